What follows belongs to an exercise in optimizing a design on an open flow for small area and few clock cycles per item; a production flow would make more cautious choices. RTL that was checked went through simulation tests only; none was proved equivalent to the original. Runs are listed by start time; runs that overlapped did not see each other's results, and the first one shown may already differ from the original design. Some runs may be left out. An edit can pass the tests and still lose a function that they never use. The RTL of runs 2 to 4 was laid out without a check of its function. No activity file was given, so power comes from the tool's default toggle rates.

### design/flow/config.mk
export PLATFORM = sky130hd
export DESIGN_NAME = sorting_network
export DESIGN_NICKNAME = sorting_network
export VERILOG_FILES = /design/flow/design.v
export SDC_FILE = /design/flow/constraint.sdc
export NUM_CORES = 4
export LEC_CHECK = 0
export CAP_MARGIN = 20
export CORE_MARGIN = 2
export CORE_UTILIZATION = 35
export PLACE_DENSITY = 0.5
export SLEW_MARGIN = 20
### design/flow/constraint.sdc
create_clock -name core_clock -period 5.0 [get_ports {clk_i}]
set_input_delay 1.0000 -clock core_clock [delete_from_list [all_inputs] [get_ports {clk_i}]]
set_output_delay 1.0000 -clock core_clock [all_outputs]
set_load 0.01 [all_outputs]
### design/flow/design.v
module sorting_network #(
  parameter int NUMBER_WIDTH   = 16,
  parameter int NUMBERS_AMOUNT = 16
)(
  input                                                 clk_i,
  input                                                 rst_i,
  input  [NUMBERS_AMOUNT * NUMBER_WIDTH - 1 : 0]       data_i,
  input                                                 data_valid_i,
  output                                                ready_o,
  output [NUMBERS_AMOUNT * NUMBER_WIDTH - 1 : 0]       data_o,
  output                                                data_valid_o,
  input                                                 ready_i
);
localparam int LAYERS_AMOUNT = NUMBERS_AMOUNT + 1;
function logic [2 * NUMBER_WIDTH - 1 : 0] comp_and_swap
(
  input logic [2 * NUMBER_WIDTH - 1 : 0] unsorted_data
);
  if( unsorted_data[NUMBER_WIDTH - 1 : 0] > unsorted_data[2 * NUMBER_WIDTH - 1 : NUMBER_WIDTH] )
    comp_and_swap = { unsorted_data[NUMBER_WIDTH - 1 : 0],
                      unsorted_data[2 * NUMBER_WIDTH - 1 : NUMBER_WIDTH] };
  else
    comp_and_swap = unsorted_data;
endfunction
logic [LAYERS_AMOUNT - 1 : 0][NUMBERS_AMOUNT - 1 : 0][NUMBER_WIDTH - 1 : 0] network;
logic [LAYERS_AMOUNT - 1 : 0][NUMBERS_AMOUNT - 1 : 0][NUMBER_WIDTH - 1 : 0] network_comb;
logic [LAYERS_AMOUNT - 1 : 0]                                               data_valid_d;
always_comb
  begin
    network_comb[0] = data_i;
    network_comb[LAYERS_AMOUNT - 1 : 1] = network[LAYERS_AMOUNT - 1 : 1];
    for( int layer = 1; layer < LAYERS_AMOUNT; layer++ )
      if( layer % 2 )
        if( NUMBERS_AMOUNT % 2 )
          begin
            for( int pair = 0; pair < NUMBERS_AMOUNT - 1; pair += 2 )
              network_comb[layer][pair + 1 -: 2] = comp_and_swap( network[layer - 1][pair + 1 -: 2] );
            network_comb[layer][NUMBERS_AMOUNT - 1] = network[layer - 1][NUMBERS_AMOUNT - 1];
          end
        else
          for( int pair = 0; pair < NUMBERS_AMOUNT; pair += 2 )
            network_comb[layer][pair + 1 -: 2] = comp_and_swap( network[layer - 1][pair + 1 -: 2] );
      else
        if( NUMBERS_AMOUNT % 2 )
          begin
            network_comb[layer][0] = network[layer - 1][0];
            for( int pair = 1; pair < NUMBERS_AMOUNT; pair += 2 ) 
              network_comb[layer][pair + 1 -: 2] = comp_and_swap( network[layer - 1][pair + 1 -: 2] );
          end
        else
          begin
            network_comb[layer][0]                  = network[layer - 1][0];
            for( int pair = 1; pair < NUMBERS_AMOUNT - 1; pair += 2 ) 
              network_comb[layer][pair + 1 -: 2] = comp_and_swap( network[layer - 1][pair + 1 -: 2] );
            network_comb[layer][NUMBERS_AMOUNT - 1] = network[layer - 1][NUMBERS_AMOUNT - 1];
          end
  end
always_ff @( posedge clk_i, posedge rst_i )
  if( rst_i )
    network <= '0;
  else
    if( ready_o )
      network <= network_comb;
always_ff @( posedge clk_i, posedge rst_i )
  if( rst_i )
    data_valid_d <= '0;
  else
    if( ready_o )
      begin
        data_valid_d[0] <= data_valid_i;
        for( int i = 1; i < LAYERS_AMOUNT; i++ )
          data_valid_d[i] <= data_valid_d[i - 1];
      end
assign data_o       = network[LAYERS_AMOUNT - 1];
assign data_valid_o = data_valid_d[LAYERS_AMOUNT - 1];
assign ready_o      = ready_i || !data_valid_o;
endmodule
### design/flow/run.sh
#!/bin/bash
# synth_recipe.tcl (not shown) runs the flow's synth.tcl, then flattens the netlist and writes it again
# the make line also repeats each setting of config.mk as NAME=value (left out here)
make -C /OpenROAD-flow-scripts/flow DESIGN_CONFIG=/design/flow/config.mk WORK_HOME=/design/flow/orfs CLKGATE_MAP_FILE= SYNTH_SCRIPT=/design/flow/synth_recipe.tcl finish
==> flow_summary.ini, run 1 <==
[synth]
async_flop_share_pct = 100.0
synth_xor_area_share_pct = 0
yosysTopAreaCell = dfrtp_1
synth_simple_gate_area_share_pct = 24.61
ys_ff_latch = 4369
synth_adder_area_share_pct = 8.571
synth-compound-area-share_pct = 19.77
synth_area_um2 = 280300
synth_cell_types = 44
synth-seq-area-share_pct = 39.01
synth_common_cells = 4369 x dfrtp_1, 3619 x nand2_1, 3424 x a21oi_1
synth_edf_count = 0
yosys-top-cells-area = dfrtp_1 39%, ha_1 8.6%, nand4_1 7.2%
ys.flop_type = dfrtp_1
yosysWarnings = 1
yosysMostFrequentCell = dfrtp_1
avgSynthCellArea_um2 = 8.235
synth_top_family_by_area = simple AND/OR/NAND/NOR gates
synth_top_area_share_pct = 39.01
synth_cells = 34040
muxShareOfSynthArea_pct = 0
synth_fp_nets = 36220

[detailed_routing]
vias_per_cell = 5.965
drt-total-wl_um = 1009000
drt_iter0_drc = 23570
ant_nets = 0
via_count = 257800
drc = 0
wl_per_cell_um = 23.35
firstDrtPassIters = 6

[power_and_ir_drop]
ir_drop_mv = 0.6131
p_total_uw = 208900
power_density_nw_per_um2 = 679.3
p_leak_uw = 0.1284

[worst_setup_path]
startpoint = data_valid_d[16]$_DFFE_PP0P_
worst_ep_required_time_ns = 4.00
crit_path_start_kind = flop
cp_max_fo = 69
regToRegStartpoint = network[4030]$_DFFE_PP0P_
path_class = reg -> out
cp.arrival_ns = 2.96
endpoint_kind = output port

[grt]
gr-total-overflow = 0
grt.total_usage_pct = 23.84
grt_pass1_wl_um = 1533000
grt_pass1_vias = 237400
grt_max_degree = 247
antenna_found_initial = 2

[timing]
maxSlewHeadroom_pct = 17.40
rsz0062_at_grt = no
min_period_over_period_pct = 79.11
finalSetupViolations = 0
clock_skew_ns = 0.05232
hold_viol = 0
slew_violations = 0
setup_tns_ns = 0
period_needed_ns = 3.956
layout_setup_ws_ns = 1.044
fmax_mhz = 252.8
tightest_slew_ns = 1.239

[cells_and_area]
areaGrowthSynthToFinish_pct = 9.728
final_cell_area_um2 = 307600
fin_util_pct = 38.55
drive_gt1_share_pct = 5.161
nNetsFinal = 34430
num-fill-cells = 81050
regArea_um2 = 109300
multi_input_area_um2 = 149600

[flow_run]
maxCapViolations = 0

[die]
start_util_pct = 35.13
dieWidth_um = 898.9
core_area_um2 = 797800
ios = 518
placementRows = 328
dieHeight_um = 898.9
die_area_um2 = 808000

[place]
io_buffers = 517
placed_area_um2 = 288800
place_ws_ns = 0.8714
gp_congestion = 0.8609
hpwl_um = 718500

[clocking]
cts.sinks = 4369
cts_tree = yes
cts_max_level = 6
post_cts_buffers = 0
clk_latency_ns = 1.12
numCtsBuffers = 554
post_cts_resized = 0
cts_root_buffer = clkbuf_16
hold_buffers = 0
cts_buffer_depth = 4
clkSlewWorstSetupHoldPaths_ns = 0.06

[run_status]
status = timing/DRC/antenna clean

[worst_hold_path]
hold_path.class = in -> async
[stage by stage]
stage	hold WS, ns	instances
floorplan	0.4300	34040
global placement	0.4495	42250
detailed placement	0.4552	42250
CTS	0.1698	43200
global route	0.2158	43220
finish	0.2535	43220
[registers in the layout, summed over array words and instances (netlist names)]
signal        count
network        4352
data_valid_d     17
[cell usage in the layout, fill, tap and decap left out, types with 74 or more instances in the layout]
master / count
dfrtp_1: 4369
nand2_1: 3554
a21oi_1: 3424
nand4_1: 3211
nor2_1: 3006
nand3_1: 2904
o211ai_1: 2029
inv_1: 1929
ha_1: 1920
a22oi_1: 992
o311ai_1: 852
and3_1: 848
clkbuf_16: 576
clkdlybuf4s50_1: 517
o21ai_0: 340
buf_4: 323
o311ai_0: 140
clkbuf_1: 129
a21o_1: 120
o22a_1: 120
buf_12: 117
clkbuf_8: 114
nor2b_1: 111
clkinv_2: 74
[layout make-up]
type	instances	area share [%]
flip-flops and latches	4369	35.55
clock buffers	818	5.350
well taps	10560	4.296
diodes	5	0.004068
repair buffers	964	3.272
multi-input cells	24430	48.63
inverters	1931	2.363
clock inverters	137	0.5415
[final timing paths]
check                      cells after the start                         to  slack, ns
max                                            3                    ready_o       1.04
min                                            2  network[4345]$_DFFE_PP0P_       0.25
max reg2reg                                    7  network[4277]$_DFFE_PP0P_       1.22
min reg2reg                                    2  network[3083]$_DFFE_PP0P_       0.46
max in group asynchronous                      5  network[1873]$_DFFE_PP0P_       2.93
min in group core_clock                        3   network[170]$_DFFE_PP0P_       0.43
[cells by family (layout without fill, tap and decap cells)]
| group | after synthesis | count (layout) |
|---|---|---|
| other cells | 0 | 5 |
| simple gates | 14120 | 14120 |
| fa+ha+maj | 1920 | 1920 |
| flops | 4369 | 4369 |
| buf+inv | 5238 | 3850 |
| compound gates | 8392 | 8392 |
[routing by layer]
| metal | vias up | track usage [%] | share of wire [%] |
|---|---|---|---|
| met3 | 1570 | 2.085 | 4.0 |
| li1 | 122200 | - | - |
| met5 | - | 0 | 0 |
| met4 | 0 | 9.867 | 4.9 |
| met1 | 127600 | 31.90 | 44 |
| met2 | 6467 | 39.72 | 48 |
[where the power goes]
part	internal (uW)	total, uW	switching [uW]
Sequential	48400	68800	20400
Clock	24100	41000	16900
Combinational	33800	99000	65300
[worst max-delay path, stage by stage, from the launching register on]
cell,delay [ns]
dfrtp_1,0.38
nor2b_4,0.18
inv_16,0.39
clkdlybuf4s50_1,0.69
Testbench counts, summed over its fixed seeds: cycles 4,068, items 4,000.
==> inputs of run 2 (changes only) <==
==> design/flow/design.v (replaced) <==
module sorting_network #(
  parameter int NUMBER_WIDTH   = 16,
  parameter int NUMBERS_AMOUNT = 16
)(
  input                                                 clk_i,
  input                                                 rst_i,
  input  [NUMBERS_AMOUNT * NUMBER_WIDTH - 1 : 0]       data_i,
  input                                                 data_valid_i,
  output                                                ready_o,
  output [NUMBERS_AMOUNT * NUMBER_WIDTH - 1 : 0]       data_o,
  output                                                data_valid_o,
  input                                                 ready_i
);
logic [1:0] valid_d;
logic       adv;
assign adv     = ready_i | ~valid_d[1];
assign ready_o = adv;
assign data_valid_o = valid_d[1];
always_ff @( posedge clk_i, posedge rst_i )
  if( rst_i )
    valid_d <= '0;
  else if( adv )
    valid_d <= { valid_d[0:0], data_valid_i };
wire [15:0] l1_0, l1_13;
sn_cas c1_0_13 ( .a( data_i[0 +: 16] ), .b( data_i[208 +: 16] ), .lo( l1_0 ), .hi( l1_13 ) );
wire [15:0] l1_1, l1_12;
sn_cas c1_1_12 ( .a( data_i[16 +: 16] ), .b( data_i[192 +: 16] ), .lo( l1_1 ), .hi( l1_12 ) );
wire [15:0] l1_2, l1_15;
sn_cas c1_2_15 ( .a( data_i[32 +: 16] ), .b( data_i[240 +: 16] ), .lo( l1_2 ), .hi( l1_15 ) );
wire [15:0] l1_3, l1_14;
sn_cas c1_3_14 ( .a( data_i[48 +: 16] ), .b( data_i[224 +: 16] ), .lo( l1_3 ), .hi( l1_14 ) );
wire [15:0] l1_4, l1_8;
sn_cas c1_4_8 ( .a( data_i[64 +: 16] ), .b( data_i[128 +: 16] ), .lo( l1_4 ), .hi( l1_8 ) );
wire [15:0] l1_5, l1_6;
sn_cas c1_5_6 ( .a( data_i[80 +: 16] ), .b( data_i[96 +: 16] ), .lo( l1_5 ), .hi( l1_6 ) );
wire [15:0] l1_7, l1_11;
sn_cas c1_7_11 ( .a( data_i[112 +: 16] ), .b( data_i[176 +: 16] ), .lo( l1_7 ), .hi( l1_11 ) );
wire [15:0] l1_9, l1_10;
sn_cas c1_9_10 ( .a( data_i[144 +: 16] ), .b( data_i[160 +: 16] ), .lo( l1_9 ), .hi( l1_10 ) );
wire [15:0] l2_0, l2_5;
sn_cas c2_0_5 ( .a( l1_0 ), .b( l1_5 ), .lo( l2_0 ), .hi( l2_5 ) );
wire [15:0] l2_1, l2_7;
sn_cas c2_1_7 ( .a( l1_1 ), .b( l1_7 ), .lo( l2_1 ), .hi( l2_7 ) );
wire [15:0] l2_2, l2_9;
sn_cas c2_2_9 ( .a( l1_2 ), .b( l1_9 ), .lo( l2_2 ), .hi( l2_9 ) );
wire [15:0] l2_3, l2_4;
sn_cas c2_3_4 ( .a( l1_3 ), .b( l1_4 ), .lo( l2_3 ), .hi( l2_4 ) );
wire [15:0] l2_6, l2_13;
sn_cas c2_6_13 ( .a( l1_6 ), .b( l1_13 ), .lo( l2_6 ), .hi( l2_13 ) );
wire [15:0] l2_8, l2_14;
sn_cas c2_8_14 ( .a( l1_8 ), .b( l1_14 ), .lo( l2_8 ), .hi( l2_14 ) );
wire [15:0] l2_10, l2_15;
sn_cas c2_10_15 ( .a( l1_10 ), .b( l1_15 ), .lo( l2_10 ), .hi( l2_15 ) );
wire [15:0] l2_11, l2_12;
sn_cas c2_11_12 ( .a( l1_11 ), .b( l1_12 ), .lo( l2_11 ), .hi( l2_12 ) );
wire [15:0] l3_0, l3_1;
sn_cas c3_0_1 ( .a( l2_0 ), .b( l2_1 ), .lo( l3_0 ), .hi( l3_1 ) );
wire [15:0] l3_2, l3_3;
sn_cas c3_2_3 ( .a( l2_2 ), .b( l2_3 ), .lo( l3_2 ), .hi( l3_3 ) );
wire [15:0] l3_4, l3_5;
sn_cas c3_4_5 ( .a( l2_4 ), .b( l2_5 ), .lo( l3_4 ), .hi( l3_5 ) );
wire [15:0] l3_6, l3_8;
sn_cas c3_6_8 ( .a( l2_6 ), .b( l2_8 ), .lo( l3_6 ), .hi( l3_8 ) );
wire [15:0] l3_7, l3_9;
sn_cas c3_7_9 ( .a( l2_7 ), .b( l2_9 ), .lo( l3_7 ), .hi( l3_9 ) );
wire [15:0] l3_10, l3_11;
sn_cas c3_10_11 ( .a( l2_10 ), .b( l2_11 ), .lo( l3_10 ), .hi( l3_11 ) );
wire [15:0] l3_12, l3_13;
sn_cas c3_12_13 ( .a( l2_12 ), .b( l2_13 ), .lo( l3_12 ), .hi( l3_13 ) );
wire [15:0] l3_14, l3_15;
sn_cas c3_14_15 ( .a( l2_14 ), .b( l2_15 ), .lo( l3_14 ), .hi( l3_15 ) );
logic [15:0][15:0] r0_d, r0_q;
assign r0_d[0] = l3_0;
assign r0_d[1] = l3_1;
assign r0_d[2] = l3_2;
assign r0_d[3] = l3_3;
assign r0_d[4] = l3_4;
assign r0_d[5] = l3_5;
assign r0_d[6] = l3_6;
assign r0_d[7] = l3_7;
assign r0_d[8] = l3_8;
assign r0_d[9] = l3_9;
assign r0_d[10] = l3_10;
assign r0_d[11] = l3_11;
assign r0_d[12] = l3_12;
assign r0_d[13] = l3_13;
assign r0_d[14] = l3_14;
assign r0_d[15] = l3_15;
always_ff @( posedge clk_i )
  if( adv )
    r0_q <= r0_d;
wire [15:0] l4_0, l4_2;
sn_cas c4_0_2 ( .a( r0_q[0] ), .b( r0_q[2] ), .lo( l4_0 ), .hi( l4_2 ) );
wire [15:0] l4_1, l4_3;
sn_cas c4_1_3 ( .a( r0_q[1] ), .b( r0_q[3] ), .lo( l4_1 ), .hi( l4_3 ) );
wire [15:0] l4_4, l4_10;
sn_cas c4_4_10 ( .a( r0_q[4] ), .b( r0_q[10] ), .lo( l4_4 ), .hi( l4_10 ) );
wire [15:0] l4_5, l4_11;
sn_cas c4_5_11 ( .a( r0_q[5] ), .b( r0_q[11] ), .lo( l4_5 ), .hi( l4_11 ) );
wire [15:0] l4_6, l4_7;
sn_cas c4_6_7 ( .a( r0_q[6] ), .b( r0_q[7] ), .lo( l4_6 ), .hi( l4_7 ) );
wire [15:0] l4_8, l4_9;
sn_cas c4_8_9 ( .a( r0_q[8] ), .b( r0_q[9] ), .lo( l4_8 ), .hi( l4_9 ) );
wire [15:0] l4_12, l4_14;
sn_cas c4_12_14 ( .a( r0_q[12] ), .b( r0_q[14] ), .lo( l4_12 ), .hi( l4_14 ) );
wire [15:0] l4_13, l4_15;
sn_cas c4_13_15 ( .a( r0_q[13] ), .b( r0_q[15] ), .lo( l4_13 ), .hi( l4_15 ) );
wire [15:0] l5_1, l5_2;
sn_cas c5_1_2 ( .a( l4_1 ), .b( l4_2 ), .lo( l5_1 ), .hi( l5_2 ) );
wire [15:0] l5_3, l5_12;
sn_cas c5_3_12 ( .a( l4_3 ), .b( l4_12 ), .lo( l5_3 ), .hi( l5_12 ) );
wire [15:0] l5_4, l5_6;
sn_cas c5_4_6 ( .a( l4_4 ), .b( l4_6 ), .lo( l5_4 ), .hi( l5_6 ) );
wire [15:0] l5_5, l5_7;
sn_cas c5_5_7 ( .a( l4_5 ), .b( l4_7 ), .lo( l5_5 ), .hi( l5_7 ) );
wire [15:0] l5_8, l5_10;
sn_cas c5_8_10 ( .a( l4_8 ), .b( l4_10 ), .lo( l5_8 ), .hi( l5_10 ) );
wire [15:0] l5_9, l5_11;
sn_cas c5_9_11 ( .a( l4_9 ), .b( l4_11 ), .lo( l5_9 ), .hi( l5_11 ) );
wire [15:0] l5_13, l5_14;
sn_cas c5_13_14 ( .a( l4_13 ), .b( l4_14 ), .lo( l5_13 ), .hi( l5_14 ) );
wire [15:0] l6_1, l6_4;
sn_cas c6_1_4 ( .a( l5_1 ), .b( l5_4 ), .lo( l6_1 ), .hi( l6_4 ) );
wire [15:0] l6_2, l6_6;
sn_cas c6_2_6 ( .a( l5_2 ), .b( l5_6 ), .lo( l6_2 ), .hi( l6_6 ) );
wire [15:0] l6_5, l6_8;
sn_cas c6_5_8 ( .a( l5_5 ), .b( l5_8 ), .lo( l6_5 ), .hi( l6_8 ) );
wire [15:0] l6_7, l6_10;
sn_cas c6_7_10 ( .a( l5_7 ), .b( l5_10 ), .lo( l6_7 ), .hi( l6_10 ) );
wire [15:0] l6_9, l6_13;
sn_cas c6_9_13 ( .a( l5_9 ), .b( l5_13 ), .lo( l6_9 ), .hi( l6_13 ) );
wire [15:0] l6_11, l6_14;
sn_cas c6_11_14 ( .a( l5_11 ), .b( l5_14 ), .lo( l6_11 ), .hi( l6_14 ) );
wire [15:0] l7_2, l7_4;
sn_cas c7_2_4 ( .a( l6_2 ), .b( l6_4 ), .lo( l7_2 ), .hi( l7_4 ) );
wire [15:0] l7_3, l7_6;
sn_cas c7_3_6 ( .a( l5_3 ), .b( l6_6 ), .lo( l7_3 ), .hi( l7_6 ) );
wire [15:0] l7_9, l7_12;
sn_cas c7_9_12 ( .a( l6_9 ), .b( l5_12 ), .lo( l7_9 ), .hi( l7_12 ) );
wire [15:0] l7_11, l7_13;
sn_cas c7_11_13 ( .a( l6_11 ), .b( l6_13 ), .lo( l7_11 ), .hi( l7_13 ) );
logic [15:0][15:0] r1_d, r1_q;
assign r1_d[0] = l4_0;
assign r1_d[1] = l6_1;
assign r1_d[2] = l7_2;
assign r1_d[3] = l7_3;
assign r1_d[4] = l7_4;
assign r1_d[5] = l6_5;
assign r1_d[6] = l7_6;
assign r1_d[7] = l6_7;
assign r1_d[8] = l6_8;
assign r1_d[9] = l7_9;
assign r1_d[10] = l6_10;
assign r1_d[11] = l7_11;
assign r1_d[12] = l7_12;
assign r1_d[13] = l7_13;
assign r1_d[14] = l6_14;
assign r1_d[15] = l4_15;
always_ff @( posedge clk_i )
  if( adv )
    r1_q <= r1_d;
wire [15:0] l8_3, l8_5;
sn_cas c8_3_5 ( .a( r1_q[3] ), .b( r1_q[5] ), .lo( l8_3 ), .hi( l8_5 ) );
wire [15:0] l8_6, l8_8;
sn_cas c8_6_8 ( .a( r1_q[6] ), .b( r1_q[8] ), .lo( l8_6 ), .hi( l8_8 ) );
wire [15:0] l8_7, l8_9;
sn_cas c8_7_9 ( .a( r1_q[7] ), .b( r1_q[9] ), .lo( l8_7 ), .hi( l8_9 ) );
wire [15:0] l8_10, l8_12;
sn_cas c8_10_12 ( .a( r1_q[10] ), .b( r1_q[12] ), .lo( l8_10 ), .hi( l8_12 ) );
wire [15:0] l9_3, l9_4;
sn_cas c9_3_4 ( .a( l8_3 ), .b( r1_q[4] ), .lo( l9_3 ), .hi( l9_4 ) );
wire [15:0] l9_5, l9_6;
sn_cas c9_5_6 ( .a( l8_5 ), .b( l8_6 ), .lo( l9_5 ), .hi( l9_6 ) );
wire [15:0] l9_7, l9_8;
sn_cas c9_7_8 ( .a( l8_7 ), .b( l8_8 ), .lo( l9_7 ), .hi( l9_8 ) );
wire [15:0] l9_9, l9_10;
sn_cas c9_9_10 ( .a( l8_9 ), .b( l8_10 ), .lo( l9_9 ), .hi( l9_10 ) );
wire [15:0] l9_11, l9_12;
sn_cas c9_11_12 ( .a( r1_q[11] ), .b( l8_12 ), .lo( l9_11 ), .hi( l9_12 ) );
wire [15:0] l10_6, l10_7;
sn_cas c10_6_7 ( .a( l9_6 ), .b( l9_7 ), .lo( l10_6 ), .hi( l10_7 ) );
wire [15:0] l10_8, l10_9;
sn_cas c10_8_9 ( .a( l9_8 ), .b( l9_9 ), .lo( l10_8 ), .hi( l10_9 ) );
assign data_o = { r1_q[15], r1_q[14], r1_q[13], l9_12, l9_11, l9_10, l10_9, l10_8, l10_7, l10_6, l9_5, l9_4, l9_3, r1_q[2], r1_q[1], r1_q[0] };
endmodule
module sn_cas (
  input  [15:0] a,
  input  [15:0] b,
  output [15:0] lo,
  output [15:0] hi
);
  wire [15:0] g0 = a & ~b;
  wire [15:0] l0 = ~a & b;
  wire [7:0]  g1, l1;
  wire [3:0]  g2, l2;
  wire [1:0]  g3, l3;
  genvar i;
  generate
    for( i = 0; i < 8; i++ ) begin : t1
      assign g1[i] = g0[2*i+1] | ( ~l0[2*i+1] & g0[2*i] );
      assign l1[i] = l0[2*i+1] | ( ~g0[2*i+1] & l0[2*i] );
    end
    for( i = 0; i < 4; i++ ) begin : t2
      assign g2[i] = g1[2*i+1] | ( ~l1[2*i+1] & g1[2*i] );
      assign l2[i] = l1[2*i+1] | ( ~g1[2*i+1] & l1[2*i] );
    end
    for( i = 0; i < 2; i++ ) begin : t3
      assign g3[i] = g2[2*i+1] | ( ~l2[2*i+1] & g2[2*i] );
      assign l3[i] = l2[2*i+1] | ( ~g2[2*i+1] & l2[2*i] );
    end
  endgenerate
  wire swap = g3[1] | ( ~l3[1] & g3[0] );
  assign lo = swap ? b : a;
  assign hi = swap ? a : b;
endmodule
--- a/design/flow/config.mk
+++ b/design/flow/config.mk
@@ -6,7 +6,8 @@
 export NUM_CORES = 4
 export LEC_CHECK = 0
+export ABC_AREA = 1
 export CAP_MARGIN = 20
 export CORE_MARGIN = 2
-export CORE_UTILIZATION = 35
-export PLACE_DENSITY = 0.5
+export CORE_UTILIZATION = 55
+export PLACE_DENSITY = 0.65
 export SLEW_MARGIN = 20
==> flow_summary.ini, run 2 <==
[die]
dieWidth_um = 335.3
ios = 518
placementRows = 121
dieHeight_um = 335.3
start_util_pct = 55.47

[synth]
synth_edf_count = 512
yosysWarnings = 1
ys_ff_latch = 514
yosys-top-cells-area = nand2_1 28%, edfxtp_1 25%, o21ai_0 9.9%
yosysMostFrequentCell = nand2_1
avgSynthCellArea_um2 = 5.494
async_flop_share_pct = 0.3891
synth_cell_types = 56
synth-seq-area-share_pct = 25.55
synth_cells = 10990
synth_area_um2 = 60380
synth_common_cells = 4494 x nand2_1, 1564 x inv_1, 1189 x o21ai_0
synth_fp_nets = 11250
ys.flop_type = edfxtp_1
yosysTopAreaCell = nand2_1
synth_top_area_share_pct = 27.94

[place]
placed_area_um2 = 86900
place_ws_ns = -1.597
io_buffers = 517
gp_congestion = 1.193
hpwl_um = 213900

[grt]
gr-total-overflow = 499
grt_max_degree = 169
grt.total_usage_pct = 80.22

[run_status]
haltStage = 5_1_grt
status = stopped before the end
tool.error = [ERROR GRT-0232] Routing congestion too high. Check the congestion heatmap in the GUI.

[clocking]
cts.sinks = 514
cts_root_buffer = clkbuf_16
cts_max_level = 2
numCtsBuffers = 53
cts_buffer_depth = 3

[timing]
crit_endpoint = data_o[122]
worst-ep-kind = primary output
run 2: cell types whose count changed after synthesis, moves of 1912 or more:
cell      change
nor2_1     -2259
o211ai_1   -1985
a21oi_1    -3125
nand4_1    -3181
ha_1       -1920
dfrtp_1    -4367
nand3_1    -1912
run 2: how the worst max path moves through the flow:
stage,endpoint,slack (ns)
2_1_floorplan,data_o[133],-0.09
3_3_place_gp,r0_q[58]$_DFFE_PP_,-1.43
3_5_place_dp,r0_q[47]$_DFFE_PP_,-1.60
4_1_cts,data_o[153],-1.12
run 2: cells by family after synthesis:
kind of cell             count (synthesis)  synth area share [%]
AND/OR/NAND/NOR                       6443                 42.92
adder cells (fa/ha/maj)                  2               0.03316
buffers and inverters                 2052                 13.48
AO/OA/AOI/OAI                         1979                 18.02
flip-flops                             514                 25.55
run 2: per-layer routing:
layer | global-route usage, % | overflow
met1 | 80.03 | 55
met2 | 92.90 | 214
met3 | 69.42 | 64
met4 | 75.76 | 160
met5 | 58.97 | 6
run 2: timing repair:
action / 4_1_cts
endpoints found under the setup margin: 608
buffers inserted: 107
hold buffers: 0
gates cloned: 25
pin swaps: 100
gates resized for setup: 701
run 2: stage by stage:
step,TNS (ns),cells
after CTS,-336.32,15470
after global placement,-385.62,15240
after floorplan,-1.772,10990
after detailed placement,-498.66,15240
==> inputs of run 3 (changes only) <==
==> design/flow/design.v (replaced) <==
module sorting_network #(
  parameter int NUMBER_WIDTH   = 16,
  parameter int NUMBERS_AMOUNT = 16
)(
  input                                                 clk_i,
  input                                                 rst_i,
  input  [NUMBERS_AMOUNT * NUMBER_WIDTH - 1 : 0]       data_i,
  input                                                 data_valid_i,
  output                                                ready_o,
  output [NUMBERS_AMOUNT * NUMBER_WIDTH - 1 : 0]       data_o,
  output                                                data_valid_o,
  input                                                 ready_i
);
logic [2:0] valid_d;
logic       adv;
assign adv          = ready_i | ~valid_d[2];
assign ready_o      = adv;
assign data_valid_o = valid_d[2];
always_ff @( posedge clk_i, posedge rst_i )
  if( rst_i )
    valid_d <= '0;
  else if( adv )
    valid_d <= { valid_d[1:0], data_valid_i };
wire s1_0_13, s1_0_13n;
sn_gt u_gt1_0_13 ( .x( data_i[0 +: 16] ), .y( data_i[208 +: 16] ), .gt( s1_0_13 ), .gtn( s1_0_13n ) );
wire [15:0] l1_0;
sn_seli u_sel1_0 ( .s( s1_0_13 ), .sn( s1_0_13n ), .a( data_i[0 +: 16] ), .b( data_i[208 +: 16] ), .y( l1_0 ) );
wire [15:0] l1_13;
sn_seli u_sel1_13 ( .s( s1_0_13 ), .sn( s1_0_13n ), .a( data_i[208 +: 16] ), .b( data_i[0 +: 16] ), .y( l1_13 ) );
wire s1_1_12, s1_1_12n;
sn_gt u_gt1_1_12 ( .x( data_i[16 +: 16] ), .y( data_i[192 +: 16] ), .gt( s1_1_12 ), .gtn( s1_1_12n ) );
wire [15:0] l1_1;
sn_seli u_sel1_1 ( .s( s1_1_12 ), .sn( s1_1_12n ), .a( data_i[16 +: 16] ), .b( data_i[192 +: 16] ), .y( l1_1 ) );
wire [15:0] l1_12;
sn_seli u_sel1_12 ( .s( s1_1_12 ), .sn( s1_1_12n ), .a( data_i[192 +: 16] ), .b( data_i[16 +: 16] ), .y( l1_12 ) );
wire s1_2_15, s1_2_15n;
sn_gt u_gt1_2_15 ( .x( data_i[32 +: 16] ), .y( data_i[240 +: 16] ), .gt( s1_2_15 ), .gtn( s1_2_15n ) );
wire [15:0] l1_2;
sn_seli u_sel1_2 ( .s( s1_2_15 ), .sn( s1_2_15n ), .a( data_i[32 +: 16] ), .b( data_i[240 +: 16] ), .y( l1_2 ) );
wire [15:0] l1_15;
sn_seli u_sel1_15 ( .s( s1_2_15 ), .sn( s1_2_15n ), .a( data_i[240 +: 16] ), .b( data_i[32 +: 16] ), .y( l1_15 ) );
wire s1_3_14, s1_3_14n;
sn_gt u_gt1_3_14 ( .x( data_i[48 +: 16] ), .y( data_i[224 +: 16] ), .gt( s1_3_14 ), .gtn( s1_3_14n ) );
wire [15:0] l1_3;
sn_seli u_sel1_3 ( .s( s1_3_14 ), .sn( s1_3_14n ), .a( data_i[48 +: 16] ), .b( data_i[224 +: 16] ), .y( l1_3 ) );
wire [15:0] l1_14;
sn_seli u_sel1_14 ( .s( s1_3_14 ), .sn( s1_3_14n ), .a( data_i[224 +: 16] ), .b( data_i[48 +: 16] ), .y( l1_14 ) );
wire s1_4_8, s1_4_8n;
sn_gt u_gt1_4_8 ( .x( data_i[64 +: 16] ), .y( data_i[128 +: 16] ), .gt( s1_4_8 ), .gtn( s1_4_8n ) );
wire [15:0] l1_4;
sn_seli u_sel1_4 ( .s( s1_4_8 ), .sn( s1_4_8n ), .a( data_i[64 +: 16] ), .b( data_i[128 +: 16] ), .y( l1_4 ) );
wire [15:0] l1_8;
sn_seli u_sel1_8 ( .s( s1_4_8 ), .sn( s1_4_8n ), .a( data_i[128 +: 16] ), .b( data_i[64 +: 16] ), .y( l1_8 ) );
wire s1_5_6, s1_5_6n;
sn_gt u_gt1_5_6 ( .x( data_i[80 +: 16] ), .y( data_i[96 +: 16] ), .gt( s1_5_6 ), .gtn( s1_5_6n ) );
wire [15:0] l1_5;
sn_seli u_sel1_5 ( .s( s1_5_6 ), .sn( s1_5_6n ), .a( data_i[80 +: 16] ), .b( data_i[96 +: 16] ), .y( l1_5 ) );
wire [15:0] l1_6;
sn_seli u_sel1_6 ( .s( s1_5_6 ), .sn( s1_5_6n ), .a( data_i[96 +: 16] ), .b( data_i[80 +: 16] ), .y( l1_6 ) );
wire s1_7_11, s1_7_11n;
sn_gt u_gt1_7_11 ( .x( data_i[112 +: 16] ), .y( data_i[176 +: 16] ), .gt( s1_7_11 ), .gtn( s1_7_11n ) );
wire [15:0] l1_7;
sn_seli u_sel1_7 ( .s( s1_7_11 ), .sn( s1_7_11n ), .a( data_i[112 +: 16] ), .b( data_i[176 +: 16] ), .y( l1_7 ) );
wire [15:0] l1_11;
sn_seli u_sel1_11 ( .s( s1_7_11 ), .sn( s1_7_11n ), .a( data_i[176 +: 16] ), .b( data_i[112 +: 16] ), .y( l1_11 ) );
wire s1_9_10, s1_9_10n;
sn_gt u_gt1_9_10 ( .x( data_i[144 +: 16] ), .y( data_i[160 +: 16] ), .gt( s1_9_10 ), .gtn( s1_9_10n ) );
wire [15:0] l1_9;
sn_seli u_sel1_9 ( .s( s1_9_10 ), .sn( s1_9_10n ), .a( data_i[144 +: 16] ), .b( data_i[160 +: 16] ), .y( l1_9 ) );
wire [15:0] l1_10;
sn_seli u_sel1_10 ( .s( s1_9_10 ), .sn( s1_9_10n ), .a( data_i[160 +: 16] ), .b( data_i[144 +: 16] ), .y( l1_10 ) );
wire s2_0_5, s2_0_5n;
sn_gt u_gt2_0_5 ( .x( l1_5 ), .y( l1_0 ), .gt( s2_0_5 ), .gtn( s2_0_5n ) );
wire [15:0] l2_0;
sn_seli u_sel2_0 ( .s( s2_0_5 ), .sn( s2_0_5n ), .a( l1_0 ), .b( l1_5 ), .y( l2_0 ) );
wire [15:0] l2_5;
sn_seli u_sel2_5 ( .s( s2_0_5 ), .sn( s2_0_5n ), .a( l1_5 ), .b( l1_0 ), .y( l2_5 ) );
wire s2_1_7, s2_1_7n;
sn_gt u_gt2_1_7 ( .x( l1_7 ), .y( l1_1 ), .gt( s2_1_7 ), .gtn( s2_1_7n ) );
wire [15:0] l2_1;
sn_seli u_sel2_1 ( .s( s2_1_7 ), .sn( s2_1_7n ), .a( l1_1 ), .b( l1_7 ), .y( l2_1 ) );
wire [15:0] l2_7;
sn_seli u_sel2_7 ( .s( s2_1_7 ), .sn( s2_1_7n ), .a( l1_7 ), .b( l1_1 ), .y( l2_7 ) );
wire s2_2_9, s2_2_9n;
sn_gt u_gt2_2_9 ( .x( l1_9 ), .y( l1_2 ), .gt( s2_2_9 ), .gtn( s2_2_9n ) );
wire [15:0] l2_2;
sn_seli u_sel2_2 ( .s( s2_2_9 ), .sn( s2_2_9n ), .a( l1_2 ), .b( l1_9 ), .y( l2_2 ) );
wire [15:0] l2_9;
sn_seli u_sel2_9 ( .s( s2_2_9 ), .sn( s2_2_9n ), .a( l1_9 ), .b( l1_2 ), .y( l2_9 ) );
wire s2_3_4, s2_3_4n;
sn_gt u_gt2_3_4 ( .x( l1_4 ), .y( l1_3 ), .gt( s2_3_4 ), .gtn( s2_3_4n ) );
wire [15:0] l2_3;
sn_seli u_sel2_3 ( .s( s2_3_4 ), .sn( s2_3_4n ), .a( l1_3 ), .b( l1_4 ), .y( l2_3 ) );
wire [15:0] l2_4;
sn_seli u_sel2_4 ( .s( s2_3_4 ), .sn( s2_3_4n ), .a( l1_4 ), .b( l1_3 ), .y( l2_4 ) );
wire s2_6_13, s2_6_13n;
sn_gt u_gt2_6_13 ( .x( l1_13 ), .y( l1_6 ), .gt( s2_6_13 ), .gtn( s2_6_13n ) );
wire [15:0] l2_6;
sn_seli u_sel2_6 ( .s( s2_6_13 ), .sn( s2_6_13n ), .a( l1_6 ), .b( l1_13 ), .y( l2_6 ) );
wire [15:0] l2_13;
sn_seli u_sel2_13 ( .s( s2_6_13 ), .sn( s2_6_13n ), .a( l1_13 ), .b( l1_6 ), .y( l2_13 ) );
wire s2_8_14, s2_8_14n;
sn_gt u_gt2_8_14 ( .x( l1_14 ), .y( l1_8 ), .gt( s2_8_14 ), .gtn( s2_8_14n ) );
wire [15:0] l2_8;
sn_seli u_sel2_8 ( .s( s2_8_14 ), .sn( s2_8_14n ), .a( l1_8 ), .b( l1_14 ), .y( l2_8 ) );
wire [15:0] l2_14;
sn_seli u_sel2_14 ( .s( s2_8_14 ), .sn( s2_8_14n ), .a( l1_14 ), .b( l1_8 ), .y( l2_14 ) );
wire s2_10_15, s2_10_15n;
sn_gt u_gt2_10_15 ( .x( l1_15 ), .y( l1_10 ), .gt( s2_10_15 ), .gtn( s2_10_15n ) );
wire [15:0] l2_10;
sn_seli u_sel2_10 ( .s( s2_10_15 ), .sn( s2_10_15n ), .a( l1_10 ), .b( l1_15 ), .y( l2_10 ) );
wire [15:0] l2_15;
sn_seli u_sel2_15 ( .s( s2_10_15 ), .sn( s2_10_15n ), .a( l1_15 ), .b( l1_10 ), .y( l2_15 ) );
wire s2_11_12, s2_11_12n;
sn_gt u_gt2_11_12 ( .x( l1_12 ), .y( l1_11 ), .gt( s2_11_12 ), .gtn( s2_11_12n ) );
wire [15:0] l2_11;
sn_seli u_sel2_11 ( .s( s2_11_12 ), .sn( s2_11_12n ), .a( l1_11 ), .b( l1_12 ), .y( l2_11 ) );
wire [15:0] l2_12;
sn_seli u_sel2_12 ( .s( s2_11_12 ), .sn( s2_11_12n ), .a( l1_12 ), .b( l1_11 ), .y( l2_12 ) );
logic [15:0][15:0] r0_q;
always_ff @( posedge clk_i )
  if( adv )
    r0_q <= { l2_15, l2_14, l2_13, l2_12, l2_11, l2_10, l2_9, l2_8, l2_7, l2_6, l2_5, l2_4, l2_3, l2_2, l2_1, l2_0 };
wire s3_0_1, s3_0_1n;
sn_gt u_gt3_0_1 ( .x( r0_q[0] ), .y( r0_q[1] ), .gt( s3_0_1 ), .gtn( s3_0_1n ) );
wire [15:0] l3_0;
sn_seli u_sel3_0 ( .s( s3_0_1 ), .sn( s3_0_1n ), .a( r0_q[0] ), .b( r0_q[1] ), .y( l3_0 ) );
wire [15:0] l3_1;
sn_seli u_sel3_1 ( .s( s3_0_1 ), .sn( s3_0_1n ), .a( r0_q[1] ), .b( r0_q[0] ), .y( l3_1 ) );
wire s3_2_3, s3_2_3n;
sn_gt u_gt3_2_3 ( .x( r0_q[2] ), .y( r0_q[3] ), .gt( s3_2_3 ), .gtn( s3_2_3n ) );
wire [15:0] l3_2;
sn_seli u_sel3_2 ( .s( s3_2_3 ), .sn( s3_2_3n ), .a( r0_q[2] ), .b( r0_q[3] ), .y( l3_2 ) );
wire [15:0] l3_3;
sn_seli u_sel3_3 ( .s( s3_2_3 ), .sn( s3_2_3n ), .a( r0_q[3] ), .b( r0_q[2] ), .y( l3_3 ) );
wire s3_4_5, s3_4_5n;
sn_gt u_gt3_4_5 ( .x( r0_q[4] ), .y( r0_q[5] ), .gt( s3_4_5 ), .gtn( s3_4_5n ) );
wire [15:0] l3_4;
sn_seli u_sel3_4 ( .s( s3_4_5 ), .sn( s3_4_5n ), .a( r0_q[4] ), .b( r0_q[5] ), .y( l3_4 ) );
wire [15:0] l3_5;
sn_seli u_sel3_5 ( .s( s3_4_5 ), .sn( s3_4_5n ), .a( r0_q[5] ), .b( r0_q[4] ), .y( l3_5 ) );
wire s3_6_8, s3_6_8n;
sn_gt u_gt3_6_8 ( .x( r0_q[6] ), .y( r0_q[8] ), .gt( s3_6_8 ), .gtn( s3_6_8n ) );
wire [15:0] l3_6;
sn_seli u_sel3_6 ( .s( s3_6_8 ), .sn( s3_6_8n ), .a( r0_q[6] ), .b( r0_q[8] ), .y( l3_6 ) );
wire [15:0] l3_8;
sn_seli u_sel3_8 ( .s( s3_6_8 ), .sn( s3_6_8n ), .a( r0_q[8] ), .b( r0_q[6] ), .y( l3_8 ) );
wire s3_7_9, s3_7_9n;
sn_gt u_gt3_7_9 ( .x( r0_q[7] ), .y( r0_q[9] ), .gt( s3_7_9 ), .gtn( s3_7_9n ) );
wire [15:0] l3_7;
sn_seli u_sel3_7 ( .s( s3_7_9 ), .sn( s3_7_9n ), .a( r0_q[7] ), .b( r0_q[9] ), .y( l3_7 ) );
wire [15:0] l3_9;
sn_seli u_sel3_9 ( .s( s3_7_9 ), .sn( s3_7_9n ), .a( r0_q[9] ), .b( r0_q[7] ), .y( l3_9 ) );
wire s3_10_11, s3_10_11n;
sn_gt u_gt3_10_11 ( .x( r0_q[10] ), .y( r0_q[11] ), .gt( s3_10_11 ), .gtn( s3_10_11n ) );
wire [15:0] l3_10;
sn_seli u_sel3_10 ( .s( s3_10_11 ), .sn( s3_10_11n ), .a( r0_q[10] ), .b( r0_q[11] ), .y( l3_10 ) );
wire [15:0] l3_11;
sn_seli u_sel3_11 ( .s( s3_10_11 ), .sn( s3_10_11n ), .a( r0_q[11] ), .b( r0_q[10] ), .y( l3_11 ) );
wire s3_12_13, s3_12_13n;
sn_gt u_gt3_12_13 ( .x( r0_q[12] ), .y( r0_q[13] ), .gt( s3_12_13 ), .gtn( s3_12_13n ) );
wire [15:0] l3_12;
sn_seli u_sel3_12 ( .s( s3_12_13 ), .sn( s3_12_13n ), .a( r0_q[12] ), .b( r0_q[13] ), .y( l3_12 ) );
wire [15:0] l3_13;
sn_seli u_sel3_13 ( .s( s3_12_13 ), .sn( s3_12_13n ), .a( r0_q[13] ), .b( r0_q[12] ), .y( l3_13 ) );
wire s3_14_15, s3_14_15n;
sn_gt u_gt3_14_15 ( .x( r0_q[14] ), .y( r0_q[15] ), .gt( s3_14_15 ), .gtn( s3_14_15n ) );
wire [15:0] l3_14;
sn_seli u_sel3_14 ( .s( s3_14_15 ), .sn( s3_14_15n ), .a( r0_q[14] ), .b( r0_q[15] ), .y( l3_14 ) );
wire [15:0] l3_15;
sn_seli u_sel3_15 ( .s( s3_14_15 ), .sn( s3_14_15n ), .a( r0_q[15] ), .b( r0_q[14] ), .y( l3_15 ) );
wire s4_0_2, s4_0_2n;
sn_gt u_gt4_0_2 ( .x( l3_2 ), .y( l3_0 ), .gt( s4_0_2 ), .gtn( s4_0_2n ) );
wire [15:0] l4_0;
sn_seli u_sel4_0 ( .s( s4_0_2 ), .sn( s4_0_2n ), .a( l3_0 ), .b( l3_2 ), .y( l4_0 ) );
wire [15:0] l4_2;
sn_seli u_sel4_2 ( .s( s4_0_2 ), .sn( s4_0_2n ), .a( l3_2 ), .b( l3_0 ), .y( l4_2 ) );
wire s4_1_3, s4_1_3n;
sn_gt u_gt4_1_3 ( .x( l3_3 ), .y( l3_1 ), .gt( s4_1_3 ), .gtn( s4_1_3n ) );
wire [15:0] l4_1;
sn_seli u_sel4_1 ( .s( s4_1_3 ), .sn( s4_1_3n ), .a( l3_1 ), .b( l3_3 ), .y( l4_1 ) );
wire [15:0] l4_3;
sn_seli u_sel4_3 ( .s( s4_1_3 ), .sn( s4_1_3n ), .a( l3_3 ), .b( l3_1 ), .y( l4_3 ) );
wire s4_4_10, s4_4_10n;
sn_gt u_gt4_4_10 ( .x( l3_10 ), .y( l3_4 ), .gt( s4_4_10 ), .gtn( s4_4_10n ) );
wire [15:0] l4_4;
sn_seli u_sel4_4 ( .s( s4_4_10 ), .sn( s4_4_10n ), .a( l3_4 ), .b( l3_10 ), .y( l4_4 ) );
wire [15:0] l4_10;
sn_seli u_sel4_10 ( .s( s4_4_10 ), .sn( s4_4_10n ), .a( l3_10 ), .b( l3_4 ), .y( l4_10 ) );
wire s4_5_11, s4_5_11n;
sn_gt u_gt4_5_11 ( .x( l3_11 ), .y( l3_5 ), .gt( s4_5_11 ), .gtn( s4_5_11n ) );
wire [15:0] l4_5;
sn_seli u_sel4_5 ( .s( s4_5_11 ), .sn( s4_5_11n ), .a( l3_5 ), .b( l3_11 ), .y( l4_5 ) );
wire [15:0] l4_11;
sn_seli u_sel4_11 ( .s( s4_5_11 ), .sn( s4_5_11n ), .a( l3_11 ), .b( l3_5 ), .y( l4_11 ) );
wire s4_6_7, s4_6_7n;
sn_gt u_gt4_6_7 ( .x( l3_7 ), .y( l3_6 ), .gt( s4_6_7 ), .gtn( s4_6_7n ) );
wire [15:0] l4_6;
sn_seli u_sel4_6 ( .s( s4_6_7 ), .sn( s4_6_7n ), .a( l3_6 ), .b( l3_7 ), .y( l4_6 ) );
wire [15:0] l4_7;
sn_seli u_sel4_7 ( .s( s4_6_7 ), .sn( s4_6_7n ), .a( l3_7 ), .b( l3_6 ), .y( l4_7 ) );
wire s4_8_9, s4_8_9n;
sn_gt u_gt4_8_9 ( .x( l3_9 ), .y( l3_8 ), .gt( s4_8_9 ), .gtn( s4_8_9n ) );
wire [15:0] l4_8;
sn_seli u_sel4_8 ( .s( s4_8_9 ), .sn( s4_8_9n ), .a( l3_8 ), .b( l3_9 ), .y( l4_8 ) );
wire [15:0] l4_9;
sn_seli u_sel4_9 ( .s( s4_8_9 ), .sn( s4_8_9n ), .a( l3_9 ), .b( l3_8 ), .y( l4_9 ) );
wire s4_12_14, s4_12_14n;
sn_gt u_gt4_12_14 ( .x( l3_14 ), .y( l3_12 ), .gt( s4_12_14 ), .gtn( s4_12_14n ) );
wire [15:0] l4_12;
sn_seli u_sel4_12 ( .s( s4_12_14 ), .sn( s4_12_14n ), .a( l3_12 ), .b( l3_14 ), .y( l4_12 ) );
wire [15:0] l4_14;
sn_seli u_sel4_14 ( .s( s4_12_14 ), .sn( s4_12_14n ), .a( l3_14 ), .b( l3_12 ), .y( l4_14 ) );
wire s4_13_15, s4_13_15n;
sn_gt u_gt4_13_15 ( .x( l3_15 ), .y( l3_13 ), .gt( s4_13_15 ), .gtn( s4_13_15n ) );
wire [15:0] l4_13;
sn_seli u_sel4_13 ( .s( s4_13_15 ), .sn( s4_13_15n ), .a( l3_13 ), .b( l3_15 ), .y( l4_13 ) );
wire [15:0] l4_15;
sn_seli u_sel4_15 ( .s( s4_13_15 ), .sn( s4_13_15n ), .a( l3_15 ), .b( l3_13 ), .y( l4_15 ) );
wire s5_1_2, s5_1_2n;
sn_gt u_gt5_1_2 ( .x( l4_1 ), .y( l4_2 ), .gt( s5_1_2 ), .gtn( s5_1_2n ) );
wire [15:0] l5_1;
sn_seli u_sel5_1 ( .s( s5_1_2 ), .sn( s5_1_2n ), .a( l4_1 ), .b( l4_2 ), .y( l5_1 ) );
wire [15:0] l5_2;
sn_seli u_sel5_2 ( .s( s5_1_2 ), .sn( s5_1_2n ), .a( l4_2 ), .b( l4_1 ), .y( l5_2 ) );
wire s5_3_12, s5_3_12n;
sn_gt u_gt5_3_12 ( .x( l4_3 ), .y( l4_12 ), .gt( s5_3_12 ), .gtn( s5_3_12n ) );
wire [15:0] l5_3;
sn_seli u_sel5_3 ( .s( s5_3_12 ), .sn( s5_3_12n ), .a( l4_3 ), .b( l4_12 ), .y( l5_3 ) );
wire [15:0] l5_12;
sn_seli u_sel5_12 ( .s( s5_3_12 ), .sn( s5_3_12n ), .a( l4_12 ), .b( l4_3 ), .y( l5_12 ) );
wire s5_4_6, s5_4_6n;
sn_gt u_gt5_4_6 ( .x( l4_4 ), .y( l4_6 ), .gt( s5_4_6 ), .gtn( s5_4_6n ) );
wire [15:0] l5_4;
sn_seli u_sel5_4 ( .s( s5_4_6 ), .sn( s5_4_6n ), .a( l4_4 ), .b( l4_6 ), .y( l5_4 ) );
wire [15:0] l5_6;
sn_seli u_sel5_6 ( .s( s5_4_6 ), .sn( s5_4_6n ), .a( l4_6 ), .b( l4_4 ), .y( l5_6 ) );
wire s5_5_7, s5_5_7n;
sn_gt u_gt5_5_7 ( .x( l4_5 ), .y( l4_7 ), .gt( s5_5_7 ), .gtn( s5_5_7n ) );
wire [15:0] l5_5;
sn_seli u_sel5_5 ( .s( s5_5_7 ), .sn( s5_5_7n ), .a( l4_5 ), .b( l4_7 ), .y( l5_5 ) );
wire [15:0] l5_7;
sn_seli u_sel5_7 ( .s( s5_5_7 ), .sn( s5_5_7n ), .a( l4_7 ), .b( l4_5 ), .y( l5_7 ) );
wire s5_8_10, s5_8_10n;
sn_gt u_gt5_8_10 ( .x( l4_8 ), .y( l4_10 ), .gt( s5_8_10 ), .gtn( s5_8_10n ) );
wire [15:0] l5_8;
sn_seli u_sel5_8 ( .s( s5_8_10 ), .sn( s5_8_10n ), .a( l4_8 ), .b( l4_10 ), .y( l5_8 ) );
wire [15:0] l5_10;
sn_seli u_sel5_10 ( .s( s5_8_10 ), .sn( s5_8_10n ), .a( l4_10 ), .b( l4_8 ), .y( l5_10 ) );
wire s5_9_11, s5_9_11n;
sn_gt u_gt5_9_11 ( .x( l4_9 ), .y( l4_11 ), .gt( s5_9_11 ), .gtn( s5_9_11n ) );
wire [15:0] l5_9;
sn_seli u_sel5_9 ( .s( s5_9_11 ), .sn( s5_9_11n ), .a( l4_9 ), .b( l4_11 ), .y( l5_9 ) );
wire [15:0] l5_11;
sn_seli u_sel5_11 ( .s( s5_9_11 ), .sn( s5_9_11n ), .a( l4_11 ), .b( l4_9 ), .y( l5_11 ) );
wire s5_13_14, s5_13_14n;
sn_gt u_gt5_13_14 ( .x( l4_13 ), .y( l4_14 ), .gt( s5_13_14 ), .gtn( s5_13_14n ) );
wire [15:0] l5_13;
sn_seli u_sel5_13 ( .s( s5_13_14 ), .sn( s5_13_14n ), .a( l4_13 ), .b( l4_14 ), .y( l5_13 ) );
wire [15:0] l5_14;
sn_seli u_sel5_14 ( .s( s5_13_14 ), .sn( s5_13_14n ), .a( l4_14 ), .b( l4_13 ), .y( l5_14 ) );
logic [15:0][15:0] r1_q;
always_ff @( posedge clk_i )
  if( adv )
    r1_q <= { l4_15, l5_14, l5_13, l5_12, l5_11, l5_10, l5_9, l5_8, l5_7, l5_6, l5_5, l5_4, l5_3, l5_2, l5_1, l4_0 };
wire s6_1_4, s6_1_4n;
sn_gt u_gt6_1_4 ( .x( r1_q[4] ), .y( r1_q[1] ), .gt( s6_1_4 ), .gtn( s6_1_4n ) );
wire [15:0] l6_1;
sn_seli u_sel6_1 ( .s( s6_1_4 ), .sn( s6_1_4n ), .a( r1_q[1] ), .b( r1_q[4] ), .y( l6_1 ) );
wire [15:0] l6_4;
sn_seli u_sel6_4 ( .s( s6_1_4 ), .sn( s6_1_4n ), .a( r1_q[4] ), .b( r1_q[1] ), .y( l6_4 ) );
wire s6_2_6, s6_2_6n;
sn_gt u_gt6_2_6 ( .x( r1_q[6] ), .y( r1_q[2] ), .gt( s6_2_6 ), .gtn( s6_2_6n ) );
wire [15:0] l6_2;
sn_seli u_sel6_2 ( .s( s6_2_6 ), .sn( s6_2_6n ), .a( r1_q[2] ), .b( r1_q[6] ), .y( l6_2 ) );
wire [15:0] l6_6;
sn_sel u_sel6_6 ( .s( s6_2_6 ), .sn( s6_2_6n ), .a( r1_q[6] ), .b( r1_q[2] ), .y( l6_6 ) );
wire s6_5_8, s6_5_8n;
sn_gt u_gt6_5_8 ( .x( r1_q[8] ), .y( r1_q[5] ), .gt( s6_5_8 ), .gtn( s6_5_8n ) );
wire [15:0] l6_5;
sn_seli u_sel6_5 ( .s( s6_5_8 ), .sn( s6_5_8n ), .a( r1_q[5] ), .b( r1_q[8] ), .y( l6_5 ) );
wire [15:0] l6_8;
sn_seli u_sel6_8 ( .s( s6_5_8 ), .sn( s6_5_8n ), .a( r1_q[8] ), .b( r1_q[5] ), .y( l6_8 ) );
wire s6_7_10, s6_7_10n;
sn_gt u_gt6_7_10 ( .x( r1_q[10] ), .y( r1_q[7] ), .gt( s6_7_10 ), .gtn( s6_7_10n ) );
wire [15:0] l6_7;
sn_seli u_sel6_7 ( .s( s6_7_10 ), .sn( s6_7_10n ), .a( r1_q[7] ), .b( r1_q[10] ), .y( l6_7 ) );
wire [15:0] l6_10;
sn_seli u_sel6_10 ( .s( s6_7_10 ), .sn( s6_7_10n ), .a( r1_q[10] ), .b( r1_q[7] ), .y( l6_10 ) );
wire s6_9_13, s6_9_13n;
sn_gt u_gt6_9_13 ( .x( r1_q[13] ), .y( r1_q[9] ), .gt( s6_9_13 ), .gtn( s6_9_13n ) );
wire [15:0] l6_9;
sn_sel u_sel6_9 ( .s( s6_9_13 ), .sn( s6_9_13n ), .a( r1_q[9] ), .b( r1_q[13] ), .y( l6_9 ) );
wire [15:0] l6_13;
sn_seli u_sel6_13 ( .s( s6_9_13 ), .sn( s6_9_13n ), .a( r1_q[13] ), .b( r1_q[9] ), .y( l6_13 ) );
wire s6_11_14, s6_11_14n;
sn_gt u_gt6_11_14 ( .x( r1_q[14] ), .y( r1_q[11] ), .gt( s6_11_14 ), .gtn( s6_11_14n ) );
wire [15:0] l6_11;
sn_seli u_sel6_11 ( .s( s6_11_14 ), .sn( s6_11_14n ), .a( r1_q[11] ), .b( r1_q[14] ), .y( l6_11 ) );
wire [15:0] l6_14;
sn_seli u_sel6_14 ( .s( s6_11_14 ), .sn( s6_11_14n ), .a( r1_q[14] ), .b( r1_q[11] ), .y( l6_14 ) );
wire s7_2_4, s7_2_4n;
sn_gt u_gt7_2_4 ( .x( l6_2 ), .y( l6_4 ), .gt( s7_2_4 ), .gtn( s7_2_4n ) );
wire [15:0] l7_2;
sn_sel u_sel7_2 ( .s( s7_2_4 ), .sn( s7_2_4n ), .a( l6_2 ), .b( l6_4 ), .y( l7_2 ) );
wire [15:0] l7_4;
sn_seli u_sel7_4 ( .s( s7_2_4 ), .sn( s7_2_4n ), .a( l6_4 ), .b( l6_2 ), .y( l7_4 ) );
wire s7_3_6, s7_3_6n;
sn_gt u_gt7_3_6 ( .x( l6_6 ), .y( r1_q[3] ), .gt( s7_3_6 ), .gtn( s7_3_6n ) );
wire [15:0] l7_3;
sn_seli u_sel7_3 ( .s( s7_3_6 ), .sn( s7_3_6n ), .a( r1_q[3] ), .b( l6_6 ), .y( l7_3 ) );
wire [15:0] l7_6;
sn_seli u_sel7_6 ( .s( s7_3_6 ), .sn( s7_3_6n ), .a( l6_6 ), .b( r1_q[3] ), .y( l7_6 ) );
wire s7_9_12, s7_9_12n;
sn_gt u_gt7_9_12 ( .x( r1_q[12] ), .y( l6_9 ), .gt( s7_9_12 ), .gtn( s7_9_12n ) );
wire [15:0] l7_9;
sn_seli u_sel7_9 ( .s( s7_9_12 ), .sn( s7_9_12n ), .a( l6_9 ), .b( r1_q[12] ), .y( l7_9 ) );
wire [15:0] l7_12;
sn_seli u_sel7_12 ( .s( s7_9_12 ), .sn( s7_9_12n ), .a( r1_q[12] ), .b( l6_9 ), .y( l7_12 ) );
wire s7_11_13, s7_11_13n;
sn_gt u_gt7_11_13 ( .x( l6_11 ), .y( l6_13 ), .gt( s7_11_13 ), .gtn( s7_11_13n ) );
wire [15:0] l7_11;
sn_seli u_sel7_11 ( .s( s7_11_13 ), .sn( s7_11_13n ), .a( l6_11 ), .b( l6_13 ), .y( l7_11 ) );
wire [15:0] l7_13;
sn_sel u_sel7_13 ( .s( s7_11_13 ), .sn( s7_11_13n ), .a( l6_13 ), .b( l6_11 ), .y( l7_13 ) );
wire s8_3_5, s8_3_5n;
sn_gt u_gt8_3_5 ( .x( l7_3 ), .y( l6_5 ), .gt( s8_3_5 ), .gtn( s8_3_5n ) );
wire [15:0] l8_3;
sn_seli u_sel8_3 ( .s( s8_3_5 ), .sn( s8_3_5n ), .a( l7_3 ), .b( l6_5 ), .y( l8_3 ) );
wire [15:0] l8_5;
sn_seli u_sel8_5 ( .s( s8_3_5 ), .sn( s8_3_5n ), .a( l6_5 ), .b( l7_3 ), .y( l8_5 ) );
wire s8_6_8, s8_6_8n;
sn_gt u_gt8_6_8 ( .x( l7_6 ), .y( l6_8 ), .gt( s8_6_8 ), .gtn( s8_6_8n ) );
wire [15:0] l8_6;
sn_seli u_sel8_6 ( .s( s8_6_8 ), .sn( s8_6_8n ), .a( l7_6 ), .b( l6_8 ), .y( l8_6 ) );
wire [15:0] l8_8;
sn_seli u_sel8_8 ( .s( s8_6_8 ), .sn( s8_6_8n ), .a( l6_8 ), .b( l7_6 ), .y( l8_8 ) );
wire s8_7_9, s8_7_9n;
sn_gt u_gt8_7_9 ( .x( l6_7 ), .y( l7_9 ), .gt( s8_7_9 ), .gtn( s8_7_9n ) );
wire [15:0] l8_7;
sn_seli u_sel8_7 ( .s( s8_7_9 ), .sn( s8_7_9n ), .a( l6_7 ), .b( l7_9 ), .y( l8_7 ) );
wire [15:0] l8_9;
sn_seli u_sel8_9 ( .s( s8_7_9 ), .sn( s8_7_9n ), .a( l7_9 ), .b( l6_7 ), .y( l8_9 ) );
wire s8_10_12, s8_10_12n;
sn_gt u_gt8_10_12 ( .x( l6_10 ), .y( l7_12 ), .gt( s8_10_12 ), .gtn( s8_10_12n ) );
wire [15:0] l8_10;
sn_seli u_sel8_10 ( .s( s8_10_12 ), .sn( s8_10_12n ), .a( l6_10 ), .b( l7_12 ), .y( l8_10 ) );
wire [15:0] l8_12;
sn_seli u_sel8_12 ( .s( s8_10_12 ), .sn( s8_10_12n ), .a( l7_12 ), .b( l6_10 ), .y( l8_12 ) );
logic [15:0][15:0] r2_q;
always_ff @( posedge clk_i )
  if( adv )
    r2_q <= { r1_q[15], l6_14, l7_13, l8_12, l7_11, l8_10, l8_9, l8_8, l8_7, l8_6, l8_5, l7_4, l8_3, l7_2, l6_1, r1_q[0] };
wire s9_3_4, s9_3_4n;
sn_gt u_gt9_3_4 ( .x( r2_q[4] ), .y( r2_q[3] ), .gt( s9_3_4 ), .gtn( s9_3_4n ) );
wire [15:0] l9_3;
sn_seli u_sel9_3 ( .s( s9_3_4 ), .sn( s9_3_4n ), .a( r2_q[3] ), .b( r2_q[4] ), .y( l9_3 ) );
wire [15:0] l9_4;
sn_seli u_sel9_4 ( .s( s9_3_4 ), .sn( s9_3_4n ), .a( r2_q[4] ), .b( r2_q[3] ), .y( l9_4 ) );
wire s9_5_6, s9_5_6n;
sn_gt u_gt9_5_6 ( .x( r2_q[6] ), .y( r2_q[5] ), .gt( s9_5_6 ), .gtn( s9_5_6n ) );
wire [15:0] l9_5;
sn_seli u_sel9_5 ( .s( s9_5_6 ), .sn( s9_5_6n ), .a( r2_q[5] ), .b( r2_q[6] ), .y( l9_5 ) );
wire [15:0] l9_6;
sn_seli u_sel9_6 ( .s( s9_5_6 ), .sn( s9_5_6n ), .a( r2_q[6] ), .b( r2_q[5] ), .y( l9_6 ) );
wire s9_7_8, s9_7_8n;
sn_gt u_gt9_7_8 ( .x( r2_q[8] ), .y( r2_q[7] ), .gt( s9_7_8 ), .gtn( s9_7_8n ) );
wire [15:0] l9_7;
sn_seli u_sel9_7 ( .s( s9_7_8 ), .sn( s9_7_8n ), .a( r2_q[7] ), .b( r2_q[8] ), .y( l9_7 ) );
wire [15:0] l9_8;
sn_seli u_sel9_8 ( .s( s9_7_8 ), .sn( s9_7_8n ), .a( r2_q[8] ), .b( r2_q[7] ), .y( l9_8 ) );
wire s9_9_10, s9_9_10n;
sn_gt u_gt9_9_10 ( .x( r2_q[10] ), .y( r2_q[9] ), .gt( s9_9_10 ), .gtn( s9_9_10n ) );
wire [15:0] l9_9;
sn_seli u_sel9_9 ( .s( s9_9_10 ), .sn( s9_9_10n ), .a( r2_q[9] ), .b( r2_q[10] ), .y( l9_9 ) );
wire [15:0] l9_10;
sn_seli u_sel9_10 ( .s( s9_9_10 ), .sn( s9_9_10n ), .a( r2_q[10] ), .b( r2_q[9] ), .y( l9_10 ) );
wire s9_11_12, s9_11_12n;
sn_gt u_gt9_11_12 ( .x( r2_q[12] ), .y( r2_q[11] ), .gt( s9_11_12 ), .gtn( s9_11_12n ) );
wire [15:0] l9_11;
sn_seli u_sel9_11 ( .s( s9_11_12 ), .sn( s9_11_12n ), .a( r2_q[11] ), .b( r2_q[12] ), .y( l9_11 ) );
wire [15:0] l9_12;
sn_seli u_sel9_12 ( .s( s9_11_12 ), .sn( s9_11_12n ), .a( r2_q[12] ), .b( r2_q[11] ), .y( l9_12 ) );
wire s10_6_7, s10_6_7n;
sn_gt u_gt10_6_7 ( .x( l9_6 ), .y( l9_7 ), .gt( s10_6_7 ), .gtn( s10_6_7n ) );
wire [15:0] l10_6;
sn_sel u_sel10_6 ( .s( s10_6_7 ), .sn( s10_6_7n ), .a( l9_6 ), .b( l9_7 ), .y( l10_6 ) );
wire [15:0] l10_7;
sn_sel u_sel10_7 ( .s( s10_6_7 ), .sn( s10_6_7n ), .a( l9_7 ), .b( l9_6 ), .y( l10_7 ) );
wire s10_8_9, s10_8_9n;
sn_gt u_gt10_8_9 ( .x( l9_8 ), .y( l9_9 ), .gt( s10_8_9 ), .gtn( s10_8_9n ) );
wire [15:0] l10_8;
sn_sel u_sel10_8 ( .s( s10_8_9 ), .sn( s10_8_9n ), .a( l9_8 ), .b( l9_9 ), .y( l10_8 ) );
wire [15:0] l10_9;
sn_sel u_sel10_9 ( .s( s10_8_9 ), .sn( s10_8_9n ), .a( l9_9 ), .b( l9_8 ), .y( l10_9 ) );
assign data_o = { r2_q[15], r2_q[14], r2_q[13], l9_12, l9_11, l9_10, l10_9, l10_8, l10_7, l10_6, l9_5, l9_4, l9_3, r2_q[2], r2_q[1], r2_q[0] };
endmodule
module sn_gt (
  input  [15:0] x,
  input  [15:0] y,
  output        gt,
  output        gtn
);
  wire [7:0] gn1, gen1;    
  wire [3:0] g2, ge2;      
  wire [1:0] gn3, gen3;    
  genvar i;
  generate
    for( i = 0; i < 8; i++ ) begin : t1
      sn_cmp2 u ( .x1( x[2*i+1] ), .x0( x[2*i] ), .y1( y[2*i+1] ), .y0( y[2*i] ), .gn( gn1[i] ), .gen( gen1[i] ) );
    end
    for( i = 0; i < 4; i++ ) begin : t2
      sn_mrgn u ( .gnh( gn1[2*i+1] ), .genh( gen1[2*i+1] ), .gnl( gn1[2*i] ), .genl( gen1[2*i] ),
                  .g( g2[i] ), .ge( ge2[i] ) );
    end
    for( i = 0; i < 2; i++ ) begin : t3
      sn_mrgp u ( .gh( g2[2*i+1] ), .geh( ge2[2*i+1] ), .gl( g2[2*i] ), .gel( ge2[2*i] ),
                  .gn( gn3[i] ), .gen( gen3[i] ) );
    end
  endgenerate
  sn_rootn u_root ( .gnh( gn3[1] ), .genh( gen3[1] ), .gnl( gn3[0] ), .g( gt ) );
  sn_inv   u_inv  ( .a( gt ), .y( gtn ) );
endmodule
module sn_cmp2 ( input x1, input x0, input y1, input y0, output gn, output gen );
  wire g1  = x1 & ~y1;
  wire ge1 = x1 | ~y1;
  wire g0  = x0 & ~y0;
  wire ge0 = x0 | ~y0;
  assign gn  = ~( g1 | ( ge1 & g0 ) );
  assign gen = ~( g1 | ( ge1 & ge0 ) );
endmodule
module sn_mrgn ( input gnh, input genh, input gnl, input genl, output g, output ge );
  assign g  = ~( gnh & ( genh | gnl ) );
  assign ge = ~( gnh & ( genh | genl ) );
endmodule
module sn_mrgp ( input gh, input geh, input gl, input gel, output gn, output gen );
  assign gn  = ~( gh | ( geh & gl ) );
  assign gen = ~( gh | ( geh & gel ) );
endmodule
module sn_rootn ( input gnh, input genh, input gnl, output g );
  assign g = ~( gnh & ( genh | gnl ) );
endmodule
module sn_inv ( input a, output y );
  assign y = ~a;
endmodule
module sn_seli (
  input         s,
  input         sn,
  input  [15:0] a,
  input  [15:0] b,
  output [15:0] y
);
  genvar i;
  generate
    for( i = 0; i < 16; i++ ) begin : m
      sn_o22ai u ( .a1( s ), .a2( a[i] ), .b1( sn ), .b2( b[i] ), .y( y[i] ) );
    end
  endgenerate
endmodule
module sn_sel (
  input         s,
  input         sn,
  input  [15:0] a,
  input  [15:0] b,
  output [15:0] y
);
  genvar i;
  generate
    for( i = 0; i < 16; i++ ) begin : m
      sn_o22a u ( .a1( s ), .a2( a[i] ), .b1( sn ), .b2( b[i] ), .y( y[i] ) );
    end
  endgenerate
endmodule
module sn_o22ai ( input a1, input a2, input b1, input b2, output y );
  assign y = ~( ( a1 | a2 ) & ( b1 | b2 ) );
endmodule
module sn_o22a ( input a1, input a2, input b1, input b2, output y );
  assign y = ( a1 | a2 ) & ( b1 | b2 );
endmodule
--- a/design/flow/config.mk
+++ b/design/flow/config.mk
@@ -6,8 +6,8 @@
 export NUM_CORES = 4
 export LEC_CHECK = 0
-export ABC_AREA = 1
 export CAP_MARGIN = 20
 export CORE_MARGIN = 2
-export CORE_UTILIZATION = 55
-export PLACE_DENSITY = 0.65
+export CORE_UTILIZATION = 40
+export PLACE_DENSITY = 0.55
 export SLEW_MARGIN = 20
+export SYNTH_HIERARCHICAL = 1
==> flow_summary.ini, run 3 <==
[run_status]
status = finished with violations
violations = setup timing

[cells_and_area]
nNetsFinal = 7883
areaGrowthSynthToFinish_pct = 52.94
final_common_cell = o22ai_1
final_cell_mix = 1100 x o22ai_1, 1040 x buf_4, 900 x maj3_2
drive_gt1_share_pct = 46.53
final_cell_area_um2 = 88040
largest_registers = r0_q: 256 flops, r1_q: 256 flops, r2_q: 256 flops

[worst_setup_path]
cp_slowest_stage_delay_ns = 0.46
worst-r2r-cell-count = 27
cp_max_fo = 8
worst_ep_required_time_ns = 4.00
path_class = reg -> out
critical_path.slowest_cell = edfxtp_1
crit_path_start_kind = flop
cp.arrival_ns = 4.22
path_buf_inv = 7
endpoint_kind = output port
crit_family = compound AO/OA/AOI/OAI gates
cp.depth = 18
crit_path_cell_trace = nor2b_4 -> maj3_2 -> o21ai_2 -> a21oi_2 -> o21ai_4 -> clkinvlp_4 -> buf_4 -> o22ai_2 -> inv_1 -> maj3_2 -> o21ai_2 -> a21oi_2 -> o21ai_2 -> buf_6 -> buf_6 -> buf_16 -> o22a_1 -> buf_2
cp_common_cell = o21ai_2

[grt]
grt_pass1_vias = 51970
grt_pass1_wl_um = 334600
grt_max_degree = 183
antenna_found_initial = 16
gr-total-overflow = 0
grt.total_usage_pct = 30.41

[place]
io_buffers = 517
placed_area_um2 = 72680
gp_congestion = 0.9622
place_ws_ns = -0.4547
hpwl_um = 190500

[clocking]
numCtsBuffers = 86
cts_max_level = 3
cts.sinks = 771
cts_buffer_depth = 3
cts_tree = yes
hold_buffers = 0
clkSlewWorstSetupHoldPaths_ns = 0.06
cts_root_buffer = clkbuf_16
clk_latency_ns = 0.71

[timing]
fmax_mhz = 191.7
maxSlewHeadroom_pct = 18.69
hold_viol = 0
period_needed_ns = 5.217
tightest_slew_ns = 1.220
layout_setup_ws_ns = -0.2172
min_period_over_period_pct = 104.3
setup_tns_ns = -26.15
finalSetupViolations = 237
rsz0062_at_grt = yes
clock_skew_ns = 0.03258
slew_violations = 0

[synth]
synth_cells = 5792
avgSynthCellArea_um2 = 9.939
yosysWarnings = 7
synth_fp_nets = 6052
synth_area_um2 = 57570

[detailed_routing]
drc = 0
ant_nets = 0
wl_per_cell_um = 25.92
firstDrtPassIters = 6
vias_per_cell = 6.056
drt-total-wl_um = 248900
drt_iter0_drc = 5047
via_count = 58150

[die]
dieHeight_um = 383.4
core_area_um2 = 143300
start_util_pct = 40.17
placementRows = 139
dieWidth_um = 383.4
ios = 518
die_area_um2 = 147000

[flow_run]
maxCapViolations = 0

[worst_hold_path]
holdPathStages = 0
hold_path.class = reg -> reg
## run 3: path summary, 6_finish.rpt
kind / start / endpoint / slack (ns)
worst max-delay path: r2_q[84]$_DFFE_PP_ / data_o[120] / -0.22
worst min-delay path: r1_q[240]$_DFFE_PP_ / r2_q[240]$_DFFE_PP_ / 0.42
worst max register to register: r0_q[158]$_DFFE_PP_ / r1_q[97]$_DFFE_PP_ / -0.20
worst min register to register: r1_q[240]$_DFFE_PP_ / r2_q[240]$_DFFE_PP_ / 0.42
max in group asynchronous: rst_i / valid_d[2]$_DFFE_PP0P_ / 4.41
min in group asynchronous: rst_i / valid_d[0]$_DFFE_PP0P_ / 0.46
## run 3: metrics by stage
stage / hold WS, ns / cells / util (%)
CTS: 0.4190 / 9317 / 53.89
global route: 0.4248 / 9597 / 61.43
finish: 0.4171 / 9601 / 61.43
global placement: 0.4031 / 9086 / 50.71
detailed placement: 0.4045 / 9086 / 50.71
floorplan: 0.4003 / 5792 / -
## run 3: repair_timing
| action | CTS | global route |
|---|---|---|
| pin swaps | 30 | 193 |
| gates resized for setup | 504 | 1437 |
| cloned | 8 | 78 |
| setup endpoints to repair | 276 | 419 |
| buffers inserted | 66 | 237 |
## run 3: cell type report
| cell class | count | area (um2) |
|---|---|---|
| Clock inverter | 57 | 579.3 |
| Multi-Input combinational cell | 4384 | 39930 |
| Inverter | 541 | 2088 |
| Sequential cell | 771 | 23140 |
| Antenna cell | 6 | 15.01 |
| Timing Repair Buffer | 1837 | 17580 |
| Fill cell | 11640 | 55270 |
| Timing Repair inverter | 2 | 15.01 |
| Clock buffer | 100 | 2311 |
| Tap cell | 1903 | 2381 |
## run 3: routing by layer
layer	vias up	track usage [%]	wire length, um
li1	26940	-	-
met1	28720	38.05	99530
met2	1964	52.28	122000
met3	507	3.968	13660
met4	20	13.64	13570
met5	-	0	137
Power of run 3 is left out: the tool's default activity adds up to more than one toggle a clock period on the data nets, which glitch-free logic cannot reach.
==> inputs of run 4 (changes only) <==
--- a/design/flow/design.v
+++ b/design/flow/design.v
@@ -402,42 +402,49 @@
   output        gtn
 );
-  wire [7:0] gn1, gen1;    
-  wire [3:0] g2, ge2;      
-  wire [1:0] gn3, gen3;    
+  wire [15:0] gn0, gen0;    
+  wire [7:0]  g1, ge1;      
+  wire [3:0]  gn2, gen2;    
+  wire [1:0]  g3, ge3;      
   genvar i;
   generate
+    for( i = 0; i < 16; i++ ) begin : t0
+      sn_nand2b u_g  ( .a( x[i] ), .b( y[i] ), .y( gn0[i] ) );
+      if( i > 0 ) begin : ge
+        sn_nor2b u_ge ( .a( x[i] ), .b( y[i] ), .y( gen0[i] ) );
+      end
+    end
     for( i = 0; i < 8; i++ ) begin : t1
-      sn_cmp2 u ( .x1( x[2*i+1] ), .x0( x[2*i] ), .y1( y[2*i+1] ), .y0( y[2*i] ), .gn( gn1[i] ), .gen( gen1[i] ) );
+      sn_o21ai u_g ( .a1( gen0[2*i+1] ), .a2( gn0[2*i] ), .b1( gn0[2*i+1] ), .y( g1[i] ) );
+      if( i > 0 ) begin : ge
+        sn_o21ai u_ge ( .a1( gen0[2*i+1] ), .a2( gen0[2*i] ), .b1( gn0[2*i+1] ), .y( ge1[i] ) );
+      end
     end
     for( i = 0; i < 4; i++ ) begin : t2
-      sn_mrgn u ( .gnh( gn1[2*i+1] ), .genh( gen1[2*i+1] ), .gnl( gn1[2*i] ), .genl( gen1[2*i] ),
-                  .g( g2[i] ), .ge( ge2[i] ) );
+      sn_a21oi u_g ( .a1( ge1[2*i+1] ), .a2( g1[2*i] ), .b1( g1[2*i+1] ), .y( gn2[i] ) );
+      if( i > 0 ) begin : ge
+        sn_a21oi u_ge ( .a1( ge1[2*i+1] ), .a2( ge1[2*i] ), .b1( g1[2*i+1] ), .y( gen2[i] ) );
+      end
     end
     for( i = 0; i < 2; i++ ) begin : t3
-      sn_mrgp u ( .gh( g2[2*i+1] ), .geh( ge2[2*i+1] ), .gl( g2[2*i] ), .gel( ge2[2*i] ),
-                  .gn( gn3[i] ), .gen( gen3[i] ) );
+      sn_o21ai u_g ( .a1( gen2[2*i+1] ), .a2( gn2[2*i] ), .b1( gn2[2*i+1] ), .y( g3[i] ) );
+      if( i > 0 ) begin : ge
+        sn_o21ai u_ge ( .a1( gen2[2*i+1] ), .a2( gen2[2*i] ), .b1( gn2[2*i+1] ), .y( ge3[i] ) );
+      end
     end
   endgenerate
-  sn_rootn u_root ( .gnh( gn3[1] ), .genh( gen3[1] ), .gnl( gn3[0] ), .g( gt ) );
-  sn_inv   u_inv  ( .a( gt ), .y( gtn ) );
+  sn_a21oi u_root ( .a1( ge3[1] ), .a2( g3[0] ), .b1( g3[1] ), .y( gtn ) );
+  sn_inv   u_inv  ( .a( gtn ), .y( gt ) );
 endmodule
-module sn_cmp2 ( input x1, input x0, input y1, input y0, output gn, output gen );
-  wire g1  = x1 & ~y1;
-  wire ge1 = x1 | ~y1;
-  wire g0  = x0 & ~y0;
-  wire ge0 = x0 | ~y0;
-  assign gn  = ~( g1 | ( ge1 & g0 ) );
-  assign gen = ~( g1 | ( ge1 & ge0 ) );
+module sn_nand2b ( input a, input b, output y );
+  assign y = ~( a & ~b );
 endmodule
-module sn_mrgn ( input gnh, input genh, input gnl, input genl, output g, output ge );
-  assign g  = ~( gnh & ( genh | gnl ) );
-  assign ge = ~( gnh & ( genh | genl ) );
+module sn_nor2b ( input a, input b, output y );
+  assign y = ~( a | ~b );
 endmodule
-module sn_mrgp ( input gh, input geh, input gl, input gel, output gn, output gen );
-  assign gn  = ~( gh | ( geh & gl ) );
-  assign gen = ~( gh | ( geh & gel ) );
+module sn_o21ai ( input a1, input a2, input b1, output y );
+  assign y = ~( ( a1 | a2 ) & b1 );
 endmodule
-module sn_rootn ( input gnh, input genh, input gnl, output g );
-  assign g = ~( gnh & ( genh | gnl ) );
+module sn_a21oi ( input a1, input a2, input b1, output y );
+  assign y = ~( ( a1 & a2 ) | b1 );
 endmodule
 module sn_inv ( input a, output y );
==> design/flow/flow/run.sh (new file) <==
#!/bin/bash
set -euo pipefail
R=orfs/results/$FLOW_PLATFORM/sorting_network/base
bash standard.sh synth > flow_synth.log 2>&1
cp $R/1_2_yosys.v $R/1_2_yosys.orig.v
python3 flow/downsize.py $FLOW_HOME/platforms/$FLOW_PLATFORM/lib/sky130_fd_sc_hd__tt_025C_1v80.lib $R/1_2_yosys.v > flow_downsize.log 2>&1
bash standard.sh "BUFFER_PORTS_ARGS=-buffer_cell sky130_fd_sc_hd__buf_1" finish > flow_finish.log 2>&1
==> design/flow/flow/downsize.py (new file) <==
#!/usr/bin/env python3
# Rewrite a gate-level netlist so that every combinational sky130hd cell uses
# its _1 drive strength (when the library has one); flip-flops keep their cell.
# usage: downsize.py LIB NETLIST
import re, sys
lib, net = sys.argv[1], sys.argv[2]
cells = set(re.findall(r'cell\s*\(\s*"?(sky130_fd_sc_hd__\w+?)"?\s*\)', open(lib).read()))
keep = re.compile(r'sky130_fd_sc_hd__(s?e?df|dl|conb|tap|fill|decap|clk|lpflow|probe|dly)')
txt = open(net).read()
count = {}
def sub(m):
    name, base, drive = m.group(0), m.group(1), m.group(2)
    if keep.match(name) or drive == '1':
        return name
    new = base + '_1'
    if new not in cells:
        return name
    count[name] = count.get(name, 0) + 1
    return new
txt = re.sub(r'\b(sky130_fd_sc_hd__[a-z0-9]+(?:_[a-z0-9]+)*?)_(\d+)\b(?=\s+\S+\s*\()', sub, txt)
open(net, 'w').write(txt)
for k, v in sorted(count.items()):
    print('downsized %5d %s' % (v, k))
==> design/flow/standard.sh (new file) <==
#!/bin/bash
# synth_recipe.tcl (not shown) runs the flow's synth.tcl, then flattens the netlist and writes it again
# the make line also repeats each setting of config.mk as NAME=value (left out here)
make -C /OpenROAD-flow-scripts/flow DESIGN_CONFIG=/design/flow/config.mk WORK_HOME=/design/flow/orfs CLKGATE_MAP_FILE= SYNTH_SCRIPT=/design/flow/synth_recipe.tcl "${@:-finish}"
removed: design/flow/run.sh
==> flow_summary.ini, run 4 <==
[run_status]
status = finished with violations
violations = setup timing

[die]
die_area_um2 = 141800
core_area_um2 = 137700
dieHeight_um = 376.6
placementRows = 136
start_util_pct = 40.34
ios = 518
dieWidth_um = 376.6

[worst_setup_path]
path_class = reg -> out
crit_path_start_kind = flop
endpoint_kind = output port
cp_max_fo = 32
cp.arrival_ns = 4.08
worst_ep_required_time_ns = 4.00

[synth]
synth_area_um2 = 55540
synth_fp_nets = 6532
yosysWarnings = 7
synth_cells = 6272
avgSynthCellArea_um2 = 8.855

[grt]
antenna_found_initial = 9
grt_max_degree = 138
grt_pass1_wl_um = 328200
grt_pass1_vias = 50110
gr-total-overflow = 0
grt.total_usage_pct = 30.87

[cells_and_area]
nNetsFinal = 7668
fin_util_pct = 51.97
drive_gt1_share_pct = 17.99
final_cell_mix = 1388 x o22ai_1, 1055 x o21ai_1, 959 x nand2b_1
largest_registers = r0_q: 256 flops, r1_q: 256 flops, r2_q: 256 flops
stdcell_count = 9276
areaGrowthSynthToFinish_pct = 28.82
final_common_cell = o22ai_1

[clocking]
clk_latency_ns = 0.74
cts_max_level = 3
clkSlewWorstSetupHoldPaths_ns = 0.06
cts_buffer_depth = 3
numCtsBuffers = 87
cts_tree = yes
cts_root_buffer = clkbuf_16
cts.sinks = 771

[detailed_routing]
ant_nets = 0
via_count = 58260
vias_per_cell = 6.281
firstDrtPassIters = 7
drc = 0
drt-total-wl_um = 234100
drt_iter0_drc = 6292
wl_per_cell_um = 25.24

[place]
post-place-cells = 8957
io_buffers = 517
place_ws_ns = -0.08023
hpwl_um = 185600
gp_congestion = 1.032

[timing]
clock_skew_ns = 0.03386
setup_tns_ns = -0.4833
slew_violations = 0
finalSetupViolations = 15
period_needed_ns = 5.083
layout_setup_ws_ns = -0.08316
tightest_slew_ns = 0.9648
hold_viol = 0
fmax_mhz = 196.7
min_period_over_period_pct = 101.7
maxSlewHeadroom_pct = 35.61
rsz0062_at_grt = yes

[flow_run]
maxCapViolations = 0

[worst_hold_path]
hold_path.class = in -> async
## run 4: changes by cell type in the layout (fill, tap and decap cells not counted), moves of 288 or more
cell             before   now
buf_1                 0   483
buf_4              1040   547
nor2b_1             357   864
maj3_2              900     0
clkdlybuf4s50_1     453     0
nand2b_1            470   959
a21oi_1              63   406
inv_1               499    49
o21ai_1             267  1055
o22ai_1            1100  1388
## run 4: layout make-up
type | instances | area, um2
Clock inverter | 56 | 679.4
Antenna cell | 5 | 12.51
Timing Repair Buffer | 1140 | 7397
Clock buffer | 102 | 2233
Multi-Input combinational cell | 5344 | 35570
Timing Repair inverter | 3 | 22.52
Inverter | 61 | 242.7
Tap cell | 1794 | 2245
Sequential cell | 771 | 23140
Fill cell | 12760 | 66120
## run 4: worst paths after layout
| check | from | endpoint | slack [ns] | cells after the start |
|---|---|---|---|---|
| max in group asynchronous | rst_i | valid_d[0]$_DFFE_PP0P_ | 4.78 | 2 |
| worst min-delay path | rst_i | valid_d[2]$_DFFE_PP0P_ | 0.1 | 2 |
| worst max-delay path | r2_q[135]$_DFFE_PP_ | data_o[102] | -0.08 | 17 |
| min in group core_clock | r1_q[11]$_DFFE_PP_ | r2_q[11]$_DFFE_PP_ | 0.39 | 0 |
| worst min register to register | r1_q[11]$_DFFE_PP_ | r2_q[11]$_DFFE_PP_ | 0.39 | 0 |
| worst max register to register | r0_q[133]$_DFFE_PP_ | r1_q[136]$_DFFE_PP_ | 0.06 | 25 |
## run 4: timing repair
action,in CTS,in global routing
setup buffers,9,140
gates resized for setup,58,631
pin swaps,1,24
gates cloned,1,6
endpoints found under the setup margin,75,416
hold endpoints to repair,0,0
hold buffers,0,0
## run 4: worst max-delay path, cell delays in order, from the launching register on
cell and delay [ns]:
edfxtp_1 0.48, nor2b_2 0.18, o21ai_1 0.10, a21oi_1 0.19, o21ai_1 0.15, a21oi_2 0.18, buf_6 0.15, clkinvlp_4 0.11
buf_12 0.16, o22ai_4 0.18, nor2b_4 0.19, o21ai_1 0.08, a21oi_1 0.20, o21ai_1 0.12, a21oi_2 0.22, buf_8 0.23
o22a_1 0.25, clkbuf_2 0.17
## run 4: layer usage
layer | track usage [%] | part of all wire [%] | up-vias
li1 | - | - | 27460
met1 | 41.30 | 42 | 27950
met2 | 50.02 | 46 | 2406
met3 | 3.505 | 6.7 | 440
met4 | 14.29 | 5.1 | 2
met5 | 0 | 0.0056 | -
## run 4: through the flow
stage	area [um2]	hold slack [ns]
after floorplan	55830	0.4003
after global placement	63650	0.4022
after detailed placement	63650	0.4052
after CTS	66960	0.04609
after global routing	71540	0.09224
final	71540	0.09665
Power of run 4 is left out for the same reason.
==> inputs of run 5 (changes only) <==
--- a/design/flow/design.v
+++ b/design/flow/design.v
@@ -433,6 +433,9 @@
     end
   endgenerate
-  sn_a21oi u_root ( .a1( ge3[1] ), .a2( g3[0] ), .b1( g3[1] ), .y( gtn ) );
-  sn_inv   u_inv  ( .a( gtn ), .y( gt ) );
+  wire r, t;
+  sn_a21oi u_root ( .a1( ge3[1] ), .a2( g3[0] ), .b1( g3[1] ), .y( r ) );
+  sn_inv   u_sdrv  ( .a( r ), .y( gt ) );
+  sn_inv_b u_ndrv1 ( .a( r ), .y( t ) );
+  sn_inv_c u_ndrv2 ( .a( t ), .y( gtn ) );
 endmodule
 module sn_nand2b ( input a, input b, output y );
@@ -451,4 +454,10 @@
   assign y = ~a;
 endmodule
+module sn_inv_b ( input a, output y );
+  assign y = ~a;
+endmodule
+module sn_inv_c ( input a, output y );
+  assign y = ~a;
+endmodule
 module sn_seli (
   input         s,
==> design/flow/flow/downsize.py (replaced) <==
#!/usr/bin/env python3
# Rewrite a gate-level netlist so that every combinational sky130hd cell uses
# its _1 drive strength (when the library has one), except cells whose output
# net matches a rule in UP (those get the given drive strength).  Flip-flops
# keep their cell.
# usage: downsize.py LIB NETLIST
import re, sys
lib, net = sys.argv[1], sys.argv[2]
cells = set(re.findall(r'cell\s*\(\s*"?(sky130_fd_sc_hd__\w+?)"?\s*\)', open(lib).read()))
keep = re.compile(r'sky130_fd_sc_hd__(s?e?df|dl|conb|tap|fill|decap|clk|lpflow|probe|dly)')
# compare-and-swap select nets: s<layer>_<a>_<b> and s<layer>_<a>_<b>n
UP = [(re.compile(r'^s\d+_\d+_\d+n?$'), '4')]
txt = open(net).read()
count = {}
inst = re.compile(r'(sky130_fd_sc_hd__[a-z0-9]+(?:_[a-z0-9]+)*?)_(\d+)(\s+\S+\s*\()(.*?\)\s*;)', re.S)
def sub(m):
    base, drive, mid, body = m.group(1), m.group(2), m.group(3), m.group(4)
    name = base + '_' + drive
    if keep.match(name):
        return m.group(0)
    want = '1'
    out = re.search(r'\.(?:X|Y)\(\s*\\?([^\s)]+)\s*\)', body)
    if out:
        for rx, d in UP:
            if rx.match(out.group(1)):
                want = d
    new = base + '_' + want
    if new == name or new not in cells:
        return m.group(0)
    count[(name, new)] = count.get((name, new), 0) + 1
    return new + mid + body
txt = inst.sub(sub, txt)
open(net, 'w').write(txt)
for (a, b), v in sorted(count.items()):
    print('%5d %s -> %s' % (v, a, b))
--- a/design/flow/config.mk
+++ b/design/flow/config.mk
@@ -8,6 +8,6 @@
 export CAP_MARGIN = 20
 export CORE_MARGIN = 2
-export CORE_UTILIZATION = 40
-export PLACE_DENSITY = 0.55
+export CORE_UTILIZATION = 45
+export PLACE_DENSITY = 0.6
 export SLEW_MARGIN = 20
 export SYNTH_HIERARCHICAL = 1
==> flow_summary.ini, run 5 <==
[run_status]
status = finished with violations
violations = setup timing

[cells_and_area]
drive_gt1_share_pct = 17.64
largest_registers = r0_q: 256 flops, r1_q: 256 flops, r2_q: 256 flops
num-fill-cells = 11080
final_common_cell = o22ai_1
areaGrowthSynthToFinish_pct = 25.98
final_cell_mix = 1422 x o22ai_1, 1060 x o21ai_1, 960 x nand2b_1
nNetsFinal = 7716

[die]
core_area_um2 = 124000
dieWidth_um = 357.7
die_area_um2 = 127900
start_util_pct = 45.41
ios = 518
dieHeight_um = 357.7
placementRows = 129

[synth]
avgSynthCellArea_um2 = 8.806
synth_fp_nets = 6652
synth_area_um2 = 56290
synth_cells = 6392
yosysWarnings = 7

[worst_setup_path]
worst_ep_required_time_ns = 4.00
crit_path_start_kind = flop
r2r_setup_slack_ns = 0.07
path_class = reg -> out
cp.arrival_ns = 4.10
endpoint_kind = output port
cp_max_fo = 16

[grt]
grtUsageMet3_pct = 3.827
use_met1_pct = 44.26
antenna_found_initial = 9
grt_pass1_wl_um = 317400
grt_max_degree = 156
busiest_layer = met2
gr-total-overflow = 0
grt_pass1_vias = 49730
grt.total_usage_pct = 33.09
grt_util_met2_pct = 53.11

[timing]
tightest_slew_ns = 0.9740
clock_skew_ns = 0.04366
layout_setup_ws_ns = -0.09603
finalSetupViolations = 42
min_period_over_period_pct = 101.9
slew_violations = 0
hold_ws_ns = 0.1614
fmax_mhz = 196.2
setup_tns_ns = -1.961
rsz0062_at_grt = yes
period_needed_ns = 5.096
maxSlewHeadroom_pct = 35.07
hold_viol = 0

[place]
gp_congestion = 1.010
hpwl_um = 178700
io_buffers = 517

[detailed_routing]
firstDrtPassIters = 8
wl_per_cell_um = 25.01
drt-total-wl_um = 229200
ant_nets = 0
vias_per_cell = 6.476
drt_iter0_drc = 7703
via_count = 59370
drc = 0

[clocking]
cts_root_buffer = clkbuf_16
cts.sinks = 771
clk_latency_ns = 0.71
cts_max_level = 3
clkSlewWorstSetupHoldPaths_ns = 0.06
cts_tree = yes
numCtsBuffers = 85
cts_buffer_depth = 3

[worst_hold_path]
hold_path.class = in -> async

[flow_run]
maxCapViolations = 0
## run 5: area by class of cell
| class | instances | area [um2] | share of cell area, % |
|---|---|---|---|
| multi-input combinational | 5344 | 35250 | 49.72 |
| sequential | 771 | 23140 | 32.63 |
| timing repair buffer | 1045 | 6230 | 8.785 |
| clock buffer | 101 | 2251 | 3.174 |
| tap | 1637 | 2048 | 2.888 |
| inverter | 181 | 1284 | 1.810 |
| clock inverter | 54 | 471.7 | 0.6652 |
| timing repair inverter | 28 | 220.2 | 0.3105 |
| antenna | 6 | 15.01 | 0.02117 |
## run 5: through the flow
| stage | utilization (%) | setup WS (ns) | cell area [um2] | cells |
|---|---|---|---|---|
| global route | 57.20 | -0.2398 | 70910 | 9166 |
| floorplan | - | -2.245 | 56300 | 6392 |
| detailed placement | 51.12 | -0.1218 | 63370 | 8872 |
| CTS | 53.60 | -0.009660 | 66440 | 9032 |
| finish | 57.20 | -0.09603 | 70910 | 9167 |
| global placement | 51.12 | -0.003948 | 63370 | 8872 |
## run 5: critical path, cell delays in order (launching register included)
cell and delay, ns:
edfxtp_1 0.49, nor2b_2 0.21, o21ai_1 0.16, a21oi_2 0.18, o21ai_2 0.09, a21oi_4 0.37
inv_8 0.17, o22ai_2 0.30, nor2b_1 0.08, o21ai_1 0.21, a21oi_2 0.10, o21ai_1 0.16
a21oi_2 0.08, buf_4 0.16, buf_4 0.14, inv_4 0.15, o22a_1 0.17, buf_1 0.16
## run 5: final timing paths
check / end / cells past startpoint / startpoint
worst max-delay path: data_o[139] / 17 / r2_q[135]$_DFFE_PP_
worst min-delay path: valid_d[2]$_DFFE_PP0P_ / 2 / rst_i
worst max register to register: r1_q[207]$_DFFE_PP_ / 28 / r0_q[203]$_DFFE_PP_
worst min register to register: r2_q[246]$_DFFE_PP_ / 0 / r1_q[246]$_DFFE_PP_
max in group asynchronous: valid_d[0]$_DFFE_PP0P_ / 2 / rst_i
min in group core_clock: r2_q[246]$_DFFE_PP_ / 0 / r1_q[246]$_DFFE_PP_
## run 5: layer usage
layer  wire length [um]  up-vias
met2             104700     3138
met3              18600      488
met1              92920    28130
li1                   -    27620
met4              13060        0
met5                  0        -
## run 5: what timing repair did
| item | in CTS | in global routing |
|---|---|---|
| pin swaps | 0 | 37 |
| cloned | 3 | 25 |
| setup buffers | 2 | 104 |
| endpoints found under the setup margin | 199 | 416 |
| hold buffers | 0 | 0 |
| resized for setup | 59 | 697 |
Power of run 5 is left out for the same reason.
==> inputs of run 6 (changes only) <==
--- a/design/flow/config.mk
+++ b/design/flow/config.mk
@@ -8,6 +8,7 @@
 export CAP_MARGIN = 20
 export CORE_MARGIN = 2
-export CORE_UTILIZATION = 45
-export PLACE_DENSITY = 0.6
+export CORE_UTILIZATION = 55
+export GPL_TIMING_DRIVEN = 0
+export PLACE_DENSITY = 0.65
 export SLEW_MARGIN = 20
 export SYNTH_HIERARCHICAL = 1
==> flow_summary.ini, run 6 <==
[clocking]
cts_max_level = 3
cts.sinks = 771
cts_buffer_depth = 3
hold_buffers = 0
numCtsBuffers = 82
clk_latency_ns = 0.68
clkSlewWorstSetupHoldPaths_ns = 0.06
cts_root_buffer = clkbuf_16
cts_tree = yes

[worst_hold_path]
hold_path.class = in -> async

[die]
start_util_pct = 55.41
ios = 518
placementRows = 117
die_area_um2 = 104900
dieWidth_um = 323.9
dieHeight_um = 323.9
core_area_um2 = 101600

[worst_setup_path]
critical_path.slowest_cell = edfxtp_1
crit_family = compound AO/OA/AOI/OAI gates
crit_path_start_kind = flop
path_buf_inv = 4
cp_max_fo = 32
endpoint_kind = flop
path_class = reg -> reg
crit_path_cell_trace = nor2b_2 -> o21ai_2 -> a21oi_2 -> o21ai_4 -> a21oi_4 -> inv_8 -> o22ai_2 -> nand2b_1 -> o21ai_1 -> a21oi_1 -> o21ai_2 -> a21oi_4 -> inv_2 -> bufinv_16 -> o22ai_4 -> nor2b_1 -> o21ai_1 -> a21oi_1 -> o21ai_1 -> a21oi_4 -> bufinv_16 -> o22ai_2
cp.arrival_ns = 5.74
cp_slowest_stage_delay_ns = 0.53
worst_ep_required_time_ns = 5.48

[run_status]
violations = setup timing
status = finished with violations

[detailed_routing]
drt-total-wl_um = 221000
wl_per_cell_um = 25.54
vias_per_cell = 6.866
top_layer = met5
via_count = 59410
firstDrtPassIters = 14
ant_nets = 0
drc = 0
wl_met1_um = 83310
drt_iter0_drc = 8246
wl_met2_um = 100400
met3_wirelength_um = 21680

[grt]
grt_max_degree = 62
gr-total-overflow = 0
antenna_found_initial = 20
grt.total_usage_pct = 37.72
grt_pass1_vias = 48120
grt_pass1_wl_um = 295900

[synth]
synth_area_um2 = 56290
yosysWarnings = 7
synth_fp_nets = 6652
synth_cells = 6392
avgSynthCellArea_um2 = 8.806

[timing]
hold_ws_ns = 0.1578
finalSetupViolations = 95
fmax_mhz = 190.2
period_needed_ns = 5.257
layout_setup_ws_ns = -0.2575
hold_viol = 0
slew_violations = 0
maxSlewHeadroom_pct = 40.91
min_period_over_period_pct = 105.1
rsz0062_at_grt = yes
clock_skew_ns = 0.02633
tightest_slew_ns = 0.8863

[cells_and_area]
areaGrowthSynthToFinish_pct = 26.54
final_cell_area_um2 = 71230
final_cell_mix = 1191 x o22ai_1, 1052 x o21ai_1, 959 x nand2b_1
final_common_cell = o22ai_1
nNetsFinal = 7460
drive_gt1_share_pct = 16.71
largest_registers = r0_q: 256 flops, r1_q: 256 flops, r2_q: 256 flops
num-fill-cells = 7782

[place]
gp_congestion = 1.039
io_buffers = 517
hpwl_um = 164100
placed_area_um2 = 60320

[flow_run]
maxCapViolations = 0
run 6: stage by stage:
step	std cells	util (%)	setup TNS (ns)	worst slack (ns)
2_1_floorplan	6392	-	-1439.60	-2.245
3_3_place_gp	8277	59.01	-2885.34	-4.534
3_5_place_dp	8291	59.37	-48.84	-0.5698
4_1_cts	8450	63.79	-2.290	-0.1214
5_1_grt	8648	70.10	-45.81	-0.2821
6_report	8653	70.11	-11.97	-0.2575
run 6: worst paths after layout:
path | start | cells after the start | slack (ns) | to
min in group core_clock | r1_q[15]$_DFFE_PP_ | 0 | 0.40 | r2_q[15]$_DFFE_PP_
min reg2reg | r1_q[15]$_DFFE_PP_ | 0 | 0.40 | r2_q[15]$_DFFE_PP_
min | rst_i | 2 | 0.16 | valid_d[0]$_DFFE_PP0P_
max in group asynchronous | rst_i | 2 | 4.71 | valid_d[2]$_DFFE_PP0P_
max reg2reg | r0_q[231]$_DFFE_PP_ | 22 | -0.26 | r1_q[53]$_DFFE_PP_
max | r0_q[231]$_DFFE_PP_ | 22 | -0.26 | r1_q[53]$_DFFE_PP_
run 6: routing by layer:
layer  track usage, %  up-vias
met2            59.60     3651
met4            22.64        6
met5                0        -
met3            5.600      738
met1            49.19    27910
li1                 -    27100
run 6: final cells by class:
class | count | area, um2 | share of cell area (%)
repair buffers | 692 | 3523 | 4.946
clock buffers | 98 | 2133 | 2.995
flip-flops and latches | 771 | 23140 | 32.48
multi-input cells | 5344 | 37620 | 52.81
plain buffers | 96 | 360.3 | 0.5059
inverters | 181 | 1608 | 2.257
diodes | 18 | 45.04 | 0.06324
repair inverters | 32 | 257.7 | 0.3618
well taps | 1368 | 1712 | 2.403
clock inverters | 53 | 838.3 | 1.177
run 6: timing repair:
action,CTS,global route
pin swaps,2,54
endpoints found under the hold margin,0,0
endpoints found under the setup margin,368,416
gates cloned,0,32
buffers inserted,8,153
gates resized for setup,252,921
Power of run 6 is left out for the same reason.
==> inputs of run 7 (changes only) <==
--- a/design/flow/design.v
+++ b/design/flow/design.v
@@ -402,21 +402,22 @@
   output        gtn
 );
-  wire [15:0] gn0, gen0;    
-  wire [7:0]  g1, ge1;      
-  wire [3:0]  gn2, gen2;    
-  wire [1:0]  g3, ge3;      
+  wire r, t;
+  sn_gtree u_t     ( .x( x ), .y( y ), .r( r ) );
+  sn_inv   u_sdrv  ( .a( r ), .y( gt ) );
+  sn_inv_b u_ndrv1 ( .a( r ), .y( t ) );
+  sn_inv_c u_ndrv2 ( .a( t ), .y( gtn ) );
+endmodule
+module sn_gtree (
+  input  [15:0] x,
+  input  [15:0] y,
+  output        r
+);
+  wire [7:0] g1, ge1;      
+  wire [3:0] gn2, gen2;    
+  wire [1:0] g3, ge3;      
   genvar i;
   generate
-    for( i = 0; i < 16; i++ ) begin : t0
-      sn_nand2b u_g  ( .a( x[i] ), .b( y[i] ), .y( gn0[i] ) );
-      if( i > 0 ) begin : ge
-        sn_nor2b u_ge ( .a( x[i] ), .b( y[i] ), .y( gen0[i] ) );
-      end
-    end
     for( i = 0; i < 8; i++ ) begin : t1
-      sn_o21ai u_g ( .a1( gen0[2*i+1] ), .a2( gn0[2*i] ), .b1( gn0[2*i+1] ), .y( g1[i] ) );
-      if( i > 0 ) begin : ge
-        sn_o21ai u_ge ( .a1( gen0[2*i+1] ), .a2( gen0[2*i] ), .b1( gn0[2*i+1] ), .y( ge1[i] ) );
-      end
+      sn_cmp2 u ( .x1( x[2*i+1] ), .x0( x[2*i] ), .y1( y[2*i+1] ), .y0( y[2*i] ), .g( g1[i] ), .ge( ge1[i] ) );
     end
     for( i = 0; i < 4; i++ ) begin : t2
@@ -433,15 +434,25 @@
     end
   endgenerate
-  wire r, t;
   sn_a21oi u_root ( .a1( ge3[1] ), .a2( g3[0] ), .b1( g3[1] ), .y( r ) );
-  sn_inv   u_sdrv  ( .a( r ), .y( gt ) );
-  sn_inv_b u_ndrv1 ( .a( r ), .y( t ) );
-  sn_inv_c u_ndrv2 ( .a( t ), .y( gtn ) );
 endmodule
-module sn_nand2b ( input a, input b, output y );
-  assign y = ~( a & ~b );
+module sn_cmp2 ( input x1, input x0, input y1, input y0, output g, output ge );
+  wire xn0, lt1, le1;
+  sn_inv    u_i  ( .a( x0 ), .y( xn0 ) );
+  sn_lt     u_lt ( .a( x1 ), .b( y1 ), .y( lt1 ) );
+  sn_le     u_le ( .a( x1 ), .b( y1 ), .y( le1 ) );
+  sn_o31ai  u_g  ( .a1( xn0 ), .a2( y0 ), .a3( lt1 ), .b1( le1 ), .y( g ) );
+  sn_a31oi  u_ge ( .a1( xn0 ), .a2( y0 ), .a3( le1 ), .b1( lt1 ), .y( ge ) );
+endmodule
+module sn_lt ( input a, input b, output y );
+  assign y = ~a & b;
+endmodule
+module sn_le ( input a, input b, output y );
+  assign y = ~a | b;
+endmodule
+module sn_o31ai ( input a1, input a2, input a3, input b1, output y );
+  assign y = ~( ( a1 | a2 | a3 ) & b1 );
 endmodule
-module sn_nor2b ( input a, input b, output y );
-  assign y = ~( a | ~b );
+module sn_a31oi ( input a1, input a2, input a3, input b1, output y );
+  assign y = ~( ( a1 & a2 & a3 ) | b1 );
 endmodule
 module sn_o21ai ( input a1, input a2, input b1, output y );
--- a/design/flow/flow/downsize.py
+++ b/design/flow/flow/downsize.py
@@ -1,5 +1,5 @@
 #!/usr/bin/env python3
 # Rewrite a gate-level netlist so that every combinational sky130hd cell uses
-# its _1 drive strength (when the library has one), except cells whose output
+# its smallest drive strength (the strongest of those of least area), except cells whose output
 # net matches a rule in UP (those get the given drive strength).  Flip-flops
 # keep their cell.
@@ -7,8 +7,21 @@
 import re, sys
 lib, net = sys.argv[1], sys.argv[2]
-cells = set(re.findall(r'cell\s*\(\s*"?(sky130_fd_sc_hd__\w+?)"?\s*\)', open(lib).read()))
+libtxt = open(lib).read()
+area = {}
+for m in re.finditer(r'cell\s*\(\s*"?(sky130_fd_sc_hd__\w+?)"?\s*\)\s*\{', libtxt):
+    a = re.search(r'area\s*:\s*([\d.]+)', libtxt[m.end():m.end() + 20000])
+    area[m.group(1)] = float(a.group(1)) if a else 0.0
+cells = set(area)
+def smallest(base):
+    # strongest drive among the sizes of least area (inv_2 has inv_1's area)
+    sizes = [(area[c], -int(c.rsplit('_', 1)[1]), c) for c in cells
+             if c.rsplit('_', 1)[0] == base and c.rsplit('_', 1)[1].isdigit()]
+    return min(sizes)[2].rsplit('_', 1)[1] if sizes else None
 keep = re.compile(r'sky130_fd_sc_hd__(s?e?df|dl|conb|tap|fill|decap|clk|lpflow|probe|dly)')
 # compare-and-swap select nets: s<layer>_<a>_<b> and s<layer>_<a>_<b>n
-UP = [(re.compile(r'^s\d+_\d+_\d+n?$'), '4')]
+UP = [(re.compile(r'^s\d+_\d+_\d+n?$'), '8'),          # select drivers, 32 loads
+      (re.compile(r'^u_gt\d+_\d+_\d+\.r$'), '2'),       # comparator root feeding them
+      (re.compile(r'^c\d+_\d+_\d+n$'), '2'),              # root of a comparator at a register
+      (re.compile(r'^e[01]_\d+_\d+_\d+$'), '8')]          # select+hold enables, 32 loads
 txt = open(net).read()
 count = {}
@@ -19,5 +32,5 @@
     if keep.match(name):
         return m.group(0)
-    want = '1'
+    want = smallest(base) or drive
     out = re.search(r'\.(?:X|Y)\(\s*\\?([^\s)]+)\s*\)', body)
     if out:
--- a/design/flow/config.mk
+++ b/design/flow/config.mk
@@ -8,7 +8,7 @@
 export CAP_MARGIN = 20
 export CORE_MARGIN = 2
-export CORE_UTILIZATION = 55
-export GPL_TIMING_DRIVEN = 0
-export PLACE_DENSITY = 0.65
+export CORE_UTILIZATION = 40
+export PLACE_DENSITY = 0.55
+export SETUP_SLACK_MARGIN = 0.1
 export SLEW_MARGIN = 20
 export SYNTH_HIERARCHICAL = 1
==> flow_summary.ini, run 7 <==
[run_status]
status = finished with violations
violations = setup timing

[detailed_routing]
ant_nets = 0
drt_iter0_drc = 6963
drt-total-wl_um = 243300
via_count = 59760
wl_per_cell_um = 26.81
met3_wirelength_um = 18310
drc = 0
wl_met2_um = 111800
wl_met1_um = 98030
vias_per_cell = 6.585
top_layer = met5
firstDrtPassIters = 6

[cells_and_area]
final_cell_area_um2 = 76580
final_common_cell = o22ai_1
areaGrowthSynthToFinish_pct = 39.20
largest_registers = r0_q: 256 flops, r1_q: 256 flops, r2_q: 256 flops
final_cell_mix = 1207 x o22ai_1, 768 x edfxtp_1, 619 x buf_4
nNetsFinal = 7466
fin_util_pct = 55.91
num-fill-cells = 11880
regArea_um2 = 23140
drive_gt1_share_pct = 37.04
multi_input_area_um2 = 36400

[die]
start_util_pct = 40.16
dieHeight_um = 374.9
core_area_um2 = 137000
placementRows = 136
die_area_um2 = 140500
ios = 518
dieWidth_um = 374.9

[timing]
tightest_slew_ns = 1.043
slew_violations = 0
finalSetupViolations = 89
fmax_mhz = 192.6
hold_ws_ns = 0.1286
hold_viol = 0
min_period_over_period_pct = 103.9
layout_setup_ws_ns = -0.1931
clock_skew_ns = 0.03255
rsz0062_at_grt = yes
period_needed_ns = 5.193
maxSlewHeadroom_pct = 30.47

[grt]
grt.total_usage_pct = 30.61
grt_pass1_wl_um = 322700
grt_pass1_vias = 49340
gr-total-overflow = 0
grt_max_degree = 156
antenna_found_initial = 10

[clocking]
clk_latency_ns = 0.70
cts_tree = yes
hold_buffers = 0
cts.sinks = 771
numCtsBuffers = 85
clkSlewWorstSetupHoldPaths_ns = 0.06
cts_buffer_depth = 3
cts_max_level = 3
cts_root_buffer = clkbuf_16

[worst_setup_path]
cp.arrival_ns = 4.19
path_class = reg -> out
cp_max_fo = 16
worst_ep_required_time_ns = 4.00
endpoint_kind = output port
crit_path_start_kind = flop

[synth]
avgSynthCellArea_um2 = 9.212
yosysWarnings = 7
synth_cells = 5972
synth_area_um2 = 55010
synth_fp_nets = 6232

[flow_run]
maxCapViolations = 0

[place]
hpwl_um = 181700
gp_congestion = 0.9960
io_buffers = 517
placed_area_um2 = 61470

[worst_hold_path]
hold_path.class = in -> async
## run 7: cell count changes in the layout (fill, tap and decap cells not counted), moves of 59 or more
cell | before | now
inv_4 | 73 | 14
inv_2 | 12 | 520
o21ai_1 | 1052 | 148
buf_4 | 161 | 619
buf_1 | 610 | 483
nand2b_1 | 959 | 430
a21oi_1 | 424 | 348
a31oi_1 | 0 | 354
nor2b_1 | 861 | 346
o31ai_1 | 0 | 367
a21oi_2 | 51 | 122
inv_8 | 10 | 86
o31ai_2 | 0 | 95
## run 7: metrics by stage
step | setup WS (ns) | setup TNS (ns) | instances
floorplan | -2.245 | -1439.58 | 5972
global placement | -0.2652 | -12.28 | 8525
detailed placement | -0.1971 | -8.065 | 8525
CTS | 0.07892 | 0 | 8731
global route | -0.3170 | -28.62 | 9071
finish | -0.1931 | -6.461 | 9076
## run 7: worst paths after layout
path                                          start                     end  slack [ns]  depth (start not counted)
worst min-delay path                          rst_i  valid_d[2]$_DFFE_PP0P_        0.13                          2
worst min register to register  r1_q[251]$_DFFE_PP_     r2_q[251]$_DFFE_PP_        0.40                          0
max in group asynchronous                     rst_i  valid_d[0]$_DFFE_PP0P_        4.77                          2
min in group core_clock         r1_q[251]$_DFFE_PP_     r2_q[251]$_DFFE_PP_        0.40                          0
worst max register to register  r0_q[111]$_DFFE_PP_     r1_q[179]$_DFFE_PP_       -0.08                         26
worst max-delay path            r2_q[117]$_DFFE_PP_             data_o[122]       -0.19                         20
## run 7: layout make-up
class	instances	share of cell area, %
antenna	6	0.01961
clock buffer	97	2.947
clock inverter	60	0.8218
inverter	661	5.120
multi-input combinational	4444	47.54
sequential	771	30.21
tap	1794	2.931
timing repair buffer	1182	9.569
timing repair inverter	61	0.8398
## run 7: timing repair
item	in CTS	in global routing
pin swaps	25	185
endpoints found under the setup margin	268	416
gates cloned	10	53
gates resized for setup	151	1485
setup buffers	39	286
## run 7: critical path: stages, from the launching register on
cell	delay [ns]
edfxtp_1	0.45
nand2b_1	0.22
a31oi_2	0.27
a21oi_2	0.11
o21ai_2	0.21
a21oi_2	0.09
buf_6	0.15
buf_12	0.14
clkinv_16	0.10
o22ai_2	0.09
buf_4	0.14
nand2b_1	0.16
a31oi_1	0.24
a21oi_1	0.10
o21ai_1	0.23
a21oi_2	0.11
buf_4	0.16
inv_8	0.10
inv_8	0.05
o22a_1	0.21
clkbuf_2	0.15
## run 7: routing by layer
layer / track usage, % / vias to the layer above
met5: 0 / -
li1: - / 27240
met2: 49.19 / 2995
met3: 4.045 / 561
met4: 15.57 / 10
met1: 40.42 / 28960
Testbench counts for the RTL of run 7, summed over its fixed seeds: cycles 4,012, items 4,000.
Power of run 7 is left out for the same reason.
==> inputs of run 8 (changes only) <==
--- a/design/flow/design.v
+++ b/design/flow/design.v
@@ -12,14 +12,14 @@
   input                                                 ready_i
 );
-logic [2:0] valid_d;
+logic [3:0] valid_d;
 logic       adv;
-assign adv          = ready_i | ~valid_d[2];
+assign adv          = ready_i | ~valid_d[3];
 assign ready_o      = adv;
-assign data_valid_o = valid_d[2];
+assign data_valid_o = valid_d[3];
 always_ff @( posedge clk_i, posedge rst_i )
   if( rst_i )
     valid_d <= '0;
   else if( adv )
-    valid_d <= { valid_d[1:0], data_valid_i };
+    valid_d <= { valid_d[2:0], data_valid_i };
 wire s1_0_13, s1_0_13n;
 sn_gt u_gt1_0_13 ( .x( data_i[0 +: 16] ), .y( data_i[208 +: 16] ), .gt( s1_0_13 ), .gtn( s1_0_13n ) );
@@ -218,86 +218,86 @@
 wire [15:0] l4_15;
 sn_seli u_sel4_15 ( .s( s4_13_15 ), .sn( s4_13_15n ), .a( l3_15 ), .b( l3_13 ), .y( l4_15 ) );
+logic [15:0][15:0] r1_q;
+always_ff @( posedge clk_i )
+  if( adv )
+    r1_q <= { l4_15, l4_14, l4_13, l4_12, l4_11, l4_10, l4_9, l4_8, l4_7, l4_6, l4_5, l4_4, l4_3, l4_2, l4_1, l4_0 };
 wire s5_1_2, s5_1_2n;
-sn_gt u_gt5_1_2 ( .x( l4_1 ), .y( l4_2 ), .gt( s5_1_2 ), .gtn( s5_1_2n ) );
+sn_gt u_gt5_1_2 ( .x( r1_q[1] ), .y( r1_q[2] ), .gt( s5_1_2 ), .gtn( s5_1_2n ) );
 wire [15:0] l5_1;
-sn_seli u_sel5_1 ( .s( s5_1_2 ), .sn( s5_1_2n ), .a( l4_1 ), .b( l4_2 ), .y( l5_1 ) );
+sn_seli u_sel5_1 ( .s( s5_1_2 ), .sn( s5_1_2n ), .a( r1_q[1] ), .b( r1_q[2] ), .y( l5_1 ) );
 wire [15:0] l5_2;
-sn_seli u_sel5_2 ( .s( s5_1_2 ), .sn( s5_1_2n ), .a( l4_2 ), .b( l4_1 ), .y( l5_2 ) );
+sn_seli u_sel5_2 ( .s( s5_1_2 ), .sn( s5_1_2n ), .a( r1_q[2] ), .b( r1_q[1] ), .y( l5_2 ) );
 wire s5_3_12, s5_3_12n;
-sn_gt u_gt5_3_12 ( .x( l4_3 ), .y( l4_12 ), .gt( s5_3_12 ), .gtn( s5_3_12n ) );
+sn_gt u_gt5_3_12 ( .x( r1_q[3] ), .y( r1_q[12] ), .gt( s5_3_12 ), .gtn( s5_3_12n ) );
 wire [15:0] l5_3;
-sn_seli u_sel5_3 ( .s( s5_3_12 ), .sn( s5_3_12n ), .a( l4_3 ), .b( l4_12 ), .y( l5_3 ) );
+sn_seli u_sel5_3 ( .s( s5_3_12 ), .sn( s5_3_12n ), .a( r1_q[3] ), .b( r1_q[12] ), .y( l5_3 ) );
 wire [15:0] l5_12;
-sn_seli u_sel5_12 ( .s( s5_3_12 ), .sn( s5_3_12n ), .a( l4_12 ), .b( l4_3 ), .y( l5_12 ) );
+sn_seli u_sel5_12 ( .s( s5_3_12 ), .sn( s5_3_12n ), .a( r1_q[12] ), .b( r1_q[3] ), .y( l5_12 ) );
 wire s5_4_6, s5_4_6n;
-sn_gt u_gt5_4_6 ( .x( l4_4 ), .y( l4_6 ), .gt( s5_4_6 ), .gtn( s5_4_6n ) );
+sn_gt u_gt5_4_6 ( .x( r1_q[4] ), .y( r1_q[6] ), .gt( s5_4_6 ), .gtn( s5_4_6n ) );
 wire [15:0] l5_4;
-sn_seli u_sel5_4 ( .s( s5_4_6 ), .sn( s5_4_6n ), .a( l4_4 ), .b( l4_6 ), .y( l5_4 ) );
+sn_seli u_sel5_4 ( .s( s5_4_6 ), .sn( s5_4_6n ), .a( r1_q[4] ), .b( r1_q[6] ), .y( l5_4 ) );
 wire [15:0] l5_6;
-sn_seli u_sel5_6 ( .s( s5_4_6 ), .sn( s5_4_6n ), .a( l4_6 ), .b( l4_4 ), .y( l5_6 ) );
+sn_seli u_sel5_6 ( .s( s5_4_6 ), .sn( s5_4_6n ), .a( r1_q[6] ), .b( r1_q[4] ), .y( l5_6 ) );
 wire s5_5_7, s5_5_7n;
-sn_gt u_gt5_5_7 ( .x( l4_5 ), .y( l4_7 ), .gt( s5_5_7 ), .gtn( s5_5_7n ) );
+sn_gt u_gt5_5_7 ( .x( r1_q[5] ), .y( r1_q[7] ), .gt( s5_5_7 ), .gtn( s5_5_7n ) );
 wire [15:0] l5_5;
-sn_seli u_sel5_5 ( .s( s5_5_7 ), .sn( s5_5_7n ), .a( l4_5 ), .b( l4_7 ), .y( l5_5 ) );
+sn_seli u_sel5_5 ( .s( s5_5_7 ), .sn( s5_5_7n ), .a( r1_q[5] ), .b( r1_q[7] ), .y( l5_5 ) );
 wire [15:0] l5_7;
-sn_seli u_sel5_7 ( .s( s5_5_7 ), .sn( s5_5_7n ), .a( l4_7 ), .b( l4_5 ), .y( l5_7 ) );
+sn_seli u_sel5_7 ( .s( s5_5_7 ), .sn( s5_5_7n ), .a( r1_q[7] ), .b( r1_q[5] ), .y( l5_7 ) );
 wire s5_8_10, s5_8_10n;
-sn_gt u_gt5_8_10 ( .x( l4_8 ), .y( l4_10 ), .gt( s5_8_10 ), .gtn( s5_8_10n ) );
+sn_gt u_gt5_8_10 ( .x( r1_q[8] ), .y( r1_q[10] ), .gt( s5_8_10 ), .gtn( s5_8_10n ) );
 wire [15:0] l5_8;
-sn_seli u_sel5_8 ( .s( s5_8_10 ), .sn( s5_8_10n ), .a( l4_8 ), .b( l4_10 ), .y( l5_8 ) );
+sn_seli u_sel5_8 ( .s( s5_8_10 ), .sn( s5_8_10n ), .a( r1_q[8] ), .b( r1_q[10] ), .y( l5_8 ) );
 wire [15:0] l5_10;
-sn_seli u_sel5_10 ( .s( s5_8_10 ), .sn( s5_8_10n ), .a( l4_10 ), .b( l4_8 ), .y( l5_10 ) );
+sn_seli u_sel5_10 ( .s( s5_8_10 ), .sn( s5_8_10n ), .a( r1_q[10] ), .b( r1_q[8] ), .y( l5_10 ) );
 wire s5_9_11, s5_9_11n;
-sn_gt u_gt5_9_11 ( .x( l4_9 ), .y( l4_11 ), .gt( s5_9_11 ), .gtn( s5_9_11n ) );
+sn_gt u_gt5_9_11 ( .x( r1_q[9] ), .y( r1_q[11] ), .gt( s5_9_11 ), .gtn( s5_9_11n ) );
 wire [15:0] l5_9;
-sn_seli u_sel5_9 ( .s( s5_9_11 ), .sn( s5_9_11n ), .a( l4_9 ), .b( l4_11 ), .y( l5_9 ) );
+sn_seli u_sel5_9 ( .s( s5_9_11 ), .sn( s5_9_11n ), .a( r1_q[9] ), .b( r1_q[11] ), .y( l5_9 ) );
 wire [15:0] l5_11;
-sn_seli u_sel5_11 ( .s( s5_9_11 ), .sn( s5_9_11n ), .a( l4_11 ), .b( l4_9 ), .y( l5_11 ) );
+sn_seli u_sel5_11 ( .s( s5_9_11 ), .sn( s5_9_11n ), .a( r1_q[11] ), .b( r1_q[9] ), .y( l5_11 ) );
 wire s5_13_14, s5_13_14n;
-sn_gt u_gt5_13_14 ( .x( l4_13 ), .y( l4_14 ), .gt( s5_13_14 ), .gtn( s5_13_14n ) );
+sn_gt u_gt5_13_14 ( .x( r1_q[13] ), .y( r1_q[14] ), .gt( s5_13_14 ), .gtn( s5_13_14n ) );
 wire [15:0] l5_13;
-sn_seli u_sel5_13 ( .s( s5_13_14 ), .sn( s5_13_14n ), .a( l4_13 ), .b( l4_14 ), .y( l5_13 ) );
+sn_seli u_sel5_13 ( .s( s5_13_14 ), .sn( s5_13_14n ), .a( r1_q[13] ), .b( r1_q[14] ), .y( l5_13 ) );
 wire [15:0] l5_14;
-sn_seli u_sel5_14 ( .s( s5_13_14 ), .sn( s5_13_14n ), .a( l4_14 ), .b( l4_13 ), .y( l5_14 ) );
-logic [15:0][15:0] r1_q;
-always_ff @( posedge clk_i )
-  if( adv )
-    r1_q <= { l4_15, l5_14, l5_13, l5_12, l5_11, l5_10, l5_9, l5_8, l5_7, l5_6, l5_5, l5_4, l5_3, l5_2, l5_1, l4_0 };
+sn_seli u_sel5_14 ( .s( s5_13_14 ), .sn( s5_13_14n ), .a( r1_q[14] ), .b( r1_q[13] ), .y( l5_14 ) );
 wire s6_1_4, s6_1_4n;
-sn_gt u_gt6_1_4 ( .x( r1_q[4] ), .y( r1_q[1] ), .gt( s6_1_4 ), .gtn( s6_1_4n ) );
+sn_gt u_gt6_1_4 ( .x( l5_4 ), .y( l5_1 ), .gt( s6_1_4 ), .gtn( s6_1_4n ) );
 wire [15:0] l6_1;
-sn_seli u_sel6_1 ( .s( s6_1_4 ), .sn( s6_1_4n ), .a( r1_q[1] ), .b( r1_q[4] ), .y( l6_1 ) );
+sn_seli u_sel6_1 ( .s( s6_1_4 ), .sn( s6_1_4n ), .a( l5_1 ), .b( l5_4 ), .y( l6_1 ) );
 wire [15:0] l6_4;
-sn_seli u_sel6_4 ( .s( s6_1_4 ), .sn( s6_1_4n ), .a( r1_q[4] ), .b( r1_q[1] ), .y( l6_4 ) );
+sn_seli u_sel6_4 ( .s( s6_1_4 ), .sn( s6_1_4n ), .a( l5_4 ), .b( l5_1 ), .y( l6_4 ) );
 wire s6_2_6, s6_2_6n;
-sn_gt u_gt6_2_6 ( .x( r1_q[6] ), .y( r1_q[2] ), .gt( s6_2_6 ), .gtn( s6_2_6n ) );
+sn_gt u_gt6_2_6 ( .x( l5_6 ), .y( l5_2 ), .gt( s6_2_6 ), .gtn( s6_2_6n ) );
 wire [15:0] l6_2;
-sn_seli u_sel6_2 ( .s( s6_2_6 ), .sn( s6_2_6n ), .a( r1_q[2] ), .b( r1_q[6] ), .y( l6_2 ) );
+sn_seli u_sel6_2 ( .s( s6_2_6 ), .sn( s6_2_6n ), .a( l5_2 ), .b( l5_6 ), .y( l6_2 ) );
 wire [15:0] l6_6;
-sn_sel u_sel6_6 ( .s( s6_2_6 ), .sn( s6_2_6n ), .a( r1_q[6] ), .b( r1_q[2] ), .y( l6_6 ) );
+sn_sel u_sel6_6 ( .s( s6_2_6 ), .sn( s6_2_6n ), .a( l5_6 ), .b( l5_2 ), .y( l6_6 ) );
 wire s6_5_8, s6_5_8n;
-sn_gt u_gt6_5_8 ( .x( r1_q[8] ), .y( r1_q[5] ), .gt( s6_5_8 ), .gtn( s6_5_8n ) );
+sn_gt u_gt6_5_8 ( .x( l5_8 ), .y( l5_5 ), .gt( s6_5_8 ), .gtn( s6_5_8n ) );
 wire [15:0] l6_5;
-sn_seli u_sel6_5 ( .s( s6_5_8 ), .sn( s6_5_8n ), .a( r1_q[5] ), .b( r1_q[8] ), .y( l6_5 ) );
+sn_seli u_sel6_5 ( .s( s6_5_8 ), .sn( s6_5_8n ), .a( l5_5 ), .b( l5_8 ), .y( l6_5 ) );
 wire [15:0] l6_8;
-sn_seli u_sel6_8 ( .s( s6_5_8 ), .sn( s6_5_8n ), .a( r1_q[8] ), .b( r1_q[5] ), .y( l6_8 ) );
+sn_seli u_sel6_8 ( .s( s6_5_8 ), .sn( s6_5_8n ), .a( l5_8 ), .b( l5_5 ), .y( l6_8 ) );
 wire s6_7_10, s6_7_10n;
-sn_gt u_gt6_7_10 ( .x( r1_q[10] ), .y( r1_q[7] ), .gt( s6_7_10 ), .gtn( s6_7_10n ) );
+sn_gt u_gt6_7_10 ( .x( l5_10 ), .y( l5_7 ), .gt( s6_7_10 ), .gtn( s6_7_10n ) );
 wire [15:0] l6_7;
-sn_seli u_sel6_7 ( .s( s6_7_10 ), .sn( s6_7_10n ), .a( r1_q[7] ), .b( r1_q[10] ), .y( l6_7 ) );
+sn_seli u_sel6_7 ( .s( s6_7_10 ), .sn( s6_7_10n ), .a( l5_7 ), .b( l5_10 ), .y( l6_7 ) );
 wire [15:0] l6_10;
-sn_seli u_sel6_10 ( .s( s6_7_10 ), .sn( s6_7_10n ), .a( r1_q[10] ), .b( r1_q[7] ), .y( l6_10 ) );
+sn_seli u_sel6_10 ( .s( s6_7_10 ), .sn( s6_7_10n ), .a( l5_10 ), .b( l5_7 ), .y( l6_10 ) );
 wire s6_9_13, s6_9_13n;
-sn_gt u_gt6_9_13 ( .x( r1_q[13] ), .y( r1_q[9] ), .gt( s6_9_13 ), .gtn( s6_9_13n ) );
+sn_gt u_gt6_9_13 ( .x( l5_13 ), .y( l5_9 ), .gt( s6_9_13 ), .gtn( s6_9_13n ) );
 wire [15:0] l6_9;
-sn_sel u_sel6_9 ( .s( s6_9_13 ), .sn( s6_9_13n ), .a( r1_q[9] ), .b( r1_q[13] ), .y( l6_9 ) );
+sn_sel u_sel6_9 ( .s( s6_9_13 ), .sn( s6_9_13n ), .a( l5_9 ), .b( l5_13 ), .y( l6_9 ) );
 wire [15:0] l6_13;
-sn_seli u_sel6_13 ( .s( s6_9_13 ), .sn( s6_9_13n ), .a( r1_q[13] ), .b( r1_q[9] ), .y( l6_13 ) );
+sn_seli u_sel6_13 ( .s( s6_9_13 ), .sn( s6_9_13n ), .a( l5_13 ), .b( l5_9 ), .y( l6_13 ) );
 wire s6_11_14, s6_11_14n;
-sn_gt u_gt6_11_14 ( .x( r1_q[14] ), .y( r1_q[11] ), .gt( s6_11_14 ), .gtn( s6_11_14n ) );
+sn_gt u_gt6_11_14 ( .x( l5_14 ), .y( l5_11 ), .gt( s6_11_14 ), .gtn( s6_11_14n ) );
 wire [15:0] l6_11;
-sn_seli u_sel6_11 ( .s( s6_11_14 ), .sn( s6_11_14n ), .a( r1_q[11] ), .b( r1_q[14] ), .y( l6_11 ) );
+sn_seli u_sel6_11 ( .s( s6_11_14 ), .sn( s6_11_14n ), .a( l5_11 ), .b( l5_14 ), .y( l6_11 ) );
 wire [15:0] l6_14;
-sn_seli u_sel6_14 ( .s( s6_11_14 ), .sn( s6_11_14n ), .a( r1_q[14] ), .b( r1_q[11] ), .y( l6_14 ) );
+sn_seli u_sel6_14 ( .s( s6_11_14 ), .sn( s6_11_14n ), .a( l5_14 ), .b( l5_11 ), .y( l6_14 ) );
 wire s7_2_4, s7_2_4n;
 sn_gt u_gt7_2_4 ( .x( l6_2 ), .y( l6_4 ), .gt( s7_2_4 ), .gtn( s7_2_4n ) );
@@ -307,15 +307,15 @@
 sn_seli u_sel7_4 ( .s( s7_2_4 ), .sn( s7_2_4n ), .a( l6_4 ), .b( l6_2 ), .y( l7_4 ) );
 wire s7_3_6, s7_3_6n;
-sn_gt u_gt7_3_6 ( .x( l6_6 ), .y( r1_q[3] ), .gt( s7_3_6 ), .gtn( s7_3_6n ) );
+sn_gt u_gt7_3_6 ( .x( l6_6 ), .y( l5_3 ), .gt( s7_3_6 ), .gtn( s7_3_6n ) );
 wire [15:0] l7_3;
-sn_seli u_sel7_3 ( .s( s7_3_6 ), .sn( s7_3_6n ), .a( r1_q[3] ), .b( l6_6 ), .y( l7_3 ) );
+sn_seli u_sel7_3 ( .s( s7_3_6 ), .sn( s7_3_6n ), .a( l5_3 ), .b( l6_6 ), .y( l7_3 ) );
 wire [15:0] l7_6;
-sn_seli u_sel7_6 ( .s( s7_3_6 ), .sn( s7_3_6n ), .a( l6_6 ), .b( r1_q[3] ), .y( l7_6 ) );
+sn_seli u_sel7_6 ( .s( s7_3_6 ), .sn( s7_3_6n ), .a( l6_6 ), .b( l5_3 ), .y( l7_6 ) );
 wire s7_9_12, s7_9_12n;
-sn_gt u_gt7_9_12 ( .x( r1_q[12] ), .y( l6_9 ), .gt( s7_9_12 ), .gtn( s7_9_12n ) );
+sn_gt u_gt7_9_12 ( .x( l5_12 ), .y( l6_9 ), .gt( s7_9_12 ), .gtn( s7_9_12n ) );
 wire [15:0] l7_9;
-sn_seli u_sel7_9 ( .s( s7_9_12 ), .sn( s7_9_12n ), .a( l6_9 ), .b( r1_q[12] ), .y( l7_9 ) );
+sn_seli u_sel7_9 ( .s( s7_9_12 ), .sn( s7_9_12n ), .a( l6_9 ), .b( l5_12 ), .y( l7_9 ) );
 wire [15:0] l7_12;
-sn_seli u_sel7_12 ( .s( s7_9_12 ), .sn( s7_9_12n ), .a( r1_q[12] ), .b( l6_9 ), .y( l7_12 ) );
+sn_seli u_sel7_12 ( .s( s7_9_12 ), .sn( s7_9_12n ), .a( l5_12 ), .b( l6_9 ), .y( l7_12 ) );
 wire s7_11_13, s7_11_13n;
 sn_gt u_gt7_11_13 ( .x( l6_11 ), .y( l6_13 ), .gt( s7_11_13 ), .gtn( s7_11_13n ) );
@@ -324,75 +324,79 @@
 wire [15:0] l7_13;
 sn_sel u_sel7_13 ( .s( s7_11_13 ), .sn( s7_11_13n ), .a( l6_13 ), .b( l6_11 ), .y( l7_13 ) );
+logic [15:0][15:0] r2_q;
+always_ff @( posedge clk_i )
+  if( adv )
+    r2_q <= { r1_q[15], l6_14, l7_13, l7_12, l7_11, l6_10, l7_9, l6_8, l6_7, l7_6, l6_5, l7_4, l7_3, l7_2, l6_1, r1_q[0] };
 wire s8_3_5, s8_3_5n;
-sn_gt u_gt8_3_5 ( .x( l7_3 ), .y( l6_5 ), .gt( s8_3_5 ), .gtn( s8_3_5n ) );
+sn_gt u_gt8_3_5 ( .x( r2_q[3] ), .y( r2_q[5] ), .gt( s8_3_5 ), .gtn( s8_3_5n ) );
 wire [15:0] l8_3;
-sn_seli u_sel8_3 ( .s( s8_3_5 ), .sn( s8_3_5n ), .a( l7_3 ), .b( l6_5 ), .y( l8_3 ) );
+sn_seli u_sel8_3 ( .s( s8_3_5 ), .sn( s8_3_5n ), .a( r2_q[3] ), .b( r2_q[5] ), .y( l8_3 ) );
 wire [15:0] l8_5;
-sn_seli u_sel8_5 ( .s( s8_3_5 ), .sn( s8_3_5n ), .a( l6_5 ), .b( l7_3 ), .y( l8_5 ) );
+sn_seli u_sel8_5 ( .s( s8_3_5 ), .sn( s8_3_5n ), .a( r2_q[5] ), .b( r2_q[3] ), .y( l8_5 ) );
 wire s8_6_8, s8_6_8n;
-sn_gt u_gt8_6_8 ( .x( l7_6 ), .y( l6_8 ), .gt( s8_6_8 ), .gtn( s8_6_8n ) );
+sn_gt u_gt8_6_8 ( .x( r2_q[6] ), .y( r2_q[8] ), .gt( s8_6_8 ), .gtn( s8_6_8n ) );
 wire [15:0] l8_6;
-sn_seli u_sel8_6 ( .s( s8_6_8 ), .sn( s8_6_8n ), .a( l7_6 ), .b( l6_8 ), .y( l8_6 ) );
+sn_seli u_sel8_6 ( .s( s8_6_8 ), .sn( s8_6_8n ), .a( r2_q[6] ), .b( r2_q[8] ), .y( l8_6 ) );
 wire [15:0] l8_8;
-sn_seli u_sel8_8 ( .s( s8_6_8 ), .sn( s8_6_8n ), .a( l6_8 ), .b( l7_6 ), .y( l8_8 ) );
+sn_seli u_sel8_8 ( .s( s8_6_8 ), .sn( s8_6_8n ), .a( r2_q[8] ), .b( r2_q[6] ), .y( l8_8 ) );
 wire s8_7_9, s8_7_9n;
-sn_gt u_gt8_7_9 ( .x( l6_7 ), .y( l7_9 ), .gt( s8_7_9 ), .gtn( s8_7_9n ) );
+sn_gt u_gt8_7_9 ( .x( r2_q[7] ), .y( r2_q[9] ), .gt( s8_7_9 ), .gtn( s8_7_9n ) );
 wire [15:0] l8_7;
-sn_seli u_sel8_7 ( .s( s8_7_9 ), .sn( s8_7_9n ), .a( l6_7 ), .b( l7_9 ), .y( l8_7 ) );
+sn_seli u_sel8_7 ( .s( s8_7_9 ), .sn( s8_7_9n ), .a( r2_q[7] ), .b( r2_q[9] ), .y( l8_7 ) );
 wire [15:0] l8_9;
-sn_seli u_sel8_9 ( .s( s8_7_9 ), .sn( s8_7_9n ), .a( l7_9 ), .b( l6_7 ), .y( l8_9 ) );
+sn_seli u_sel8_9 ( .s( s8_7_9 ), .sn( s8_7_9n ), .a( r2_q[9] ), .b( r2_q[7] ), .y( l8_9 ) );
 wire s8_10_12, s8_10_12n;
-sn_gt u_gt8_10_12 ( .x( l6_10 ), .y( l7_12 ), .gt( s8_10_12 ), .gtn( s8_10_12n ) );
+sn_gt u_gt8_10_12 ( .x( r2_q[10] ), .y( r2_q[12] ), .gt( s8_10_12 ), .gtn( s8_10_12n ) );
 wire [15:0] l8_10;
-sn_seli u_sel8_10 ( .s( s8_10_12 ), .sn( s8_10_12n ), .a( l6_10 ), .b( l7_12 ), .y( l8_10 ) );
+sn_seli u_sel8_10 ( .s( s8_10_12 ), .sn( s8_10_12n ), .a( r2_q[10] ), .b( r2_q[12] ), .y( l8_10 ) );
 wire [15:0] l8_12;
-sn_seli u_sel8_12 ( .s( s8_10_12 ), .sn( s8_10_12n ), .a( l7_12 ), .b( l6_10 ), .y( l8_12 ) );
-logic [15:0][15:0] r2_q;
-always_ff @( posedge clk_i )
-  if( adv )
-    r2_q <= { r1_q[15], l6_14, l7_13, l8_12, l7_11, l8_10, l8_9, l8_8, l8_7, l8_6, l8_5, l7_4, l8_3, l7_2, l6_1, r1_q[0] };
+sn_seli u_sel8_12 ( .s( s8_10_12 ), .sn( s8_10_12n ), .a( r2_q[12] ), .b( r2_q[10] ), .y( l8_12 ) );
 wire s9_3_4, s9_3_4n;
-sn_gt u_gt9_3_4 ( .x( r2_q[4] ), .y( r2_q[3] ), .gt( s9_3_4 ), .gtn( s9_3_4n ) );
+sn_gt u_gt9_3_4 ( .x( r2_q[4] ), .y( l8_3 ), .gt( s9_3_4 ), .gtn( s9_3_4n ) );
 wire [15:0] l9_3;
-sn_seli u_sel9_3 ( .s( s9_3_4 ), .sn( s9_3_4n ), .a( r2_q[3] ), .b( r2_q[4] ), .y( l9_3 ) );
+sn_seli u_sel9_3 ( .s( s9_3_4 ), .sn( s9_3_4n ), .a( l8_3 ), .b( r2_q[4] ), .y( l9_3 ) );
 wire [15:0] l9_4;
-sn_seli u_sel9_4 ( .s( s9_3_4 ), .sn( s9_3_4n ), .a( r2_q[4] ), .b( r2_q[3] ), .y( l9_4 ) );
+sn_seli u_sel9_4 ( .s( s9_3_4 ), .sn( s9_3_4n ), .a( r2_q[4] ), .b( l8_3 ), .y( l9_4 ) );
 wire s9_5_6, s9_5_6n;
-sn_gt u_gt9_5_6 ( .x( r2_q[6] ), .y( r2_q[5] ), .gt( s9_5_6 ), .gtn( s9_5_6n ) );
+sn_gt u_gt9_5_6 ( .x( l8_6 ), .y( l8_5 ), .gt( s9_5_6 ), .gtn( s9_5_6n ) );
 wire [15:0] l9_5;
-sn_seli u_sel9_5 ( .s( s9_5_6 ), .sn( s9_5_6n ), .a( r2_q[5] ), .b( r2_q[6] ), .y( l9_5 ) );
+sn_seli u_sel9_5 ( .s( s9_5_6 ), .sn( s9_5_6n ), .a( l8_5 ), .b( l8_6 ), .y( l9_5 ) );
 wire [15:0] l9_6;
-sn_seli u_sel9_6 ( .s( s9_5_6 ), .sn( s9_5_6n ), .a( r2_q[6] ), .b( r2_q[5] ), .y( l9_6 ) );
+sn_seli u_sel9_6 ( .s( s9_5_6 ), .sn( s9_5_6n ), .a( l8_6 ), .b( l8_5 ), .y( l9_6 ) );
 wire s9_7_8, s9_7_8n;
-sn_gt u_gt9_7_8 ( .x( r2_q[8] ), .y( r2_q[7] ), .gt( s9_7_8 ), .gtn( s9_7_8n ) );
+sn_gt u_gt9_7_8 ( .x( l8_8 ), .y( l8_7 ), .gt( s9_7_8 ), .gtn( s9_7_8n ) );
 wire [15:0] l9_7;
-sn_seli u_sel9_7 ( .s( s9_7_8 ), .sn( s9_7_8n ), .a( r2_q[7] ), .b( r2_q[8] ), .y( l9_7 ) );
+sn_seli u_sel9_7 ( .s( s9_7_8 ), .sn( s9_7_8n ), .a( l8_7 ), .b( l8_8 ), .y( l9_7 ) );
 wire [15:0] l9_8;
-sn_seli u_sel9_8 ( .s( s9_7_8 ), .sn( s9_7_8n ), .a( r2_q[8] ), .b( r2_q[7] ), .y( l9_8 ) );
+sn_seli u_sel9_8 ( .s( s9_7_8 ), .sn( s9_7_8n ), .a( l8_8 ), .b( l8_7 ), .y( l9_8 ) );
 wire s9_9_10, s9_9_10n;
-sn_gt u_gt9_9_10 ( .x( r2_q[10] ), .y( r2_q[9] ), .gt( s9_9_10 ), .gtn( s9_9_10n ) );
+sn_gt u_gt9_9_10 ( .x( l8_10 ), .y( l8_9 ), .gt( s9_9_10 ), .gtn( s9_9_10n ) );
 wire [15:0] l9_9;
-sn_seli u_sel9_9 ( .s( s9_9_10 ), .sn( s9_9_10n ), .a( r2_q[9] ), .b( r2_q[10] ), .y( l9_9 ) );
+sn_seli u_sel9_9 ( .s( s9_9_10 ), .sn( s9_9_10n ), .a( l8_9 ), .b( l8_10 ), .y( l9_9 ) );
 wire [15:0] l9_10;
-sn_seli u_sel9_10 ( .s( s9_9_10 ), .sn( s9_9_10n ), .a( r2_q[10] ), .b( r2_q[9] ), .y( l9_10 ) );
+sn_seli u_sel9_10 ( .s( s9_9_10 ), .sn( s9_9_10n ), .a( l8_10 ), .b( l8_9 ), .y( l9_10 ) );
 wire s9_11_12, s9_11_12n;
-sn_gt u_gt9_11_12 ( .x( r2_q[12] ), .y( r2_q[11] ), .gt( s9_11_12 ), .gtn( s9_11_12n ) );
+sn_gt u_gt9_11_12 ( .x( l8_12 ), .y( r2_q[11] ), .gt( s9_11_12 ), .gtn( s9_11_12n ) );
 wire [15:0] l9_11;
-sn_seli u_sel9_11 ( .s( s9_11_12 ), .sn( s9_11_12n ), .a( r2_q[11] ), .b( r2_q[12] ), .y( l9_11 ) );
+sn_seli u_sel9_11 ( .s( s9_11_12 ), .sn( s9_11_12n ), .a( r2_q[11] ), .b( l8_12 ), .y( l9_11 ) );
 wire [15:0] l9_12;
-sn_seli u_sel9_12 ( .s( s9_11_12 ), .sn( s9_11_12n ), .a( r2_q[12] ), .b( r2_q[11] ), .y( l9_12 ) );
+sn_seli u_sel9_12 ( .s( s9_11_12 ), .sn( s9_11_12n ), .a( l8_12 ), .b( r2_q[11] ), .y( l9_12 ) );
+logic [15:0][15:0] r3_q;
+always_ff @( posedge clk_i )
+  if( adv )
+    r3_q <= { r2_q[15], r2_q[14], r2_q[13], l9_12, l9_11, l9_10, l9_9, l9_8, l9_7, l9_6, l9_5, l9_4, l9_3, r2_q[2], r2_q[1], r2_q[0] };
 wire s10_6_7, s10_6_7n;
-sn_gt u_gt10_6_7 ( .x( l9_6 ), .y( l9_7 ), .gt( s10_6_7 ), .gtn( s10_6_7n ) );
+sn_gt u_gt10_6_7 ( .x( r3_q[6] ), .y( r3_q[7] ), .gt( s10_6_7 ), .gtn( s10_6_7n ) );
 wire [15:0] l10_6;
-sn_sel u_sel10_6 ( .s( s10_6_7 ), .sn( s10_6_7n ), .a( l9_6 ), .b( l9_7 ), .y( l10_6 ) );
+sn_sel u_sel10_6 ( .s( s10_6_7 ), .sn( s10_6_7n ), .a( r3_q[6] ), .b( r3_q[7] ), .y( l10_6 ) );
 wire [15:0] l10_7;
-sn_sel u_sel10_7 ( .s( s10_6_7 ), .sn( s10_6_7n ), .a( l9_7 ), .b( l9_6 ), .y( l10_7 ) );
+sn_sel u_sel10_7 ( .s( s10_6_7 ), .sn( s10_6_7n ), .a( r3_q[7] ), .b( r3_q[6] ), .y( l10_7 ) );
 wire s10_8_9, s10_8_9n;
-sn_gt u_gt10_8_9 ( .x( l9_8 ), .y( l9_9 ), .gt( s10_8_9 ), .gtn( s10_8_9n ) );
+sn_gt u_gt10_8_9 ( .x( r3_q[8] ), .y( r3_q[9] ), .gt( s10_8_9 ), .gtn( s10_8_9n ) );
 wire [15:0] l10_8;
-sn_sel u_sel10_8 ( .s( s10_8_9 ), .sn( s10_8_9n ), .a( l9_8 ), .b( l9_9 ), .y( l10_8 ) );
+sn_sel u_sel10_8 ( .s( s10_8_9 ), .sn( s10_8_9n ), .a( r3_q[8] ), .b( r3_q[9] ), .y( l10_8 ) );
 wire [15:0] l10_9;
-sn_sel u_sel10_9 ( .s( s10_8_9 ), .sn( s10_8_9n ), .a( l9_9 ), .b( l9_8 ), .y( l10_9 ) );
-assign data_o = { r2_q[15], r2_q[14], r2_q[13], l9_12, l9_11, l9_10, l10_9, l10_8, l10_7, l10_6, l9_5, l9_4, l9_3, r2_q[2], r2_q[1], r2_q[0] };
+sn_sel u_sel10_9 ( .s( s10_8_9 ), .sn( s10_8_9n ), .a( r3_q[9] ), .b( r3_q[8] ), .y( l10_9 ) );
+assign data_o = { r3_q[15], r3_q[14], r3_q[13], r3_q[12], r3_q[11], r3_q[10], l10_9, l10_8, l10_7, l10_6, r3_q[5], r3_q[4], r3_q[3], r3_q[2], r3_q[1], r3_q[0] };
 endmodule
 module sn_gt (
@@ -402,22 +406,21 @@
   output        gtn
 );
-  wire r, t;
-  sn_gtree u_t     ( .x( x ), .y( y ), .r( r ) );
-  sn_inv   u_sdrv  ( .a( r ), .y( gt ) );
-  sn_inv_b u_ndrv1 ( .a( r ), .y( t ) );
-  sn_inv_c u_ndrv2 ( .a( t ), .y( gtn ) );
-endmodule
-module sn_gtree (
-  input  [15:0] x,
-  input  [15:0] y,
-  output        r
-);
-  wire [7:0] g1, ge1;      
-  wire [3:0] gn2, gen2;    
-  wire [1:0] g3, ge3;      
+  wire [15:0] gn0, gen0;    
+  wire [7:0]  g1, ge1;      
+  wire [3:0]  gn2, gen2;    
+  wire [1:0]  g3, ge3;      
   genvar i;
   generate
+    for( i = 0; i < 16; i++ ) begin : t0
+      sn_nand2b u_g  ( .a( x[i] ), .b( y[i] ), .y( gn0[i] ) );
+      if( i > 0 ) begin : ge
+        sn_nor2b u_ge ( .a( x[i] ), .b( y[i] ), .y( gen0[i] ) );
+      end
+    end
     for( i = 0; i < 8; i++ ) begin : t1
-      sn_cmp2 u ( .x1( x[2*i+1] ), .x0( x[2*i] ), .y1( y[2*i+1] ), .y0( y[2*i] ), .g( g1[i] ), .ge( ge1[i] ) );
+      sn_o21ai u_g ( .a1( gen0[2*i+1] ), .a2( gn0[2*i] ), .b1( gn0[2*i+1] ), .y( g1[i] ) );
+      if( i > 0 ) begin : ge
+        sn_o21ai u_ge ( .a1( gen0[2*i+1] ), .a2( gen0[2*i] ), .b1( gn0[2*i+1] ), .y( ge1[i] ) );
+      end
     end
     for( i = 0; i < 4; i++ ) begin : t2
@@ -434,25 +437,15 @@
     end
   endgenerate
+  wire r, t;
   sn_a21oi u_root ( .a1( ge3[1] ), .a2( g3[0] ), .b1( g3[1] ), .y( r ) );
+  sn_inv   u_sdrv  ( .a( r ), .y( gt ) );
+  sn_inv_b u_ndrv1 ( .a( r ), .y( t ) );
+  sn_inv_c u_ndrv2 ( .a( t ), .y( gtn ) );
 endmodule
-module sn_cmp2 ( input x1, input x0, input y1, input y0, output g, output ge );
-  wire xn0, lt1, le1;
-  sn_inv    u_i  ( .a( x0 ), .y( xn0 ) );
-  sn_lt     u_lt ( .a( x1 ), .b( y1 ), .y( lt1 ) );
-  sn_le     u_le ( .a( x1 ), .b( y1 ), .y( le1 ) );
-  sn_o31ai  u_g  ( .a1( xn0 ), .a2( y0 ), .a3( lt1 ), .b1( le1 ), .y( g ) );
-  sn_a31oi  u_ge ( .a1( xn0 ), .a2( y0 ), .a3( le1 ), .b1( lt1 ), .y( ge ) );
-endmodule
-module sn_lt ( input a, input b, output y );
-  assign y = ~a & b;
-endmodule
-module sn_le ( input a, input b, output y );
-  assign y = ~a | b;
-endmodule
-module sn_o31ai ( input a1, input a2, input a3, input b1, output y );
-  assign y = ~( ( a1 | a2 | a3 ) & b1 );
+module sn_nand2b ( input a, input b, output y );
+  assign y = ~( a & ~b );
 endmodule
-module sn_a31oi ( input a1, input a2, input a3, input b1, output y );
-  assign y = ~( ( a1 & a2 & a3 ) | b1 );
+module sn_nor2b ( input a, input b, output y );
+  assign y = ~( a | ~b );
 endmodule
 module sn_o21ai ( input a1, input a2, input b1, output y );
==> flow_summary.ini, run 8 <==
[clocking]
clk_latency_ns = 0.76
numCtsBuffers = 108
cts.sinks = 1028
cts_buffer_depth = 3
cts_root_buffer = clkbuf_16
cts_tree = yes
clkSlewWorstSetupHoldPaths_ns = 0.06
cts_max_level = 3

[timing]
rsz0062_at_grt = no
maxSlewHeadroom_pct = 26.74
min_period_over_period_pct = 94.75
fmax_mhz = 211.1
period_needed_ns = 4.737
clock_skew_ns = 0.04079
tightest_slew_ns = 1.099
finalSetupViolations = 0
hold_viol = 0
slew_violations = 0

[grt]
grt_pass1_wl_um = 339900
grt_pass1_vias = 51680
gr-total-overflow = 0
grt.total_usage_pct = 27.19
antenna_found_initial = 6
grt_max_degree = 180

[die]
placementRows = 148
core_area_um2 = 162400
die_area_um2 = 166200
ios = 518
start_util_pct = 40.15
dieWidth_um = 407.7
dieHeight_um = 407.7

[worst_setup_path]
crit_path_start_kind = flop
cp_max_fo = 32
endpoint_kind = flop
path_class = reg -> reg
worst_ep_required_time_ns = 5.48
regToRegStartpoint = r1_q[102]$_DFFE_PP_
crit_family = compound AO/OA/AOI/OAI gates
startpoint = r1_q[102]$_DFFE_PP_
cp_slowest_stage_delay_ns = 0.49
critical_path.slowest_cell = edfxtp_1
worst-r2r-cell-count = 24
cp_common_cell = o21ai_1
path_buf_inv = 6
cp.depth = 24
cp.arrival_ns = 5.22
crit_path_cell_trace = nor2b_1 -> o21ai_1 -> a21oi_1 -> o21ai_1 -> a21oi_2 -> inv_2 -> clkinv_8 -> o22ai_4 -> nor2b_1 -> o21ai_1 -> a21oi_1 -> o21ai_2 -> a21oi_4 -> inv_2 -> clkinv_8 -> o22ai_2 -> nor2b_1 -> o21ai_1 -> a21oi_1 -> o21ai_1 -> a21oi_2 -> buf_4 -> inv_8 -> o22a_1

[place]
placed_area_um2 = 69830
gp_congestion = 0.9690
hpwl_um = 188900
io_buffers = 517

[synth]
synth_cells = 6746
yosysWarnings = 7
synth_area_um2 = 65200
avgSynthCellArea_um2 = 9.665
synth_fp_nets = 7006

[cells_and_area]
nNetsFinal = 7577
num-fill-cells = 15320
final_common_cell = o22ai_1
areaGrowthSynthToFinish_pct = 16.04
drive_gt1_share_pct = 9.907
fin_util_pct = 46.59
final_cell_mix = 1622 x o22ai_1, 1077 x o21ai_1, 1024 x edfxtp_1
final_cell_area_um2 = 75660

[detailed_routing]
vias_per_cell = 6.147
via_count = 58940
ant_nets = 0
firstDrtPassIters = 8
drt-total-wl_um = 238100
drc = 0
drt_iter0_drc = 6934
wl_per_cell_um = 24.83

[flow_run]
maxCapViolations = 0

[run_status]
status = timing/DRC/antenna clean

[worst_hold_path]
hold_path.class = in -> async
==> run 8: repair_timing <==
item / in CTS / in global routing
setup endpoints to repair: 0 / 128
hold buffers: 0 / 0
setup buffers: 0 / 55
gates resized for setup: 0 / 258
==> run 8: final timing paths <==
kind	slack, ns	endpoint
worst max register to register	0.26	r2_q[33]$_DFFE_PP_
worst min register to register	0.40	r2_q[240]$_DFFE_PP_
min in group core_clock	0.40	r2_q[240]$_DFFE_PP_
worst min-delay path	0.1	valid_d[1]$_DFFE_PP0P_
worst max-delay path	0.26	r2_q[33]$_DFFE_PP_
max in group asynchronous	4.79	valid_d[2]$_DFFE_PP0P_
==> run 8: area by class of cell <==
class                   count  area (um2)  area share [%]
inverters                 181        1670           2.208
repair inverters            2       20.02         0.02646
flip-flops and latches   1028       30850           40.78
repair buffers            651        3034           4.011
well taps                2175        2721           3.597
clock buffers             123        2844           3.759
diodes                      4       10.01         0.01323
clock inverters            79       887.1           1.173
multi-input cells        5345       33620           44.44
==> run 8: metrics by stage <==
| stage | instances | setup TNS [ns] | hold WS (ns) | setup WS (ns) |
|---|---|---|---|---|
| after detailed placement | 9325 | 0 | 0.4045 | 0.1188 |
| after CTS | 9527 | 0 | 0.03357 | 0.1034 |
| after global routing | 9585 | 0 | 0.08217 | 0.05759 |
| after floorplan | 6746 | -3772.15 | 0.4003 | -4.095 |
| after global placement | 9325 | 0 | 0.4019 | 0.1968 |
| final | 9588 | 0 | 0.09521 | 0.2626 |
==> run 8: metal layers <==
layer | wire (um) | up-vias | GRT usage (%) | share of wire [%]
met5 | 26 | - | 0 | 0.011
met2 | 111700 | 2418 | 44.51 | 47
li1 | - | 27890 | - | -
met1 | 100600 | 28230 | 36.56 | 42
met3 | 15160 | 397 | 3.090 | 6.4
met4 | 10590 | 4 | 11.37 | 4.4
==> run 8: worst register-to-register path: cells and delay by family, from the launching register on <==
family	cells	cell delay, ns
AOI/OAI and AO/OA	15	2.62
buffers and inverters	6	0.85
DFF	1	0.49
and+or+nand+nor	3	0.50
Testbench counts for the RTL of run 8, summed over its fixed seeds: cycles 4,016, items 4,000.
Power of run 8 is left out for the same reason.
==> inputs of run 9 (changes only) <==
--- a/design/flow/config.mk
+++ b/design/flow/config.mk
@@ -9,6 +9,7 @@
 export CORE_MARGIN = 2
 export CORE_UTILIZATION = 40
+export CTS_BUF_LIST = sky130_fd_sc_hd__clkbuf_4 sky130_fd_sc_hd__clkbuf_8
 export PLACE_DENSITY = 0.55
-export SETUP_SLACK_MARGIN = 0.1
+export SETUP_SLACK_MARGIN = 0.05
 export SLEW_MARGIN = 20
 export SYNTH_HIERARCHICAL = 1
==> flow_summary.ini, run 9 <==
[timing]
rsz0062_at_grt = yes
tightest_slew_ns = 1.104
finalSetupViolations = 0
period_needed_ns = 4.764
clock_skew_ns = 0.06417
hold_viol = 0
maxSlewHeadroom_pct = 26.38
slew_violations = 0
fmax_mhz = 209.9
hold_ws_ns = 0.3114
min_period_over_period_pct = 95.28

[synth]
synth_fp_nets = 7006
yosysWarnings = 7
avgSynthCellArea_um2 = 9.665
synth_area_um2 = 65200
synth_cells = 6746

[cells_and_area]
final_cell_mix = 1660 x o22ai_1, 1078 x o21ai_1, 1024 x edfxtp_1
areaGrowthSynthToFinish_pct = 14.24
nNetsFinal = 7595
final_common_cell = o22ai_1
drive_gt1_share_pct = 9.873

[clocking]
cts_buffer_depth = 3
cts.sinks = 1028
cts_root_buffer = clkbuf_8
cts_tree = yes
cts_max_level = 4
clkSlewWorstSetupHoldPaths_ns = 0.06
clk_latency_ns = 0.94
numCtsBuffers = 172

[die]
start_util_pct = 40.15
ios = 518
dieHeight_um = 407.7
placementRows = 148
die_area_um2 = 166200
core_area_um2 = 162400
dieWidth_um = 407.7

[grt]
antenna_found_initial = 10
grt_pass1_wl_um = 340500
grt_max_degree = 180
gr-total-overflow = 0
use_met1_pct = 36.35
busiest_layer = met2
grt.total_usage_pct = 27.30
grtUsageMet3_pct = 3.846
grt_util_met2_pct = 44.68
grt_pass1_vias = 52230

[detailed_routing]
drt_iter0_drc = 6870
drt-total-wl_um = 238100
ant_nets = 0
firstDrtPassIters = 8
wl_per_cell_um = 24.66
vias_per_cell = 6.139
drc = 0
via_count = 59270

[worst_setup_path]
worst_ep_required_time_ns = 5.66
cp.arrival_ns = 5.42
crit_path_start_kind = flop
path_class = reg -> reg
endpoint_kind = flop
cp_max_fo = 32

[flow_run]
maxCapViolations = 0

[run_status]
status = timing/DRC/antenna clean

[place]
gp_congestion = 0.9690
hpwl_um = 188900
io_buffers = 517

[worst_hold_path]
hold_path.class = in -> reg
==> run 9: layout make-up <==
type / instances / area, um2
fillers: 15490 / 87920
multi-input cells: 5345 / 33000
flip-flops and latches: 1028 / 30850
well taps: 2175 / 2721
repair buffers: 606 / 2699
clock buffers: 212 / 2686
inverters: 181 / 1605
clock inverters: 102 / 905.9
diodes: 4 / 10.01
repair inverters: 1 / 8.758
==> run 9: what timing repair did <==
action | CTS | global route
gates resized for setup | 0 | 157
endpoints found under the setup margin | 0 | 128
setup buffers | 0 | 9
hold buffers | 1 | 0
hold endpoints to repair | 4 | 0
==> run 9: metrics by stage <==
step / instance area (um2) / util [%] / setup TNS, ns / cells / setup WS, ns
detailed placement: 69830 / 43.00 / 0 / 9325 / 0.1188
global placement: 69830 / 43.00 / 0 / 9325 / 0.1968
CTS: 73430 / 45.22 / 0 / 9640 / 0.1139
global route: 74480 / 45.86 / 0 / 9653 / 0.008499
floorplan: 65210 / - / -3772.15 / 6746 / -4.095
finish: 74480 / 45.86 / 0 / 9654 / 0.2358
==> run 9: final timing paths <==
check,from,end,slack [ns],cells after the start
min in group asynchronous,rst_i,valid_d[0]$_DFFE_PP0P_,0.47,3
max,r1_q[159]$_DFFE_PP_,r2_q[217]$_DFFE_PP_,0.24,21
min,data_valid_i,valid_d[0]$_DFFE_PP0P_,0.31,2
min reg2reg,r2_q[252]$_DFFE_PP_,r3_q[252]$_DFFE_PP_,0.39,0
max reg2reg,r1_q[159]$_DFFE_PP_,r2_q[217]$_DFFE_PP_,0.24,21
max in group asynchronous,rst_i,valid_d[2]$_DFFE_PP0P_,4.41,3
==> run 9: critical path, stage by stage (launching register included) <==
cell	delay, ns
edfxtp_1	0.47
nor2b_1	0.20
o21ai_1	0.10
a21oi_1	0.20
o21ai_1	0.11
a21oi_2	0.30
inv_8	0.18
o22ai_2	0.25
nor2b_1	0.23
o21ai_1	0.11
a21oi_1	0.21
o21ai_1	0.09
a21oi_2	0.29
inv_8	0.15
o22ai_1	0.35
nor2b_1	0.19
o21ai_1	0.08
a21oi_1	0.17
o21ai_1	0.12
a21oi_2	0.30
inv_8	0.14
o22a_1	0.24
==> run 9: metal layers <==
| layer | wire (um) | share of wire (%) |
|---|---|---|
| met4 | 10080 | 4.2 |
| met1 | 99780 | 42 |
| met2 | 112000 | 47 |
| met3 | 16140 | 6.8 |
| met5 | 55 | 0.023 |
Power of run 9 is left out for the same reason.
==> inputs of run 10 (changes only) <==
--- a/design/flow/design.v
+++ b/design/flow/design.v
@@ -406,21 +406,22 @@
   output        gtn
 );
-  wire [15:0] gn0, gen0;    
-  wire [7:0]  g1, ge1;      
-  wire [3:0]  gn2, gen2;    
-  wire [1:0]  g3, ge3;      
+  wire r, t;
+  sn_gtree u_t     ( .x( x ), .y( y ), .r( r ) );
+  sn_inv   u_sdrv  ( .a( r ), .y( gt ) );
+  sn_inv_b u_ndrv1 ( .a( r ), .y( t ) );
+  sn_inv_c u_ndrv2 ( .a( t ), .y( gtn ) );
+endmodule
+module sn_gtree (
+  input  [15:0] x,
+  input  [15:0] y,
+  output        r
+);
+  wire [7:0] g1, ge1;      
+  wire [3:0] gn2, gen2;    
+  wire [1:0] g3, ge3;      
   genvar i;
   generate
-    for( i = 0; i < 16; i++ ) begin : t0
-      sn_nand2b u_g  ( .a( x[i] ), .b( y[i] ), .y( gn0[i] ) );
-      if( i > 0 ) begin : ge
-        sn_nor2b u_ge ( .a( x[i] ), .b( y[i] ), .y( gen0[i] ) );
-      end
-    end
     for( i = 0; i < 8; i++ ) begin : t1
-      sn_o21ai u_g ( .a1( gen0[2*i+1] ), .a2( gn0[2*i] ), .b1( gn0[2*i+1] ), .y( g1[i] ) );
-      if( i > 0 ) begin : ge
-        sn_o21ai u_ge ( .a1( gen0[2*i+1] ), .a2( gen0[2*i] ), .b1( gn0[2*i+1] ), .y( ge1[i] ) );
-      end
+      sn_cmp2 u ( .x1( x[2*i+1] ), .x0( x[2*i] ), .y1( y[2*i+1] ), .y0( y[2*i] ), .g( g1[i] ), .ge( ge1[i] ) );
     end
     for( i = 0; i < 4; i++ ) begin : t2
@@ -437,15 +438,25 @@
     end
   endgenerate
-  wire r, t;
   sn_a21oi u_root ( .a1( ge3[1] ), .a2( g3[0] ), .b1( g3[1] ), .y( r ) );
-  sn_inv   u_sdrv  ( .a( r ), .y( gt ) );
-  sn_inv_b u_ndrv1 ( .a( r ), .y( t ) );
-  sn_inv_c u_ndrv2 ( .a( t ), .y( gtn ) );
 endmodule
-module sn_nand2b ( input a, input b, output y );
-  assign y = ~( a & ~b );
+module sn_cmp2 ( input x1, input x0, input y1, input y0, output g, output ge );
+  wire xn0, lt1, le1;
+  sn_inv    u_i  ( .a( x0 ), .y( xn0 ) );
+  sn_lt     u_lt ( .a( x1 ), .b( y1 ), .y( lt1 ) );
+  sn_le     u_le ( .a( x1 ), .b( y1 ), .y( le1 ) );
+  sn_o31ai  u_g  ( .a1( xn0 ), .a2( y0 ), .a3( lt1 ), .b1( le1 ), .y( g ) );
+  sn_a31oi  u_ge ( .a1( xn0 ), .a2( y0 ), .a3( le1 ), .b1( lt1 ), .y( ge ) );
+endmodule
+module sn_lt ( input a, input b, output y );
+  assign y = ~a & b;
+endmodule
+module sn_le ( input a, input b, output y );
+  assign y = ~a | b;
+endmodule
+module sn_o31ai ( input a1, input a2, input a3, input b1, output y );
+  assign y = ~( ( a1 | a2 | a3 ) & b1 );
 endmodule
-module sn_nor2b ( input a, input b, output y );
-  assign y = ~( a | ~b );
+module sn_a31oi ( input a1, input a2, input a3, input b1, output y );
+  assign y = ~( ( a1 & a2 & a3 ) | b1 );
 endmodule
 module sn_o21ai ( input a1, input a2, input b1, output y );
--- a/design/flow/config.mk
+++ b/design/flow/config.mk
@@ -11,5 +11,5 @@
 export CTS_BUF_LIST = sky130_fd_sc_hd__clkbuf_4 sky130_fd_sc_hd__clkbuf_8
 export PLACE_DENSITY = 0.55
-export SETUP_SLACK_MARGIN = 0.05
+export SETUP_SLACK_MARGIN = 0.1
 export SLEW_MARGIN = 20
 export SYNTH_HIERARCHICAL = 1
==> flow_summary.ini, run 10 <==
[run_status]
status = timing/DRC/antenna clean

[clocking]
cts.sinks = 1028
cts_max_level = 4
cts_buffer_depth = 3
cts_root_buffer = clkbuf_8
clk_latency_ns = 0.93
clkSlewWorstSetupHoldPaths_ns = 0.06
numCtsBuffers = 174
cts_tree = yes

[cells_and_area]
areaGrowthSynthToFinish_pct = 17.90
regArea_um2 = 30850
multi_input_area_um2 = 30040
nNetsFinal = 7322
drive_gt1_share_pct = 20.72
final_common_cell = o22ai_1
final_cell_mix = 1632 x o22ai_1, 1024 x edfxtp_1, 536 x inv_2
num-fill-cells = 14680
stdcell_count = 9277

[worst_setup_path]
worst_ep_required_time_ns = 5.60
cp_slowest_stage_delay_ns = 0.50
crit_path_start_kind = flop
path_buf_inv = 9
cp_common_cell = a21oi_2
cp.arrival_ns = 5.45
path_class = reg -> reg
endpoint_kind = flop
crit_family = compound AO/OA/AOI/OAI gates
cp_max_fo = 16
critical_path.slowest_cell = edfxtp_1

[worst_hold_path]
hold_path.class = in -> reg

[timing]
period_needed_ns = 4.849
tightest_slew_ns = 1.019
rsz0062_at_grt = yes
fmax_mhz = 206.2
finalSetupViolations = 0
hold_viol = 0
clock_skew_ns = 0.05328
maxSlewHeadroom_pct = 32.09
slew_violations = 0
min_period_over_period_pct = 96.97

[synth]
synth_cells = 6326
avgSynthCellArea_um2 = 9.974
yosysWarnings = 7
synth_fp_nets = 6586
synth_area_um2 = 63100

[detailed_routing]
drt-total-wl_um = 246000
wl_per_cell_um = 26.52
drt_iter0_drc = 7343
firstDrtPassIters = 8
drc = 0
via_count = 59160
vias_per_cell = 6.377
ant_nets = 0

[die]
core_area_um2 = 156400
dieWidth_um = 401.2
die_area_um2 = 160900
dieHeight_um = 401.2
start_util_pct = 40.35
ios = 518
placementRows = 145

[grt]
antenna_found_initial = 17
grt_pass1_vias = 51590
grt_pass1_wl_um = 344400
grt_max_degree = 155
gr-total-overflow = 0
grt.total_usage_pct = 28.80

[place]
gp_congestion = 0.9899
hpwl_um = 195000
post-place-cells = 8856
io_buffers = 517

[flow_run]
maxCapViolations = 0
==> run 10: cell type report <==
type / instances / area share, %
repair buffers: 736 / 4.990
multi-input cells: 4445 / 40.38
repair inverters: 16 / 0.2220
clock inverters: 93 / 0.9789
well taps: 2058 / 3.461
clock buffers: 226 / 3.778
flip-flops and latches: 1028 / 41.47
inverters: 661 / 4.672
diodes: 14 / 0.04709
==> run 10: per-stage QoR <==
stage / utilization, % / worst slack, ns / setup TNS (ns) / hold slack [ns] / instance area, um2
global route: 47.55 / -0.03068 / -0.2835 / 0.2665 / 74360
global placement: 43.56 / 0.1687 / 0 / 0.4009 / 68130
CTS: 45.85 / 0.1103 / 0 / 0.2448 / 71700
detailed placement: 43.56 / 0.08771 / 0 / 0.4045 / 68130
finish: 47.57 / 0.1514 / 0 / 0.3241 / 74390
floorplan: - / -4.095 / -3772.15 / 0.4003 / 63100
==> run 10: metal layers <==
layer,track usage (%),up-vias,part of all wire (%)
met5,0,-,0.019
met4,12.38,6,4.7
met3,4.127,415,7.4
met2,46.41,2664,46
met1,38.71,28540,42
li1,-,27540,-
==> run 10: path summary, 6_finish.rpt <==
kind | endpoint | from | slack [ns] | cells after the start
max | r2_q[98]$_DFFE_PP_ | r1_q[111]$_DFFE_PP_ | 0.15 | 26
min | valid_d[0]$_DFFE_PP0P_ | data_valid_i | 0.32 | 2
max reg2reg | r2_q[98]$_DFFE_PP_ | r1_q[111]$_DFFE_PP_ | 0.15 | 26
min reg2reg | r2_q[245]$_DFFE_PP_ | r1_q[245]$_DFFE_PP_ | 0.40 | 0
max in group asynchronous | valid_d[0]$_DFFE_PP0P_ | rst_i | 4.41 | 3
min in group asynchronous | valid_d[2]$_DFFE_PP0P_ | rst_i | 0.47 | 3
==> run 10: repair_timing <==
action	in CTS	in global routing
endpoints found under the setup margin	14	128
gates resized for setup	4	359
pin swaps	0	41
setup buffers	0	71
hold buffers	1	0
cloned	0	16
hold endpoints to repair	4	0
==> run 10: worst register-to-register path, delay by kind of cell (launching register included) <==
family | cells | cell delay (ns)
AO/OA/AOI/OAI | 15 | 2.46
buffers and inverters | 9 | 1.22
flip-flops | 1 | 0.50
AND/OR/NAND/NOR | 2 | 0.38
Testbench counts for the RTL of run 10, summed over its fixed seeds: cycles 4,016, items 4,000.
Power of run 10 is left out for the same reason.
==> inputs of run 11 (changes only) <==
==> design/flow/design.v: back to that of run 8 <==
--- a/design/flow/config.mk
+++ b/design/flow/config.mk
@@ -8,8 +8,8 @@
 export CAP_MARGIN = 20
 export CORE_MARGIN = 2
-export CORE_UTILIZATION = 40
+export CORE_UTILIZATION = 48
 export CTS_BUF_LIST = sky130_fd_sc_hd__clkbuf_4 sky130_fd_sc_hd__clkbuf_8
-export PLACE_DENSITY = 0.55
-export SETUP_SLACK_MARGIN = 0.1
+export PLACE_DENSITY = 0.62
+export SETUP_SLACK_MARGIN = 0.05
 export SLEW_MARGIN = 20
 export SYNTH_HIERARCHICAL = 1
==> flow_summary.ini, run 11 <==
[place]
hpwl_um = 182900
gp_congestion = 1.017
placed_area_um2 = 69240
io_buffers = 517

[worst_setup_path]
path_class = reg -> reg
cp_max_fo = 32
regToRegStartpoint = r1_q[183]$_DFFE_PP_
crit_path_start_kind = flop
startpoint = r1_q[183]$_DFFE_PP_
r2r_setup_slack_ns = 0.23
endpoint_kind = flop
worst-r2r-cell-count = 25
cp.arrival_ns = 5.37
worst_ep_required_time_ns = 5.60
reg2reg_to = r2_q[149]$_DFFE_PP_

[synth]
avgSynthCellArea_um2 = 9.665
synth_cells = 6746
yosysWarnings = 7
synth_fp_nets = 7006
synth_area_um2 = 65200

[clocking]
clkSlewWorstSetupHoldPaths_ns = 0.06
cts.sinks = 1028
clk_latency_ns = 0.91
cts_max_level = 4
cts_root_buffer = clkbuf_8
cts_buffer_depth = 3
cts_tree = yes
numCtsBuffers = 167

[timing]
slew_violations = 0
tightest_slew_ns = 1.056
period_needed_ns = 4.770
fmax_mhz = 209.7
hold_viol = 0
finalSetupViolations = 0
min_period_over_period_pct = 95.39
rsz0062_at_grt = yes
maxSlewHeadroom_pct = 29.58
setup_tns_ns = 0
clock_skew_ns = 0.03299

[cells_and_area]
num-fill-cells = 12230
final_cell_area_um2 = 73500
fin_util_pct = 54.40
drive_gt1_share_pct = 9.347
nNetsFinal = 7583
final_cell_mix = 1694 x o22ai_1, 1080 x o21ai_1, 1024 x edfxtp_1
areaGrowthSynthToFinish_pct = 12.74
final_common_cell = o22ai_1

[grt]
gr-total-overflow = 0
grt.total_usage_pct = 32.00
grt_pass1_vias = 51280
grt_max_degree = 190
grt_pass1_wl_um = 329500
antenna_found_initial = 11

[detailed_routing]
drc = 0
wl_per_cell_um = 25.14
ant_nets = 0
drt-total-wl_um = 232200
vias_per_cell = 6.467
via_count = 59730
drt_iter0_drc = 7545
firstDrtPassIters = 10

[die]
dieWidth_um = 372.6
ios = 518
core_area_um2 = 135100
dieHeight_um = 372.6
start_util_pct = 48.25
placementRows = 135
die_area_um2 = 138800

[flow_run]
maxCapViolations = 0

[worst_hold_path]
hold_path_end = valid_d[0]$_DFFE_PP0P_
hold_path.class = in -> reg
hp-start = data_valid_i
holdPathStages = 2

[run_status]
status = timing/DRC/antenna clean
==> run 11: timing repair <==
| action | CTS | global route |
|---|---|---|
| setup buffers | 0 | 14 |
| resized for setup | 0 | 129 |
| endpoints found under the hold margin | 4 | 0 |
| endpoints found under the setup margin | 0 | 128 |
| hold buffers | 1 | 0 |
==> run 11: worst max path at each step <==
| stage | to | slack [ns] | cells after the start |
|---|---|---|---|
| finish | r2_q[149]$_DFFE_PP_ | 0.23 | 25 |
| global route | r2_q[39]$_DFFE_PP_ | 0.02 | 24 |
| CTS | r2_q[65]$_DFFE_PP_ | 0.1 | 22 |
| detailed placement | r2_q[65]$_DFFE_PP_ | 0.10 | 22 |
| global placement | r2_q[69]$_DFFE_PP_ | 0.23 | 22 |
| floorplan | valid_d[0]$_DFFE_PP0P_ | -4.10 | 2 |
==> run 11: critical path, cell delays in order (launching register included) <==
cell and delay [ns]:
edfxtp_1 0.50, nor2b_1 0.19, o21ai_1 0.17, a21oi_1 0.10, o21ai_1 0.17, a21oi_2 0.14
inv_2 0.13, clkinv_8 0.17, o22ai_4 0.24, nor2b_1 0.24, o21ai_1 0.10, a21oi_1 0.24
o21ai_1 0.11, a21oi_2 0.13, buf_4 0.16, inv_2 0.09, clkinv_8 0.10, o22a_1 0.20
nor2b_1 0.20, o21ai_1 0.10, a21oi_1 0.20, o21ai_1 0.12, a21oi_2 0.30, inv_2 0.12
clkinv_8 0.14, o22ai_1 0.09
==> run 11: cell type report <==
type,count,area [um2],area share (%)
inverters,181,1600,2.177
clock buffers,203,2575,3.503
diodes,8,20.02,0.02724
repair buffers,598,2639,3.590
clock inverters,89,770.7,1.049
repair inverters,2,17.52,0.02383
well taps,1781,2228,3.032
flip-flops and latches,1028,30850,41.97
multi-input cells,5345,32800,44.63
==> run 11: stage by stage <==
stage	hold WS, ns	setup slack, ns	cells
after floorplan	0.4003	-4.095	6746
after global placement	0.4019	0.2308	8918
after detailed placement	0.4045	0.1033	8918
after CTS	0.2446	0.09829	9211
after global routing	0.3074	0.01611	9233
final	0.3352	0.2305	9235
==> run 11: per-layer routing <==
layer	GRT usage [%]	vias to the layer above	part of all wire [%]
met1	42.92	28290	41
met2	50.55	3052	46
li1	-	27910	-
met3	4.283	469	7.9
met4	16.88	4	5.6
met5	0	-	0.020
Testbench counts for the RTL of run 11, summed over its fixed seeds: cycles 4,016, items 4,000.
Power of run 11 is left out for the same reason.
==> inputs of run 12 (changes only) <==
==> design/flow/flow/run.sh (replaced) <==
#!/bin/bash
set -euo pipefail
R=orfs/results/$FLOW_PLATFORM/sorting_network/base
bash standard.sh synth > flow_synth.log 2>&1
cp $R/1_2_yosys.v $R/1_2_yosys.orig.v
python3 flow/downsize.py $FLOW_HOME/platforms/$FLOW_PLATFORM/lib/sky130_fd_sc_hd__tt_025C_1v80.lib $R/1_2_yosys.v > flow_downsize.log 2>&1
bash standard.sh "BUFFER_PORTS_ARGS=-buffer_cell sky130_fd_sc_hd__buf_1" RECOVER_POWER=100 finish > flow_finish.log 2>&1
--- a/design/flow/config.mk
+++ b/design/flow/config.mk
@@ -8,7 +8,7 @@
 export CAP_MARGIN = 20
 export CORE_MARGIN = 2
-export CORE_UTILIZATION = 48
+export CORE_UTILIZATION = 44
 export CTS_BUF_LIST = sky130_fd_sc_hd__clkbuf_4 sky130_fd_sc_hd__clkbuf_8
-export PLACE_DENSITY = 0.62
+export PLACE_DENSITY = 0.58
 export SETUP_SLACK_MARGIN = 0.05
 export SLEW_MARGIN = 20
==> flow_summary.ini, run 12 <==
[run_status]
status = finished with violations
violations = capacitance limit, slew limit

[synth]
synth_cells = 6746
synth_area_um2 = 65200
synth_fp_nets = 7006
avgSynthCellArea_um2 = 9.665
yosysWarnings = 7

[clocking]
cts_root_buffer = clkbuf_8
clk_latency_ns = 0.94
clkSlewWorstSetupHoldPaths_ns = 0.06
numCtsBuffers = 174
cts_max_level = 4
cts_tree = yes
cts_buffer_depth = 3
cts.sinks = 1028

[cells_and_area]
nNetsFinal = 7567
multi_input_area_um2 = 32650
num-fill-cells = 13750
final_common_cell = o22ai_1
areaGrowthSynthToFinish_pct = 12.58
regArea_um2 = 30850
drive_gt1_share_pct = 8.609
final_cell_area_um2 = 73400
final_cell_mix = 1699 x o22ai_1, 1065 x o21ai_1, 1024 x edfxtp_1

[worst_setup_path]
cp_max_fo = 32
path_class = reg -> reg
crit_path_cell_trace = nor2b_1 -> o21ai_1 -> a21oi_1 -> o21ai_1 -> a21oi_2 -> buf_4 -> inv_8 -> o22ai_2 -> nor2b_1 -> o21ai_1 -> a21oi_1 -> o21ai_1 -> a21oi_2 -> buf_4 -> inv_8 -> o22ai_1 -> nor2b_1 -> o21ai_1 -> a21oi_1 -> o21ai_1 -> a21oi_2 -> buf_4 -> inv_8 -> o22a_1
cp_common_cell = o21ai_1
critical_path.slowest_cell = edfxtp_1
worst_ep_required_time_ns = 5.67
cp_slowest_stage_delay_ns = 0.45
crit_path_start_kind = flop
endpoint_kind = flop
cp.arrival_ns = 5.40

[place]
place_ws_ns = 0.04774
placed_area_um2 = 69310
io_buffers = 517
gp_congestion = 1.033
hpwl_um = 186400

[grt]
grt_pass1_wl_um = 335900
grt_pass1_vias = 51600
gr-total-overflow = 0
grt.total_usage_pct = 29.72
antenna_found_initial = 7
grt_max_degree = 147

[detailed_routing]
ant_nets = 0
top_layer = met5
drc = 0
firstDrtPassIters = 9
met3_wirelength_um = 16580
drt_iter0_drc = 7023
vias_per_cell = 6.328
wl_met2_um = 109500
wl_met1_um = 98650
wl_per_cell_um = 25.17
drt-total-wl_um = 236000
via_count = 59340

[timing]
clock_skew_ns = 0.03675
period_needed_ns = 4.730
hold_viol = 0
fmax_mhz = 211.4
tightest_slew_ns = 1.993
min_period_over_period_pct = 94.59
maxSlewHeadroom_pct = -32.90
hold_ws_ns = 0.3089
rsz0062_at_grt = yes
layout_setup_ws_ns = 0.2704
setup_tns_ns = 0
slew_violations = 280
finalSetupViolations = 0

[die]
dieWidth_um = 388.9
dieHeight_um = 388.9
start_util_pct = 44.21
placementRows = 141
die_area_um2 = 151300
ios = 518
core_area_um2 = 147500

[worst_hold_path]
hold_path.class = in -> reg

[flow_run]
maxCapViolations = 4
-- run 12: changes by cell type in the layout (fill, tap and decap cells not counted), sizes merged --
cell      previous run  this run
clkbuf             203       242
buf                597       559
clkinv              62        69
diode                8         1
inv                188       183
clkinvlp            10         8
bufinv              12        11
-- run 12: final timing paths --
check,startpoint,end,slack (ns),cells after the start
max reg2reg,r1_q[179]$_DFFE_PP_,r2_q[209]$_DFFE_PP_,0.27,24
min in group asynchronous,rst_i,valid_d[2]$_DFFE_PP0P_,0.47,3
min,data_valid_i,valid_d[0]$_DFFE_PP0P_,0.31,2
min reg2reg,r1_q[240]$_DFFE_PP_,r2_q[240]$_DFFE_PP_,0.40,0
max in group asynchronous,rst_i,valid_d[3]$_DFFE_PP0P_,4.38,3
max,r1_q[179]$_DFFE_PP_,r2_q[209]$_DFFE_PP_,0.27,24
-- run 12: timing repair --
action	CTS	global route
gates resized for setup	0	101
endpoints found under the hold margin	4	0
buffers inserted	0	13
hold buffers	1	0
endpoints found under the setup margin	0	128
-- run 12: final cells by class --
| type | count | area share, % |
|---|---|---|
| timing repair buffer | 577 | 3.241 |
| multi-input combinational | 5345 | 44.49 |
| tap | 1930 | 3.290 |
| clock buffer | 225 | 3.818 |
| sequential | 1028 | 42.03 |
| inverter | 181 | 2.085 |
| clock inverter | 90 | 1.047 |
| antenna | 1 | 0.003409 |
-- run 12: worst max-delay path: cells and delay by family, from the launching register on --
family / cells / cell delay [ns]
compound gates: 15 / 2.63
buf+inv: 6 / 0.74
simple gates: 3 / 0.65
flops: 1 / 0.45
-- run 12: per-layer routing --
| metal | up-vias | global-route usage, % |
|---|---|---|
| met5 | - | 0 |
| met4 | 2 | 13.57 |
| met3 | 412 | 3.977 |
| met2 | 2637 | 47.94 |
| met1 | 28380 | 39.84 |
| li1 | 27910 | - |
-- run 12: stage by stage --
| stage | instances | utilization, % |
|---|---|---|
| final | 9377 | 49.77 |
| after global routing | 9377 | 49.77 |
| after CTS | 9363 | 49.42 |
| after detailed placement | 9047 | 47.00 |
| after global placement | 9047 | 47.00 |
| after floorplan | 6746 | - |
Power of run 12 is left out for the same reason.

afterwards: timing with drivers on the ports:
How much do the figures lean on ideal ports? The routed layouts below were timed once more, with nothing changed but the port constraints. Step 1: set_driving_cell puts a clkbuf_16 on clk_i and a buf_2 on each other input, an assumption about the parent block. Step 2 times the ports against the registers' clock, not the clock port: input delays grow and output delays shrink by t, the midpoint of the rising clock arrivals with the driver on. Three values: no drivers, after step 1, after step 2; two values: the first two.
run	t (ns)	setup slack, ns	clock arrival spread, ns	slew at the worst register clock pin (ns)	worst data-port slew with drivers (ns)
run 1	1.243	1.044 / 0.891 / 0.792	0.072 / 0.072	0.07 / 0.07	0.13
run 3	0.782	-0.217 / -0.304 / -0.540	0.038 / 0.037	0.07 / 0.07	0.18
run 4	0.797	-0.083 / -0.162 / -0.130	0.035 / 0.036	0.07 / 0.07	0.13
run 5	0.765	-0.096 / -0.176 / -0.102	0.043 / 0.044	0.07 / 0.07	0.11
run 6	0.748	-0.257 / -0.257 / -0.257	0.028 / 0.029	0.07 / 0.07	0.11
run 7	0.774	-0.193 / -0.277 / -0.079	0.039 / 0.039	0.07 / 0.07	0.21
run 8	0.819	0.263 / 0.263 / 0.216	0.041 / 0.042	0.07 / 0.07	0.25
run 9	0.994	0.236 / 0.236 / 0.098	0.067 / 0.067	0.07 / 0.07	0.27
run 10	0.993	0.151 / 0.151 / 0.151	0.053 / 0.054	0.07 / 0.07	0.22
run 11	0.982	0.230 / 0.230 / 0.230	0.040 / 0.039	0.08 / 0.08	0.17
run 12	1.004	0.270 / 0.270 / -0.667	0.040 / 0.040	0.07 / 0.07	0.07
For run 12, which loses most, drivers alone change the setup slack by 0.000 ns; drivers and shift together by -0.937 ns.
